What follows belongs to an exercise in optimizing a design on an open flow for small area and a short achievable clock period; a production flow would make more cautious choices. In this exercise RTL edits were held to simulation tests only and were not proved equivalent to the original. The runs stand in the order in which they began. Some may have run side by side, so a run need not build on the results above it, and the first need not be the original design. The series may have gaps, and a smaller design here may also do less where the tests do not look. Power figures rest on the tool's default switching activity, not on a simulated workload.

### design.v
`timescale 1ns / 1ps
module constant(input [5:0] immidiate_value,input cs,output [7:0] constant_unit_out);
reg [7:0] constantunit;
always@(cs , immidiate_value)
begin
if (cs)
    if (immidiate_value[5] == 1'b0)
        constantunit =  8'b0000_0000+  immidiate_value ;
    else
        constantunit = 8'b1100_0000 + immidiate_value;
else
    constantunit = 8'b0000_0000+  immidiate_value;
end
assign constant_unit_out = constantunit;
endmodule
module mux_a(
input MA,  
input [7:0]PC_minus1,   
input [7:0]register_a,  
output [7:0] mux_a_out   
);
reg [7:0] mux_a;   
always@(MA,PC_minus1,register_a)begin
if (MA)
    mux_a = PC_minus1;
else
    mux_a = register_a;
end
assign mux_a_out = mux_a ;
endmodule
module mux_b(
input MB,  
input [7:0]constantunit_out,   
input [7:0]register_b,  
output [7:0]mux_b_out   
);
reg [7:0]mux_b;   
always@(MB,constantunit_out,register_b)begin
if (MB)
    mux_b = constantunit_out;
else
    mux_b = register_b;
end
assign mux_b_out = mux_b ;
endmodule
module mux_d(
input [1:0] MD,  
input [7:0]alu_out,   
input [7:0] mem_data,  
input [7:0] in_out,
output [7:0] mux_d_out   
);
reg [7:0]mux_d;   
always@(MD,alu_out,mem_data,in_out)begin
if (MD == 2'b01)
    begin
    mux_d = mem_data;
    end
else if (MD == 2'b10)
    begin
    mux_d = in_out;
    end
else
    begin
    mux_d = alu_out;
    end
end
assign mux_d_out = mux_d ;
endmodule
module mux_c(
input [1:0] BS,  
input [7:0] pc_value,   
input [7:0] RAA,  
input [7:0] Braa,
output [7:0] pc_out);
parameter pc = 2'b00;
parameter jump = 2'b10;
reg [7:0]mux_c; 
always@( BS , pc_value, RAA, Braa)begin
case (BS)  
    pc:
    mux_c = pc_value + 8'h1;
    jump:
    mux_c = RAA;
    default:
    mux_c = Braa; 
endcase
end
assign pc_out = mux_c ;
endmodule
module adder(input [7:0]pc,input [7:0]bus_b,output [7:0]BrA);
assign BrA = pc + bus_b;
endmodule
module brancher(input [1:0] BS_in,input ps,input z,output [1:0] BS_out);
assign BS_out = {BS_in[1],(BS_in[0]&(BS_in[1]|(ps ^ z)))};
endmodule
`timescale 1ns / 1ps
module inst_decoder(
    input [16:0] instruction,
    output  RW,
    output  [2:0] DA, 
    output [1:0] MD , 
    output [1:0] BS,  
    output PS, 
    output MW, 
    output [3:0] FS, 
    output MA, 
    output MB, 
    output [2:0]AA,  
    output [2:0]BA,  
    output CS,  
    output [2:0] SH,  
    output output_write_enable );
parameter NOP = 5'b00000;  
parameter SUB = 5'b00001;  
parameter JML = 5'b00010;  
parameter JMP =	5'b00011;  
parameter AIU =	5'b00100;  
parameter ST  = 5'b00101;  
parameter AND = 5'b00110;  
parameter JMR =	5'b00111;  
parameter LSL =	5'b01000;  
parameter ADI = 5'b01001;  
parameter OR  = 5'b01010;  
parameter BZ  = 5'b01011;  
parameter MOV = 5'b01100;  
parameter LD  = 5'b01101;  
parameter SLT = 5'b01110;  
parameter ADD = 5'b01111;  
parameter OUT = 5'b10000;  
parameter NOT = 5'b10001;  
parameter IN  = 5'b10010;  
parameter BNZ = 5'b10011;  
parameter XRI = 5'b10100;  
parameter LSR = 5'b10101;  
reg RW_WIRE;
reg [2:0] DA_WIRE;   
reg[1:0] MD_WIRE ; 
reg[1:0] BS_WIRE;   
reg  PS_WIRE ;  
reg  MW_WIRE ;  
reg [3:0] FS_WIRE;  
reg MA_WIRE ;  
reg MB_WIRE ;  
reg [2:0]AA_WIRE ;  
reg [2:0]BA_WIRE ;  
reg CS_WIRE ;  
reg [2:0] SH_WIRE;
reg [4:0] opcode;
reg output_write_enable_wire;
always@(*) begin
opcode = instruction[16:12]; 
case(opcode)
    NOP:begin     
    RW_WIRE = 1'b0; DA_WIRE = 3'b000; MD_WIRE = 2'b00;BS_WIRE = 2'b00;PS_WIRE = 1'b0;MW_WIRE = 1'b0;FS_WIRE = 4'b0000; MA_WIRE = 1'b0; MB_WIRE = 1'b0; AA_WIRE = 3'b000; BA_WIRE = 3'b000; CS_WIRE = 1'b0;SH_WIRE=3'h0; output_write_enable_wire = 1'b0;
    end 
    SUB:begin  
    RW_WIRE = 1'b1; DA_WIRE = instruction[11:9]; MD_WIRE = 2'b00;BS_WIRE = 2'b00;PS_WIRE = 1'b0;MW_WIRE = 1'b0;FS_WIRE = 4'b0010; MA_WIRE = 1'b0; MB_WIRE = 1'b0; AA_WIRE = instruction[8:6]; BA_WIRE = instruction[5:3]; CS_WIRE = 1'b0;SH_WIRE = 3'h0; output_write_enable_wire = 1'b0; 
    end 
    JML:begin    
    RW_WIRE = 1'b1; DA_WIRE = instruction[11:9]; MD_WIRE = 2'b00;BS_WIRE = 2'b11;PS_WIRE = 1'b0;MW_WIRE = 1'b0 ;FS_WIRE = 4'b1000; MA_WIRE = 1'b1; MB_WIRE = 1'b1; AA_WIRE = 3'b000; BA_WIRE = 3'b000; CS_WIRE = 1'b1;SH_WIRE = 3'h0;SH_WIRE=3'h0; output_write_enable_wire = 1'b0; 
    end 
    JMP:begin  
    RW_WIRE = 1'b0; DA_WIRE = 3'b000; MD_WIRE = 2'b00;BS_WIRE = 2'b11;PS_WIRE = 1'b0;MW_WIRE = 1'b0;FS_WIRE = 4'b0000; MA_WIRE = 1'b0; MB_WIRE = 1'b1; AA_WIRE = 3'b000; BA_WIRE = 3'b000; CS_WIRE = 1'b1;SH_WIRE = 3'h0;  output_write_enable_wire = 1'b0; 
    end 
    AIU:begin  
    RW_WIRE = 1'b1; DA_WIRE = instruction[11:9]; MD_WIRE = 2'b00;BS_WIRE = 2'b00;PS_WIRE = 1'b0;MW_WIRE = 1'b0;FS_WIRE = 4'b0001; MA_WIRE = 1'b0; MB_WIRE = 1'b1; AA_WIRE = instruction[8:6]; BA_WIRE = 3'b000; CS_WIRE = 1'b1;SH_WIRE = 3'h0; output_write_enable_wire = 1'b0; 
    end
    ST:begin   
    RW_WIRE = 1'b0; DA_WIRE = instruction[11:9]; MD_WIRE = 2'b00;BS_WIRE = 2'b00;PS_WIRE = 1'b0;MW_WIRE = 1'b1;FS_WIRE = 4'b0000; MA_WIRE = 1'b0; MB_WIRE = 1'b0; AA_WIRE = instruction[8:6]; BA_WIRE = instruction[5:3]; CS_WIRE = 1'b0; SH_WIRE = 3'h0;output_write_enable_wire = 1'b0; 
    end 
    AND:begin   
    RW_WIRE = 1'b1; DA_WIRE = instruction[11:9]; MD_WIRE = 2'b00;BS_WIRE = 2'b00;PS_WIRE = 1'b0;MW_WIRE = 1'b0;FS_WIRE = 4'b1001; MA_WIRE = 1'b0; MB_WIRE = 1'b0; AA_WIRE = instruction[8:6]; BA_WIRE = instruction[5:3]; CS_WIRE = 1'b0; SH_WIRE = 3'h0; output_write_enable_wire = 1'b0;
    end
    JMR:begin   
    RW_WIRE = 1'b0; DA_WIRE = 3'b000; MD_WIRE = 2'b00;BS_WIRE = 2'b10;PS_WIRE = 1'b0;MW_WIRE = 1'b0;FS_WIRE = 4'b0000; MA_WIRE = 1'b0; MB_WIRE = 1'b0; AA_WIRE = instruction[8:6]; BA_WIRE = 3'b000; CS_WIRE = 1'b0; SH_WIRE = 3'h0;output_write_enable_wire = 1'b0; 
    end 
    LSL:begin   
    RW_WIRE = 1'b1; DA_WIRE = instruction[11:9]; MD_WIRE = 2'b00;BS_WIRE = 2'b00;PS_WIRE = 1'b0;MW_WIRE = 1'b0;FS_WIRE = 4'b0110; MA_WIRE = 1'b0; MB_WIRE = 1'b0; AA_WIRE = instruction[8:6]; BA_WIRE = 3'b000; CS_WIRE = 1'b0;SH_WIRE = instruction[2:0];output_write_enable_wire = 1'b0;  
    end 
    ADI:begin   
    RW_WIRE = 1'b1; DA_WIRE = instruction[11:9]; MD_WIRE = 2'b00;BS_WIRE = 2'b00;PS_WIRE = 1'b0;MW_WIRE = 1'b0;FS_WIRE = 4'b0001; MA_WIRE = 1'b0; MB_WIRE = 1'b1; AA_WIRE = instruction[8:6]; BA_WIRE = 3'b000; CS_WIRE = 1'b1;SH_WIRE=3'h0;output_write_enable_wire = 1'b0;  
    end 
    OR:begin  
    RW_WIRE = 1'b1; DA_WIRE = instruction[11:9]; MD_WIRE = 2'b00;BS_WIRE = 2'b00;PS_WIRE = 1'b0;MW_WIRE = 1'b0;FS_WIRE = 4'b0011; MA_WIRE = 1'b0; MB_WIRE = 1'b0; AA_WIRE = instruction[8:6]; BA_WIRE = instruction[5:3]; CS_WIRE = 1'b0;SH_WIRE=3'h0; output_write_enable_wire = 1'b0; 
    end
    BZ:begin   
    RW_WIRE = 1'b0; DA_WIRE = 3'b000; MD_WIRE = 2'b00;BS_WIRE = 2'b01;PS_WIRE = 1'b0;MW_WIRE = 1'b0;FS_WIRE = 4'b1000; MA_WIRE = 1'b0; MB_WIRE = 1'b1; AA_WIRE = instruction[8:6]; BA_WIRE = 3'b000; CS_WIRE = 1'b1;SH_WIRE =3'h0;output_write_enable_wire = 1'b0;  
    end 
    MOV:begin  
    RW_WIRE = 1'b1; DA_WIRE = instruction[11:9]; MD_WIRE = 2'b00;BS_WIRE = 2'b00;PS_WIRE = 1'b0;MW_WIRE = 1'b0;FS_WIRE = 4'b1000; MA_WIRE = 1'b0; MB_WIRE = 1'b0; AA_WIRE = instruction[8:6]; BA_WIRE = 3'b000; CS_WIRE = 1'b0;SH_WIRE = 3'h0; output_write_enable_wire = 1'b0; 
    end 
    LD:begin   
    RW_WIRE = 1'b1; DA_WIRE = instruction[11:9]; MD_WIRE = 2'b01;BS_WIRE = 2'b00;PS_WIRE = 1'b0;MW_WIRE = 1'b0;FS_WIRE = 4'b0000; MA_WIRE = 1'b0; MB_WIRE = 1'b0; AA_WIRE = instruction[8:6]; BA_WIRE = 3'b000; CS_WIRE = 1'b0;SH_WIRE = 3'h0; output_write_enable_wire = 1'b0; 
    end 
    SLT:begin  
    RW_WIRE = 1'b1; DA_WIRE = instruction[11:9]; MD_WIRE = 2'b00;BS_WIRE = 2'b00;PS_WIRE = 1'b0;MW_WIRE = 1'b0;FS_WIRE = 4'b1010; MA_WIRE = 1'b0; MB_WIRE = 1'b0; AA_WIRE = instruction[8:6]; BA_WIRE = instruction[5:3]; CS_WIRE = 1'b0;SH_WIRE = 3'h0;  output_write_enable_wire = 1'b0;
    end 
    ADD:begin  
    RW_WIRE = 1'b1; DA_WIRE = instruction[11:9]; MD_WIRE = 2'b00;BS_WIRE = 2'b00;PS_WIRE = 1'b0;MW_WIRE = 1'b0;FS_WIRE = 4'b0001; MA_WIRE = 1'b0; MB_WIRE = 1'b0; AA_WIRE = instruction[8:6]; BA_WIRE = instruction[5:3]; CS_WIRE = 1'b0;SH_WIRE = 3'h0; output_write_enable_wire = 1'b0; 
    end
    OUT:begin   
    RW_WIRE = 1'b0; DA_WIRE = 3'b000; MD_WIRE = 2'b00;BS_WIRE = 2'b00;PS_WIRE = 1'b0;MW_WIRE = 1'b1;FS_WIRE = 4'b0000; MA_WIRE = 1'b0; MB_WIRE = 1'b0; AA_WIRE = instruction[8:6]; BA_WIRE = instruction[5:3]; CS_WIRE = 1'b0;SH_WIRE=3'h0; output_write_enable_wire = 1'b1; 
    end 
    NOT:begin  
    RW_WIRE = 1'b1; DA_WIRE = instruction[11:9]; MD_WIRE = 2'b00;BS_WIRE = 2'b00;PS_WIRE = 1'b0;MW_WIRE = 1'b0;FS_WIRE = 4'b1100; MA_WIRE = 1'b0; MB_WIRE = 1'b0; AA_WIRE = instruction[8:6]; BA_WIRE = 3'b000; CS_WIRE = 1'b0;SH_WIRE=3'h0; output_write_enable_wire = 1'b0; 
    end 
    IN:begin  
    RW_WIRE = 1'b1; DA_WIRE = instruction[11:9]; MD_WIRE = 2'b10;BS_WIRE = 2'b00;PS_WIRE = 1'b0;MW_WIRE = 1'b0;FS_WIRE = 4'b0000; MA_WIRE = 1'b0; MB_WIRE = 1'b0; AA_WIRE = instruction[8:6]; BA_WIRE = 3'b000; CS_WIRE = 1'b0;SH_WIRE=3'h0; output_write_enable_wire = 1'b0; 
    end 
    BNZ:begin  
    RW_WIRE = 1'b0; DA_WIRE = 3'b000; MD_WIRE = 2'b00;BS_WIRE = 2'b11;PS_WIRE = 1'b1;MW_WIRE = 1'b0;FS_WIRE = 4'b1000; MA_WIRE = 1'b0; MB_WIRE = 1'b1; AA_WIRE = instruction[8:6]; BA_WIRE = 3'b000; CS_WIRE = 1'b1;SH_WIRE= 3'h0; output_write_enable_wire = 1'b0; 
    end 
    XRI:begin   
    RW_WIRE = 1'b1; DA_WIRE = instruction[11:9]; MD_WIRE = 2'b00;BS_WIRE = 2'b00;PS_WIRE = 1'b0;MW_WIRE = 1'b0;FS_WIRE = 4'b0100; MA_WIRE = 1'b0; MB_WIRE = 1'b1; AA_WIRE = instruction[8:6]; BA_WIRE = 3'b000; CS_WIRE = 1'b0;SH_WIRE=3'h0; output_write_enable_wire = 1'b0;  
    end 
    LSR:begin   
    RW_WIRE = 1'b1; DA_WIRE = instruction[11:9]; MD_WIRE = 2'b00;BS_WIRE = 2'b00;PS_WIRE = 1'b0;MW_WIRE = 1'b0;FS_WIRE = 4'b0101; MA_WIRE = 1'b0; MB_WIRE = 1'b0; AA_WIRE = instruction[8:6]; BA_WIRE = 3'b000; CS_WIRE = 1'b0;SH_WIRE = instruction[2:0];output_write_enable_wire = 1'b0;  
    end 
    default: begin
    RW_WIRE = 1'b0; DA_WIRE = 3'b000; MD_WIRE = 2'b00;BS_WIRE = 2'b00;PS_WIRE = 1'b0;MW_WIRE = 1'b0;FS_WIRE = 4'b0000; MA_WIRE = 1'b0; MB_WIRE = 1'b0; AA_WIRE = 3'b000; BA_WIRE = 3'b000; CS_WIRE = 1'b0;SH_WIRE=3'h0;output_write_enable_wire = 1'b0;
    end 
    endcase
end
assign RW = RW_WIRE;
assign DA = DA_WIRE;
assign MD = MD_WIRE;
assign BS = BS_WIRE;
assign PS = PS_WIRE;
assign MW = MW_WIRE;
assign FS = FS_WIRE;
assign MA = MA_WIRE;
assign MB = MB_WIRE;
assign AA = AA_WIRE;
assign BA = BA_WIRE;
assign CS = CS_WIRE;
assign SH = SH_WIRE;
assign output_write_enable = output_write_enable_wire;
endmodule
`timescale 1ns / 1ps
module Data_hazard(input [2:0] AA,input [2:0] BA,input [2:0] DA,input RW,input MA,input MB,output DHS);
reg or_1,comp_1,comp_2,HA,HB;
always@(AA,BA,DA,RW,MA,MB)
begin    
or_1 = DA[0]|DA[1]|DA[2];
if (AA ^ DA)   
    comp_1 = 1'b0;
else
    comp_1 = 1'b1;
if (BA ^ DA)   
    comp_2 = 1'b0;
else
    comp_2 = 1'b1; 
HA = RW & or_1 & ~MA & comp_1;
HB = RW & or_1 & ~MB & comp_2;    
end  
assign DHS = ~(HA | HB);
endmodule
module branchpredictor(
input [1:0] BS,
output B_D);
assign B_D = ~(BS[0] | BS [1]);
endmodule
`timescale 1ns / 1ps
module alu(
           input [7:0] A,B,  
           input [3:0] FS, 
           input [2:0] sh,  
           output [7:0] F,  
           output C,  
           output N , 
           output V , 
           output Z  
           );
reg [8:0] outputreg ; 
reg zeroflag;
reg overflowflag;
reg carryflag;
reg negativeflag;
reg [7:0]overflowregister;
reg [2:0] shift;
parameter d = 0;
parameter nop = 4'b0000; 
parameter add = 4'b0001; 
parameter sub = 4'b0010; 
parameter xor2 = 4'b0011; 
parameter or2 = 4'b0100; 
parameter logicshift_right = 4'b0101; 
parameter logicshift_left = 4'b0110; 
parameter compliment = 4'b0111; 
parameter bypass =	4'b1000; 
parameter and2 = 4'b1001; 
parameter greater_comparison = 4'b1010; 
parameter equality_comparison = 4'b1011; 
parameter not2 = 4'b1100; 
always @(A,B,FS,sh)
begin
overflowflag = 1'b0;
overflowregister = 8'h0;
case(FS)
    add:outputreg = A + B; 
    sub:outputreg = A + ~B + 1; 
    and2:outputreg = A & B; 
    or2:outputreg = A | B; 
    xor2:outputreg = A ^ B; 
    bypass:outputreg = A; 
    not2:outputreg = ~A; 
    greater_comparison:outputreg = A>B ? 1'b0 : 1'b1 ;
    equality_comparison:outputreg = A==B ? 8'h0 : 8'h1; 
    logicshift_right:outputreg = A >> sh; 
    logicshift_left:outputreg = A << sh; 
    compliment:outputreg = ~A;
    default:outputreg = 9'h0;
endcase
zeroflag = (outputreg == 0)? 1'b1: 1'b0;  
negativeflag = outputreg[7];  
carryflag = outputreg[8];  
if (FS == 1 )begin
  overflowflag = ( (A[7] == B[7]) && (A[7] !=  outputreg[7])) ? 1'b1 : 1'b0;
   end
  else if (FS == 2 )begin
   overflowregister = ~B+8'b1;
  overflowflag = ((A[7] == overflowregister[7]) && (A[7] !=  outputreg[7])) ? 1'b1 : 1'b0;
   end
end
assign F = outputreg[7:0];
assign N = negativeflag;
assign C = carryflag;
assign V = overflowflag;
assign Z = zeroflag;
endmodule
`timescale 1ns / 1ps
module Register_file(clk,reset,a_address,b_address,d_address,datain,write_en,a_data,b_data);
input clk;
input reset;  
input [2:0]a_address;
input [2:0]b_address;
input [2:0]d_address;
input [7:0]datain;
input write_en;
output [7:0]a_data;
output [7:0]b_data;
reg [7:0]regs[7:0];
integer k;
always@(negedge clk )begin
    if (~reset) begin
        for (k=0; k<8; k=k+1)
            regs[k] <= 8'h0;
    end else if(d_address == 3'h0 && write_en)begin
        regs[d_address] <= 8'h0;
    end else if( write_en )  begin
        regs[d_address] <= datain;
    end
    end
assign a_data = regs [a_address];
assign b_data = regs [b_address ];                              
endmodule
`timescale 1ns / 1ps
module Data_memory(
    input clk,  
    input reset,  
    input write,  
    input [7:0] address,  
    input [7:0] datain,  
    output[7:0] dataout  
      );
     reg [0:7]ram[0:255] ;  
     reg [7:0] addressregister;  
     integer i;
     always @(negedge clk)  
     begin
        if (~reset) begin
        for (i=0; i<256; i=i+1)
            ram[i] <= 8'h0;
        addressregister <= 8'h0;
        end
        else if (write)   
        ram[address]<=datain;   
        else  
        addressregister <= address;  
     end 
     assign dataout = ram[addressregister];     
endmodule
`timescale 10ns / 1ps
module mcu_main(input clk,input reset,
                input [16:0] instr,      
                input [7:0] io_in,       
                output [7:0] pc,         
                output io_we,            
                output [7:0] io_addr,    
                output [7:0] io_data);   
reg[7:0] pc_1_reg;
reg[16:0] instruction_reg;
reg [7:0] pc_2_reg ;
reg RW_decode_reg ; 
reg [2:0] DA_decode_reg;  
reg  [1:0] MD_decode_reg;  
reg [1:0] BS_reg;  
reg  PS_reg ; 
reg MW_reg;  
reg [3:0] FS_reg ; 
reg [2:0] SH_reg ;  
reg [7:0] MUX_A_out_reg ;  
reg [7:0] MUX_B_out_reg ;
reg output_write_enable_reg;
reg RW_execute_reg ; 
reg [2:0] DA_execute_reg;  
reg [2:0] MD_execute_reg;  
reg [7:0] F_out_reg ;  
reg [7:0] data_out_reg ;
reg [7:0] inout_reg;
reg[7:0] pc_reg;   
wire resetwire;
wire [7:0] pc_1_wire;  
wire [16:0] instruction_wire;   
wire [7:0] pc_2_wire ; 
wire RW_decode_wire ; 
wire [2:0] DA_decode_wire;  
wire  [1:0] MD_decode_wire;  
wire [1:0] BS_decode_wire;  
wire  PS_wire ; 
wire MW_wire;  
wire [3:0] FS_wire ; 
wire [2:0] SH_wire ;  
wire [7:0] MUX_A_out_wire ;  
wire [7:0] MUX_B_out_wire ;  
wire output_write_enable_wire;
wire cs_wire ;
wire MA_wire;
wire MB_wire;
wire [2:0]AA_wire;
wire [2:0]BA_wire;
wire [7:0] constant_unit_wire;
wire [7:0] a_data_wire;
wire [7:0] b_data_wire;
wire [2:0] DA_hazard_wire;
wire RW_hazard_wire;
wire RW_execute_wire ; 
wire [2:0] DA_execute_wire;  
wire [2:0] MD_execute_wire;  
wire [7:0] F_out_wire ;  
wire [7:0] data_out_wire ;
wire [7:0] inout_wire;
wire zero_flag_wire;
wire carry_wire;
wire negative_flag_wire;
wire [7:0]BrA_wire;
wire [7:0] pc_wire;   
wire [7:0] mux_d_out_wire; 
wire [1:0] BS_wire;
wire B_D_wire;
wire DHS;
wire [1:0]BS_brancher_wire;
assign resetwire = ~reset;
assign pc = pc_reg;
assign instruction_wire = instr;
assign pc_1_wire = pc_reg + 8'h1;
assign pc_2_wire = pc_1_reg;
assign RW_execute_wire = RW_decode_reg;
constant interface2 (.immidiate_value(instruction_reg[5:0]),.cs(cs_wire),.constant_unit_out(constant_unit_wire));
mux_a interface3 (.MA(MA_wire),.PC_minus1(pc_1_reg),.register_a(a_data_wire),.mux_a_out(MUX_A_out_wire));
mux_b interface4 (.MB(MB_wire),.constantunit_out(constant_unit_wire),.register_b(b_data_wire),.mux_b_out(MUX_B_out_wire));
Register_file interface5 (.clk(clk),.reset(reset),.a_address(AA_wire),.b_address(BA_wire),.d_address(DA_execute_reg),.datain(mux_d_out_wire),
                         .write_en(RW_execute_reg),.a_data(a_data_wire),.b_data(b_data_wire));
inst_decoder interface6(.instruction(instruction_reg),.MA(MA_wire),.MB(MB_wire),.AA(AA_wire),.BA(BA_wire),.CS(cs_wire),
                              .RW(RW_decode_wire),.DA(DA_decode_wire),.MD(MD_decode_wire),.BS(BS_decode_wire),.PS(PS_wire),
                              .MW(MW_wire),.FS(FS_wire),.SH(SH_wire),.output_write_enable(output_write_enable_wire));
Data_hazard interface7(.AA(AA_wire),.BA(BA_wire),.DA(DA_decode_reg),.RW(RW_decode_reg),.MA(MA_wire),.MB(MB_wire),.DHS(DHS));
assign MD_execute_wire = MD_decode_reg;
assign DA_execute_wire = DA_decode_reg;
Data_memory interface8(.clk(clk),.reset(reset),.write(MW_reg),.address(MUX_A_out_reg),.datain(MUX_B_out_reg),.dataout(data_out_wire));
adder interface9(.pc(pc_2_reg),.bus_b(MUX_B_out_reg),.BrA(BrA_wire));
alu interface10(.A(MUX_A_out_reg),.B(MUX_B_out_reg),.FS(FS_reg),.sh(SH_reg),.F(F_out_wire),.C(carry_wire),
                .N(negative_flag_wire),.Z(zero_flag_wire));
assign io_we = output_write_enable_reg;
assign io_addr = MUX_A_out_reg;
assign io_data = MUX_B_out_reg;
assign inout_wire = io_in;
mux_d interface11(.MD(MD_execute_reg),.alu_out(F_out_reg),.in_out(inout_reg),.mem_data(data_out_reg),.mux_d_out(mux_d_out_wire));
brancher interface12(.BS_in(BS_reg),.ps(PS_wire),.z(zero_flag_wire),.BS_out(BS_brancher_wire));
mux_c interface13(.BS(BS_brancher_wire),.pc_value(pc_reg),.RAA(MUX_A_out_reg),.Braa(BrA_wire),.pc_out(pc_wire));
branchpredictor interface14(.BS(BS_brancher_wire),.B_D(B_D_wire));   
always @(posedge clk ) begin
if (~reset) begin
pc_1_reg <= 8'h0;
instruction_reg <= 17'h0;
pc_2_reg <= 8'h0;
RW_decode_reg <= 1'h0;
DA_decode_reg <= 3'h0;
MD_decode_reg <= 2'h0;
BS_reg <= 2'h0;
PS_reg <= 2'h0;
MW_reg <= 1'h0;
FS_reg <= 4'h0;
SH_reg <= 3'h0;
MUX_A_out_reg <= 8'h0;
MUX_B_out_reg <= 8'h0;
output_write_enable_reg <= 1'h0;
RW_execute_reg <= 1'h0;
DA_execute_reg <= 3'h0;
MD_execute_reg <= 2'h0;
F_out_reg <= 8'h0;
data_out_reg <= 8'h0;
inout_reg <= 8'h0;
pc_reg <= 8'h0;
end
else 
begin
if (DHS )
    pc_1_reg <= pc_1_wire;
if (DHS)
    instruction_reg <= instruction_wire;
if (DHS)
    pc_2_reg <= pc_2_wire;
RW_decode_reg <= (RW_decode_wire  & B_D_wire &DHS);
DA_decode_reg <= { DA_decode_wire[2] & DHS & B_D_wire ,DA_decode_wire[1] & DHS & B_D_wire ,DA_decode_wire[0] & DHS & B_D_wire };
MD_decode_reg <= MD_decode_wire;
BS_reg <= {BS_decode_wire[1] & DHS & B_D_wire ,BS_decode_wire[0] & DHS & B_D_wire };        
PS_reg <= PS_wire;
MW_reg <= (MW_wire & DHS & B_D_wire);
FS_reg <= FS_wire;
SH_reg <= SH_wire;
MUX_A_out_reg <= MUX_A_out_wire;
MUX_B_out_reg <= MUX_B_out_wire;
output_write_enable_reg <= output_write_enable_wire;
RW_execute_reg <= RW_execute_wire;
DA_execute_reg <= DA_execute_wire ;
MD_execute_reg <= MD_execute_wire;
F_out_reg <= F_out_wire;
data_out_reg <= data_out_wire;
inout_reg <= inout_wire;
if (DHS)
    pc_reg <= pc_wire;
end
end
endmodule
### run.sh
#!/bin/bash
# synth_recipe.tcl (not shown) runs the flow's synth.tcl, then flattens the netlist and writes it again
# the make line also repeats each setting of config.mk as NAME=value (left out here)
make -C /OpenROAD-flow-scripts/flow DESIGN_CONFIG=/design/flow/config.mk WORK_HOME=/design/flow/orfs CLKGATE_MAP_FILE= SYNTH_SCRIPT=/design/flow/synth_recipe.tcl finish
### config.mk
export PLATFORM = sky130hd
export DESIGN_NAME = mcu_main
export DESIGN_NICKNAME = mcu_main
export VERILOG_FILES = /design/flow/design.v
export SDC_FILE = /design/flow/constraint.sdc
export NUM_CORES = 4
export LEC_CHECK = 0
export CAP_MARGIN = 20
export CORE_MARGIN = 2
export CORE_UTILIZATION = 40
export PLACE_DENSITY = 0.6
export SLEW_MARGIN = 20
### constraint.sdc
create_clock -name core_clock -period 10.0 [get_ports {clk}]
set_input_delay 2.0000 -clock core_clock [delete_from_list [all_inputs] [get_ports {clk}]]
set_output_delay 2.0000 -clock core_clock [all_outputs]
set_load 0.01 [all_outputs]
==> notes.md, run 1 <==
drt pass-1 iters 6; r2r setup slk 1.05 ns; largest net degree at the start of global routing 145; highest routed layer met5; Setup Buffers After CTS 0; I/O pins 52; routability cong. 0.896; IO buf count 51; clock tree sinks 2224; Yosys top cell area share 0.620; power per cell area 210 nW/um^2; total negative slack 0 ns; Worst setup EP type flip-flop; measured slew at the worst slew-check pin 1.08 ns; status no timing/DRC/antenna violations; first-pass GRT wire length 458 mm; WS Path Type in -> reg; WHS 0.455 ns; endpoints failing hold 0; WHS Endpoint DA_decode_reg[1]; grt ovf 0; Wirelength per Cell 24.4 um; Metal-1 WL 123 mm; synthesis-to-finish area growth 20.8%; die width 510 um; hold crit path type reg -> reg; Rows 185; critical path fanouts, max 16; hpwl dp 185 mm; CTS buffer count 235; Initial Utilization 0.402; Critical Path AT 4.47 ns; Rel. slew slack 0.273; worst slack, placed 0.217 ns; Post-Route WL 309 mm; EDFF count, synth 2112; Clock Path Buffers 3; Slew Limit Fails 0; total of max-cap violations 0; Vias/cell 5.81; GR Util All Layers 0.234; Lkg Pwr 47.2 nW; Worst Hold Depth 2; Final nets 9148; count leader, synth edfxtp_1; fraction of registers with async set/reset 0; CTS Hold Bufs 0; cell-by-cell trace of the critical path buf_8 -> and2_2 -> nand3_4 -> o21ai_0; Synth area leaders edfxtp_1 (62%), mux4_2 (15%), nor3_1 (9.4%); Die Height 510 um; initial drt markers 9764; final instance area 123000 um^2; cts repair resizes 0; mapped cell area 102000 um^2; sequential area share after synthesis 0.642; CP startpoint reset; CTS tree built; clock latency on the worst-skew pair 0.90 ns; Bufs and invs on worst path 1; cell count after synthesis 7168; hold_sp instruction_reg[10]; worst flop-to-flop path endpoint data_out_reg[4]; Reg-to-Reg Start interface8.addressregister[0]; Synth Flop Type edfxtp_1; Synth Area per Inst 14.3 um^2; CTS H-Tree Depth 4; dominant cell type by area after synthesis edfxtp_1; met3 wire len 31.9 mm; Crit path max-delay family simple AND/OR/NAND/NOR gates; post-placement cell area 108000 um^2; layout cells sized above 1 0.168; clk_skew 0.110 ns; Worst R2R Path Depth 6; max reg flops 2048; met2 WL 146 mm; vias in the first global route 75700; Routed Antenna Nets 0; Ys Warns 12; Slowest-stage cell, CP o21ai_0; die area 260000 um^2; Post-synth top cells edfxtp_1 (2112), nor3_1 (1915), clkbuf_1 (824), mux4_2 (690), nor2_1 (292); antenna violations before repair 12; peak supply drop 0.199 mV; CP startpoint kind input pin; CTS root buffer clkbuf_16; Yosys cell types 75; clock transition at the registers of the reported paths 0.07 ns; core area 254000 um^2; WP data required 5.44 ns; unrepaired setup endpoints after global routing no; Vias 73500; Final setup violation count 0; Final WS setup 0.973 ns; CP max stage delay 1.01 ns; drt drc 0; Seq cells post-synth 2224
-- cell usage in the layout, fill, tap and decap left out, types with 8 or more instances in the layout --
master and count:
edfxtp_1 2112, ha_1 33, clkbuf_16 237, a22oi_1 9, nor3_1 1914, clkinvlp_2 52
nor4_1 9, inv_4 16, nor2b_1 21, nand3_4 17, inv_8 11, a31oi_1 23
and2_1 67, o211ai_1 25, o21ai_1 25, a211oi_1 31, o21ai_0 244, buf_4 381
inv_1 2201, or3_1 18, xnor2_1 14, nand2b_1 22, mux2_2 8, mux4_2 690
buf_12 48, a21oi_1 63, nand4_1 24, conb_1 8, mux2i_1 36, bufinv_16 32
dfxtp_1 106, clkdlybuf4s50_1 50, nand3_1 43, nor2_1 290, nand2_1 204, and3_1 16
nand2_4 9
-- worst max-delay path by stage --
stage          slack [ns]  cells after the start                endpoint
2_1_floorplan        0.96                      6  interface8.ram[174][0]
3_3_place_gp         0.29                      5  interface8.ram[148][5]
3_5_place_dp         0.22                      4  interface8.ram[194][0]
4_1_cts              1.06                      5  interface8.ram[196][3]
5_1_grt              0.90                      4  interface8.ram[146][7]
6_report             0.97                      4  interface8.ram[194][3]
-- per-layer routing --
metal | vias up | track usage
met5 | - | 0
met1 | 36800 | 0.311
met4 | 8 | 0.102
met3 | 491 | 0.0702
li1 | 31900 | -
met2 | 4242 | 0.358
-- final cells by class --
class	instances	area, um^2
fillers	21900	131000
flip-flops and latches	2224	65700
multi-input cells	3985	33200
clock inverters	2309	9890
clock buffers	239	5950
repair buffers	483	4360
well taps	3366	4210
inverters	36	195
diodes	3	7.51
-- kinds of logic (layout without fill, tap and decap cells) --
| group | Yosys count | after routing | share of synthesized area |
|---|---|---|---|
| other cells | 1 | 11 | 0.0000367 |
| mux | 737 | 737 | 0.157 |
| fa+ha+maj | 37 | 37 | 0.00472 |
| simple gates | 2693 | 2693 | 0.129 |
| xor+xnor | 18 | 18 | 0.00154 |
| flops | 2224 | 2224 | 0.642 |
| compound gates | 492 | 492 | 0.0287 |
| buf+inv | 966 | 3067 | 0.0365 |
-- worst reg2reg max path, delay by kind of cell, from the launching register on --
family                 cells  cell delay [ns]
and+or+nand+nor            1             0.17
DFF                        1             0.88
buffers and inverters      1             0.58
muxes                      4             2.29
-- per-stage QoR --
| step | util | cells | power [mW] |
|---|---|---|---|
| final | 0.486 | 12600 | 25.9 |
| after global routing | 0.486 | 12600 | 27.2 |
| after CTS | 0.486 | 12600 | 26.1 |
| after detailed placement | 0.423 | 10100 | 14.7 |
| after global placement | 0.423 | 10100 | 14.7 |
| after floorplan | - | 7175 | 13.6 |
-- report_power, final --
part	total (mW)	switching, mW	leakage (nW)	internal (mW)
sequential	10.8	0.215	22.7	10.6
combinational	2.61	1.73	9.28	0.879
clock	12.5	6.21	15.2	6.29
==> run 2: changes to the inputs <==
==> design.v (replaced) <==
`timescale 1ns / 1ps
module mcu_main(input clk, input reset,
                input [16:0] instr,      
                input [7:0] io_in,       
                output [7:0] pc,         
                output io_we,            
                output [7:0] io_addr,    
                output [7:0] io_data);   
localparam [3:0] OP_ADD = 4'd0, OP_SUB = 4'd1, OP_XOR = 4'd2, OP_OR  = 4'd3,
                 OP_AND = 4'd4, OP_PA  = 4'd5, OP_NOT = 4'd6, OP_SLE = 4'd7,
                 OP_SHL = 4'd8, OP_SHR = 4'd9, OP_MEM = 4'd10, OP_IN = 4'd11;
reg [7:0]  pc_reg;
reg [7:0]  pc1;       
reg [16:0] ir;        
reg [7:0]  pc2;       
reg        rw_e;      
reg [2:0]  da_e;
reg [1:0]  bs_e;
reg        mw_e;
reg        owe_e;
reg [3:0]  op_e;
reg [7:0]  a_e, b_e;
reg [7:0]  a_out, b_out;  
reg [7:0]  md;            
reg [15:0] alo_n, ahi_n;  
reg        rw_w;
reg [2:0]  da_w;
reg [7:0]  res_w;
reg        rst_q;     
reg [7:0] r1, r2, r3, r4, r5, r6, r7;
reg [7:0] mem [0:255];
assign pc      = pc_reg;
assign io_we   = owe_e;
assign io_addr = a_out;
assign io_data = b_out;
wire [4:0] opc = ir[16:12];
wire [31:0] d = 32'd1 << opc;    
wire rw  = d[1] | d[2] | d[4] | d[6] | d[8] | d[9] | d[10] | d[12] | d[13] | d[14] |
           d[15] | d[17] | d[18] | d[20] | d[21];
wire ps  = d[19];
wire mw  = d[5] | d[16];
wire ma  = d[2];
wire mb  = d[2] | d[3] | d[4] | d[8] | d[9] | d[11] | d[19] | d[20] | d[21];
wire cs  = d[2] | d[3] | d[4] | d[9] | d[11] | d[19];
wire ua  = |d[21:4] | d[1];      
wire ub  = d[1] | d[5] | d[6] | d[10] | d[14] | d[15] | d[16];
wire owe = d[16];
wire [1:0] bs = {d[2] | d[3] | d[7] | d[19], d[2] | d[3] | d[11] | d[19]};
wire [3:0] op = ({4{d[4] | d[9] | d[15]}} & OP_ADD) | ({4{d[1]}}  & OP_SUB) |
                ({4{d[10]}} & OP_XOR) | ({4{d[20]}} & OP_OR)  | ({4{d[6]}}  & OP_AND) |
                ({4{d[17]}} & OP_NOT) | ({4{d[14]}} & OP_SLE) | ({4{d[8]}}  & OP_SHL) |
                ({4{d[21]}} & OP_SHR) | ({4{d[13]}} & OP_MEM) | ({4{d[18]}} & OP_IN)  |
                ({4{~(d[4] | d[9] | d[15] | d[1] | d[10] | d[20] | d[6] | d[17] | d[14] |
                     d[8] | d[21] | d[13] | d[18])}} & OP_PA);
wire memop = d[5] | d[13] | d[16];    
function [7:0] rdreg(input [2:0] a);
  if (rw_w && da_w == a)
    rdreg = res_w;
  else
    case (a)
      3'd1: rdreg = r1; 3'd2: rdreg = r2; 3'd3: rdreg = r3; 3'd4: rdreg = r4;
      3'd5: rdreg = r5; 3'd6: rdreg = r6; 3'd7: rdreg = r7; default: rdreg = 8'h00;
    endcase
endfunction
wire [7:0] kon    = {ir[5] & cs, ir[5] & cs, ir[5:0]};
wire [7:0] a_next = ma ? pc1 : rdreg(ir[8:6]);
wire [7:0] b_next = mb ? kon : rdreg(ir[5:3]);
wire haz = rw_e & ((ua & (ir[8:6] == da_e)) | (ub & (ir[5:3] == da_e)));
wire dhs = ~haz;
wire z      = (a_e == 8'h00);
wire t0     = bs_e[0] & (bs_e[1] | (ps ^ z));
wire taken  = t0 | bs_e[1];
wire [7:0] bra    = pc2 + b_e;
wire [7:0] pc_inc = pc_reg + 8'h01;
wire [7:0] pc_next = ~taken ? pc_inc : (bs_e == 2'b10) ? a_e : bra;
wire g = dhs & ~taken;
wire [255:0] msel;    
wire [255:0] mwen;    
wire [7:0]   res;     
wire [7:0]   in_n;    
reg [7:0] f;
always @(*) begin
  case (op_e)
    OP_ADD: f = a_e + b_e;
    OP_SUB: f = a_e - b_e;
    OP_XOR: f = a_e ^ b_e;
    OP_OR:  f = a_e | b_e;
    OP_AND: f = a_e & b_e;
    OP_NOT: f = ~a_e;
    OP_SLE: f = {7'b0, a_e <= b_e};
    OP_SHL: f = a_e << b_e[2:0];
    OP_SHR: f = a_e >> b_e[2:0];
    OP_MEM: f = 8'h00;
    OP_IN:  f = 8'h00;
    default: f = a_e;
  endcase
end
integer n;
always @(posedge clk) begin
  rst_q <= reset;
  if (~reset) begin
    pc_reg <= 8'h00;
    ir[16:12] <= 5'h00;
    rw_e <= 1'b0; bs_e <= 2'b00; mw_e <= 1'b0; owe_e <= 1'b0;
  end else begin
    if (dhs) begin
      pc_reg <= pc_next;
      ir[16:12] <= instr[16:12];
    end
    rw_e  <= rw & (ir[11:9] != 3'd0) & g;
    bs_e  <= bs & {2{g}};
    mw_e  <= mw & g;
    owe_e <= owe;
  end
  if (dhs) begin
    ir[11:0] <= instr[11:0];
    pc1 <= pc_inc;
    pc2 <= pc1;
  end
  da_e  <= ir[11:9];
  op_e  <= op;
  a_e   <= a_next;
  b_e   <= b_next;
  md    <= b_next & {8{reset}};
  a_out <= a_next & {8{owe}};
  b_out <= b_next & {8{owe}};
  for (n = 0; n < 16; n = n + 1) begin
    alo_n[n] <= ~((a_next[3:0] == n) & memop);
    ahi_n[n] <= (a_next[7:4] != n);
  end
  rw_w  <= rw_e;
  da_w  <= da_e;
  res_w <= res;
end
wire [7:0] wd = res_w & {8{rst_q}};
always @(posedge clk) begin
  if (~rst_q | (rw_w & da_w == 3'd1)) r1 <= wd;
  if (~rst_q | (rw_w & da_w == 3'd2)) r2 <= wd;
  if (~rst_q | (rw_w & da_w == 3'd3)) r3 <= wd;
  if (~rst_q | (rw_w & da_w == 3'd4)) r4 <= wd;
  if (~rst_q | (rw_w & da_w == 3'd5)) r5 <= wd;
  if (~rst_q | (rw_w & da_w == 3'd6)) r6 <= wd;
  if (~rst_q | (rw_w & da_w == 3'd7)) r7 <= wd;
end
wire [15:0] wlo_n = (alo_n | {16{~mw_e}}) & {16{rst_q}};
wire [15:0] whi_n = ahi_n & {16{rst_q}};
wire [255:0] mcol [0:7];
genvar i, j;
generate
  for (i = 0; i < 256; i = i + 1) begin : row
    assign msel[i] = ~(ahi_n[i / 16] | alo_n[i % 16]);
    assign mwen[i] = ~(whi_n[i / 16] | wlo_n[i % 16]);
    always @(posedge clk)
      if (mwen[i]) mem[i] <= md;
    for (j = 0; j < 8; j = j + 1) begin : col
      assign mcol[j][i] = mem[i][j];
    end
  end
  for (j = 0; j < 8; j = j + 1) begin : rd
    g_nand2 u_in (.a({io_in[j], op_e == OP_IN}), .y(in_n[j]));
    mem_rdbit u (.sel(msel), .d(mcol[j]), .oth_n(~f[j]), .in_n(in_n[j]), .y(res[j]));
  end
endgenerate
endmodule
module mem_rdbit(input [255:0] sel, input [255:0] d, input oth_n, input in_n, output y);
wire [85:0] yn;    
wire [21:0] h1;
wire [10:0] l2;
wire [2:0]  h3;
wire        l4;
genvar i;
generate
  for (i = 0; i < 85; i = i + 1) begin : g
    g_ao222n u (.s(sel[3*i+2:3*i]), .d(d[3*i+2:3*i]), .yn(yn[i]));
  end
  for (i = 0; i < 21; i = i + 1) begin : t1
    g_nand4 u (.a(yn[4*i+3:4*i]), .y(h1[i]));
  end
  for (i = 0; i < 11; i = i + 1) begin : t2
    g_nor2 u (.a(h1[2*i+1:2*i]), .y(l2[i]));
  end
endgenerate
g_nand2 u_last (.a({sel[255], d[255]}), .y(yn[85]));
g_nand2 u_t1   (.a(yn[85:84]), .y(h1[21]));
g_nand4 u_t3a  (.a(l2[3:0]), .y(h3[0]));
g_nand4 u_t3b  (.a(l2[7:4]), .y(h3[1]));
g_nand3 u_t3c  (.a(l2[10:8]), .y(h3[2]));
g_nor3  u_t4   (.a(h3), .y(l4));
g_nand3 u_out  (.a({l4, oth_n, in_n}), .y(y));
endmodule
module g_ao222n(input [2:0] s, input [2:0] d, output yn);
assign yn = ~|(s & d);
endmodule
module g_nand4(input [3:0] a, output y);
assign y = ~&a;
endmodule
module g_nand3(input [2:0] a, output y);
assign y = ~&a;
endmodule
module g_nand2(input [1:0] a, output y);
assign y = ~&a;
endmodule
module g_nor3(input [2:0] a, output y);
assign y = ~|a;
endmodule
module g_nor2(input [1:0] a, output y);
assign y = ~|a;
endmodule
==> flow/run.sh (new file) <==
#!/bin/bash
# Layout: the standard flow (standard.sh: the standard synthesis and the
# ORFS steps, unchanged), except that
set -euo pipefail
bash standard.sh SETUP_SLACK_MARGIN=7.0 "BUFFER_PORTS_ARGS=-buffer_cell sky130_fd_sc_hd__buf_4" finish > run_standard.log 2>&1
==> standard.sh (new file) <==
#!/bin/bash
# synth_recipe.tcl (not shown) runs the flow's synth.tcl, then flattens the netlist and writes it again
# the make line also repeats each setting of config.mk as NAME=value (left out here)
make -C /OpenROAD-flow-scripts/flow DESIGN_CONFIG=/design/flow/config.mk WORK_HOME=/design/flow/orfs CLKGATE_MAP_FILE= SYNTH_SCRIPT=/design/flow/synth_recipe.tcl "${@:-finish}"
--- a/config.mk
+++ b/config.mk
@@ -5,8 +5,11 @@
 export SDC_FILE = /design/flow/constraint.sdc
 export NUM_CORES = 4
 export LEC_CHECK = 0
-export CAP_MARGIN = 20
+export CAP_MARGIN = 30
 export CORE_MARGIN = 2
 export CORE_UTILIZATION = 40
+export CTS_CLUSTER_DIAMETER = 150
+export CTS_CLUSTER_SIZE = 25
 export PLACE_DENSITY = 0.6
 export SLEW_MARGIN = 20
+export SYNTH_HIERARCHICAL = 1
removed: run.sh
==> notes.md, run 2 <==
Yosys top cell area share 0.771 (+0.151); measured slew at the worst slew-check pin 1.10 ns (+0.0214 ns); routability cong. 0.905 (+0.99%); WHS 0.404 ns (-0.0513 ns); Synth area leaders edfxtp_1 (77%), a222oi_1 (8.2%), nor2_1 (3.1%); Vias/cell 6.49 (+12%); CP startpoint kind flip-flop; Critical Path AT 1.27 ns (-3.20 ns); unrepaired setup endpoints after global routing yes; Vias 49300 (-33%); clk_skew 0.0487 ns (-0.0618 ns); fillcell total 17700 (-19%); count leader, synth edfxtp_1; Die Height 460 um (-9.8%); CP max stage delay 0.38 ns (-0.63 ns); layout cells sized above 1 0.0974 (-0.0709); commonest non-fill, non-tap cell in the layout edfxtp_1; Slew Limit Fails 0 (unchanged); critical path fanouts, max 1 (-15); core area 207000 um^2 (-19%); clock tree sinks 2242 (+0.81%); endpoints failing hold 0 (unchanged); CTS root buffer clkbuf_16; Rel. slew slack 0.266 (-0.00668); hold crit path type reg -> reg; power per cell area 204 nW/um^2 (-2.9%); clock transition at the registers of the reported paths 0.11 ns (+0.04 ns); Initial Utilization 0.402 (-0.000463); die area 211000 um^2 (-19%); vias in the first global route 46400 (-39%); EDFF count, synth 2132 (+0.95%); fmax 0.306 GHz; WP data required 8.00 ns (+2.56 ns); antenna violations before repair 9 (-3); crit share post-route 0.327; Lkg Pwr 29.0 nW (-39%); Slowest-stage cell, CP dfxtp_4; synthesis-to-finish area growth 9.23%; total negative slack 0 ns (unchanged); Wirelength per Cell 31.5 um (+29%); Final nets 4876 (-47%); CTS tree built; register with the most flip-flops mem; sequential area share after synthesis 0.798 (+0.155); first-pass GRT wire length 338 mm (-26%); grt ovf 0 (unchanged); die width 460 um (-9.8%); WS Path Type reg -> out; dominant cell type by area after synthesis edfxtp_1; Synth Area per Inst 17.5 um^2 (+23%); cell-by-cell trace of the critical path buf_6; Ys Warns 9 (-3); peak supply drop 0.158 mV (-20%); Crit path max-delay family flip-flops; fin crit period 3.27 ns; Worst setup EP type output port; cell count after synthesis 4732 (-34%); Post-synth top cells edfxtp_1 (2132), a222oi_1 (681), nor2_1 (678), nand4_1 (200), clkbuf_1 (154); mapped cell area 83000 um^2 (-19%); drt drc 0 (unchanged); Clock Path Buffers 3 (unchanged); GR Util All Layers 0.219 (-0.0157); initial drt markers 9133 (-6.5%); total of max-cap violations 0 (unchanged); Rows 167 (-9.7%); fraction of registers with async set/reset 0 (unchanged); CTS buffer count 99 (-58%); largest net degree at the start of global routing 193 (+33%); Post-Route WL 239 mm (-23%); CTS H-Tree Depth 3 (-1); status no timing/DRC/antenna violations; Synth Flop Type edfxtp_1; Seq cells post-synth 2242 (+0.81%); I/O pins 52 (unchanged); IO buf count 51 (unchanged); Final setup violation count 0 (unchanged); Routed Antenna Nets 0 (unchanged); most frequent cells in the layout edfxtp_1 (2132), a222oi_1 (681), nor2_1 (643); drt pass-1 iters 10 (+4); hpwl dp 147 mm (-20%); Bufs and invs on worst path 1 (unchanged); Yosys cell types 95 (+27%); clock latency on the worst-skew pair 0.78 ns (-0.12 ns); max reg flops 2048 (unchanged)
-- run 2: worst paths after layout --
check / from / to / slack [ns] / cells after the start
worst max-delay path: b_out[5] / io_data[5] / 6.73 / 1
worst min-delay path: da_e[0] / da_w[0] / 0.40 / 0
worst max register to register: alo_n[10] / res_w[7] / 6.92 / 8
worst min register to register: da_e[0] / da_w[0] / 0.40 / 0
-- run 2: where the power goes --
group / internal, mW / total, mW / switching, mW
Clock: 1.90 / 4.69 / 2.80
Combinational: 0.434 / 1.73 / 1.30
Sequential: 11.6 / 12.0 / 0.483
-- run 2: modules after synthesis, one instance, submodules excluded, a selection --
module    copies in the design  cells inside  flops+latches  area [um^2]
mcu_main                     1          3732           2242        74500
g_ao222n                   680             1              0         10.0
g_nor3                       8             1              0         10.0
g_nand4                    184             1              0         6.26
g_nand3                     16             1              0         5.00
g_nand2                     24             1              0         3.75
g_nor2                      88             1              0         3.75
-- run 2: stage by stage --
stage	util	power (mW)	instance area [um^2]	setup WS (ns)	instances
CTS	0.437	18.5	90300	6.69	7564
global placement	0.420	13.9	86800	6.21	7371
detailed placement	0.420	13.9	86900	6.30	7377
finish	0.439	18.5	90700	6.73	7590
floorplan	-	13.0	83000	7.27	4732
global route	0.439	19.0	90700	6.68	7584
-- run 2: timing repair --
item / CTS / global route
hold buffers: 0 / 0
endpoints found under the setup margin: 235 / 113
setup buffers: 20 / 11
pin swaps: 28 / 21
resized for setup: 135 / 42
-- run 2: cell families after synthesis --
kind of cell,synth area share
compound gates,0.105
fa+ha+maj,0.00594
simple gates,0.0687
xor+xnor,0.00211
mux,0.00885
flops,0.798
buf+inv,0.0120
-- run 2: layout make-up --
type | instances | area, um^2 | share of cell area
flip-flops and latches | 2242 | 66400 | 0.732
multi-input cells | 2241 | 16200 | 0.178
well taps | 2704 | 3380 | 0.0373
clock buffers | 162 | 2740 | 0.0302
repair buffers | 167 | 1700 | 0.0187
inverters | 62 | 233 | 0.00257
clock inverters | 5 | 80.1 | 0.000883
diodes | 7 | 17.5 | 0.000193
-- run 2: metal layers --
layer	GRT usage	part of all wire
met1	0.306	0.39
met2	0.346	0.47
met3	0.0402	0.10
met4	0.0724	0.037
met5	0	0.000088
==> run 3: changes to the inputs <==
--- a/design.v
+++ b/design.v
@@ -78,16 +78,18 @@
 wire [255:0] mwen;    
 wire [7:0]   res;     
 wire [7:0]   in_n;    
+wire       sub = (op_e == OP_SUB) | (op_e == OP_SLE);
+wire [8:0] sum = {1'b0, a_e} + {1'b0, b_e ^ {8{sub}}} + {8'h00, sub};
 reg [7:0] f;
 always @(*) begin
   case (op_e)
-    OP_ADD: f = a_e + b_e;
-    OP_SUB: f = a_e - b_e;
+    OP_ADD: f = sum[7:0];
+    OP_SUB: f = sum[7:0];
     OP_XOR: f = a_e ^ b_e;
     OP_OR:  f = a_e | b_e;
     OP_AND: f = a_e & b_e;
     OP_NOT: f = ~a_e;
-    OP_SLE: f = {7'b0, a_e <= b_e};
+    OP_SLE: f = {7'b0, ~sum[8] | (sum[7:0] == 8'h00)};
     OP_SHL: f = a_e << b_e[2:0];
     OP_SHR: f = a_e >> b_e[2:0];
     OP_MEM: f = 8'h00;
==> flow/run.sh (replaced) <==
#!/bin/bash
# Layout: the standard flow (standard.sh: the standard synthesis and the
# ORFS steps, unchanged), except that
set -euo pipefail
bash standard.sh SETUP_SLACK_MARGIN=6.8 "BUFFER_PORTS_ARGS=-buffer_cell sky130_fd_sc_hd__buf_4" finish > run_standard.log 2>&1
==> notes.md, run 3 <==
status no timing/DRC/antenna violations; fraction of registers with async set/reset 0 (unchanged); Synth Flop Type edfxtp_1; hpwl dp 143 mm (-3.0%); CTS tree built; peak supply drop 0.128 mV (-19%); largest family of logic cells by synthesized area compound AO/OA/AOI/OAI gates; Finished Core Util 0.439 (+0.000614); register with the most flip-flops mem; GR Util All Layers 0.215 (-0.00376); commonest non-fill, non-tap cell in the layout edfxtp_1; largest net degree at the start of global routing 212 (+9.8%); total negative slack 0 ns (unchanged); die area 210000 um^2 (-0.46%); unrepaired setup endpoints after global routing yes; Synth Area per Inst 17.6 um^2 (+0.13%); clock tree sinks 2242 (unchanged); fmax 0.301 GHz (-1.7%); initial drt markers 9555 (+4.6%); layout cells sized above 1 0.0887 (-0.00868); cell count after synthesis 4704 (-0.59%); Final nets 4833 (-0.88%); dominant cell type by area after synthesis edfxtp_1; max reg flops 2048 (unchanged); xor/xnor share of the synthesized area 0.00350 (+0.00139); Vias/cell 6.44 (-0.72%); Post-synth top cells edfxtp_1 (2132), a222oi_1 (681), nor2_1 (665), nand4_1 (210), clkbuf_1 (148); clock transition at the registers of the reported paths 0.10 ns (about the same); power per cell area 202 nW/um^2 (-0.69%); fillcell total 17500 (-1.0%); WP data required 10.63 ns (+2.63 ns); clock latency on the worst-skew pair 0.79 ns (about the same); Wirelength per Cell 31.0 um (-1.3%); hold crit path type reg -> reg; WS Path Type reg -> reg; drt drc 0 (unchanged); die width 459 um (-0.23%); Synth area leaders edfxtp_1 (77%), a222oi_1 (8.2%), nor2_1 (3.0%); routability cong. 0.873 (-3.5%); first-pass GRT wire length 331 mm (-2.0%); I/O pins 52 (unchanged); Lkg Pwr 28.9 nW (-0.52%); Worst setup EP type flip-flop; fin crit period 3.32 ns (+0.0553 ns); CTS buffer count 99 (unchanged); IO buf count 51 (unchanged); Post-Route WL 234 mm (-2.1%); Yosys cell types 83 (-13%); total of max-cap violations 0 (unchanged); adder-cell share of the synthesized area 0.00545 (-0.000487); Yosys top cell area share 0.775 (+0.00356); CTS Hold Bufs 0 (unchanged); Routed Antenna Nets 0 (unchanged); Rel. slew slack 0.283 (+0.0166); crit share post-route 0.332 (+0.00553); Seq cells post-synth 2242 (unchanged); grt ovf 0 (unchanged); post-synthesis mux area share 0.00987 (+0.00103); CP startpoint kind flip-flop; vias in the first global route 45300 (-2.4%); post-synthesis compound-gate area fraction 0.104 (-0.000712); CTS H-Tree Depth 3 (unchanged); antenna violations before repair 1 (-8); endpoints failing hold 0 (unchanged); clk_skew 0.0446 ns (-0.00403 ns); Critical Path AT 3.95 ns (+2.68 ns); drt pass-1 iters 9 (-1); Die Height 459 um (-0.23%); Ys Warns 9 (unchanged); Vias 48500 (-1.5%); most frequent cells in the layout edfxtp_1 (2132), a222oi_1 (681), nor2_1 (651); CTS root buffer clkbuf_16; synthesis-to-finish area growth 9.01%; count leader, synth edfxtp_1; Final setup violation count 0 (unchanged); measured slew at the worst slew-check pin 1.08 ns (-0.0250 ns); critical path fanouts, max 17 (+16); Initial Utilization 0.403 (+0.00138); Clock Path Buffers 3 (unchanged); mapped cell area 82600 um^2 (-0.46%); sequential area share after synthesis 0.801 (+0.00368); Slew Limit Fails 0 (unchanged); core area 205000 um^2 (-0.80%); Rows 166 (-0.60%); EDFF count, synth 2132 (unchanged); simple-gate area share of the yosys netlist 0.0638 (-0.00485)
## run 3: cell types whose count changed in the layout (fill, tap and decap cells not counted), sizes merged, moves of 9 or more
cell	change
o21ai	+25
nand2	+23
mux2i	+21
buf	-15
nor2	-13
nand3	-11
o32ai	-11
a22o	+10
nand4	+10
o21bai	-10
nand2b	-9
## run 3: Yosys stat by module (local to each module, per instance), a selection
| module | cells | area (um^2) |
|---|---|---|
| g_nor3 | 1 | 10.0 |
| g_ao222n | 1 | 10.0 |
| mcu_main | 3704 | 74100 |
| g_nand3 | 1 | 5.00 |
| g_nand4 | 1 | 6.26 |
| g_nor2 | 1 | 3.75 |
| g_nand2 | 1 | 3.75 |
## run 3: worst paths after layout
kind | startpoint | endpoint | slack, ns | cells past startpoint
worst min register to register | rw_e | rw_w | 0.39 | 0
worst max register to register | ahi_n[5] | res_w[7] | 6.68 | 7
worst min-delay path | rw_e | rw_w | 0.39 | 0
worst max-delay path | ahi_n[5] | res_w[7] | 6.68 | 7
## run 3: kinds of logic (layout without fill, tap and decap cells)
| family | after synthesis | in the layout |
|---|---|---|
| AO/OA/AOI/OAI | 942 | 942 |
| XOR/XNOR | 33 | 33 |
| adder cells (fa/ha/maj) | 35 | 35 |
| buffers and inverters | 247 | 381 |
| flip-flops | 2242 | 2242 |
| multiplexers | 59 | 59 |
| other | 0 | 1 |
| AND/OR/NAND/NOR | 1146 | 1146 |
## run 3: critical path, stage by stage, from the launching register on
cell and delay (ns):
dfxtp_1 0.85, nor2_1 0.33, a222oi_1 0.63, nand4_1 0.27, nor2_1 0.46, nand4_1 0.28, nor3_2 0.26, nand3_1 0.11
## run 3: where the power goes
group / switching, mW / total (mW) / internal, mW
logic: 1.20 / 1.62 / 0.417
registers: 0.452 / 11.9 / 11.4
clock network: 2.79 / 4.70 / 1.91
total: 4.44 / 18.2 / 13.8
## run 3: per-stage QoR
| step | std cells | total power [mW] | worst slack, ns | hold slack [ns] | instance area, um^2 |
|---|---|---|---|---|---|
| after detailed placement | 7326 | 13.6 | 6.00 | 0.373 | 86400 |
| after global placement | 7325 | 13.6 | 6.03 | 0.386 | 86400 |
| after CTS | 7503 | 18.2 | 6.66 | 0.391 | 89600 |
| final | 7527 | 18.2 | 6.68 | 0.394 | 90100 |
| after floorplan | 4704 | 12.8 | 6.84 | 0.348 | 82600 |
| after global routing | 7526 | 18.8 | 6.67 | 0.399 | 90100 |
## run 3: layout make-up
class	instances	area, um^2	area share
well taps	2688	3360	0.0373
flip-flops and latches	2242	66400	0.737
diodes	1	2.50	0.0000278
repair buffers	151	1560	0.0173
clock inverters	6	67.6	0.000750
multi-input cells	2215	15700	0.174
clock buffers	161	2750	0.0306
inverters	63	245	0.00272
## run 3: what timing repair did
item	4_1_cts	5_1_grt
cloned	0	0
setup buffers	10	12
setup endpoints to repair	48	44
pin swaps	9	13
gates resized for setup	107	44
## run 3: layer usage
| metal | vias to the layer above | GRT usage | share of wire |
|---|---|---|---|
| met4 | 0 | 0.0615 | 0.032 |
| met3 | 331 | 0.0335 | 0.10 |
| met2 | 2859 | 0.332 | 0.46 |
| met1 | 25200 | 0.315 | 0.40 |
| met5 | - | 0 | 0 |
| li1 | 20200 | - | - |
==> run 4: changes to the inputs <==
--- a/config.mk
+++ b/config.mk
@@ -7,9 +7,9 @@
 export LEC_CHECK = 0
 export CAP_MARGIN = 30
 export CORE_MARGIN = 2
-export CORE_UTILIZATION = 40
+export CORE_UTILIZATION = 55
 export CTS_CLUSTER_DIAMETER = 150
 export CTS_CLUSTER_SIZE = 25
-export PLACE_DENSITY = 0.6
+export PLACE_DENSITY = 0.7
 export SLEW_MARGIN = 20
 export SYNTH_HIERARCHICAL = 1
==> notes.md, run 4 <==
fmax 0.304 GHz (+1.1%); Synth Area per Inst 17.6 um^2 (unchanged); register with the most flip-flops mem; CTS tree built; layout cells sized above 1 0.0861 (-0.00260); die area 153000 um^2 (-27%); Seq cells post-synth 2242 (unchanged); WP data required 10.66 ns (+0.03 ns); commonest non-fill, non-tap cell in the layout edfxtp_1; Reg-to-Reg Start alo_n[8]; drt drc 0 (unchanged); Slew Limit Fails 0 (unchanged); combinational share of power 0.086 (-0.003); Clock Path Buffers 3 (unchanged); drt pass-1 iters 8 (-1); r2r setup slk 6.71 ns (+0.04 ns); Yosys cell types 83 (unchanged); Synth area leaders edfxtp_1 (77%), a222oi_1 (8.2%), nor2_1 (3.0%); cell-by-cell trace of the critical path buf_8 -> nor2_1 -> a222oi_1 -> nand4_1 -> nor2_1 -> nand4_1 -> nor3_2 -> nand3_1; CP startpoint kind flip-flop; Worst Hold Depth 0 (unchanged); IO buf count 51 (unchanged); Rel. slew slack 0.338 (+0.0557); unrepaired setup endpoints after global routing yes; CTS buffer count 99 (unchanged); Post-synth top cells edfxtp_1 (2132), a222oi_1 (681), nor2_1 (665), nand4_1 (210), clkbuf_1 (148); EDFF count, synth 2132 (unchanged); Ys Warns 9 (unchanged); Initial Utilization 0.553 (+0.150); Lkg Pwr 28.9 nW (+0.16%); count leader, synth edfxtp_1; mapped cell area 82600 um^2 (unchanged); clk_skew 0.0529 ns (+0.00825 ns); first-pass GRT wire length 315 mm (-4.7%); Worst setup EP type flip-flop; CTS root buffer clkbuf_16; routability cong. 0.938 (+7.4%); dominant cell type by area after synthesis edfxtp_1; Vias/cell 7.07 (+9.8%); Wirelength per Cell 32.2 um (+3.8%); crit share post-route 0.329 (-0.00370); largest net degree at the start of global routing 185 (-13%); total of max-cap violations 0 (unchanged); GR Util All Layers 0.284 (+0.0689); Internal 13.7 mW (-0.31%); Crit path max-delay family simple AND/OR/NAND/NOR gates; grt ovf 0 (unchanged); clock latency on the worst-skew pair 0.79 ns (about the same); fin crit period 3.29 ns (-0.0370 ns); hpwl dp 134 mm (-6.1%); WHS Endpoint da_w[0]; hold_sp da_e[0]; Final setup violation count 0 (unchanged); status no timing/DRC/antenna violations; Bufs and invs on worst path 1 (+1); Rows 142 (-14%); worst flop-to-flop path endpoint res_w[1]; die width 392 um (-15%); Routed Antenna Nets 0 (unchanged); Final nets 4836 (+0.062%); Seq pwr share 0.658 (+0.005); Slowest-stage cell, CP a222oi_1; Yosys top cell area share 0.775 (unchanged); peak supply drop 0.167 mV (+30%); Net Sw Frac 0.241 (-0.00323); total power draw 18.1 mW (-0.73%); clock transition at the registers of the reported paths 0.10 ns (about the same); cell count after synthesis 4704 (unchanged); sequential area share after synthesis 0.801 (unchanged); Synth Flop Type edfxtp_1; critical path fanouts, max 14 (-3); hold crit path type reg -> reg; Net Switching 4.35 mW (-2.0%); Critical Path AT 3.94 ns (about the same); I/O pins 52 (unchanged); max reg flops 2048 (unchanged); Vias 48500 (-0.076%); power per cell area 202 nW/um^2 (+0.12%); clock tree sinks 2242 (unchanged); Clk pwr share 0.256 (-0.002); CTS Hold Bufs 0 (unchanged); vias in the first global route 45500 (+0.55%); CTS H-Tree Depth 3 (unchanged); endpoints failing hold 0 (unchanged); most frequent cells in the layout edfxtp_1 (2132), a222oi_1 (681), nor2_1 (655); total negative slack 0 ns (unchanged); synthesis-to-finish area growth 8.09%; fraction of registers with async set/reset 0 (unchanged); Post-Route WL 221 mm (-5.6%); initial drt markers 9269 (-3.0%); Worst R2R Path Depth 8 (+1); WS Path Type reg -> reg; antenna violations before repair 6 (+5); core area 149000 um^2 (-27%); measured slew at the worst slew-check pin 0.992 ns (-0.0835 ns); CP max stage delay 0.53 ns (-0.32 ns); Die Height 392 um (-15%)
==> run 4: cell counts after synthesis <==
No cell type changed its count.
==> run 4: layer usage <==
layer	up-vias	GRT usage	share of wire	routed length [um]
met5	-	0	0	0
met1	24600	0.401	0.37	81100
li1	20200	-	-	-
met4	0	0.0930	0.036	7970
met3	366	0.0558	0.13	27700
met2	3329	0.448	0.47	104000
==> run 4: cell families after synthesis <==
logic type,synth area share
DFF,0.801
adders and majority gates,0.00545
AOI/OAI and AO/OA,0.104
buffers and inverters,0.0119
muxes,0.00987
xor gates and xnor gates,0.00350
and+or+nand+nor,0.0638
==> run 4: final cells by class <==
cell class / count / area, um^2
antenna: 2 / 5.00
clock buffer: 150 / 2670
clock inverter: 9 / 125
fill: 10800 / 60100
inverter: 63 / 253
multi-input combinational: 2215 / 15700
sequential: 2242 / 66400
tap: 2016 / 2520
timing repair buffer: 154 / 1690
==> run 4: what timing repair did <==
| item | 4_1_cts | 5_1_grt |
|---|---|---|
| setup endpoints to repair | 46 | 49 |
| pin swaps | 10 | 19 |
| gates cloned | 0 | 0 |
| setup buffers | 20 | 5 |
| gates resized for setup | 103 | 45 |
==> run 4: how the worst max path moves through the flow <==
| stage | end | slack (ns) | startpoint | cells past startpoint |
|---|---|---|---|---|
| 2_1_floorplan | res_w[5] | 6.84 | op_e[0] | 13 |
| 3_3_place_gp | res_w[6] | 6.18 | alo_n[0] | 7 |
| 3_5_place_dp | res_w[6] | 6.23 | alo_n[9] | 7 |
| 4_1_cts | io_data[7] | 6.69 | b_out[7] | 1 |
| 5_1_grt | pc[7] | 6.72 | pc_reg[7] | 1 |
| 6_report | res_w[1] | 6.71 | alo_n[8] | 8 |
==> run 4: power groups by stage <==
stage	combinational [mW]	clock [mW]	sequential, mW
finish	1.55	4.63	11.9
floorplan	0.825	0	12.0
CTS	1.49	4.66	11.9
global placement	1.40	0	12.1
detailed placement	1.46	0	12.1
global route	1.66	4.96	12.0
==> run 4: Yosys stat by module (local to each module, per instance), a selection <==
| module | cells inside | flops+latches | copies in the design |
|---|---|---|---|
| g_nand4 | 1 | 0 | 184 |
| g_nor3 | 1 | 0 | 8 |
| g_nand2 | 1 | 0 | 24 |
| g_ao222n | 1 | 0 | 680 |
| g_nand3 | 1 | 0 | 16 |
| g_nor2 | 1 | 0 | 88 |
| mcu_main | 3704 | 2242 | 1 |
==> run 4: per-stage QoR <==
| stage | setup slack, ns | hold slack (ns) | instance area [um^2] | util | cells |
|---|---|---|---|---|---|
| final | 6.71 | 0.401 | 89300 | 0.598 | 6851 |
| after global routing | 6.72 | 0.417 | 89300 | 0.598 | 6849 |
| after CTS | 6.69 | 0.404 | 89000 | 0.595 | 6836 |
| after detailed placement | 6.23 | 0.369 | 85700 | 0.573 | 6657 |
| after global placement | 6.18 | 0.374 | 85500 | 0.572 | 6650 |
| after floorplan | 6.84 | 0.348 | 82600 | - | 4704 |
==> run 5: changes to the inputs <==
==> flow/run.sh (replaced) <==
#!/bin/bash
# Layout: the standard flow (standard.sh: the standard synthesis and the
# ORFS steps, unchanged), except that
set -euo pipefail
bash standard.sh SETUP_SLACK_MARGIN=7.0 "BUFFER_PORTS_ARGS=-buffer_cell sky130_fd_sc_hd__buf_4" finish > run_standard.log 2>&1
--- a/config.mk
+++ b/config.mk
@@ -7,9 +7,9 @@
 export LEC_CHECK = 0
 export CAP_MARGIN = 30
 export CORE_MARGIN = 2
-export CORE_UTILIZATION = 55
+export CORE_UTILIZATION = 40
 export CTS_CLUSTER_DIAMETER = 150
 export CTS_CLUSTER_SIZE = 25
-export PLACE_DENSITY = 0.7
+export PLACE_DENSITY = 0.6
 export SLEW_MARGIN = 20
 export SYNTH_HIERARCHICAL = 1
==> notes.md, run 5 <==
clock transition at the registers of the reported paths 0.11 ns (about the same); Final nets 4890 (+1.1%); vias in the first global route 46200 (+1.4%); Yosys top cell area share 0.775 (unchanged); critical path fanouts, max 2 (-12); EDFF count, synth 2132 (unchanged); die width 459 um (+17%); fillcell total 17500 (+63%); Worst R2R Path Depth 9 (+1); peak supply drop 0.163 mV (-2.5%); fmax 0.309 GHz (+1.6%); crit share post-route 0.324 (-0.00504); CTS root buffer clkbuf_16; Routed Antenna Nets 0 (unchanged); total stage count of the critical path 1 (-7); CP max stage delay 0.37 ns (-0.16 ns); Slew Limit Fails 0 (unchanged); hpwl dp 151 mm (+12%); Clock Path Buffers 3 (unchanged); Finished Core Util 0.444 (-0.154); Wirelength per Cell 32.1 um (-0.35%); dominant cell type by area after synthesis edfxtp_1; drt drc 0 (unchanged); met2 WL 110 mm (+5.5%); clock tree sinks 2242 (unchanged); CTS Hold Bufs 0 (unchanged); Rows 166 (+17%); largest net degree at the start of global routing 202 (+9.2%); CTS buffer count 99 (unchanged); Post-Route WL 243 mm (+10%); drt pass-1 iters 11 (+3); hold crit path type reg -> reg; clock latency on the worst-skew pair 0.79 ns (about the same); Crit path max-delay family flip-flops; count leader, synth edfxtp_1; routability cong. 0.903 (-3.7%); Slowest-stage cell, CP dfxtp_4; fraction of registers with async set/reset 0 (unchanged); Vias/cell 6.50 (-8.1%); total negative slack 0 ns (unchanged); Bufs and invs on worst path 1 (unchanged); sequential area share after synthesis 0.801 (unchanged); highest routed layer met5; WP data required 8.00 ns (-2.66 ns); first-pass GRT wire length 341 mm (+8.0%); unrepaired setup endpoints after global routing yes; Vias 49200 (+1.5%); area of the multi-input gates 16000 um^2 (+2.2%); IO buf count 51 (unchanged); Ys Warns 9 (unchanged); endpoints failing hold 0 (unchanged); CP startpoint kind flip-flop; Yosys cell types 83 (unchanged); CP startpoint pc_reg[0]; grt ovf 0 (unchanged); synthesis-to-finish area growth 10.2%; Worst Hold Depth 0 (unchanged); Synth Flop Type edfxtp_1; Seq. cell area 66400 um^2 (about the same); Synth area leaders edfxtp_1 (77%), a222oi_1 (8.2%), nor2_1 (3.0%); Critical Path AT 1.24 ns (-2.70 ns); CTS tree built; total of max-cap violations 0 (unchanged); Die Height 459 um (+17%); fin crit period 3.24 ns (-0.0504 ns); commonest non-fill, non-tap cell in the layout edfxtp_1; initial drt markers 9328 (+0.64%); Seq cells post-synth 2242 (unchanged); Rel. slew slack 0.296 (-0.0429); status no timing/DRC/antenna violations; met3 wire len 28.0 mm (+1.2%); Post-synth top cells edfxtp_1 (2132), a222oi_1 (681), nor2_1 (665), nand4_1 (210), clkbuf_1 (148); most frequent cells in the layout edfxtp_1 (2132), a222oi_1 (681), nor2_1 (617); cell-by-cell trace of the critical path buf_6; mapped cell area 82600 um^2 (unchanged); Lkg Pwr 29.3 nW (+1.3%); Worst setup EP type output port; Synth Area per Inst 17.6 um^2 (unchanged); antenna violations before repair 6 (unchanged); measured slew at the worst slew-check pin 1.05 ns (+0.0604 ns); CTS H-Tree Depth 3 (unchanged); core area 205000 um^2 (+37%); WS Path Type reg -> out; Final setup violation count 0 (unchanged); register with the most flip-flops mem; I/O pins 52 (unchanged); Reg-to-Reg Start alo_n[0]; cell count after synthesis 4704 (unchanged); power per cell area 202 nW/um^2 (-0.16%); Metal-1 WL 95.6 mm (+18%); clk_skew 0.0532 ns (+0.000354 ns); Initial Utilization 0.403 (-0.150); layout cells sized above 1 0.111 (+0.0249); GR Util All Layers 0.223 (-0.0609); max reg flops 2048 (unchanged); hold_sp rw_e; die area 210000 um^2 (+37%)
-- run 5: cell types whose count changed in the layout (fill, tap and decap cells not counted), sizes merged --
| cell | previous run | this run |
|---|---|---|
| diode | 2 | 1 |
| bufinv | 1 | 2 |
| inv | 64 | 61 |
| clkbuf | 151 | 154 |
| clkinvlp | 1 | 0 |
| dlymetal6s2s | 1 | 0 |
| clkinv | 6 | 5 |
| buf | 152 | 204 |
-- run 5: layer usage --
metal | vias to the layer above | GRT usage
li1 | 20300 | -
met1 | 25300 | 0.319
met2 | 3197 | 0.341
met3 | 386 | 0.0453
met4 | 8 | 0.0739
met5 | - | 0
-- run 5: where the power goes --
group / total (mW) / internal, mW / leakage, nW / switching, mW
clock network: 4.74 / 1.94 / 1.36 / 2.80
logic: 1.73 / 0.465 / 6.29 / 1.27
registers: 11.9 / 11.4 / 21.7 / 0.481
-- run 5: per-module statistics from Yosys, one instance, submodules excluded, a selection --
module,copies in the design,cell area [um^2],flops+latches,cells
mcu_main,1,74100,2242,3704
g_ao222n,680,10.0,0,1
g_nor3,8,10.0,0,1
g_nand4,184,6.26,0,1
g_nand3,16,5.00,0,1
g_nand2,24,3.75,0,1
g_nor2,88,3.75,0,1
-- run 5: cells by family after synthesis --
group	Yosys count	synth area share
AOI/OAI and AO/OA	942	0.104
xor gates and xnor gates	33	0.00350
adders and majority gates	35	0.00545
buffers and inverters	247	0.0119
DFF	2242	0.801
muxes	59	0.00987
and+or+nand+nor	1146	0.0638
-- run 5: repair_timing --
action	in CTS	in global routing
setup endpoints to repair	65	66
resized for setup	185	73
cloned	0	3
buffers inserted	43	28
hold endpoints to repair	0	0
pin swaps	47	42
-- run 5: metrics by stage --
stage                     hold WS (ns)  worst slack, ns  total power, mW  cell area (um^2)  instances
final                            0.398             6.76             18.4             91100       7572
after global routing             0.410             6.72             18.9             91100       7571
after CTS                        0.397             6.72             18.3             90300       7536
after detailed placement         0.373             5.97             13.7             86600       7338
after global placement           0.368             5.91             13.7             86400       7331
after floorplan                  0.348             7.05             12.8             82700       4704
-- run 5: area by class of cell --
type                            count  share of cell area
Inverter                           63             0.00276
Tap cell                         2688              0.0369
Clock inverter                      5             0.00131
Timing Repair Buffer              208              0.0241
Multi-Input combinational cell   2215               0.176
Antenna cell                        1           0.0000275
Clock buffer                      150              0.0298
Sequential cell                  2242               0.729
-- run 5: worst paths after layout --
path | slack (ns) | to
worst max-delay path | 6.76 | pc[0]
worst min-delay path | 0.40 | rw_w
worst max register to register | 6.85 | res_w[5]
worst min register to register | 0.40 | rw_w
==> run 6: changes to the inputs <==
--- a/config.mk
+++ b/config.mk
@@ -7,9 +7,9 @@
 export LEC_CHECK = 0
 export CAP_MARGIN = 30
 export CORE_MARGIN = 2
-export CORE_UTILIZATION = 40
+export CORE_UTILIZATION = 55
 export CTS_CLUSTER_DIAMETER = 150
 export CTS_CLUSTER_SIZE = 25
-export PLACE_DENSITY = 0.6
+export PLACE_DENSITY = 0.7
 export SLEW_MARGIN = 20
 export SYNTH_HIERARCHICAL = 1
==> notes.md, run 6 <==
status no timing/DRC/antenna violations; drt pass-1 iters 10 (-1); CTS tree built; power per cell area 203 nW/um^2 (+0.31%); Critical Path AT 1.26 ns (+0.02 ns); Crit path max-delay family flip-flops; synthesis-to-finish area growth 8.24%; endpoints failing hold 0 (unchanged); cell count after synthesis 4704 (unchanged); IO buf count 51 (unchanged); fmax 0.307 GHz (-0.68%); dominant cell type by area after synthesis edfxtp_1; Yosys top cell area share 0.775 (unchanged); critical path fanouts, max 4 (+2); combinational share of power 0.087 (-0.007); crit share post-route 0.326 (+0.00222); Reg-to-Reg Start alo_n[11]; Worst R2R Path Depth 8 (-1); Slowest-stage cell, CP dfxtp_4; Initial Utilization 0.553 (+0.150); r2r setup slk 6.85 ns (about the same); die area 153000 um^2 (-27%); Setup crit end pc[6]; cell-by-cell trace of the critical path buf_6; clock latency on the worst-skew pair 0.76 ns (-0.03 ns); Internal 13.8 mW (-0.63%); commonest non-fill, non-tap cell in the layout edfxtp_1; register with the most flip-flops mem; WP data required 8.00 ns (about the same); clock transition at the registers of the reported paths 0.10 ns (about the same); CTS buffer count 99 (unchanged); layout cells sized above 1 0.0942 (-0.0168); Final nets 4849 (-0.84%); Synth area leaders edfxtp_1 (77%), a222oi_1 (8.2%), nor2_1 (3.0%); measured slew at the worst slew-check pin 1.11 ns (+0.0568 ns); max reg flops 2048 (unchanged); CP startpoint kind flip-flop; worst flop-to-flop path endpoint res_w[5]; vias in the first global route 45500 (-1.6%); initial drt markers 9452 (+1.3%); Die Height 392 um (-15%); I/O pins 52 (unchanged); Synth Flop Type edfxtp_1; Clock Path Buffers 3 (unchanged); hold crit path type reg -> reg; Lkg Pwr 29.0 nW (-1.2%); total stage count of the critical path 1 (unchanged); grt ovf 0 (unchanged); Synth Area per Inst 17.6 um^2 (unchanged); clock tree sinks 2242 (unchanged); mapped cell area 82600 um^2 (unchanged); clk_skew 0.0388 ns (-0.0145 ns); total negative slack 0 ns (unchanged); Net Switching 4.36 mW (-4.0%); drt drc 0 (unchanged); Post-synth top cells edfxtp_1 (2132), a222oi_1 (681), nor2_1 (665), nand4_1 (210), clkbuf_1 (148); Rel. slew slack 0.260 (-0.0353); Vias/cell 7.13 (+9.7%); routability cong. 0.932 (+3.2%); count leader, synth edfxtp_1; fin crit period 3.26 ns (+0.0222 ns); CTS root buffer clkbuf_16; Vias 49000 (-0.50%); Worst setup EP type output port; GR Util All Layers 0.285 (+0.0616); EDFF count, synth 2132 (unchanged); fraction of registers with async set/reset 0 (unchanged); WS Path Type reg -> out; largest net degree at the start of global routing 206 (+2.0%); Net Sw Frac 0.241 (-0.00643); total of max-cap violations 0 (unchanged); Post-Route WL 223 mm (-8.3%); Finished Core Util 0.599 (+0.154); Routed Antenna Nets 0 (unchanged); CP max stage delay 0.38 ns (about the same); Slew Limit Fails 0 (unchanged); peak supply drop 0.147 mV (-9.7%); Wirelength per Cell 32.5 um (+1.1%); CTS H-Tree Depth 3 (unchanged); Ys Warns 9 (unchanged); first-pass GRT wire length 316 mm (-7.3%); core area 149000 um^2 (-27%); die width 392 um (-15%); Final setup violation count 0 (unchanged); Rows 142 (-14%); most frequent cells in the layout edfxtp_1 (2132), a222oi_1 (681), nor2_1 (649); hpwl dp 137 mm (-9.4%); Final WS setup 6.74 ns (-0.0222 ns); Seq cells post-synth 2242 (unchanged); Bufs and invs on worst path 1 (unchanged); antenna violations before repair 10 (+4); sequential area share after synthesis 0.801 (unchanged); Clk pwr share 0.256 (-0.002); CP startpoint pc_reg[6]; Seq pwr share 0.657 (+0.009); fillcell total 10700 (-39%); worst slack, placed 6.25 ns (+0.280 ns); unrepaired setup endpoints after global routing yes; Yosys cell types 83 (unchanged)
## run 6: cell counts after synthesis
No cell type changed its count.
## run 6: metrics by stage
step / total power, mW / area [um^2] / hold WS [ns] / cells
floorplan: 12.8 / 82700 / 0.348 / 4704
global placement: 13.5 / 85500 / 0.376 / 6648
detailed placement: 13.6 / 85600 / 0.368 / 6655
CTS: 18.1 / 89000 / 0.394 / 6838
global route: 18.7 / 89400 / 0.410 / 6866
finish: 18.1 / 89400 / 0.393 / 6867
## run 6: how the worst min path moves through the flow
stage	slack, ns	depth (start not counted)	startpoint	to
floorplan	0.35	0	ir[10]	da_e[1]
global placement	0.38	0	ir[11]	da_e[2]
detailed placement	0.37	0	ir[9]	da_e[0]
CTS	0.39	0	rw_e	rw_w
global route	0.41	0	rw_e	rw_w
finish	0.39	0	rw_e	rw_w
## run 6: Yosys stat by module (local to each module, per instance), a selection
module,cells inside,copies in the design
g_ao222n,1,680
g_nand2,1,24
g_nand3,1,16
g_nand4,1,184
g_nor2,1,88
g_nor3,1,8
mcu_main,3704,1
## run 6: area by class of cell
class	count	area, um^2	share of cell area
sequential	2242	66400	0.742
inverter	63	265	0.00297
antenna	1	2.50	0.0000280
multi-input combinational	2215	15800	0.176
tap	2016	2520	0.0282
timing repair buffer	167	1660	0.0186
clock inverter	7	126	0.00141
clock buffer	156	2710	0.0303
## run 6: metal layers
layer	global-route usage	wire length (um)	up-vias
met1	0.411	82000	24800
met4	0.0985	8770	12
met3	0.0541	29800	474
met2	0.439	102000	3539
met5	0	77	-
li1	-	-	20200
## run 6: logic make-up (layout without fill, tap and decap cells)
group	after synthesis	after routing	share of synthesized area
other	0	1	0
adder cells (fa/ha/maj)	35	35	0.00545
AND/OR/NAND/NOR	1146	1146	0.0638
XOR/XNOR	33	33	0.00350
flip-flops	2242	2242	0.801
multiplexers	59	59	0.00987
AO/OA/AOI/OAI	942	942	0.104
buffers and inverters	247	393	0.0119
## run 6: power groups by stage
| stage | clock, mW | combinational [mW] | sequential (mW) |
|---|---|---|---|
| 2_1_floorplan | 0 | 0.827 | 12.0 |
| 3_3_place_gp | 0 | 1.42 | 12.1 |
| 3_5_place_dp | 0 | 1.46 | 12.1 |
| 4_1_cts | 4.67 | 1.49 | 11.9 |
| 5_1_grt | 4.99 | 1.68 | 12.0 |
| 6_report | 4.65 | 1.57 | 11.9 |
## run 6: timing repair
item                                    in CTS  in global routing
gates resized for setup                    118                 58
hold buffers                                 0                  0
gates cloned                                 0                  0
pin swaps                                   13                 29
hold endpoints to repair                     0                  0
buffers inserted                            20                 23
endpoints found under the setup margin     188                213
==> run 7: changes to the inputs <==
--- a/design.v
+++ b/design.v
@@ -12,7 +12,6 @@
 reg [7:0]  pc_reg;
 reg [7:0]  pc1;       
 reg [16:0] ir;        
-reg [7:0]  pc2;       
 reg        rw_e;      
 reg [2:0]  da_e;
 reg [1:0]  bs_e;
@@ -20,6 +19,7 @@
 reg        owe_e;
 reg [3:0]  op_e;
 reg [7:0]  a_e, b_e;
+reg [7:0]  bra_e;         
 reg [7:0]  a_out, b_out;  
 reg [7:0]  md;            
 reg [15:0] alo_n, ahi_n;  
@@ -70,9 +70,8 @@
 wire z      = (a_e == 8'h00);
 wire t0     = bs_e[0] & (bs_e[1] | (ps ^ z));
 wire taken  = t0 | bs_e[1];
-wire [7:0] bra    = pc2 + b_e;
 wire [7:0] pc_inc = pc_reg + 8'h01;
-wire [7:0] pc_next = ~taken ? pc_inc : (bs_e == 2'b10) ? a_e : bra;
+wire [7:0] pc_next = ~taken ? pc_inc : (bs_e == 2'b10) ? a_e : bra_e;
 wire g = dhs & ~taken;
 wire [255:0] msel;    
 wire [255:0] mwen;    
@@ -117,12 +116,12 @@
   if (dhs) begin
     ir[11:0] <= instr[11:0];
     pc1 <= pc_inc;
-    pc2 <= pc1;
   end
   da_e  <= ir[11:9];
   op_e  <= op;
   a_e   <= a_next;
   b_e   <= b_next;
+  bra_e <= pc1 + kon;
   md    <= b_next & {8{reset}};
   a_out <= a_next & {8{owe}};
   b_out <= b_next & {8{owe}};
--- a/config.mk
+++ b/config.mk
@@ -7,9 +7,9 @@
 export LEC_CHECK = 0
 export CAP_MARGIN = 30
 export CORE_MARGIN = 2
-export CORE_UTILIZATION = 55
+export CORE_UTILIZATION = 40
 export CTS_CLUSTER_DIAMETER = 150
 export CTS_CLUSTER_SIZE = 25
-export PLACE_DENSITY = 0.7
+export PLACE_DENSITY = 0.6
 export SLEW_MARGIN = 20
 export SYNTH_HIERARCHICAL = 1
==> notes.md, run 7 <==
clock transition at the registers of the reported paths 0.11 ns (about the same); Post-synth top cells edfxtp_1 (2124), a222oi_1 (680), nor2_1 (665), nand4_1 (189), clkbuf_1 (137); fin crit period 3.32 ns (+0.0637 ns); hold crit path type reg -> reg; Slew Limit Fails 0 (unchanged); worst slack, placed 5.81 ns (-0.445 ns); clock tree sinks 2242 (unchanged); CTS root buffer clkbuf_16; hpwl dp 146 mm (+7.1%); CTS Hold Bufs 0 (unchanged); register with the most flip-flops mem; post-placement cell area 86400 um^2 (+0.93%); cell-by-cell trace of the critical path buf_6; Final WS setup 6.68 ns (-0.0637 ns); Yosys cell types 90 (+8.4%); total power draw 18.4 mW (+1.7%); status no timing/DRC/antenna violations; Vias/cell 6.45 (-9.6%); IO buf count 51 (unchanged); Initial Utilization 0.403 (-0.150); GR Util All Layers 0.220 (-0.0647); Worst setup EP type output port; power per cell area 203 nW/um^2 (about the same); Rel. slew slack 0.323 (+0.0631); Synth area leaders edfxtp_1 (77%), a222oi_1 (8.2%), nor2_1 (3.0%); Rows 166 (+17%); initial drt markers 8929 (-5.5%); EDFF count, synth 2124 (-0.38%); core area 205000 um^2 (+37%); Clock Path Buffers 3 (unchanged); die area 210000 um^2 (+37%); critical path fanouts, max 1 (-3); CTS tree built; first-pass GRT wire length 337 mm (+6.7%); max reg flops 2048 (unchanged); drt drc 0 (unchanged); Lkg Pwr 29.4 nW (+1.5%); measured slew at the worst slew-check pin 1.00 ns (-0.105 ns); antenna violations before repair 7 (-3); die width 458 um (+17%); CTS buffer count 99 (unchanged); Synth Flop Type edfxtp_1; Ys Warns 9 (unchanged); Seq cells post-synth 2242 (unchanged); Routed Antenna Nets 0 (unchanged); dominant cell type by area after synthesis edfxtp_1; Critical Path AT 1.32 ns (+0.06 ns); total of max-cap violations 0 (unchanged); vias in the first global route 46000 (+1.2%); Final setup violation count 0 (unchanged); Synth Area per Inst 17.7 um^2 (+0.52%); WP data required 8.00 ns (about the same); mapped cell area 82500 um^2 (-0.14%); layout cells sized above 1 0.113 (+0.0185); commonest non-fill, non-tap cell in the layout edfxtp_1; Final nets 4876 (+0.56%); WS Path Type reg -> out; Wirelength per Cell 31.7 um (-2.3%); Vias 48800 (-0.34%); synthesis-to-finish area growth 10.3%; fraction of registers with async set/reset 0 (unchanged); total negative slack 0 ns (unchanged); unrepaired setup endpoints after global routing yes; fmax 0.301 GHz (-1.9%); CP startpoint kind flip-flop; largest net degree at the start of global routing 217 (+5.3%); sequential area share after synthesis 0.802 (about the same); final instance area 91000 um^2 (+1.8%); grt ovf 0 (unchanged); Yosys top cell area share 0.773 (-0.00182); Crit path max-delay family flip-flops; fillcell total 17600 (+64%); clk_skew 0.0420 ns (+0.00326 ns); Die Height 458 um (+17%); peak supply drop 0.139 mV (-5.3%); endpoints failing hold 0 (unchanged); count leader, synth edfxtp_1; cell count after synthesis 4673 (-0.66%); I/O pins 52 (unchanged); routability cong. 0.905 (-2.8%); Bufs and invs on worst path 1 (unchanged); CP max stage delay 0.42 ns (+0.04 ns); clock latency on the worst-skew pair 0.78 ns (+0.02 ns); most frequent cells in the layout edfxtp_1 (2124), a222oi_1 (680), nor2_1 (609); drt pass-1 iters 14 (+4); Post-Route WL 240 mm (+7.7%); Slowest-stage cell, CP dfxtp_4; crit share post-route 0.332 (+0.00637); Finished Core Util 0.445 (-0.154); CTS H-Tree Depth 3 (unchanged)
-- run 7: cell count changes in the layout (fill, tap and decap cells not counted), moves of 8 or more --
cell	change
nand4_1	-21
buf_12	+16
nor2b_1	-9
nor3_1	-8
mux2i_1	+16
o211ai_1	-9
buf_4	+31
nor2_1	-40
nand2_1	+17
nor2_2	+29
edfxtp_1	-8
dfxtp_2	-12
dfxtp_1	+14
nor2_4	+11
-- run 7: worst paths after layout --
| check | start | endpoint | slack [ns] | cells past startpoint |
|---|---|---|---|---|
| max | a_out[6] | io_addr[6] | 6.68 | 1 |
| min | rw_e | rw_w | 0.39 | 0 |
| max reg2reg | op_e[2] | res_w[3] | 6.80 | 11 |
| min reg2reg | rw_e | rw_w | 0.39 | 0 |
-- run 7: modules after synthesis (local to each module, per instance), excerpt --
module,copies in the design,cells,flip-flops and latches,cell area (um^2)
mcu_main,1,3673,2242,74000
g_ao222n,680,1,0,10.0
g_nor3,8,1,0,10.0
g_nand4,184,1,0,6.26
g_nand3,16,1,0,5.00
g_nand2,24,1,0,3.75
g_nor2,88,1,0,3.75
-- run 7: where the power goes --
group          total [mW]  internal [mW]  switching (mW)
clock network        4.73           1.92            2.80
logic                1.76          0.470            1.29
registers            11.9           11.5           0.475
-- run 7: area by class of cell --
class | instances | area, um^2 | area share
Antenna cell | 3 | 7.51 | 0.0000825
Inverter | 55 | 208 | 0.00228
Sequential cell | 2242 | 66300 | 0.729
Tap cell | 2688 | 3360 | 0.0369
Multi-Input combinational cell | 2200 | 16000 | 0.175
Timing Repair Buffer | 217 | 2340 | 0.0257
Clock inverter | 5 | 66.3 | 0.000728
Clock buffer | 160 | 2770 | 0.0304
-- run 7: per-layer routing --
metal | vias up | share of wire | track usage
met5 | - | 0.00016 | 0
met4 | 6 | 0.036 | 0.0669
met3 | 382 | 0.11 | 0.0389
met2 | 3121 | 0.47 | 0.355
met1 | 25100 | 0.38 | 0.305
li1 | 20100 | - | -
-- run 7: metrics by stage --
step           instances  hold WS, ns
2_1_floorplan       4673        0.349
3_3_place_gp        7303        0.378
3_5_place_dp        7310        0.379
4_1_cts             7527        0.395
5_1_grt             7567        0.403
6_report            7570        0.395
-- run 7: logic make-up after synthesis --
| kind of cell | synth area share |
|---|---|
| AO/OA/AOI/OAI | 0.103 |
| multiplexers | 0.0109 |
| buffers and inverters | 0.0115 |
| XOR/XNOR | 0.00403 |
| flip-flops | 0.802 |
| adder cells (fa/ha/maj) | 0.00546 |
| AND/OR/NAND/NOR | 0.0639 |
-- run 7: timing repair --
item	4_1_cts	5_1_grt
gates resized for setup	172	70
setup endpoints to repair	179	111
gates cloned	0	2
setup buffers	52	30
pin swaps	45	67
==> run 8: changes to the inputs <==
--- a/design.v
+++ b/design.v
@@ -20,7 +20,6 @@
 reg [3:0]  op_e;
 reg [7:0]  a_e, b_e;
 reg [7:0]  bra_e;         
-reg [7:0]  a_out, b_out;  
 reg [7:0]  md;            
 reg [15:0] alo_n, ahi_n;  
 reg        rw_w;
@@ -31,8 +30,8 @@
 reg [7:0] mem [0:255];
 assign pc      = pc_reg;
 assign io_we   = owe_e;
-assign io_addr = a_out;
-assign io_data = b_out;
+assign io_addr = a_e;
+assign io_data = b_e;
 wire [4:0] opc = ir[16:12];
 wire [31:0] d = 32'd1 << opc;    
 wire rw  = d[1] | d[2] | d[4] | d[6] | d[8] | d[9] | d[10] | d[12] | d[13] | d[14] |
@@ -123,8 +122,6 @@
   b_e   <= b_next;
   bra_e <= pc1 + kon;
   md    <= b_next & {8{reset}};
-  a_out <= a_next & {8{owe}};
-  b_out <= b_next & {8{owe}};
   for (n = 0; n < 16; n = n + 1) begin
     alo_n[n] <= ~((a_next[3:0] == n) & memop);
     ahi_n[n] <= (a_next[7:4] != n);
==> notes.md, run 8 <==
status no timing/DRC/antenna violations; critical path's most frequent cell buf_6; Seq cells post-synth 2226 (-0.71%); largest net degree at the start of global routing 202 (-6.9%); dpl cells 7264 (-0.63%); Post-synth top cells edfxtp_1 (2124), a222oi_1 (680), nor2_1 (649), nand4_1 (199), clkbuf_1 (150); initial drt markers 9432 (+5.6%); unrepaired setup endpoints after global routing yes; fmax 0.299 GHz (-0.63%); total negative slack 0 ns (unchanged); clock tree sinks 2226 (-0.71%); GR Util All Layers 0.220 (+0.000592); cell count after synthesis 4625 (-1.0%); CP startpoint kind flip-flop; clk_skew 0.0334 ns (-0.00868 ns); Routed Antenna Nets 0 (unchanged); CTS Hold Bufs 0 (unchanged); dominant cell type by area after synthesis edfxtp_1; vias in the first global route 45800 (-0.45%); Synth Area per Inst 17.7 um^2 (+0.40%); total power draw 18.6 mW (+0.69%); Final nets 4800 (-1.6%); Clock Path Buffers 3 (unchanged); Post-Route WL 239 mm (-0.56%); hpwl dp 149 mm (+1.8%); Vias 48500 (-0.57%); EDFF count, synth 2124 (unchanged); first-pass GRT wire length 337 mm (about the same); Die Height 457 um (-0.31%); Non-Filler Instances 7496 (-0.98%); Wirelength per Cell 31.8 um (+0.42%); WP data required 8.00 ns (about the same); drt pass-1 iters 10 (-4); CTS tree built; critical path fanouts, max 2 (+1); fraction of registers with async set/reset 0 (unchanged); peak supply drop 0.141 mV (+1.0%); routability cong. 0.894 (-1.2%); most frequent cells in the layout edfxtp_1 (2124), a222oi_1 (680), nor2_1 (627); CP max stage delay 0.33 ns (-0.09 ns); Ys Warns 9 (unchanged); commonest non-fill, non-tap cell in the layout edfxtp_1; hold crit path type reg -> reg; sequential area share after synthesis 0.803 (+0.00116); drt drc 0 (unchanged); max reg flops 2048 (unchanged); area of the multi-input gates 15800 um^2 (-0.71%); register with the most flip-flops mem; total of max-cap violations 0 (unchanged); core area 204000 um^2 (-0.30%); Synth Flop Type edfxtp_1; crit share post-route 0.334 (+0.00211); WS Path Type reg -> out; antenna violations before repair 8 (+1); CTS buffer count 99 (unchanged); Initial Utilization 0.402 (-0.00131); clock transition at the registers of the reported paths 0.11 ns (about the same); Slew Limit Fails 0 (unchanged); layout cells sized above 1 0.103 (-0.00950); endpoints failing hold 0 (unchanged); CTS root buffer clkbuf_16; grt ovf 0 (unchanged); fin crit period 3.34 ns (+0.0211 ns); WHS 0.398 ns (+0.00333 ns); count leader, synth edfxtp_1; mapped cell area 82000 um^2 (-0.63%); Rows 166 (unchanged); Critical Path AT 1.34 ns (+0.02 ns); I/O pins 52 (unchanged); measured slew at the worst slew-check pin 1.06 ns (+0.0598 ns); Final setup violation count 0 (unchanged); Slowest-stage cell, CP dfxtp_2; Lkg Pwr 29.0 nW (-1.3%); Crit path max-delay family flip-flops; Finished Core Util 0.442 (-0.00275); Bufs and invs on worst path 2 (+1); synthesis-to-finish area growth 9.99%; CTS H-Tree Depth 3 (unchanged); Vias/cell 6.47 (+0.41%); Worst setup EP type output port; Rel. slew slack 0.291 (-0.0328); IO buf count 51 (unchanged); Yosys top cell area share 0.778 (+0.00488); Seq. cell area 66000 um^2 (-0.47%); fillcell total 17500 (-0.40%); power per cell area 206 nW/um^2 (+1.6%); die area 209000 um^2 (-0.62%); Yosys cell types 93 (+3.3%); cell-by-cell trace of the critical path buf_6 -> buf_6; die width 457 um (-0.31%); clock latency on the worst-skew pair 0.77 ns (about the same); Synth area leaders edfxtp_1 (78%), a222oi_1 (8.3%), nor2_1 (3.0%)
## run 8: cell count changes after synthesis, moves of 8 or more
cell	delta
nor2_1	-16
a21oi_1	-15
clkbuf_1	+13
o21ai_1	+8
nand4_1	+10
o21ai_0	-10
dfxtp_1	-16
## run 8: path summary, 6_finish.rpt
kind / slack (ns) / from / depth (start not counted) / endpoint
worst max-delay path: 6.66 / a_e[7] / 2 / io_addr[7]
worst min-delay path: 0.40 / rw_e / 0 / rw_w
worst max register to register: 6.91 / alo_n[11] / 8 / res_w[4]
worst min register to register: 0.40 / rw_e / 0 / rw_w
## run 8: Yosys stat by module, one instance, submodules excluded, a selection
module,flops+latches,cell area [um^2]
g_ao222n,0,10.0
g_nand2,0,3.75
g_nand3,0,5.00
g_nand4,0,6.26
g_nor2,0,3.75
g_nor3,0,10.0
mcu_main,2226,73500
## run 8: area by class of cell
class | count | share of cell area
antenna | 3 | 0.0000832
clock buffer | 162 | 0.0306
clock inverter | 5 | 0.00104
inverter | 59 | 0.00246
multi-input combinational | 2166 | 0.176
sequential | 2226 | 0.732
tap | 2688 | 0.0373
timing repair buffer | 187 | 0.0211
## run 8: stage by stage
stage	instance area (um^2)	setup slack, ns
after global placement	85800	5.88
final	90200	6.66
after global routing	90200	6.61
after CTS	89700	6.62
after detailed placement	86000	5.88
after floorplan	82000	7.03
## run 8: per-layer routing
metal | routed length (um) | GRT usage | part of all wire
met4 | 8380 | 0.0693 | 0.035
met1 | 95700 | 0.315 | 0.40
met5 | 26 | 0 | 0.00011
met3 | 24700 | 0.0412 | 0.10
met2 | 110000 | 0.342 | 0.46
## run 8: repair_timing
item,in CTS,in global routing
setup endpoints to repair,112,43
pin swaps,32,41
gates resized for setup,162,51
buffers inserted,43,13
cloned,1,0
## run 8: power by group
group          total (mW)  switching [mW]  internal [mW]
combinational        1.87            1.33          0.537
clock                4.72            2.80           1.92
sequential           12.0           0.521           11.5
## run 8: logic make-up after synthesis
logic type	share of synthesized area
AO/OA/AOI/OAI	0.102
XOR/XNOR	0.00395
adder cells (fa/ha/maj)	0.00549
buffers and inverters	0.0114
flip-flops	0.803
multiplexers	0.0109
AND/OR/NAND/NOR	0.0639
==> run 9: changes to the inputs <==
--- a/config.mk
+++ b/config.mk
@@ -7,9 +7,9 @@
 export LEC_CHECK = 0
 export CAP_MARGIN = 30
 export CORE_MARGIN = 2
-export CORE_UTILIZATION = 40
+export CORE_UTILIZATION = 55
 export CTS_CLUSTER_DIAMETER = 150
 export CTS_CLUSTER_SIZE = 25
-export PLACE_DENSITY = 0.6
+export PLACE_DENSITY = 0.7
 export SLEW_MARGIN = 20
 export SYNTH_HIERARCHICAL = 1
==> notes.md, run 9 <==
hold crit path type reg -> reg; WS Path Type reg -> out; CTS H-Tree Depth 3 (unchanged); unrepaired setup endpoints after global routing yes; routability cong. 0.907 (+1.5%); measured slew at the worst slew-check pin 1.08 ns (+0.0127 ns); total of max-cap violations 0 (unchanged); vias in the first global route 45900 (+0.13%); Vias 48700 (+0.29%); Slowest-stage cell, CP dfxtp_2; Post-Route WL 223 mm (-6.6%); Rows 141 (-15%); sequential area share after synthesis 0.803 (unchanged); Clock Path Buffers 3 (unchanged); combinational share of power 0.095 (-0.006); commonest non-fill, non-tap cell in the layout edfxtp_1; crit share post-route 0.331 (-0.00366); CTS root buffer clkbuf_16; peak supply drop 0.168 mV (+19%); met2 WL 104 mm (-5.2%); status no timing/DRC/antenna violations; synthesis-to-finish area growth 8.69%; Die Height 390 um (-15%); highest routed layer met5; power per cell area 205 nW/um^2 (-0.43%); dpl cells 6506 (-10%); cell-by-cell trace of the critical path buf_6 -> buf_6; layout cells sized above 1 0.104 (+0.000308); Internal 13.8 mW (-0.55%); critical path's most frequent cell buf_6; Lkg Pwr 29.0 nW (about the same); WP data required 8.00 ns (about the same); clk_skew 0.0480 ns (+0.0147 ns); CTS tree built; core area 148000 um^2 (-28%); Yosys cell types 93 (unchanged); CTS buffer count 99 (unchanged); I/O pins 52 (unchanged); initial drt markers 9740 (+3.3%); first-pass GRT wire length 318 mm (-5.8%); Critical Path AT 1.31 ns (-0.03 ns); CTS Hold Bufs 0 (unchanged); Wirelength per Cell 33.1 um (+3.9%); max reg flops 2048 (unchanged); largest net degree at the start of global routing 185 (-8.4%); Final setup violation count 0 (unchanged); Clk pwr share 0.254 (about the same); drt pass-1 iters 9 (-1); Crit path max-delay family flip-flops; Synth area leaders edfxtp_1 (78%), a222oi_1 (8.3%), nor2_1 (3.0%); Post-synth top cells edfxtp_1 (2124), a222oi_1 (680), nor2_1 (649), nand4_1 (199), clkbuf_1 (150); fillcell total 10500 (-40%); die width 390 um (-15%); dominant cell type by area after synthesis edfxtp_1; Rel. slew slack 0.282 (-0.00846); clock tree sinks 2226 (unchanged); Synth Area per Inst 17.7 um^2 (unchanged); CP startpoint kind flip-flop; Yosys top cell area share 0.778 (unchanged); most frequent cells in the layout edfxtp_1 (2124), a222oi_1 (680), nor2_1 (624); Routed Antenna Nets 0 (unchanged); Net Sw Frac 0.243 (-0.00808); register with the most flip-flops mem; EDFF count, synth 2124 (unchanged); antenna violations before repair 12 (+4); post-placement cell area 85000 um^2 (-1.1%); grt ovf 0 (unchanged); Initial Utilization 0.555 (+0.153); CP max stage delay 0.33 ns (about the same); Worst setup EP type output port; final instance area 89100 um^2 (-1.2%); Seq cells post-synth 2226 (unchanged); critical path fanouts, max 2 (unchanged); Slew Limit Fails 0 (unchanged); count leader, synth edfxtp_1; Synth Flop Type edfxtp_1; clock transition at the registers of the reported paths 0.10 ns (about the same); Vias/cell 7.22 (+11%); Non-Filler Instances 6743 (-10%); IO buf count 51 (unchanged); Seq pwr share 0.651 (+0.006); hpwl dp 137 mm (-8.3%); Net Switching 4.43 mW (-4.8%); Ys Warns 9 (unchanged); mapped cell area 82000 um^2 (unchanged); met3 wire len 29.1 mm (+18%); drt drc 0 (unchanged); cell count after synthesis 4625 (unchanged); total negative slack 0 ns (unchanged); Bufs and invs on worst path 2 (unchanged); Metal-1 WL 80.9 mm (-15%); fin crit period 3.31 ns (-0.0366 ns); die area 152000 um^2 (-27%); fmax 0.302 GHz (+1.1%); fraction of registers with async set/reset 0 (unchanged); clock latency on the worst-skew pair 0.78 ns (about the same); Final nets 4806 (+0.13%); GR Util All Layers 0.287 (+0.0669); endpoints failing hold 0 (unchanged)
## run 9: cell counts after synthesis
No cell type changed its count.
## run 9: cells by family after synthesis
family	Yosys count	synth area share
flip-flops	2226	0.803
multiplexers	68	0.0109
AO/OA/AOI/OAI	898	0.102
adder cells (fa/ha/maj)	35	0.00549
AND/OR/NAND/NOR	1128	0.0639
XOR/XNOR	37	0.00395
buffers and inverters	233	0.0114
## run 9: timing repair
action / 4_1_cts / 5_1_grt
pin swaps: 18 / 42
setup endpoints to repair: 138 / 49
resized for setup: 159 / 42
buffers inserted: 42 / 20
endpoints found under the hold margin: 0 / 0
## run 9: stage by stage
stage	utilization	hold WS, ns	power (mW)	worst slack (ns)
floorplan	-	0.349	12.9	7.03
global placement	0.574	0.380	13.6	6.19
detailed placement	0.575	0.368	13.7	6.21
CTS	0.600	0.399	18.2	6.66
global route	0.603	0.416	18.8	6.65
finish	0.603	0.402	18.3	6.69
## run 9: area by class of cell
cell class	instances	area, um^2	share of cell area
Antenna cell	3	7.51	0.0000842
Clock buffer	160	2750	0.0308
Clock inverter	6	86.3	0.000969
Inverter	59	221	0.00248
Multi-Input combinational cell	2166	15700	0.176
Sequential cell	2226	66000	0.741
Tap cell	1930	2410	0.0271
Timing Repair Buffer	193	1940	0.0217
## run 9: path summary, 6_finish.rpt
check	from	endpoint	slack (ns)	cells after the start
worst min register to register	ir[10]	da_e[1]	0.40	0
worst max register to register	alo_n[14]	res_w[6]	6.95	8
worst max-delay path	a_e[4]	io_addr[4]	6.69	2
worst min-delay path	ir[10]	da_e[1]	0.40	0
## run 9: metal layers
layer / global-route usage / up-vias
li1: - / 20000
met1: 0.404 / 24700
met2: 0.449 / 3516
met3: 0.0630 / 452
met4: 0.100 / 10
met5: 0 / -
## run 9: power by group through the flow
stage | Combinational [mW] | Sequential, mW | Clock [mW]
after detailed placement | 1.53 | 12.1 | 0
after floorplan | 0.821 | 12.0 | 0
after CTS | 1.64 | 11.9 | 4.67
after global placement | 1.47 | 12.1 | 0
final | 1.74 | 11.9 | 4.63
after global routing | 1.86 | 12.0 | 4.97
## run 9: per-module statistics from Yosys (local to each module, per instance), a selection
module,cells inside,area (um^2),copies in the design,flops+latches
g_nand4,1,6.26,184,0
mcu_main,3625,73500,1,2226
g_nand3,1,5.00,16,0
g_nand2,1,3.75,24,0
g_nor3,1,10.0,8,0
g_nor2,1,3.75,88,0
g_ao222n,1,10.0,680,0
==> run 10: changes to the inputs <==
--- a/config.mk
+++ b/config.mk
@@ -7,9 +7,9 @@
 export LEC_CHECK = 0
 export CAP_MARGIN = 30
 export CORE_MARGIN = 2
-export CORE_UTILIZATION = 55
+export CORE_UTILIZATION = 65
 export CTS_CLUSTER_DIAMETER = 150
 export CTS_CLUSTER_SIZE = 25
-export PLACE_DENSITY = 0.7
+export PLACE_DENSITY = 0.78
 export SLEW_MARGIN = 20
 export SYNTH_HIERARCHICAL = 1
==> notes.md, run 10 <==
power per cell area 207 nW/um^2 (+1.2%); combinational share of power 0.101 (+0.006); layout cells sized above 1 0.103 (-0.000997); Vias 49600 (+1.8%); mapped cell area 82000 um^2 (unchanged); endpoints failing hold 0 (unchanged); Slew Limit Fails 0 (unchanged); Synth Area per Inst 17.7 um^2 (unchanged); clk_skew 0.0299 ns (-0.0181 ns); drt drc 0 (unchanged); WP data required 8.00 ns (about the same); sequential area share after synthesis 0.803 (unchanged); cell-by-cell trace of the critical path buf_12 -> buf_6; fin crit period 3.34 ns (+0.0324 ns); CP startpoint kind flip-flop; dominant cell type by area after synthesis edfxtp_1; WS Path Type reg -> out; fillcell total 7491 (-29%); Finished Core Util 0.709 (+0.106); critical path fanouts, max 2 (unchanged); Net Switching 4.52 mW (+2.0%); measured slew at the worst slew-check pin 1.06 ns (-0.0173 ns); routability cong. 0.940 (+3.5%); Seq. cell area 66000 um^2 (about the same); Vias/cell 7.67 (+6.3%); grt ovf 0 (unchanged); synthesis-to-finish area growth 8.38%; unrepaired setup endpoints after global routing yes; Slowest-stage cell, CP dfxtp_4; Synth Flop Type edfxtp_1; Seq pwr share 0.648 (-0.003); die width 359 um (-7.9%); max reg flops 2048 (unchanged); crit share post-route 0.334 (+0.00324); Critical Path AT 1.34 ns (+0.03 ns); Rows 130 (-7.8%); clock tree sinks 2226 (unchanged); vias in the first global route 46600 (+1.5%); WHS Endpoint rw_w; Rel. slew slack 0.294 (+0.0116); Initial Utilization 0.654 (+0.0992); core area 125000 um^2 (-15%); register with the most flip-flops mem; Seq cells post-synth 2226 (unchanged); die area 129000 um^2 (-15%); fraction of registers with async set/reset 0 (unchanged); area of the multi-input gates 15700 um^2 (+0.23%); Lkg Pwr 29.0 nW (about the same); Reg-to-Reg Start alo_n[2]; Internal 13.9 mW (+0.49%); peak supply drop 0.194 mV (+15%); post-placement cell area 84500 um^2 (-0.54%); antenna violations before repair 9 (-3); Clk pwr share 0.251 (-0.003); CP max stage delay 0.37 ns (+0.04 ns); I/O pins 52 (unchanged); most frequent cells in the layout edfxtp_1 (2124), a222oi_1 (680), nor2_1 (634); CTS buffer count 99 (unchanged); EDFF count, synth 2124 (unchanged); Post-Route WL 226 mm (+1.2%); hold crit path type reg -> reg; Net Sw Frac 0.245 (+0.00283); CTS tree built; hpwl dp 137 mm (+0.33%); hold_sp rw_e; worst flop-to-flop path endpoint res_w[1]; r2r setup slk 6.88 ns (-0.07 ns); Final setup violation count 0 (unchanged); Post-synth top cells edfxtp_1 (2124), a222oi_1 (680), nor2_1 (649), nand4_1 (199), clkbuf_1 (150); Routed Antenna Nets 0 (unchanged); Synth area leaders edfxtp_1 (78%), a222oi_1 (8.3%), nor2_1 (3.0%); Worst R2R Path Depth 8 (unchanged); CTS H-Tree Depth 3 (unchanged); fmax 0.299 GHz (-0.97%); Ys Warns 9 (unchanged); clock latency on the worst-skew pair 0.74 ns (-0.04 ns); total negative slack 0 ns (unchanged); Final nets 4803 (-0.062%); Yosys top cell area share 0.778 (unchanged); Clock Path Buffers 3 (unchanged); GR Util All Layers 0.344 (+0.0561); total of max-cap violations 0 (unchanged); status no timing/DRC/antenna violations; commonest non-fill, non-tap cell in the layout edfxtp_1; initial drt markers 10900 (+12%); cell count after synthesis 4625 (unchanged); CTS root buffer clkbuf_16; drt pass-1 iters 17 (+8); clock transition at the registers of the reported paths 0.10 ns (about the same); first-pass GRT wire length 322 mm (+1.4%); Worst setup EP type output port; IO buf count 51 (unchanged); Yosys cell types 93 (unchanged); largest net degree at the start of global routing 199 (+7.6%); count leader, synth edfxtp_1; final instance area 88900 um^2 (-0.29%); Worst Hold Depth 0 (unchanged); Wirelength per Cell 34.9 um (+5.6%); Die Height 359 um (-7.9%)
## run 10: cell count changes in the layout (fill, tap and decap cells not counted), moves of 3 or more
cell and change:
nor2_2 -6, dfxtp_4 +3, buf_12 +6, buf_4 -6, nor2_4 -4, nor2_1 +10, buf_16 -3, xnor2_1 -3
## run 10: power by group through the flow
stage / clock network [mW] / registers [mW] / logic, mW
3_3_place_gp: 0 / 12.2 / 1.44
2_1_floorplan: 0 / 12.0 / 0.821
5_1_grt: 4.93 / 12.0 / 1.95
4_1_cts: 4.62 / 11.9 / 1.66
3_5_place_dp: 0 / 12.2 / 1.49
6_report: 4.63 / 11.9 / 1.85
## run 10: final cells by class
class	count	area share
clock inverter	5	0.00103
tap	1650	0.0232
inverter	59	0.00249
timing repair buffer	190	0.0222
sequential	2226	0.743
antenna	3	0.0000845
clock buffer	162	0.0310
multi-input combinational	2166	0.177
## run 10: worst max-delay path by stage
stage / start / to / slack (ns) / depth (start not counted)
6_report: b_e[1] / io_data[1] / 6.66 / 2
3_5_place_dp: op_e[1] / res_w[0] / 6.08 / 10
5_1_grt: b_e[1] / io_data[1] / 6.63 / 2
4_1_cts: b_e[1] / io_data[1] / 6.64 / 2
2_1_floorplan: op_e[0] / res_w[6] / 7.03 / 13
3_3_place_gp: op_e[1] / res_w[2] / 5.95 / 9
## run 10: what timing repair did
action                     in CTS  in global routing
cloned                          2                  0
hold buffers                    0                  0
resized for setup             144                 48
setup endpoints to repair     131                105
buffers inserted               43                 24
pin swaps                      13                 37
## run 10: critical path: cells and delay by family (launching register included)
kind | cells | cell delay, ns
flops | 1 | 0.37
buf+inv | 2 | 0.23
## run 10: per-stage QoR
| step | hold WS (ns) | worst slack, ns | total power, mW | instances |
|---|---|---|---|---|
| after detailed placement | 0.364 | 6.08 | 13.7 | 6217 |
| after floorplan | 0.349 | 7.03 | 12.9 | 4625 |
| after global routing | 0.409 | 6.63 | 18.9 | 6458 |
| after CTS | 0.401 | 6.64 | 18.2 | 6429 |
| final | 0.395 | 6.66 | 18.4 | 6461 |
| after global placement | 0.366 | 5.95 | 13.6 | 6213 |
## run 10: routing by layer
layer	vias up	global-route usage	wire length, um
met5	-	0	59
met4	10	0.162	13000
met3	684	0.0830	33400
met2	4331	0.528	104000
met1	24600	0.471	75500
li1	19900	-	-
## run 10: cells by family after synthesis
family | after synthesis | synth area share
multiplexers | 68 | 0.0109
AO/OA/AOI/OAI | 898 | 0.102
buffers and inverters | 233 | 0.0114
AND/OR/NAND/NOR | 1128 | 0.0639
XOR/XNOR | 37 | 0.00395
adder cells (fa/ha/maj) | 35 | 0.00549
flip-flops | 2226 | 0.803
## run 10: modules after synthesis, one instance, submodules excluded, a selection
module / times used / cells inside / area (um^2)
mcu_main: 1 / 3625 / 73500
g_nor2: 88 / 1 / 3.75
g_nand4: 184 / 1 / 6.26
g_nand2: 24 / 1 / 3.75
g_ao222n: 680 / 1 / 10.0
g_nor3: 8 / 1 / 10.0
==> run 11: changes to the inputs <==
--- a/design.v
+++ b/design.v
@@ -12,6 +12,7 @@
 reg [7:0]  pc_reg;
 reg [7:0]  pc1;       
 reg [16:0] ir;        
+reg [7:0]  pc2;       
 reg        rw_e;      
 reg [2:0]  da_e;
 reg [1:0]  bs_e;
@@ -19,7 +20,7 @@
 reg        owe_e;
 reg [3:0]  op_e;
 reg [7:0]  a_e, b_e;
-reg [7:0]  bra_e;         
+reg [7:0]  a_out, b_out;  
 reg [7:0]  md;            
 reg [15:0] alo_n, ahi_n;  
 reg        rw_w;
@@ -30,8 +31,8 @@
 reg [7:0] mem [0:255];
 assign pc      = pc_reg;
 assign io_we   = owe_e;
-assign io_addr = a_e;
-assign io_data = b_e;
+assign io_addr = a_out;
+assign io_data = b_out;
 wire [4:0] opc = ir[16:12];
 wire [31:0] d = 32'd1 << opc;    
 wire rw  = d[1] | d[2] | d[4] | d[6] | d[8] | d[9] | d[10] | d[12] | d[13] | d[14] |
@@ -69,8 +70,9 @@
 wire z      = (a_e == 8'h00);
 wire t0     = bs_e[0] & (bs_e[1] | (ps ^ z));
 wire taken  = t0 | bs_e[1];
+wire [7:0] bra    = pc2 + b_e;
 wire [7:0] pc_inc = pc_reg + 8'h01;
-wire [7:0] pc_next = ~taken ? pc_inc : (bs_e == 2'b10) ? a_e : bra_e;
+wire [7:0] pc_next = ~taken ? pc_inc : (bs_e == 2'b10) ? a_e : bra;
 wire g = dhs & ~taken;
 wire [255:0] msel;    
 wire [255:0] mwen;    
@@ -115,13 +117,15 @@
   if (dhs) begin
     ir[11:0] <= instr[11:0];
     pc1 <= pc_inc;
+    pc2 <= pc1;
   end
   da_e  <= ir[11:9];
   op_e  <= op;
   a_e   <= a_next;
   b_e   <= b_next;
-  bra_e <= pc1 + kon;
   md    <= b_next & {8{reset}};
+  a_out <= a_next & {8{owe}};
+  b_out <= b_next & {8{owe}};
   for (n = 0; n < 16; n = n + 1) begin
     alo_n[n] <= ~((a_next[3:0] == n) & memop);
     ahi_n[n] <= (a_next[7:4] != n);
--- a/config.mk
+++ b/config.mk
@@ -7,9 +7,10 @@
 export LEC_CHECK = 0
 export CAP_MARGIN = 30
 export CORE_MARGIN = 2
-export CORE_UTILIZATION = 65
+export CORE_UTILIZATION = 55
 export CTS_CLUSTER_DIAMETER = 150
 export CTS_CLUSTER_SIZE = 25
-export PLACE_DENSITY = 0.78
+export PLACE_DENSITY = 0.7
 export SLEW_MARGIN = 20
 export SYNTH_HIERARCHICAL = 1
+export TNS_END_PERCENT = 10
==> notes.md, run 11 <==
CTS root buffer clkbuf_16; Routed Antenna Nets 0 (unchanged); fmax 0.308 GHz (+2.9%); synthesis-to-finish area growth 9.14%; Post-synth top cells edfxtp_1 (2132), a222oi_1 (681), nor2_1 (665), nand4_1 (210), clkbuf_1 (148); first-pass GRT wire length 319 mm (-1.1%); measured slew at the worst slew-check pin 0.987 ns (-0.0727 ns); Lkg Pwr 29.3 nW (+1.1%); hpwl dp 139 mm (+1.1%); WHS 0.396 ns (+0.00126 ns); CP startpoint pc_reg[6]; max reg flops 2048 (unchanged); Vias 49400 (-0.22%); routability cong. 0.928 (-1.2%); Rel. slew slack 0.342 (+0.0485); dominant cell type by area after synthesis edfxtp_1; WP data required 8.00 ns (about the same); Slowest-stage cell, CP dfxtp_4; IO buf count 51 (unchanged); Worst setup EP type output port; sequential area share after synthesis 0.801 (-0.00132); Rows 142 (+9.2%); Wirelength per Cell 32.7 um (-6.4%); fillcell total 10600 (+42%); cell-by-cell trace of the critical path buf_6; drt pass-1 iters 10 (-7); Post-Route WL 226 mm (about the same); Worst R2R Path Depth 7 (-1); dpl cells 6662 (+7.2%); Bufs and invs on worst path 1 (-1); Inserted Diodes 0 (-3); unrepaired setup endpoints after global routing yes; Worst Hold Depth 0 (unchanged); vias in the first global route 45800 (-1.7%); Non-Filler Instances 6905 (+6.9%); Yosys cell types 83 (-11%); Initial Utilization 0.553 (-0.101); Synth Flop Type edfxtp_1; peak supply drop 0.169 mV (-13%); cell count after synthesis 4704 (+1.7%); Synth area leaders edfxtp_1 (77%), a222oi_1 (8.2%), nor2_1 (3.0%); Seq cells post-synth 2242 (+0.72%); total stage count of the critical path 1 (-1); Critical Path AT 1.25 ns (-0.09 ns); Final nets 4895 (+1.9%); Clock Path Buffers 3 (unchanged); I/O pins 52 (unchanged); CP max stage delay 0.38 ns (about the same); clk_skew 0.0335 ns (+0.00360 ns); count leader, synth edfxtp_1; Ys Warns 9 (unchanged); Yosys top cell area share 0.775 (-0.00306); fin crit period 3.25 ns (-0.0931 ns); drt drc 0 (unchanged); CP startpoint kind flip-flop; largest net degree at the start of global routing 99 (-50%); layout cells sized above 1 0.105 (+0.00198); die width 392 um (+9.0%); crit share post-route 0.325 (-0.00931); grt ovf 0 (unchanged); power per cell area 202 nW/um^2 (-2.8%); die area 153000 um^2 (+19%); Reg-to-Reg Start ahi_n[7]; WS Path Type reg -> out; clock transition at the registers of the reported paths 0.10 ns (about the same); most frequent cells in the layout edfxtp_1 (2132), a222oi_1 (681), nor2_1 (620); GR Util All Layers 0.287 (-0.0569); Synth Area per Inst 17.6 um^2 (-0.92%); fraction of registers with async set/reset 0 (unchanged); Die Height 392 um (+9.0%); Vias/cell 7.16 (-6.6%); initial drt markers 10100 (-7.0%); endpoints failing hold 0 (unchanged); area of the multi-input gates 15800 um^2 (+0.64%); total negative slack 0 ns (unchanged); Final setup violation count 0 (unchanged); commonest non-fill, non-tap cell in the layout edfxtp_1; register with the most flip-flops mem; antenna violations before repair 2 (-7); mapped cell area 82600 um^2 (+0.77%); CTS H-Tree Depth 3 (unchanged); hold crit path type reg -> reg; CTS buffer count 99 (unchanged); Seq. cell area 66400 um^2 (+0.55%); EDFF count, synth 2132 (+0.38%); CTS tree built; Setup crit end pc[6]; r2r setup slk 6.79 ns (-0.09 ns); Crit path max-delay family flip-flops; total of max-cap violations 0 (unchanged); critical path fanouts, max 4 (+2); worst flop-to-flop path endpoint res_w[1]; clock tree sinks 2242 (+0.72%); core area 149000 um^2 (+19%); clock latency on the worst-skew pair 0.77 ns (+0.03 ns); Slew Limit Fails 0 (unchanged); status no timing/DRC/antenna violations
[run 11: changes by cell type in the layout (fill, tap and decap cells not counted), moves of 21 or more]
cell     previous run  this run
buf_6              35        14
buf_4             124       147
nor2_2             12        43
dfxtp_1            26        51
a21oi_1            26        47
[run 11: worst min path at each step]
stage                      start  endpoint  slack (ns)
after global placement      rw_e      rw_w        0.37
after CTS                   rw_e      rw_w        0.39
after global routing        rw_e      rw_w        0.40
after detailed placement  ir[11]   da_e[2]        0.37
after floorplan           ir[10]   da_e[1]        0.35
final                       rw_e      rw_w        0.40
[run 11: modules after synthesis, one instance, submodules excluded, a selection]
module	cell area (um^2)	times used	cells inside	flip-flops and latches
g_nand2	3.75	24	1	0
g_nor2	3.75	88	1	0
g_nor3	10.0	8	1	0
g_ao222n	10.0	680	1	0
mcu_main	74100	1	3704	2242
g_nand3	5.00	16	1	0
g_nand4	6.26	184	1	0
[run 11: cells by family (layout without fill, tap and decap cells)]
group           after synthesis  in the layout  share of synthesized area
compound gates              942            942                      0.104
xor+xnor                     33             33                    0.00350
fa+ha+maj                    35             35                    0.00545
buf+inv                     247            432                     0.0119
flops                      2242           2242                      0.801
mux                          59             59                    0.00987
simple gates               1146           1146                     0.0638
[run 11: layer usage]
| layer | vias up | global-route usage | wire [um] |
|---|---|---|---|
| li1 | 20300 | - | - |
| met1 | 25000 | 0.402 | 81200 |
| met2 | 3712 | 0.447 | 106000 |
| met3 | 450 | 0.0517 | 28900 |
| met4 | 0 | 0.120 | 9630 |
| met5 | - | 0 | 0 |
[run 11: area by class of cell]
| type | instances | share of cell area |
|---|---|---|
| Tap cell | 2016 | 0.0280 |
| Inverter | 63 | 0.00298 |
| Timing Repair Buffer | 213 | 0.0264 |
| Clock inverter | 5 | 0.000694 |
| Clock buffer | 151 | 0.0303 |
| Multi-Input combinational cell | 2215 | 0.176 |
| Sequential cell | 2242 | 0.736 |
[run 11: power by group]
part	switching [mW]	leakage [nW]	internal [mW]	total, mW
Clock	2.72	1.35	1.91	4.63
Combinational	1.22	6.36	0.455	1.68
Sequential	0.426	21.6	11.4	11.9
[run 11: per-stage QoR]
stage	util	setup WS, ns	instance area, um^2	power [mW]
after detailed placement	0.574	6.15	85700	13.6
final	0.604	6.75	90200	18.2
after global placement	0.572	6.19	85500	13.5
after CTS	0.597	6.70	89200	18.1
after floorplan	-	6.77	82600	12.8
after global routing	0.604	6.71	90200	18.7
[run 11: what timing repair did]
item | CTS | global route
resized for setup | 133 | 53
hold endpoints to repair | 0 | 0
pin swaps | 30 | 35
endpoints found under the setup margin | 182 | 338
hold buffers | 0 | 0
gates cloned | 0 | 1
setup buffers | 32 | 45
==> run 12: changes to the inputs <==
--- a/config.mk
+++ b/config.mk
@@ -9,7 +9,7 @@
 export CORE_MARGIN = 2
 export CORE_UTILIZATION = 55
 export CTS_CLUSTER_DIAMETER = 150
-export CTS_CLUSTER_SIZE = 25
+export CTS_CLUSTER_SIZE = 28
 export PLACE_DENSITY = 0.7
 export SLEW_MARGIN = 20
 export SYNTH_HIERARCHICAL = 1
==> notes.md, run 12 <==
sequential area share after synthesis 0.801 (unchanged); Synth Area per Inst 17.6 um^2 (unchanged); Yosys cell types 83 (unchanged); max reg flops 2048 (unchanged); grt ovf 0 (unchanged); commonest non-fill, non-tap cell in the layout edfxtp_1; Synth area leaders edfxtp_1 (77%), a222oi_1 (8.2%), nor2_1 (3.0%); WP data required 10.43 ns (+2.43 ns); I/O pins 52 (unchanged); drt drc 0 (unchanged); fillcell total 10600 (-0.36%); Wirelength per Cell 32.7 um (about the same); most frequent cells in the layout edfxtp_1 (2132), a222oi_1 (681), nor2_1 (604); Worst setup EP type flip-flop; die width 392 um (unchanged); total of max-cap violations 0 (unchanged); Lkg Pwr 29.3 nW (-0.20%); Vias/cell 7.18 (+0.33%); Synth Flop Type edfxtp_1; critical path fanouts, max 30 (+26); EDFF count, synth 2132 (unchanged); Yosys top cell area share 0.775 (unchanged); Ys Warns 9 (unchanged); Initial Utilization 0.553 (unchanged); Rows 142 (unchanged); r2r setup slk 6.71 ns (-0.08 ns); IO buf count 51 (unchanged); Finished Core Util 0.603 (about the same); power per cell area 200 nW/um^2 (-0.80%); drt pass-1 iters 8 (-2); hpwl dp 139 mm (unchanged); CTS buffer count 90 (-9.1%); clk_skew 0.0453 ns (+0.0118 ns); CP startpoint kind flip-flop; Slew Limit Fails 0 (unchanged); Post-synth top cells edfxtp_1 (2132), a222oi_1 (681), nor2_1 (665), nand4_1 (210), clkbuf_1 (148); Die Height 392 um (unchanged); status no timing/DRC/antenna violations; Reg-to-Reg Start rst_q; initial drt markers 10300 (+1.7%); measured slew at the worst slew-check pin 0.977 ns (-0.00988 ns); synthesis-to-finish area growth 9.08% (about the same); CTS H-Tree Depth 3 (unchanged); count leader, synth edfxtp_1; vias in the first global route 45600 (-0.29%); clock transition at the registers of the reported paths 0.11 ns (about the same); fmax 0.304 GHz (-1.3%); WS Path Type reg -> reg; Setup crit end mem[34][0]; hold crit path type reg -> reg; die area 153000 um^2 (unchanged); unrepaired setup endpoints after global routing yes; routability cong. 0.928 (unchanged); Final nets 4906 (+0.22%); first-pass GRT wire length 318 mm (-0.37%); Rel. slew slack 0.346 (+0.00418); clock tree sinks 2242 (unchanged); dpl cells 6662 (unchanged); CTS tree built; clock latency on the worst-skew pair 0.76 ns (about the same); CP startpoint rst_q; CTS Hold Bufs 0 (unchanged); mapped cell area 82600 um^2 (unchanged); layout cells sized above 1 0.110 (+0.00502); Worst R2R Path Depth 4 (-3); GR Util All Layers 0.286 (-0.000770); fraction of registers with async set/reset 0 (unchanged); total power draw 18.0 mW (-0.85%); Post-Route WL 226 mm (about the same); Routed Antenna Nets 0 (unchanged); antenna violations before repair 5 (+3); worst flop-to-flop path endpoint mem[34][0]; dominant cell type by area after synthesis edfxtp_1; Critical Path AT 3.71 ns (+2.46 ns); total negative slack 0 ns (unchanged); Final setup violation count 0 (unchanged); peak supply drop 0.162 mV (-4.0%); Non-Filler Instances 6910 (+0.072%); CTS root buffer clkbuf_16; largest net degree at the start of global routing 99 (unchanged); Vias 49600 (+0.41%); fin crit period 3.29 ns (+0.0415 ns); crit share post-route 0.329 (+0.00415); Clock Path Buffers 3 (unchanged); endpoints failing hold 0 (unchanged); register with the most flip-flops mem; Seq cells post-synth 2242 (unchanged); cell count after synthesis 4704 (unchanged); core area 149000 um^2 (unchanged)
run 12: cell types whose count changed in the layout (fill, tap and decap cells not counted), moves of 5 or more:
cell / previous run / this run
buf_4: 147 / 170
nor2_1: 620 / 604
nor2_2: 43 / 51
nor2_4: 2 / 10
clkbuf_16: 103 / 96
buf_12: 35 / 29
clkbuf_1: 49 / 44
run 12: report_power, final:
part | internal [mW] | switching, mW | leakage [nW]
Sequential | 11.4 | 0.423 | 21.6
Clock | 1.76 | 2.69 | 1.23
Combinational | 0.472 | 1.23 | 6.41
run 12: kinds of logic after synthesis:
| logic type | count (synthesis) | share of synthesized area |
|---|---|---|
| buf+inv | 247 | 0.0119 |
| fa+ha+maj | 35 | 0.00545 |
| compound gates | 942 | 0.104 |
| flops | 2242 | 0.801 |
| simple gates | 1146 | 0.0638 |
| xor+xnor | 33 | 0.00350 |
| mux | 59 | 0.00987 |
run 12: worst min-delay path by stage:
stage / from / end / slack (ns) / cells after the start
final: rw_e / rw_w / 0.40 / 0
after global routing: rw_e / rw_w / 0.40 / 0
after CTS: rw_e / rw_w / 0.40 / 0
after detailed placement: ir[11] / da_e[2] / 0.37 / 0
after global placement: rw_e / rw_w / 0.37 / 0
after floorplan: ir[10] / da_e[1] / 0.35 / 0
run 12: cell type report:
| cell class | instances | area [um^2] | area share |
|---|---|---|---|
| Timing Repair Buffer | 233 | 2490 | 0.0276 |
| Sequential cell | 2242 | 66400 | 0.737 |
| Clock inverter | 2 | 46.3 | 0.000514 |
| Antenna cell | 1 | 2.50 | 0.0000278 |
| Inverter | 63 | 269 | 0.00298 |
| Multi-Input combinational cell | 2215 | 15900 | 0.176 |
| Tap cell | 2016 | 2520 | 0.0280 |
| Clock buffer | 138 | 2520 | 0.0279 |
run 12: stage by stage:
step	hold WS [ns]	setup WS, ns	cell area (um^2)
finish	0.399	6.71	90100
global route	0.399	6.74	90100
CTS	0.396	6.71	88700
detailed placement	0.369	6.15	85700
global placement	0.367	6.19	85500
floorplan	0.348	6.77	82600
run 12: timing repair:
action,in CTS,in global routing
buffers inserted,14,82
gates resized for setup,96,124
pin swaps,19,64
endpoints found under the setup margin,174,216
gates cloned,0,2
run 12: modules after synthesis, one instance, submodules excluded, excerpt:
module / flops+latches / cells inside / copies in the design / area, um^2
g_nand4: 0 / 1 / 184 / 6.26
g_ao222n: 0 / 1 / 680 / 10.0
g_nand2: 0 / 1 / 24 / 3.75
g_nor2: 0 / 1 / 88 / 3.75
mcu_main: 2242 / 3704 / 1 / 74100
g_nor3: 0 / 1 / 8 / 10.0
g_nand3: 0 / 1 / 16 / 5.00
run 12: worst max-delay path, stage by stage (launching register included):
cell      delay [ns]
dfxtp_2         0.76
buf_4           0.65
a21boi_4        0.80
buf_4           0.45
nor2_1          0.26
run 12: metal layers:
layer  GRT usage  up-vias  wire length [um]
li1            -    20300                 -
met5           0        -                54
met4       0.115        8              9590
met1       0.404    25200             82600
met3      0.0503      483             28000
met2       0.446     3657            106000
==> run 13: changes to the inputs <==
--- a/config.mk
+++ b/config.mk
@@ -7,10 +7,9 @@
 export LEC_CHECK = 0
 export CAP_MARGIN = 30
 export CORE_MARGIN = 2
-export CORE_UTILIZATION = 55
+export CORE_UTILIZATION = 50
 export CTS_CLUSTER_DIAMETER = 150
-export CTS_CLUSTER_SIZE = 28
-export PLACE_DENSITY = 0.7
+export CTS_CLUSTER_SIZE = 25
+export PLACE_DENSITY = 0.65
 export SLEW_MARGIN = 20
 export SYNTH_HIERARCHICAL = 1
-export TNS_END_PERCENT = 10
==> notes.md, run 13 <==
status no timing/DRC/antenna violations; I/O pins 52 (unchanged); post-synthesis compound-gate area fraction 0.104 (unchanged); WP data required 8.00 ns (-2.43 ns); Post-synth top cells edfxtp_1 (2132), a222oi_1 (681), nor2_1 (665), nand4_1 (210), clkbuf_1 (148); endpoints failing hold 0 (unchanged); fin crit period 3.27 ns (-0.0214 ns); Net Switching 4.44 mW (+2.3%); Lkg Pwr 29.1 nW (-0.55%); CTS Hold Bufs 0 (unchanged); dominant cell type by area after synthesis edfxtp_1; Net Sw Frac 0.244 (+0.00304); Synth area leaders edfxtp_1 (77%), a222oi_1 (8.2%), nor2_1 (3.0%); Yosys top cell area share 0.775 (unchanged); clock tree sinks 2242 (unchanged); die area 169000 um^2 (+9.9%); initial drt markers 9817 (-4.9%); antenna violations before repair 8 (+3); Slowest-stage cell, CP dfxtp_4; layout cells sized above 1 0.0994 (-0.0102); count leader, synth edfxtp_1; Synth Area per Inst 17.6 um^2 (unchanged); Initial Utilization 0.502 (-0.0511); GR Util All Layers 0.266 (-0.0202); Worst Hold Depth 0 (unchanged); synthesis-to-finish area growth 8.88%; adder-cell share of the synthesized area 0.00545 (unchanged); sequential area share after synthesis 0.801 (unchanged); CTS tree built; Worst setup EP type output port; Slew Limit Fails 0 (unchanged); area of the multi-input gates 15800 um^2 (-0.40%); Wirelength per Cell 32.5 um (-0.54%); Non-Filler Instances 7060 (+2.2%); commonest non-fill, non-tap cell in the layout edfxtp_1; Synth Flop Type edfxtp_1; Rows 149 (+4.9%); register with the most flip-flops mem; fmax 0.306 GHz (+0.66%); critical path fanouts, max 2 (-93%); grt ovf 0 (unchanged); simple-gate area share of the yosys netlist 0.0638 (unchanged); cell-by-cell trace of the critical path buf_6; Clk pwr share 0.257 (+0.010); clk_skew 0.0481 ns (+0.00282 ns); Seq cells post-synth 2242 (unchanged); drt pass-1 iters 9 (+1); crit share post-route 0.327 (-0.00214); max reg flops 2048 (unchanged); Seq pwr share 0.653 (-0.005); Seq. cell area 66400 um^2 (unchanged); Final setup violation count 0 (unchanged); Clock Path Buffers 3 (unchanged); mapped cell area 82600 um^2 (unchanged); largest net degree at the start of global routing 170 (+72%); r2r setup slk 6.97 ns (+0.26 ns); Ys Warns 9 (unchanged); total negative slack 0 ns (unchanged); CTS H-Tree Depth 3 (unchanged); CTS root buffer clkbuf_16; Vias 48800 (-1.6%); Critical Path AT 1.27 ns (-2.44 ns); vias in the first global route 45600 (-0.090%); Routed Antenna Nets 0 (unchanged); CP startpoint kind flip-flop; Yosys cell types 83 (unchanged); routability cong. 0.921 (-0.83%); first-pass GRT wire length 324 mm (+2.1%); Internal 13.8 mW (+0.63%); peak supply drop 0.145 mV (-11%); Die Height 411 um (+4.8%); unrepaired setup endpoints after global routing yes; hold_sp rw_e; Reg-to-Reg Start ahi_n[15]; most frequent cells in the layout edfxtp_1 (2132), a222oi_1 (681), nor2_1 (651); EDFF count, synth 2132 (unchanged); WHS Endpoint rw_w; Post-Route WL 230 mm (+1.6%); clock latency on the worst-skew pair 0.80 ns (+0.04 ns); hold crit path type reg -> reg; Rel. slew slack 0.333 (-0.0132); power per cell area 202 nW/um^2 (+1.2%); worst flop-to-flop path endpoint res_w[7]; cell count after synthesis 4704 (unchanged); xor/xnor share of the synthesized area 0.00350 (unchanged); WS Path Type reg -> out; measured slew at the worst slew-check pin 1.00 ns (+0.0234 ns); total of max-cap violations 0 (unchanged); combinational share of power 0.089 (-0.006); IO buf count 51 (unchanged); fraction of registers with async set/reset 0 (unchanged); hpwl dp 140 mm (+1.2%); Final nets 4867 (-0.79%); post-synthesis mux area share 0.00987 (unchanged); drt drc 0 (unchanged); dpl cells 6837 (+2.6%); Bufs and invs on worst path 1 (-1); die width 411 um (+4.8%); CTS buffer count 99 (+10%); core area 165000 um^2 (+10%); fillcell total 12600 (+20%); CP max stage delay 0.38 ns (-0.42 ns); Crit path max-delay family flip-flops; clock transition at the registers of the reported paths 0.11 ns (about the same); largest family of logic cells by synthesized area compound AO/OA/AOI/OAI gates; Vias/cell 6.92 (-3.7%); Worst R2R Path Depth 7 (+3)
run 13: cell counts after synthesis:
No cell type changed its count.
run 13: stage by stage:
step	power, mW	setup slack, ns	hold WS [ns]	instance area [um^2]	utilization
floorplan	12.8	7.05	0.348	82700	-
global placement	13.5	6.15	0.366	85800	0.521
detailed placement	13.6	6.25	0.368	85900	0.522
CTS	18.2	6.69	0.382	89300	0.543
global route	18.7	6.70	0.394	90000	0.547
finish	18.2	6.73	0.387	90000	0.547
run 13: layout make-up:
type / instances / share of cell area
clock inverters: 9 / 0.00146
diodes: 1 / 0.0000278
inverters: 63 / 0.00299
clock buffers: 156 / 0.0299
multi-input cells: 2215 / 0.176
well taps: 2189 / 0.0304
repair buffers: 185 / 0.0212
flip-flops and latches: 2242 / 0.738
run 13: power groups by stage:
stage | Clock, mW | Sequential [mW] | Combinational (mW)
after floorplan | 0 | 12.0 | 0.827
after global placement | 0 | 12.1 | 1.47
after detailed placement | 0 | 12.1 | 1.52
after CTS | 4.73 | 11.9 | 1.55
after global routing | 5.02 | 12.0 | 1.74
final | 4.68 | 11.9 | 1.63
run 13: worst max-delay path by stage:
stage | from | to | cells past startpoint | slack, ns
2_1_floorplan | op_e[0] | res_w[5] | 13 | 7.05
3_3_place_gp | ir[8] | ahi_n[6] | 6 | 6.15
3_5_place_dp | op_e[1] | res_w[5] | 11 | 6.25
4_1_cts | pc_reg[5] | pc[5] | 1 | 6.69
5_1_grt | pc_reg[3] | pc[3] | 1 | 6.70
6_report | pc_reg[5] | pc[5] | 1 | 6.73
run 13: logic make-up (layout without fill, tap and decap cells):
logic type / count (synthesis) / in the layout
mux: 59 / 59
other cells: 0 / 1
buf+inv: 247 / 413
simple gates: 1146 / 1146
compound gates: 942 / 942
flops: 2242 / 2242
fa+ha+maj: 35 / 35
xor+xnor: 33 / 33
run 13: timing repair:
item                       CTS  global route
pin swaps                   12            35
setup endpoints to repair  198            57
gates resized for setup    135            65
buffers inserted            22            29
hold endpoints to repair     0             0
cloned                       0             1
run 13: per-layer routing:
layer / vias up / part of all wire / track usage
met1: 25000 / 0.38 / 0.382
met3: 354 / 0.12 / 0.0493
met2: 3240 / 0.46 / 0.413
met5: - / 0.00013 / 0
met4: 6 / 0.034 / 0.0872
li1: 20200 / - / -
run 13: modules after synthesis, one instance, submodules excluded, a selection:
module,cells inside,area [um^2],copies in the design
mcu_main,3704,74100,1
g_nand3,1,5.00,16
g_nand2,1,3.75,24
g_ao222n,1,10.0,680
g_nand4,1,6.26,184
g_nor3,1,10.0,8
==> run 14: changes to the inputs <==
==> flow/run.sh (replaced) <==
#!/bin/bash
# Layout: the standard flow (standard.sh: the standard synthesis and the
# ORFS steps, unchanged), except that
set -euo pipefail
bash standard.sh SETUP_SLACK_MARGIN=7.15 "BUFFER_PORTS_ARGS=-buffer_cell sky130_fd_sc_hd__buf_4" finish > run_standard.log 2>&1
--- a/config.mk
+++ b/config.mk
@@ -7,9 +7,9 @@
 export LEC_CHECK = 0
 export CAP_MARGIN = 30
 export CORE_MARGIN = 2
-export CORE_UTILIZATION = 50
+export CORE_UTILIZATION = 55
 export CTS_CLUSTER_DIAMETER = 150
 export CTS_CLUSTER_SIZE = 25
-export PLACE_DENSITY = 0.65
+export PLACE_DENSITY = 0.7
 export SLEW_MARGIN = 20
 export SYNTH_HIERARCHICAL = 1
==> notes.md, run 14 <==
WP data required 8.00 ns (about the same); Post-synth top cells edfxtp_1 (2132), a222oi_1 (681), nor2_1 (665), nand4_1 (210), clkbuf_1 (148); unrepaired setup endpoints after global routing yes; Routed Antenna Nets 0 (unchanged); Lkg Pwr 29.4 nW (+0.79%); GR Util All Layers 0.293 (+0.0273); largest net degree at the start of global routing 212 (+25%); routability cong. 0.914 (-0.67%); die width 392 um (-4.6%); mapped cell area 82600 um^2 (unchanged); antenna violations before repair 5 (-3); sequential area share after synthesis 0.801 (unchanged); commonest non-fill, non-tap cell in the layout edfxtp_1; hpwl dp 139 mm (-0.56%); core area 149000 um^2 (-9.2%); total negative slack 0 ns (unchanged); Global Route met2 Usage 0.460 (+0.0468); Bufs and invs on worst path 1 (unchanged); cell count after synthesis 4704 (unchanged); fmax 0.309 GHz (+0.98%); Critical Path AT 1.23 ns (-0.04 ns); Rows 142 (-4.7%); hold crit path type reg -> reg; CP startpoint kind flip-flop; Vias 49700 (+1.8%); EDFF count, synth 2132 (unchanged); status no timing/DRC/antenna violations; vias in the first global route 46200 (+1.2%); power per cell area 203 nW/um^2 (+0.39%); Synth Area per Inst 17.6 um^2 (unchanged); initial drt markers 10200 (+4.0%); Slew Limit Fails 0 (unchanged); Final nets 4896 (+0.60%); Yosys cell types 83 (unchanged); Die Height 392 um (-4.6%); WS Path Type reg -> out; CTS tree built; Final WS setup 6.77 ns (+0.0319 ns); cell-by-cell trace of the critical path buf_6; critical path fanouts, max 2 (unchanged); register with the most flip-flops mem; dominant cell type by area after synthesis edfxtp_1; die area 153000 um^2 (-9.0%); Initial Utilization 0.553 (+0.0511); final instance area 90400 um^2 (+0.51%); Rel. slew slack 0.194 (-0.139); Post-Route WL 231 mm (+0.68%); clock tree sinks 2242 (unchanged); worst slack, placed 6.24 ns (-0.0148 ns); most crowded layer after global routing met2; total power draw 18.4 mW (+0.89%); Worst setup EP type output port; fraction of registers with async set/reset 0 (unchanged); CTS H-Tree Depth 3 (unchanged); drt drc 0 (unchanged); Final setup violation count 0 (unchanged); Clock Path Buffers 3 (unchanged); GR met1 Demand/Resource 0.417 (+0.0355); count leader, synth edfxtp_1; max reg flops 2048 (unchanged); layout cells sized above 1 0.115 (+0.0153); fin crit period 3.23 ns (-0.0319 ns); Ys Warns 9 (unchanged); CTS Hold Bufs 0 (unchanged); grt ovf 0 (unchanged); Crit path max-delay family flip-flops; Synth area leaders edfxtp_1 (77%), a222oi_1 (8.2%), nor2_1 (3.0%); total of max-cap violations 0 (unchanged); GRT met3 Usage 0.0566 (+0.00732); peak supply drop 0.175 mV (+21%); endpoints failing hold 0 (unchanged); drt pass-1 iters 11 (+2); clock transition at the registers of the reported paths 0.10 ns (about the same); CP max stage delay 0.37 ns (about the same); Slowest-stage cell, CP dfxtp_4; most frequent cells in the layout edfxtp_1 (2132), a222oi_1 (681), nor2_1 (606); crit share post-route 0.323 (-0.00319); post-placement cell area 85600 um^2 (-0.37%); CTS buffer count 99 (unchanged); I/O pins 52 (unchanged); clock latency on the worst-skew pair 0.80 ns (about the same); IO buf count 51 (unchanged); Yosys top cell area share 0.775 (unchanged); Seq cells post-synth 2242 (unchanged); CTS root buffer clkbuf_16; clk_skew 0.0756 ns (+0.0275 ns); Vias/cell 7.18 (+3.8%); measured slew at the worst slew-check pin 1.21 ns (+0.209 ns); first-pass GRT wire length 326 mm (+0.43%); Wirelength per Cell 33.4 um (+2.6%); synthesis-to-finish area growth 9.43%; Synth Flop Type edfxtp_1
==> run 14: final timing paths <==
path / slack, ns / depth (start not counted) / startpoint / to
max: 6.77 / 1 / pc_reg[0] / pc[0]
min: 0.39 / 0 / da_e[2] / da_w[2]
max reg2reg: 7.00 / 8 / alo_n[1] / res_w[7]
min reg2reg: 0.39 / 0 / da_e[2] / da_w[2]
==> run 14: Yosys stat by module (local to each module, per instance), a selection <==
| module | cells | times used | area (um^2) | flops+latches |
|---|---|---|---|---|
| g_ao222n | 1 | 680 | 10.0 | 0 |
| g_nand3 | 1 | 16 | 5.00 | 0 |
| g_nor3 | 1 | 8 | 10.0 | 0 |
| mcu_main | 3704 | 1 | 74100 | 2242 |
| g_nand2 | 1 | 24 | 3.75 | 0 |
| g_nor2 | 1 | 88 | 3.75 | 0 |
| g_nand4 | 1 | 184 | 6.26 | 0 |
==> run 14: timing repair <==
item / in CTS / in global routing
endpoints found under the hold margin: 0 / 0
buffers inserted: 40 / 46
gates cloned: 0 / 5
endpoints found under the setup margin: 680 / 56
pin swaps: 49 / 87
resized for setup: 187 / 101
==> run 14: cells by family after synthesis <==
logic type,Yosys count,share of synthesized area
xor gates and xnor gates,33,0.00350
and+or+nand+nor,1146,0.0638
muxes,59,0.00987
DFF,2242,0.801
AOI/OAI and AO/OA,942,0.104
adders and majority gates,35,0.00545
buffers and inverters,247,0.0119
==> run 14: metrics by stage <==
| stage | cells | util | hold slack, ns |
|---|---|---|---|
| after floorplan | 4704 | - | 0.348 |
| after global placement | 6652 | 0.573 | 0.382 |
| after detailed placement | 6654 | 0.573 | 0.365 |
| after CTS | 6871 | 0.599 | 0.397 |
| after global routing | 6927 | 0.605 | 0.413 |
| final | 6928 | 0.605 | 0.394 |
==> run 14: area by class of cell <==
class	count	area, um^2
diodes	1	2.50
clock buffers	169	2750
clock inverters	8	160
fillers	10500	59000
inverters	63	265
multi-input cells	2215	16100
flip-flops and latches	2242	66400
well taps	2016	2520
repair buffers	214	2250
==> run 14: layer usage <==
layer / part of all wire / vias up / wire [um]
li1: - / 20300 / -
met4: 0.041 / 4 / 9560
met5: 0.00012 / - / 27
met1: 0.36 / 25200 / 83600
met2: 0.46 / 3833 / 107000
met3: 0.13 / 456 / 30800
==> run 14: where the power goes <==
group          total, mW  switching [mW]  internal (mW)  leakage, nW
logic               1.75            1.25          0.493         6.33
registers           11.9           0.457           11.4         21.7
clock network       4.72            2.80           1.91         1.38

port drivers added, routing unchanged:
The results above use ideal ports. As a check the final layouts listed here were re-extracted and re-timed, cells and wires unchanged. Step 1 (the two cells are an assumption about what drives the block):
set clk [get_ports {clk}]
set_driving_cell -lib_cell sky130_fd_sc_hd__clkbuf_16 $clk
set_driving_cell -lib_cell sky130_fd_sc_hd__buf_2 [delete_from_list [all_inputs] $clk]
Step 2, shift: input delay + t, output delay - t, t = (earliest + latest rising clock arrival at the registers) / 2. This alone moves slack from input paths to output paths. a / b / c = no drivers / after step 1 / after step 2; a / b = the first two.
run	t (ns)	setup WS [ns]	worst setup path after step 2	worst data-port slew with drivers (ns)
run 2	0.844	6.731 / 6.645 / 6.894	input to register	0.09
run 3	0.851	6.676 / 6.642 / 6.414	input to register	0.09
run 4	0.849	6.713 / 6.647 / 6.700	input to register	0.05
run 5	0.844	6.764 / 6.682 / 6.718	input to register	0.05
run 6	0.833	6.741 / 6.658 / 6.647	input to register	0.05
run 7	0.847	6.678 / 6.595 / 6.804	register to register	0.13
run 8	0.845	6.657 / 6.563 / 6.898	input to register	0.05
run 9	0.838	6.693 / 6.612 / 6.953	register to register	0.09
run 10	0.811	6.661 / 6.580 / 6.880	register to register	0.06
run 11	0.830	6.754 / 6.677 / 6.790	register to register	0.05
run 12	0.821	6.712 / 6.687 / 6.712	register to register	0.05
run 13	0.865	6.734 / 6.642 / 6.728	input to register	0.06
run 14	0.844	6.766 / 6.683 / 6.708	input to register	0.05
After both steps every run listed still meets setup and hold. For run 3, which loses most, drivers alone change the setup slack by -0.034 ns; drivers and shift together by -0.262 ns.
